This is an optimization exercise on Yosys and OpenROAD, whose aim is small area, not a production implementation.
Where RTL was checked, it was by simulation tests only, not by an equivalence proof against the original.
Order is by start time. A run may have started before the one above it ended, and the first run may already hold edits.
Some runs may be left out. An edit can pass the tests and still lose a function that they never use.
No functional check of the RTL was part of runs 2 and 3.
The clock cells of runs 17 to 22 come from the design's own scripts or RTL, not from TritonCTS.
The clock port is modelled as an ideal driver, which makes a skipped or thinned clock tree look cheaper than it is; a real chip needs a root buffer or a tree.

## flow/config.mk

```make
export PLATFORM = sky130hd
export DESIGN_NAME = MultMan
export DESIGN_NICKNAME = MultMan
export VERILOG_FILES = /design/flow/design.v
export SDC_FILE = /design/flow/constraint.sdc
export NUM_CORES = 4
export LEC_CHECK = 0
export CAP_MARGIN = 20
export CORE_MARGIN = 2
export CORE_UTILIZATION = 40
export SLEW_MARGIN = 20
```

## flow/run.sh

```bash
#!/bin/bash
# synth_recipe.tcl (not shown) runs the flow's synth.tcl, then flattens the netlist and writes it again
# the make line also repeats each setting of config.mk as NAME=value (left out here)
make -C /OpenROAD-flow-scripts/flow DESIGN_CONFIG=/design/flow/config.mk WORK_HOME=/design/flow/orfs CLKGATE_MAP_FILE= SYNTH_SCRIPT=/design/flow/synth_recipe.tcl finish
```

## flow/design.v

```verilog
module MultCell(
  input         clock,
  input         reset,
  input         io_rstn,
  input         io_en,
  input  [19:0] io_mult1,
  input  [9:0]  io_mult2,
  input  [19:0] io_mult1_acci,
  output [19:0] io_mult1_o,
  output [9:0]  io_mult2_shift,
  output [19:0] io_mult1_acco,
  output        io_rdy
);
  reg [9:0] mult2_shift_reg;  
  reg [19:0] mult1_o_reg;  
  reg [19:0] mult1_acc_reg;  
  reg  rdy_reg;  
  wire [9:0] _mult2_shift_reg_T = {{1'd0}, io_mult2[9:1]};  
  wire [20:0] _mult1_o_reg_T = {io_mult1, 1'h0};  
  wire [19:0] _mult1_acc_reg_T_1 = io_mult1_acci + io_mult1;  
  wire [20:0] _GEN_3 = io_en ? _mult1_o_reg_T : 21'h0;  
  wire [20:0] _GEN_6 = ~io_rstn ? 21'h0 : _GEN_3;  
  wire [20:0] _GEN_10 = reset ? 21'h0 : _GEN_6;  
  assign io_mult1_o = mult1_o_reg;  
  assign io_mult2_shift = mult2_shift_reg;  
  assign io_mult1_acco = mult1_acc_reg;  
  assign io_rdy = rdy_reg;  
  always @(posedge clock) begin
    if (reset) begin  
      mult2_shift_reg <= 10'h0;  
    end else if (~io_rstn) begin  
      mult2_shift_reg <= 10'h0;  
    end else if (io_en) begin  
      mult2_shift_reg <= _mult2_shift_reg_T;  
    end else begin
      mult2_shift_reg <= 10'h0;  
    end
    mult1_o_reg <= _GEN_10[19:0];  
    if (reset) begin  
      mult1_acc_reg <= 20'h0;  
    end else if (~io_rstn) begin  
      mult1_acc_reg <= 20'h0;  
    end else if (io_en) begin  
      if (io_mult2[0]) begin  
        mult1_acc_reg <= _mult1_acc_reg_T_1;  
      end else begin
        mult1_acc_reg <= io_mult1_acci;  
      end
    end else begin
      mult1_acc_reg <= 20'h0;  
    end
    if (reset) begin  
      rdy_reg <= 1'h0;  
    end else if (~io_rstn) begin  
      rdy_reg <= 1'h0;  
    end else begin
      rdy_reg <= io_en;
    end
  end
endmodule
module MultMan(
  input         clock,
  input         reset,
  input         io_rstn,
  input         io_data_rdy,
  input  [9:0]  io_mult1,
  input  [9:0]  io_mult2,
  output        io_res_rdy,
  output [19:0] io_res
);
  wire  u_mult_step0_clock;  
  wire  u_mult_step0_reset;  
  wire  u_mult_step0_io_rstn;  
  wire  u_mult_step0_io_en;  
  wire [19:0] u_mult_step0_io_mult1;  
  wire [9:0] u_mult_step0_io_mult2;  
  wire [19:0] u_mult_step0_io_mult1_acci;  
  wire [19:0] u_mult_step0_io_mult1_o;  
  wire [9:0] u_mult_step0_io_mult2_shift;  
  wire [19:0] u_mult_step0_io_mult1_acco;  
  wire  u_mult_step0_io_rdy;  
  wire  u_mult_step_clock;  
  wire  u_mult_step_reset;  
  wire  u_mult_step_io_rstn;  
  wire  u_mult_step_io_en;  
  wire [19:0] u_mult_step_io_mult1;  
  wire [9:0] u_mult_step_io_mult2;  
  wire [19:0] u_mult_step_io_mult1_acci;  
  wire [19:0] u_mult_step_io_mult1_o;  
  wire [9:0] u_mult_step_io_mult2_shift;  
  wire [19:0] u_mult_step_io_mult1_acco;  
  wire  u_mult_step_io_rdy;  
  wire  u_mult_step_1_clock;  
  wire  u_mult_step_1_reset;  
  wire  u_mult_step_1_io_rstn;  
  wire  u_mult_step_1_io_en;  
  wire [19:0] u_mult_step_1_io_mult1;  
  wire [9:0] u_mult_step_1_io_mult2;  
  wire [19:0] u_mult_step_1_io_mult1_acci;  
  wire [19:0] u_mult_step_1_io_mult1_o;  
  wire [9:0] u_mult_step_1_io_mult2_shift;  
  wire [19:0] u_mult_step_1_io_mult1_acco;  
  wire  u_mult_step_1_io_rdy;  
  wire  u_mult_step_2_clock;  
  wire  u_mult_step_2_reset;  
  wire  u_mult_step_2_io_rstn;  
  wire  u_mult_step_2_io_en;  
  wire [19:0] u_mult_step_2_io_mult1;  
  wire [9:0] u_mult_step_2_io_mult2;  
  wire [19:0] u_mult_step_2_io_mult1_acci;  
  wire [19:0] u_mult_step_2_io_mult1_o;  
  wire [9:0] u_mult_step_2_io_mult2_shift;  
  wire [19:0] u_mult_step_2_io_mult1_acco;  
  wire  u_mult_step_2_io_rdy;  
  wire  u_mult_step_3_clock;  
  wire  u_mult_step_3_reset;  
  wire  u_mult_step_3_io_rstn;  
  wire  u_mult_step_3_io_en;  
  wire [19:0] u_mult_step_3_io_mult1;  
  wire [9:0] u_mult_step_3_io_mult2;  
  wire [19:0] u_mult_step_3_io_mult1_acci;  
  wire [19:0] u_mult_step_3_io_mult1_o;  
  wire [9:0] u_mult_step_3_io_mult2_shift;  
  wire [19:0] u_mult_step_3_io_mult1_acco;  
  wire  u_mult_step_3_io_rdy;  
  wire  u_mult_step_4_clock;  
  wire  u_mult_step_4_reset;  
  wire  u_mult_step_4_io_rstn;  
  wire  u_mult_step_4_io_en;  
  wire [19:0] u_mult_step_4_io_mult1;  
  wire [9:0] u_mult_step_4_io_mult2;  
  wire [19:0] u_mult_step_4_io_mult1_acci;  
  wire [19:0] u_mult_step_4_io_mult1_o;  
  wire [9:0] u_mult_step_4_io_mult2_shift;  
  wire [19:0] u_mult_step_4_io_mult1_acco;  
  wire  u_mult_step_4_io_rdy;  
  wire  u_mult_step_5_clock;  
  wire  u_mult_step_5_reset;  
  wire  u_mult_step_5_io_rstn;  
  wire  u_mult_step_5_io_en;  
  wire [19:0] u_mult_step_5_io_mult1;  
  wire [9:0] u_mult_step_5_io_mult2;  
  wire [19:0] u_mult_step_5_io_mult1_acci;  
  wire [19:0] u_mult_step_5_io_mult1_o;  
  wire [9:0] u_mult_step_5_io_mult2_shift;  
  wire [19:0] u_mult_step_5_io_mult1_acco;  
  wire  u_mult_step_5_io_rdy;  
  wire  u_mult_step_6_clock;  
  wire  u_mult_step_6_reset;  
  wire  u_mult_step_6_io_rstn;  
  wire  u_mult_step_6_io_en;  
  wire [19:0] u_mult_step_6_io_mult1;  
  wire [9:0] u_mult_step_6_io_mult2;  
  wire [19:0] u_mult_step_6_io_mult1_acci;  
  wire [19:0] u_mult_step_6_io_mult1_o;  
  wire [9:0] u_mult_step_6_io_mult2_shift;  
  wire [19:0] u_mult_step_6_io_mult1_acco;  
  wire  u_mult_step_6_io_rdy;  
  wire  u_mult_step_7_clock;  
  wire  u_mult_step_7_reset;  
  wire  u_mult_step_7_io_rstn;  
  wire  u_mult_step_7_io_en;  
  wire [19:0] u_mult_step_7_io_mult1;  
  wire [9:0] u_mult_step_7_io_mult2;  
  wire [19:0] u_mult_step_7_io_mult1_acci;  
  wire [19:0] u_mult_step_7_io_mult1_o;  
  wire [9:0] u_mult_step_7_io_mult2_shift;  
  wire [19:0] u_mult_step_7_io_mult1_acco;  
  wire  u_mult_step_7_io_rdy;  
  wire  u_mult_step_8_clock;  
  wire  u_mult_step_8_reset;  
  wire  u_mult_step_8_io_rstn;  
  wire  u_mult_step_8_io_en;  
  wire [19:0] u_mult_step_8_io_mult1;  
  wire [9:0] u_mult_step_8_io_mult2;  
  wire [19:0] u_mult_step_8_io_mult1_acci;  
  wire [19:0] u_mult_step_8_io_mult1_o;  
  wire [9:0] u_mult_step_8_io_mult2_shift;  
  wire [19:0] u_mult_step_8_io_mult1_acco;  
  wire  u_mult_step_8_io_rdy;  
  MultCell u_mult_step0 (  
    .clock(u_mult_step0_clock),
    .reset(u_mult_step0_reset),
    .io_rstn(u_mult_step0_io_rstn),
    .io_en(u_mult_step0_io_en),
    .io_mult1(u_mult_step0_io_mult1),
    .io_mult2(u_mult_step0_io_mult2),
    .io_mult1_acci(u_mult_step0_io_mult1_acci),
    .io_mult1_o(u_mult_step0_io_mult1_o),
    .io_mult2_shift(u_mult_step0_io_mult2_shift),
    .io_mult1_acco(u_mult_step0_io_mult1_acco),
    .io_rdy(u_mult_step0_io_rdy)
  );
  MultCell u_mult_step (  
    .clock(u_mult_step_clock),
    .reset(u_mult_step_reset),
    .io_rstn(u_mult_step_io_rstn),
    .io_en(u_mult_step_io_en),
    .io_mult1(u_mult_step_io_mult1),
    .io_mult2(u_mult_step_io_mult2),
    .io_mult1_acci(u_mult_step_io_mult1_acci),
    .io_mult1_o(u_mult_step_io_mult1_o),
    .io_mult2_shift(u_mult_step_io_mult2_shift),
    .io_mult1_acco(u_mult_step_io_mult1_acco),
    .io_rdy(u_mult_step_io_rdy)
  );
  MultCell u_mult_step_1 (  
    .clock(u_mult_step_1_clock),
    .reset(u_mult_step_1_reset),
    .io_rstn(u_mult_step_1_io_rstn),
    .io_en(u_mult_step_1_io_en),
    .io_mult1(u_mult_step_1_io_mult1),
    .io_mult2(u_mult_step_1_io_mult2),
    .io_mult1_acci(u_mult_step_1_io_mult1_acci),
    .io_mult1_o(u_mult_step_1_io_mult1_o),
    .io_mult2_shift(u_mult_step_1_io_mult2_shift),
    .io_mult1_acco(u_mult_step_1_io_mult1_acco),
    .io_rdy(u_mult_step_1_io_rdy)
  );
  MultCell u_mult_step_2 (  
    .clock(u_mult_step_2_clock),
    .reset(u_mult_step_2_reset),
    .io_rstn(u_mult_step_2_io_rstn),
    .io_en(u_mult_step_2_io_en),
    .io_mult1(u_mult_step_2_io_mult1),
    .io_mult2(u_mult_step_2_io_mult2),
    .io_mult1_acci(u_mult_step_2_io_mult1_acci),
    .io_mult1_o(u_mult_step_2_io_mult1_o),
    .io_mult2_shift(u_mult_step_2_io_mult2_shift),
    .io_mult1_acco(u_mult_step_2_io_mult1_acco),
    .io_rdy(u_mult_step_2_io_rdy)
  );
  MultCell u_mult_step_3 (  
    .clock(u_mult_step_3_clock),
    .reset(u_mult_step_3_reset),
    .io_rstn(u_mult_step_3_io_rstn),
    .io_en(u_mult_step_3_io_en),
    .io_mult1(u_mult_step_3_io_mult1),
    .io_mult2(u_mult_step_3_io_mult2),
    .io_mult1_acci(u_mult_step_3_io_mult1_acci),
    .io_mult1_o(u_mult_step_3_io_mult1_o),
    .io_mult2_shift(u_mult_step_3_io_mult2_shift),
    .io_mult1_acco(u_mult_step_3_io_mult1_acco),
    .io_rdy(u_mult_step_3_io_rdy)
  );
  MultCell u_mult_step_4 (  
    .clock(u_mult_step_4_clock),
    .reset(u_mult_step_4_reset),
    .io_rstn(u_mult_step_4_io_rstn),
    .io_en(u_mult_step_4_io_en),
    .io_mult1(u_mult_step_4_io_mult1),
    .io_mult2(u_mult_step_4_io_mult2),
    .io_mult1_acci(u_mult_step_4_io_mult1_acci),
    .io_mult1_o(u_mult_step_4_io_mult1_o),
    .io_mult2_shift(u_mult_step_4_io_mult2_shift),
    .io_mult1_acco(u_mult_step_4_io_mult1_acco),
    .io_rdy(u_mult_step_4_io_rdy)
  );
  MultCell u_mult_step_5 (  
    .clock(u_mult_step_5_clock),
    .reset(u_mult_step_5_reset),
    .io_rstn(u_mult_step_5_io_rstn),
    .io_en(u_mult_step_5_io_en),
    .io_mult1(u_mult_step_5_io_mult1),
    .io_mult2(u_mult_step_5_io_mult2),
    .io_mult1_acci(u_mult_step_5_io_mult1_acci),
    .io_mult1_o(u_mult_step_5_io_mult1_o),
    .io_mult2_shift(u_mult_step_5_io_mult2_shift),
    .io_mult1_acco(u_mult_step_5_io_mult1_acco),
    .io_rdy(u_mult_step_5_io_rdy)
  );
  MultCell u_mult_step_6 (  
    .clock(u_mult_step_6_clock),
    .reset(u_mult_step_6_reset),
    .io_rstn(u_mult_step_6_io_rstn),
    .io_en(u_mult_step_6_io_en),
    .io_mult1(u_mult_step_6_io_mult1),
    .io_mult2(u_mult_step_6_io_mult2),
    .io_mult1_acci(u_mult_step_6_io_mult1_acci),
    .io_mult1_o(u_mult_step_6_io_mult1_o),
    .io_mult2_shift(u_mult_step_6_io_mult2_shift),
    .io_mult1_acco(u_mult_step_6_io_mult1_acco),
    .io_rdy(u_mult_step_6_io_rdy)
  );
  MultCell u_mult_step_7 (  
    .clock(u_mult_step_7_clock),
    .reset(u_mult_step_7_reset),
    .io_rstn(u_mult_step_7_io_rstn),
    .io_en(u_mult_step_7_io_en),
    .io_mult1(u_mult_step_7_io_mult1),
    .io_mult2(u_mult_step_7_io_mult2),
    .io_mult1_acci(u_mult_step_7_io_mult1_acci),
    .io_mult1_o(u_mult_step_7_io_mult1_o),
    .io_mult2_shift(u_mult_step_7_io_mult2_shift),
    .io_mult1_acco(u_mult_step_7_io_mult1_acco),
    .io_rdy(u_mult_step_7_io_rdy)
  );
  MultCell u_mult_step_8 (  
    .clock(u_mult_step_8_clock),
    .reset(u_mult_step_8_reset),
    .io_rstn(u_mult_step_8_io_rstn),
    .io_en(u_mult_step_8_io_en),
    .io_mult1(u_mult_step_8_io_mult1),
    .io_mult2(u_mult_step_8_io_mult2),
    .io_mult1_acci(u_mult_step_8_io_mult1_acci),
    .io_mult1_o(u_mult_step_8_io_mult1_o),
    .io_mult2_shift(u_mult_step_8_io_mult2_shift),
    .io_mult1_acco(u_mult_step_8_io_mult1_acco),
    .io_rdy(u_mult_step_8_io_rdy)
  );
  assign io_res_rdy = u_mult_step_8_io_rdy;  
  assign io_res = u_mult_step_8_io_mult1_acco;  
  assign u_mult_step0_clock = clock;
  assign u_mult_step0_reset = reset;
  assign u_mult_step0_io_rstn = io_rstn;  
  assign u_mult_step0_io_en = io_data_rdy;  
  assign u_mult_step0_io_mult1 = {10'h0,io_mult1};  
  assign u_mult_step0_io_mult2 = io_mult2;  
  assign u_mult_step0_io_mult1_acci = 20'h0;  
  assign u_mult_step_clock = clock;
  assign u_mult_step_reset = reset;
  assign u_mult_step_io_rstn = io_rstn;  
  assign u_mult_step_io_en = u_mult_step0_io_rdy;  
  assign u_mult_step_io_mult1 = u_mult_step0_io_mult1_o;  
  assign u_mult_step_io_mult2 = u_mult_step0_io_mult2_shift;  
  assign u_mult_step_io_mult1_acci = u_mult_step0_io_mult1_acco;  
  assign u_mult_step_1_clock = clock;
  assign u_mult_step_1_reset = reset;
  assign u_mult_step_1_io_rstn = io_rstn;  
  assign u_mult_step_1_io_en = u_mult_step_io_rdy;  
  assign u_mult_step_1_io_mult1 = u_mult_step_io_mult1_o;  
  assign u_mult_step_1_io_mult2 = u_mult_step_io_mult2_shift;  
  assign u_mult_step_1_io_mult1_acci = u_mult_step_io_mult1_acco;  
  assign u_mult_step_2_clock = clock;
  assign u_mult_step_2_reset = reset;
  assign u_mult_step_2_io_rstn = io_rstn;  
  assign u_mult_step_2_io_en = u_mult_step_1_io_rdy;  
  assign u_mult_step_2_io_mult1 = u_mult_step_1_io_mult1_o;  
  assign u_mult_step_2_io_mult2 = u_mult_step_1_io_mult2_shift;  
  assign u_mult_step_2_io_mult1_acci = u_mult_step_1_io_mult1_acco;  
  assign u_mult_step_3_clock = clock;
  assign u_mult_step_3_reset = reset;
  assign u_mult_step_3_io_rstn = io_rstn;  
  assign u_mult_step_3_io_en = u_mult_step_2_io_rdy;  
  assign u_mult_step_3_io_mult1 = u_mult_step_2_io_mult1_o;  
  assign u_mult_step_3_io_mult2 = u_mult_step_2_io_mult2_shift;  
  assign u_mult_step_3_io_mult1_acci = u_mult_step_2_io_mult1_acco;  
  assign u_mult_step_4_clock = clock;
  assign u_mult_step_4_reset = reset;
  assign u_mult_step_4_io_rstn = io_rstn;  
  assign u_mult_step_4_io_en = u_mult_step_3_io_rdy;  
  assign u_mult_step_4_io_mult1 = u_mult_step_3_io_mult1_o;  
  assign u_mult_step_4_io_mult2 = u_mult_step_3_io_mult2_shift;  
  assign u_mult_step_4_io_mult1_acci = u_mult_step_3_io_mult1_acco;  
  assign u_mult_step_5_clock = clock;
  assign u_mult_step_5_reset = reset;
  assign u_mult_step_5_io_rstn = io_rstn;  
  assign u_mult_step_5_io_en = u_mult_step_4_io_rdy;  
  assign u_mult_step_5_io_mult1 = u_mult_step_4_io_mult1_o;  
  assign u_mult_step_5_io_mult2 = u_mult_step_4_io_mult2_shift;  
  assign u_mult_step_5_io_mult1_acci = u_mult_step_4_io_mult1_acco;  
  assign u_mult_step_6_clock = clock;
  assign u_mult_step_6_reset = reset;
  assign u_mult_step_6_io_rstn = io_rstn;  
  assign u_mult_step_6_io_en = u_mult_step_5_io_rdy;  
  assign u_mult_step_6_io_mult1 = u_mult_step_5_io_mult1_o;  
  assign u_mult_step_6_io_mult2 = u_mult_step_5_io_mult2_shift;  
  assign u_mult_step_6_io_mult1_acci = u_mult_step_5_io_mult1_acco;  
  assign u_mult_step_7_clock = clock;
  assign u_mult_step_7_reset = reset;
  assign u_mult_step_7_io_rstn = io_rstn;  
  assign u_mult_step_7_io_en = u_mult_step_6_io_rdy;  
  assign u_mult_step_7_io_mult1 = u_mult_step_6_io_mult1_o;  
  assign u_mult_step_7_io_mult2 = u_mult_step_6_io_mult2_shift;  
  assign u_mult_step_7_io_mult1_acci = u_mult_step_6_io_mult1_acco;  
  assign u_mult_step_8_clock = clock;
  assign u_mult_step_8_reset = reset;
  assign u_mult_step_8_io_rstn = io_rstn;  
  assign u_mult_step_8_io_en = u_mult_step_7_io_rdy;  
  assign u_mult_step_8_io_mult1 = u_mult_step_7_io_mult1_o;  
  assign u_mult_step_8_io_mult2 = u_mult_step_7_io_mult2_shift;  
  assign u_mult_step_8_io_mult1_acci = u_mult_step_7_io_mult1_acco;  
endmodule
```

## flow/constraint.sdc

```tcl
create_clock -name core_clock -period 8.0 [get_ports {clock}]
set_input_delay 1.6000 -clock core_clock [delete_from_list [all_inputs] [get_ports {clock}]]
set_output_delay 1.6000 -clock core_clock [all_outputs]
set_load 0.01 [all_outputs]
```

==> metrics.cfg, run 1 <==
[setup_path]
worstSetupPathType=primary input to register
r2r_end=u_mult_step_8.mult1_acc_reg[17]
cpMostUsedCell=nand2_1
path_buf_inv=3
cp_num_cells=7
worst_ep_required_time_ps=8460
slowest_stage=clkdlybuf4s50_1
slowest_delay_ps=460
crit_family=buffers and inverters
startpoint=io_rstn
startpoint_type=primary input
crit_chain=clkdlybuf4s50_1 > nor2b_4 > buf_12 > nand2_1 > inv_1 > nand2_1 > o31ai_1
r2r_cells=9
rr_startpoint=u_mult_step_7.mult1_acc_reg[9]
cp.arrival_ps=3760
critPathCapture=u_mult_step_4.mult1_acc_reg[14]
cp_max_fo=183
reg2reg_slack_ps=5890
critPathCaptureType=register

[yosys]
syn-num-nets=1325
seq_area_frac_synth=0.490
ys.flop_type=dfxtp_1
ys_types=41
ys_ff_latch=299
avgSynthCellArea_um2=10.1
async_flop_share=0
synth-warning-count=1
synth-edff-count=0
synth_cells=1203
synth_area_um2=12200

[placed_design]
placed_cell_area_um2=13000
io_buffer_count=44
place_congestion=0.808
dpl.hpwl_mm=17.0

[clock_network]
worstSkewPairLatency_ps=550
cts_hold_buf=0
cts_root_buffer=clkbuf_16
cts.sinks=299
clk_path_buf_depth=3
cts_setup_buffers=0
cts_tree=built
clk_pin_slew_ps=60
htreeDepth=1
ctsResizeCount=0
cts-buffers-inserted=31

[grt]
grt_overflow_total=0
grt_pass1_vias=8203
grt_use_total=0.147
grt_antenna_before_repair=0
grt_pass1_wl_mm=38.6
grt_max_degree=184

[final_layout]
drive_gt1_frac=0.0486
fin_util=0.469
fin_nets=1355
fin_area_um2=14000
nFillCells=2799
seqCellArea_um2=5990
largest_register_ffs=20
area_growth_syn_to_layout_pct=14.7
antenna_cells=0
multi_input_area_um2=5880

[min_path]
worstHoldPathType=register to register
min-delay-start=u_mult_step_5.mult1_acc_reg[3]

[die]
core_um2=29900
die_w_um=179
start_util=0.409
rows=63
dieArea_um2=31900
ios=45
die_y_um=179

[detailed_routing]
via_per_inst=4.99
ant_nets=0
wirelength_mm=22.9
drtIter0Drc=379
drc=0
via_count=8202
drt_pass1_iterations=4
wl_per_cell_um=13.9

[timing]
post-route-min-period_ps=3300
report.final.slew_viol_count=0
post-route-period-util=0.413
rsz0062_at_grt=false
final_hold_viol_count=0
timing.setup.tns_ps=0
timing.fmax_ghz=0.303
finalSetupViolCount=0
finalClockSkew_ps=8.44
relSlewSlack=0.545
max_slew.worst_pin.slew_ps=682

[outcome]
status=complete, no violations

[run]
max_cap_violations=0

[through the flow]
step | worst slack, ps | std cells | hold WS (ps)
floorplan | 5340 | 1203 | 437
global placement | 4280 | 1590 | 439
detailed placement | 4230 | 1590 | 443
CTS | 4780 | 1645 | 458
global route | 4540 | 1645 | 463
finish | 4700 | 1645 | 454
[how the worst min path moves through the flow]
stage               depth (start not counted)  slack, ps                              to
global placement                            1        440  u_mult_step_6.mult1_acc_reg[3]
detailed placement                          1        440  u_mult_step_5.mult1_acc_reg[1]
finish                                      1        450  u_mult_step_6.mult1_acc_reg[3]
CTS                                         1        460  u_mult_step_4.mult1_acc_reg[0]
floorplan                                   1        440    u_mult_step.mult1_acc_reg[0]
global route                                1        460  u_mult_step_2.mult1_acc_reg[0]
[layout by cell type, fill, tap and decap left out, types with 20 or more instances in the layout]
master / instances
dfxtp_1: 299
and3_1: 173
nor2_1: 119
ha_1: 89
mux2i_1: 53
clkdlybuf4s50_1: 44
inv_1: 43
a21oi_1: 38
xnor2_1: 38
nor2b_1: 31
clkbuf_16: 31
nand2_1: 25
xor2_1: 25
o21a_1: 24
a211oi_1: 20
[layout make-up]
cell class | instances | share of cell area
clock buffer | 40 | 0.0600
inverter | 43 | 0.0115
sequential | 299 | 0.428
multi-input combinational | 813 | 0.420
timing repair buffer | 45 | 0.0329
tap | 390 | 0.0349
clock inverter | 15 | 0.0128
[Yosys cell counts (16+ instances only)]
library cell	number	area share
nor2b_1	32	0.016
xnor2_1	38	0.027
nand2_1	25	0.0077
ha_1	89	0.091
xor2_1	25	0.018
o21a_1	24	0.015
nor2_1	119	0.037
o21ai_0	16	0.0066
and3_1	173	0.089
and2_1	19	0.0097
clkbuf_1	38	0.012
a211oi_1	20	0.012
inv_1	43	0.013
mux2i_1	53	0.043
dfxtp_1	299	0.49
a21oi_1	38	0.016
[kinds of logic after synthesis]
kind of cell | count (synthesis) | share of synthesized area
fa+ha+maj | 98 | 0.106
buf+inv | 91 | 0.0281
xor+xnor | 63 | 0.0452
flops | 299 | 0.490
mux | 61 | 0.0509
simple gates | 423 | 0.187
compound gates | 168 | 0.0920
[layer usage]
metal	vias to the layer above	share of wire	GRT usage
li1	4289	-	-
met1	3785	0.44	0.171
met2	91	0.51	0.276
met3	37	0.027	0.0246
met4	0	0.024	0.0400
met5	-	0	0
Power of run 1 is not shown: the default activity estimate is doubtful for this run.
==> run 2: changes to the inputs <==
==> flow/design.v (replaced) <==
module MultMan(
  input         clock,
  input         reset,
  input         io_rstn,
  input         io_data_rdy,
  input  [9:0]  io_mult1,
  input  [9:0]  io_mult2,
  output        io_res_rdy,
  output [19:0] io_res
);
  reg [99:0] a;
  reg [99:0] b;
  reg [9:0]  v;
  wire clr = reset | ~io_rstn;
  always @(posedge clock) begin
    a <= {a[89:0], io_mult1};
    b <= {b[89:0], io_mult2};
    v <= clr ? 10'd0 : {v[8:0], io_data_rdy};
  end
  assign io_res_rdy = v[9];
  assign io_res = (a[99:90] & {10{v[9]}}) * b[99:90];
endmodule
==> metrics.cfg, run 2 <==
[clock_network]
clk_pin_slew_ps=70
cts-buffers-inserted=17
cts_tree=built
clk_path_buf_depth=3
worstSkewPairLatency_ps=450
cts_root_buffer=clkbuf_16
cts_setup_buffers=0
cts.sinks=210
htreeDepth=1

[yosys]
yosysTopAreaCellShare=0.532
synth_area_leaders=dfxtp_1 (53%), fa_1 (16%), ha_1 (8.7%)
yosys.area.top_type=dfxtp_1
ys_ff_latch=210
seq_area_frac_synth=0.532
ys.flop_type=dfxtp_1
syn-num-nets=800
netlist_top_cells_count=dfxtp_1 (210), inv_1 (74), fa_1 (62)
async_flop_share=0
synth_cells=659
synth_area_um2=7910
synth.most_common_cell=dfxtp_1
avgSynthCellArea_um2=12.0
synth-edff-count=0
synth-warning-count=1
ys_types=46

[min_path]
min-delay-start=a[17]
worstHoldPathType=register to register

[timing]
post-route-period-util=0.959
final_hold_viol_count=0
timing.setup.tns_ps=0
finalClockSkew_ps=3.84
post-route-min-period_ps=7670
max_slew.worst_pin.slew_ps=551
report.final.slew_viol_count=0
timing.fmax_ghz=0.130
rsz0062_at_grt=false
relSlewSlack=0.631
finalSetupViolCount=0

[detailed_routing]
drc=0
wirelength_mm=12.2
wl_per_cell_um=12.6
via_count=4343
via_per_inst=4.48
drt_pass1_iterations=4
drtIter0Drc=122
ant_nets=0

[setup_path]
startpoint=v[9]
startpoint_type=register
cp_max_fo=26
reg2reg_slack_ps=7470
rr_startpoint=v[8]
worstSetupPathType=register to primary output
worst_ep_required_time_ps=6400
cp.arrival_ps=6070
critPathCaptureType=primary output

[placed_design]
io_buffer_count=44
dpl.hpwl_mm=9.33
placed_cell_area_um2=8550
place_congestion=0.831

[die]
dieArea_um2=20900
start_util=0.408
ios=45
rows=51
die_y_um=145
core_um2=19400
die_w_um=145

[run]
max_cap_violations=0

[final_layout]
antenna_cells=0
fin_nets=835
final_cell_mix=dfxtp_1 (209), inv_1 (74), fa_1 (62)
drive_gt1_frac=0.0568
area_growth_syn_to_layout_pct=15.7
layout_commonest_cell=dfxtp_1
fin_area_um2=9150
fin_util=0.472

[outcome]
status=complete, no violations

[grt]
grt_pass1_vias=4476
grt_overflow_total=0
grt_pass1_wl_mm=21.1
grt_antenna_before_repair=0
grt_use_total=0.125
grt_max_degree=47

==> run 2: changes by cell type after synthesis, sizes merged, moves of 21 or more <==
| cell | delta |
|---|---|
| ha | -34 |
| nor2b | -32 |
| fa | +53 |
| xnor2 | -31 |
| clkbuf | -24 |
| and3 | -121 |
| inv | +31 |
| nor2 | -110 |
| dfxtp | -89 |
| a21oi | -21 |
| nand2 | +24 |
| mux2i | -53 |
==> run 2: what timing repair did <==
item                                    4_1_cts  5_1_grt
gates resized for setup                       1        4
endpoints found under the setup margin        1        9
hold buffers                                  0        0
==> run 2: path summary, 6_finish.rpt <==
check / cells past startpoint / endpoint
worst max register to register: 1 / v[9]
worst min-delay path: 0 / a[27]
worst min register to register: 0 / a[27]
worst max-delay path: 18 / io_res[19]
==> run 2: layer usage <==
metal  vias to the layer above  share of wire  global-route usage
li1                       2190              -                   -
met1                      2024           0.47               0.160
met2                       107           0.47               0.216
met3                        22          0.038              0.0129
met4                         0          0.028              0.0496
met5                         -              0                   0
==> run 2: area by class of cell <==
type,instances,area (µm²)
Multi-Input combinational cell,346,3300
Timing Repair Buffer,45,452
Fill cell,1799,10300
Tap cell,265,332
Clock inverter,6,83.8
Sequential cell,210,4210
Clock buffer,23,498
Inverter,74,278
==> run 2: cell families (layout without fill, tap and decap cells) <==
logic type               count (synthesis)  count (layout)  share of synthesized area
adder cells (fa/ha/maj)                117             117                      0.244
flip-flops                             210             210                      0.532
AND/OR/NAND/NOR                        168             168                      0.112
AO/OA/AOI/OAI                           49              49                     0.0469
buffers and inverters                  103             148                     0.0522
XOR/XNOR                                12              12                     0.0133
==> run 2: stage by stage <==
stage               instances  hold WS, ps  setup slack (ps)
floorplan                 659          310              1450
global route              969          328              8.34
CTS                       969          321               229
global placement          940          310               639
detailed placement        940          312               518
finish                    969          324               328
==> run 2: critical path, stage by stage (launching register included) <==
cell and delay (ps):
dfxtp_4 480, and2_1 310, nand2_1 120, fa_1 550, inv_1 50, fa_1 490
inv_1 50, fa_1 520, inv_1 50, fa_1 470, inv_1 50, fa_1 470
inv_1 40, ha_1 370, nand4_1 240, a211oi_4 370, nor4_1 100, nor4_1 290
clkdlybuf4s50_1 600
Power of run 2 is not shown: the default activity estimate is doubtful for this run.
==> run 3: changes to the inputs <==
==> flow/design.v (replaced) <==
module MultMan(
  input         clock,
  input         reset,
  input         io_rstn,
  input         io_data_rdy,
  input  [9:0]  io_mult1,
  input  [9:0]  io_mult2,
  output        io_res_rdy,
  output [19:0] io_res
);
  reg [89:0] a;
  reg [89:0] b;
  reg [9:0]  v;
  reg [19:0] res;
  wire clr = reset | ~io_rstn;
  wire [19:0] prod;
  mul10 u_mul(.x(a[89:80]), .y(b[89:80]), .g(v[8] & ~clr), .p(prod));
  always @(posedge clock) begin
    a <= {a[79:0], io_mult1};
    b <= {b[79:0], io_mult2};
    v <= clr ? 10'd0 : {v[8:0], io_data_rdy};
    res <= prod;
  end
  assign io_res_rdy = v[9];
  assign io_res = res;
endmodule
module mul10(
  input [9:0] x,
  input [9:0] y,
  input g,
  output [19:0] p
);
  wire pp_0_0 = x[0] & y[0] & g;
  wire pp_0_1 = x[0] & y[1] & g;
  wire pp_0_2 = x[0] & y[2] & g;
  wire pp_0_3 = x[0] & y[3] & g;
  wire pp_0_4 = x[0] & y[4] & g;
  wire pp_0_5 = x[0] & y[5] & g;
  wire pp_0_6 = x[0] & y[6] & g;
  wire pp_0_7 = x[0] & y[7] & g;
  wire pp_0_8 = x[0] & y[8] & g;
  wire pp_0_9 = x[0] & y[9] & g;
  wire pp_1_0 = x[1] & y[0] & g;
  wire pp_1_1 = x[1] & y[1] & g;
  wire pp_1_2 = x[1] & y[2] & g;
  wire pp_1_3 = x[1] & y[3] & g;
  wire pp_1_4 = x[1] & y[4] & g;
  wire pp_1_5 = x[1] & y[5] & g;
  wire pp_1_6 = x[1] & y[6] & g;
  wire pp_1_7 = x[1] & y[7] & g;
  wire pp_1_8 = x[1] & y[8] & g;
  wire pp_1_9 = x[1] & y[9] & g;
  wire pp_2_0 = x[2] & y[0] & g;
  wire pp_2_1 = x[2] & y[1] & g;
  wire pp_2_2 = x[2] & y[2] & g;
  wire pp_2_3 = x[2] & y[3] & g;
  wire pp_2_4 = x[2] & y[4] & g;
  wire pp_2_5 = x[2] & y[5] & g;
  wire pp_2_6 = x[2] & y[6] & g;
  wire pp_2_7 = x[2] & y[7] & g;
  wire pp_2_8 = x[2] & y[8] & g;
  wire pp_2_9 = x[2] & y[9] & g;
  wire pp_3_0 = x[3] & y[0] & g;
  wire pp_3_1 = x[3] & y[1] & g;
  wire pp_3_2 = x[3] & y[2] & g;
  wire pp_3_3 = x[3] & y[3] & g;
  wire pp_3_4 = x[3] & y[4] & g;
  wire pp_3_5 = x[3] & y[5] & g;
  wire pp_3_6 = x[3] & y[6] & g;
  wire pp_3_7 = x[3] & y[7] & g;
  wire pp_3_8 = x[3] & y[8] & g;
  wire pp_3_9 = x[3] & y[9] & g;
  wire pp_4_0 = x[4] & y[0] & g;
  wire pp_4_1 = x[4] & y[1] & g;
  wire pp_4_2 = x[4] & y[2] & g;
  wire pp_4_3 = x[4] & y[3] & g;
  wire pp_4_4 = x[4] & y[4] & g;
  wire pp_4_5 = x[4] & y[5] & g;
  wire pp_4_6 = x[4] & y[6] & g;
  wire pp_4_7 = x[4] & y[7] & g;
  wire pp_4_8 = x[4] & y[8] & g;
  wire pp_4_9 = x[4] & y[9] & g;
  wire pp_5_0 = x[5] & y[0] & g;
  wire pp_5_1 = x[5] & y[1] & g;
  wire pp_5_2 = x[5] & y[2] & g;
  wire pp_5_3 = x[5] & y[3] & g;
  wire pp_5_4 = x[5] & y[4] & g;
  wire pp_5_5 = x[5] & y[5] & g;
  wire pp_5_6 = x[5] & y[6] & g;
  wire pp_5_7 = x[5] & y[7] & g;
  wire pp_5_8 = x[5] & y[8] & g;
  wire pp_5_9 = x[5] & y[9] & g;
  wire pp_6_0 = x[6] & y[0] & g;
  wire pp_6_1 = x[6] & y[1] & g;
  wire pp_6_2 = x[6] & y[2] & g;
  wire pp_6_3 = x[6] & y[3] & g;
  wire pp_6_4 = x[6] & y[4] & g;
  wire pp_6_5 = x[6] & y[5] & g;
  wire pp_6_6 = x[6] & y[6] & g;
  wire pp_6_7 = x[6] & y[7] & g;
  wire pp_6_8 = x[6] & y[8] & g;
  wire pp_6_9 = x[6] & y[9] & g;
  wire pp_7_0 = x[7] & y[0] & g;
  wire pp_7_1 = x[7] & y[1] & g;
  wire pp_7_2 = x[7] & y[2] & g;
  wire pp_7_3 = x[7] & y[3] & g;
  wire pp_7_4 = x[7] & y[4] & g;
  wire pp_7_5 = x[7] & y[5] & g;
  wire pp_7_6 = x[7] & y[6] & g;
  wire pp_7_7 = x[7] & y[7] & g;
  wire pp_7_8 = x[7] & y[8] & g;
  wire pp_7_9 = x[7] & y[9] & g;
  wire pp_8_0 = x[8] & y[0] & g;
  wire pp_8_1 = x[8] & y[1] & g;
  wire pp_8_2 = x[8] & y[2] & g;
  wire pp_8_3 = x[8] & y[3] & g;
  wire pp_8_4 = x[8] & y[4] & g;
  wire pp_8_5 = x[8] & y[5] & g;
  wire pp_8_6 = x[8] & y[6] & g;
  wire pp_8_7 = x[8] & y[7] & g;
  wire pp_8_8 = x[8] & y[8] & g;
  wire pp_8_9 = x[8] & y[9] & g;
  wire pp_9_0 = x[9] & y[0] & g;
  wire pp_9_1 = x[9] & y[1] & g;
  wire pp_9_2 = x[9] & y[2] & g;
  wire pp_9_3 = x[9] & y[3] & g;
  wire pp_9_4 = x[9] & y[4] & g;
  wire pp_9_5 = x[9] & y[5] & g;
  wire pp_9_6 = x[9] & y[6] & g;
  wire pp_9_7 = x[9] & y[7] & g;
  wire pp_9_8 = x[9] & y[8] & g;
  wire pp_9_9 = x[9] & y[9] & g;
  wire hs0 = pp_0_1 ^ pp_1_0;
  wire hc0 = pp_0_1 & pp_1_0;
  wire fs0 = pp_0_2 ^ pp_1_1 ^ pp_2_0;
  wire fc0 = (pp_0_2 & pp_1_1) | (pp_2_0 & (pp_0_2 ^ pp_1_1));
  wire hs1 = hc0 ^ fs0;
  wire hc1 = hc0 & fs0;
  wire fs1 = pp_0_3 ^ pp_1_2 ^ pp_2_1;
  wire fc1 = (pp_0_3 & pp_1_2) | (pp_2_1 & (pp_0_3 ^ pp_1_2));
  wire fs2 = pp_3_0 ^ fc0 ^ fs1;
  wire fc2 = (pp_3_0 & fc0) | (fs1 & (pp_3_0 ^ fc0));
  wire hs2 = hc1 ^ fs2;
  wire hc2 = hc1 & fs2;
  wire fs3 = pp_0_4 ^ pp_1_3 ^ pp_2_2;
  wire fc3 = (pp_0_4 & pp_1_3) | (pp_2_2 & (pp_0_4 ^ pp_1_3));
  wire fs4 = pp_3_1 ^ pp_4_0 ^ fc1;
  wire fc4 = (pp_3_1 & pp_4_0) | (fc1 & (pp_3_1 ^ pp_4_0));
  wire fs5 = fs3 ^ fs4 ^ fc2;
  wire fc5 = (fs3 & fs4) | (fc2 & (fs3 ^ fs4));
  wire hs3 = hc2 ^ fs5;
  wire hc3 = hc2 & fs5;
  wire fs6 = pp_0_5 ^ pp_1_4 ^ pp_2_3;
  wire fc6 = (pp_0_5 & pp_1_4) | (pp_2_3 & (pp_0_5 ^ pp_1_4));
  wire fs7 = pp_3_2 ^ pp_4_1 ^ pp_5_0;
  wire fc7 = (pp_3_2 & pp_4_1) | (pp_5_0 & (pp_3_2 ^ pp_4_1));
  wire fs8 = fc3 ^ fs6 ^ fs7;
  wire fc8 = (fc3 & fs6) | (fs7 & (fc3 ^ fs6));
  wire fs9 = fc4 ^ fs8 ^ fc5;
  wire fc9 = (fc4 & fs8) | (fc5 & (fc4 ^ fs8));
  wire hs4 = hc3 ^ fs9;
  wire hc4 = hc3 & fs9;
  wire fs10 = pp_0_6 ^ pp_1_5 ^ pp_2_4;
  wire fc10 = (pp_0_6 & pp_1_5) | (pp_2_4 & (pp_0_6 ^ pp_1_5));
  wire fs11 = pp_3_3 ^ pp_4_2 ^ pp_5_1;
  wire fc11 = (pp_3_3 & pp_4_2) | (pp_5_1 & (pp_3_3 ^ pp_4_2));
  wire fs12 = pp_6_0 ^ fc6 ^ fc7;
  wire fc12 = (pp_6_0 & fc6) | (fc7 & (pp_6_0 ^ fc6));
  wire fs13 = fs10 ^ fs11 ^ fc8;
  wire fc13 = (fs10 & fs11) | (fc8 & (fs10 ^ fs11));
  wire fs14 = fs12 ^ fs13 ^ fc9;
  wire fc14 = (fs12 & fs13) | (fc9 & (fs12 ^ fs13));
  wire hs5 = hc4 ^ fs14;
  wire hc5 = hc4 & fs14;
  wire fs15 = pp_0_7 ^ pp_1_6 ^ pp_2_5;
  wire fc15 = (pp_0_7 & pp_1_6) | (pp_2_5 & (pp_0_7 ^ pp_1_6));
  wire fs16 = pp_3_4 ^ pp_4_3 ^ pp_5_2;
  wire fc16 = (pp_3_4 & pp_4_3) | (pp_5_2 & (pp_3_4 ^ pp_4_3));
  wire fs17 = pp_6_1 ^ pp_7_0 ^ fc10;
  wire fc17 = (pp_6_1 & pp_7_0) | (fc10 & (pp_6_1 ^ pp_7_0));
  wire fs18 = fc11 ^ fs15 ^ fs16;
  wire fc18 = (fc11 & fs15) | (fs16 & (fc11 ^ fs15));
  wire fs19 = fs17 ^ fc12 ^ fs18;
  wire fc19 = (fs17 & fc12) | (fs18 & (fs17 ^ fc12));
  wire fs20 = fc13 ^ fs19 ^ fc14;
  wire fc20 = (fc13 & fs19) | (fc14 & (fc13 ^ fs19));
  wire hs6 = hc5 ^ fs20;
  wire hc6 = hc5 & fs20;
  wire fs21 = pp_0_8 ^ pp_1_7 ^ pp_2_6;
  wire fc21 = (pp_0_8 & pp_1_7) | (pp_2_6 & (pp_0_8 ^ pp_1_7));
  wire fs22 = pp_3_5 ^ pp_4_4 ^ pp_5_3;
  wire fc22 = (pp_3_5 & pp_4_4) | (pp_5_3 & (pp_3_5 ^ pp_4_4));
  wire fs23 = pp_6_2 ^ pp_7_1 ^ pp_8_0;
  wire fc23 = (pp_6_2 & pp_7_1) | (pp_8_0 & (pp_6_2 ^ pp_7_1));
  wire fs24 = fc15 ^ fc16 ^ fs21;
  wire fc24 = (fc15 & fc16) | (fs21 & (fc15 ^ fc16));
  wire fs25 = fs22 ^ fs23 ^ fc17;
  wire fc25 = (fs22 & fs23) | (fc17 & (fs22 ^ fs23));
  wire fs26 = fc18 ^ fs24 ^ fs25;
  wire fc26 = (fc18 & fs24) | (fs25 & (fc18 ^ fs24));
  wire fs27 = fc19 ^ fs26 ^ fc20;
  wire fc27 = (fc19 & fs26) | (fc20 & (fc19 ^ fs26));
  wire hs7 = hc6 ^ fs27;
  wire hc7 = hc6 & fs27;
  wire fs28 = pp_0_9 ^ pp_1_8 ^ pp_2_7;
  wire fc28 = (pp_0_9 & pp_1_8) | (pp_2_7 & (pp_0_9 ^ pp_1_8));
  wire fs29 = pp_3_6 ^ pp_4_5 ^ pp_5_4;
  wire fc29 = (pp_3_6 & pp_4_5) | (pp_5_4 & (pp_3_6 ^ pp_4_5));
  wire fs30 = pp_6_3 ^ pp_7_2 ^ pp_8_1;
  wire fc30 = (pp_6_3 & pp_7_2) | (pp_8_1 & (pp_6_3 ^ pp_7_2));
  wire fs31 = pp_9_0 ^ fc21 ^ fc22;
  wire fc31 = (pp_9_0 & fc21) | (fc22 & (pp_9_0 ^ fc21));
  wire fs32 = fc23 ^ fs28 ^ fs29;
  wire fc32 = (fc23 & fs28) | (fs29 & (fc23 ^ fs28));
  wire fs33 = fs30 ^ fc24 ^ fs31;
  wire fc33 = (fs30 & fc24) | (fs31 & (fs30 ^ fc24));
  wire fs34 = fs32 ^ fc25 ^ fs33;
  wire fc34 = (fs32 & fc25) | (fs33 & (fs32 ^ fc25));
  wire fs35 = fc26 ^ fs34 ^ fc27;
  wire fc35 = (fc26 & fs34) | (fc27 & (fc26 ^ fs34));
  wire hs8 = hc7 ^ fs35;
  wire hc8 = hc7 & fs35;
  wire fs36 = pp_1_9 ^ pp_2_8 ^ pp_3_7;
  wire fc36 = (pp_1_9 & pp_2_8) | (pp_3_7 & (pp_1_9 ^ pp_2_8));
  wire fs37 = pp_4_6 ^ pp_5_5 ^ pp_6_4;
  wire fc37 = (pp_4_6 & pp_5_5) | (pp_6_4 & (pp_4_6 ^ pp_5_5));
  wire fs38 = pp_7_3 ^ pp_8_2 ^ pp_9_1;
  wire fc38 = (pp_7_3 & pp_8_2) | (pp_9_1 & (pp_7_3 ^ pp_8_2));
  wire fs39 = fc28 ^ fc29 ^ fc30;
  wire fc39 = (fc28 & fc29) | (fc30 & (fc28 ^ fc29));
  wire fs40 = fs36 ^ fs37 ^ fs38;
  wire fc40 = (fs36 & fs37) | (fs38 & (fs36 ^ fs37));
  wire fs41 = fc31 ^ fc32 ^ fs39;
  wire fc41 = (fc31 & fc32) | (fs39 & (fc31 ^ fc32));
  wire fs42 = fs40 ^ fc33 ^ fs41;
  wire fc42 = (fs40 & fc33) | (fs41 & (fs40 ^ fc33));
  wire fs43 = fc34 ^ fs42 ^ fc35;
  wire fc43 = (fc34 & fs42) | (fc35 & (fc34 ^ fs42));
  wire hs9 = hc8 ^ fs43;
  wire hc9 = hc8 & fs43;
  wire fs44 = pp_2_9 ^ pp_3_8 ^ pp_4_7;
  wire fc44 = (pp_2_9 & pp_3_8) | (pp_4_7 & (pp_2_9 ^ pp_3_8));
  wire fs45 = pp_5_6 ^ pp_6_5 ^ pp_7_4;
  wire fc45 = (pp_5_6 & pp_6_5) | (pp_7_4 & (pp_5_6 ^ pp_6_5));
  wire fs46 = pp_8_3 ^ pp_9_2 ^ fc36;
  wire fc46 = (pp_8_3 & pp_9_2) | (fc36 & (pp_8_3 ^ pp_9_2));
  wire fs47 = fc37 ^ fc38 ^ fs44;
  wire fc47 = (fc37 & fc38) | (fs44 & (fc37 ^ fc38));
  wire fs48 = fs45 ^ fs46 ^ fc39;
  wire fc48 = (fs45 & fs46) | (fc39 & (fs45 ^ fs46));
  wire fs49 = fc40 ^ fs47 ^ fs48;
  wire fc49 = (fc40 & fs47) | (fs48 & (fc40 ^ fs47));
  wire fs50 = fc41 ^ fs49 ^ fc42;
  wire fc50 = (fc41 & fs49) | (fc42 & (fc41 ^ fs49));
  wire fs51 = fs50 ^ fc43 ^ hc9;
  wire fc51 = (fs50 & fc43) | (hc9 & (fs50 ^ fc43));
  wire fs52 = pp_3_9 ^ pp_4_8 ^ pp_5_7;
  wire fc52 = (pp_3_9 & pp_4_8) | (pp_5_7 & (pp_3_9 ^ pp_4_8));
  wire fs53 = pp_6_6 ^ pp_7_5 ^ pp_8_4;
  wire fc53 = (pp_6_6 & pp_7_5) | (pp_8_4 & (pp_6_6 ^ pp_7_5));
  wire fs54 = pp_9_3 ^ fc44 ^ fc45;
  wire fc54 = (pp_9_3 & fc44) | (fc45 & (pp_9_3 ^ fc44));
  wire fs55 = fs52 ^ fs53 ^ fc46;
  wire fc55 = (fs52 & fs53) | (fc46 & (fs52 ^ fs53));
  wire fs56 = fc47 ^ fs54 ^ fs55;
  wire fc56 = (fc47 & fs54) | (fs55 & (fc47 ^ fs54));
  wire fs57 = fc48 ^ fs56 ^ fc49;
  wire fc57 = (fc48 & fs56) | (fc49 & (fc48 ^ fs56));
  wire fs58 = fs57 ^ fc50 ^ fc51;
  wire fc58 = (fs57 & fc50) | (fc51 & (fs57 ^ fc50));
  wire fs59 = pp_4_9 ^ pp_5_8 ^ pp_6_7;
  wire fc59 = (pp_4_9 & pp_5_8) | (pp_6_7 & (pp_4_9 ^ pp_5_8));
  wire fs60 = pp_7_6 ^ pp_8_5 ^ pp_9_4;
  wire fc60 = (pp_7_6 & pp_8_5) | (pp_9_4 & (pp_7_6 ^ pp_8_5));
  wire fs61 = fc52 ^ fc53 ^ fs59;
  wire fc61 = (fc52 & fc53) | (fs59 & (fc52 ^ fc53));
  wire fs62 = fs60 ^ fc54 ^ fs61;
  wire fc62 = (fs60 & fc54) | (fs61 & (fs60 ^ fc54));
  wire fs63 = fc55 ^ fs62 ^ fc56;
  wire fc63 = (fc55 & fs62) | (fc56 & (fc55 ^ fs62));
  wire fs64 = fs63 ^ fc57 ^ fc58;
  wire fc64 = (fs63 & fc57) | (fc58 & (fs63 ^ fc57));
  wire fs65 = pp_5_9 ^ pp_6_8 ^ pp_7_7;
  wire fc65 = (pp_5_9 & pp_6_8) | (pp_7_7 & (pp_5_9 ^ pp_6_8));
  wire fs66 = pp_8_6 ^ pp_9_5 ^ fc59;
  wire fc66 = (pp_8_6 & pp_9_5) | (fc59 & (pp_8_6 ^ pp_9_5));
  wire fs67 = fc60 ^ fs65 ^ fs66;
  wire fc67 = (fc60 & fs65) | (fs66 & (fc60 ^ fs65));
  wire fs68 = fc61 ^ fs67 ^ fc62;
  wire fc68 = (fc61 & fs67) | (fc62 & (fc61 ^ fs67));
  wire fs69 = fs68 ^ fc63 ^ fc64;
  wire fc69 = (fs68 & fc63) | (fc64 & (fs68 ^ fc63));
  wire fs70 = pp_6_9 ^ pp_7_8 ^ pp_8_7;
  wire fc70 = (pp_6_9 & pp_7_8) | (pp_8_7 & (pp_6_9 ^ pp_7_8));
  wire fs71 = pp_9_6 ^ fc65 ^ fs70;
  wire fc71 = (pp_9_6 & fc65) | (fs70 & (pp_9_6 ^ fc65));
  wire fs72 = fc66 ^ fs71 ^ fc67;
  wire fc72 = (fc66 & fs71) | (fc67 & (fc66 ^ fs71));
  wire fs73 = fs72 ^ fc68 ^ fc69;
  wire fc73 = (fs72 & fc68) | (fc69 & (fs72 ^ fc68));
  wire fs74 = pp_7_9 ^ pp_8_8 ^ pp_9_7;
  wire fc74 = (pp_7_9 & pp_8_8) | (pp_9_7 & (pp_7_9 ^ pp_8_8));
  wire fs75 = fc70 ^ fs74 ^ fc71;
  wire fc75 = (fc70 & fs74) | (fc71 & (fc70 ^ fs74));
  wire fs76 = fs75 ^ fc72 ^ fc73;
  wire fc76 = (fs75 & fc72) | (fc73 & (fs75 ^ fc72));
  wire fs77 = pp_8_9 ^ pp_9_8 ^ fc74;
  wire fc77 = (pp_8_9 & pp_9_8) | (fc74 & (pp_8_9 ^ pp_9_8));
  wire fs78 = fs77 ^ fc75 ^ fc76;
  wire fc78 = (fs77 & fc75) | (fc76 & (fs77 ^ fc75));
  wire fs79 = pp_9_9 ^ fc77 ^ fc78;
  wire fc79 = (pp_9_9 & fc77) | (fc78 & (pp_9_9 ^ fc77));
  assign p = {fc79, fs79, fs78, fs76, fs73, fs69, fs64, fs58, fs51, hs9, hs8, hs7, hs6, hs5, hs4, hs3, hs2, hs1, hs0, pp_0_0};
endmodule
==> metrics.cfg, run 3 <==
[detailed_routing]
drtIter0Drc=140
wirelength_mm=9.82
ant_nets=0
via_per_inst=4.32
drc=0
drt_pass1_iterations=4
via_count=3402
wl_per_cell_um=12.5

[placed_design]
io_buffer_count=44
place_congestion=0.818
placed_cell_area_um2=7620
dpl.hpwl_mm=6.76

[min_path]
worstHoldPathType=register to register

[setup_path]
critPathCaptureType=register
slowest_stage=fa_2
cp_max_fo=5
worstSetupPathType=primary input to register
startpoint_type=primary input
cpMostUsedCell=fa_2
slowest_delay_ps=520
crit_chain=buf_6 > and3b_2 > and3_4 > fa_2 > fa_2 > fa_2 > fa_2 > fa_2 > fa_2 > fa_2 > fa_2 > fa_1 > ha_2 > fa_2 > fa_2 > fa_2 > fa_2 > fa_2 > inv_2 > fa_2 > inv_2 > fa_2 > fa_2
cp.arrival_ps=8590
worst_ep_required_time_ps=8450

[timing]
finalSetupViolCount=2
relSlewSlack=0.689
finalClockSkew_ps=7.20
post-route-min-period_ps=8140
max_slew.worst_pin.slew_ps=466
post-route-period-util=1.02
rsz0062_at_grt=true
finalWorstSetupSlack_ps=-144
final_hold_viol_count=0
report.final.slew_viol_count=0
timing.fmax_ghz=0.123

[grt]
busiest_layer=met2
grt_antenna_before_repair=0
grtUsageMet1=0.140
grt_max_degree=34
grtUsageMet3=0.0303
grt_overflow_total=0
grt_pass1_vias=3631
grt_util_met2=0.207
grt_use_total=0.118
grt_pass1_wl_mm=17.2

[final_layout]
layout_commonest_cell=dfxtp_1
fin_nets=662
antenna_cells=0
final_cell_mix=dfxtp_1 (210), fa_1 (63), inv_1 (57)
area_growth_syn_to_layout_pct=21.6
drive_gt1_frac=0.125
fin_area_um2=8430

[yosys]
avgSynthCellArea_um2=13.9
ys_types=15
synth-edff-count=0
synth.most_common_cell=dfxtp_1
syn-num-nets=614
synth_area_leaders=dfxtp_1 (61%), fa_1 (23%), and3_1 (3.6%)
ys_ff_latch=210
yosysTopAreaCellShare=0.606
seq_area_frac_synth=0.606
async_flop_share=0
netlist_top_cells_count=dfxtp_1 (210), fa_1 (80), inv_1 (59)
synth_cells=500
yosys.area.top_type=dfxtp_1
synth_area_um2=6940
synth-warning-count=1
ys.flop_type=dfxtp_1

[die]
dieArea_um2=18400
core_um2=17100
die_y_um=136
die_w_um=136
ios=45
rows=48
start_util=0.405

[run]
max_cap_violations=0

[clock_network]
cts_setup_buffers=0
clk_path_buf_depth=3
cts_tree=built
cts-buffers-inserted=20
cts_root_buffer=clkbuf_16
cts.sinks=210
worstSkewPairLatency_ps=500
cts_hold_buf=0
clk_pin_slew_ps=60
htreeDepth=1

[outcome]
so_faults=negative setup slack
status=complete, but fails checks

==> run 3: cell types whose count changed in the layout (fill, tap and decap cells not counted), sizes merged, moves of 11 or more <==
cell,change
a21oi,-17
inv,-15
buf,+11
nand2,-32
ha,-45
fa,+18
nand3,+17
and3,-12
==> run 3: logic make-up (layout without fill, tap and decap cells) <==
logic type               Yosys count  in the layout  synth area share
buffers and inverters             87            149            0.0550
AND/OR/NAND/NOR                  113            113            0.0900
adder cells (fa/ha/maj)           90             90             0.249
flip-flops                       210            210             0.606
==> run 3: worst max-delay path: cells and delay by family <==
family | cells | cell delay, ps
adders and majority gates | 18 | 6330
buffers and inverters | 3 | 190
and+or+nand+nor | 2 | 480
==> run 3: repair_timing <==
action                                  in CTS  in global routing
endpoints found under the setup margin       3                  3
pin swaps                                    1                  1
resized for setup                           15                  3
==> run 3: cell type report <==
| class | count | area [µm²] |
|---|---|---|
| clock buffers | 25 | 549 |
| flip-flops and latches | 210 | 4200 |
| multi-input cells | 203 | 2410 |
| repair buffers | 54 | 529 |
| inverters | 59 | 221 |
| well taps | 225 | 282 |
| fillers | 1499 | 8680 |
| clock inverters | 11 | 236 |
==> run 3: metal layers <==
| metal | up-vias | part of all wire |
|---|---|---|
| met5 | - | 0 |
| met4 | 0 | 0.035 |
| met3 | 27 | 0.060 |
| met2 | 88 | 0.50 |
| met1 | 1668 | 0.40 |
| li1 | 1619 | - |
==> run 3: path summary, 6_finish.rpt <==
check	from	endpoint	slack, ps	depth (start not counted)
max reg2reg	b[83]	res[18]	660	21
max	reset	res[18]	-140	23
min reg2reg	b[75]	b[85]	320	0
min	b[75]	b[85]	320	0
==> run 3: metrics by stage <==
| stage | cells | TNS (ps) | utilization | setup slack, ps | hold slack (ps) |
|---|---|---|---|---|---|
| floorplan | 500 | -1080 | - | -488 | 310 |
| global placement | 751 | -3110 | 0.445 | -983 | 310 |
| detailed placement | 751 | -3370 | 0.445 | -1050 | 312 |
| CTS | 787 | -165 | 0.492 | -150 | 312 |
| global route | 787 | -479 | 0.493 | -305 | 320 |
| finish | 787 | -154 | 0.493 | -144 | 321 |
Power of run 3 is not shown: the default activity estimate is doubtful for this run.
==> run 4: changes to the inputs <==
==> flow/design.v (replaced) <==
module MultMan(
  input         clock,
  input         reset,
  input         io_rstn,
  input         io_data_rdy,
  input  [9:0]  io_mult1,
  input  [9:0]  io_mult2,
  output        io_res_rdy,
  output [19:0] io_res
);
  reg [89:0] a;
  reg [89:0] b;
  reg [19:0] res;
  reg v1n, v2, v3n, v4, v5n, v6, v7n, v8, v9n, v10;
  wire clr, clrn;
  ClearDecode u_clr(.reset(reset), .rstn(io_rstn), .clr(clr), .clrn(clrn));
  wire v1n_d, v2_d, v3n_d, v4_d, v5n_d, v6_d, v7n_d, v8_d, v9n_d, v10_d, gn;
  Nand2 u_v1 (.a(io_data_rdy), .b(clrn), .y(v1n_d));
  Nor2  u_v2 (.a(clr), .b(v1n), .y(v2_d));
  Nand2 u_v3 (.a(v2), .b(clrn), .y(v3n_d));
  Nor2  u_v4 (.a(clr), .b(v3n), .y(v4_d));
  Nand2 u_v5 (.a(v4), .b(clrn), .y(v5n_d));
  Nor2  u_v6 (.a(clr), .b(v5n), .y(v6_d));
  Nand2 u_v7 (.a(v6), .b(clrn), .y(v7n_d));
  Nor2  u_v8 (.a(clr), .b(v7n), .y(v8_d));
  Nand2 u_v9 (.a(v8), .b(clrn), .y(v9n_d));
  Nor2  u_v10(.a(clr), .b(v9n), .y(v10_d));
  Inv   u_gn (.a(v10_d), .y(gn));
  wire [19:0] pn, res_d;
  wire pn_0_0;
  Nand2 u_pn_0_0(.a(a[80]), .b(b[80]), .y(pn_0_0));
  wire pn_0_1;
  Nand2 u_pn_0_1(.a(a[80]), .b(b[81]), .y(pn_0_1));
  wire pn_0_2;
  Nand2 u_pn_0_2(.a(a[80]), .b(b[82]), .y(pn_0_2));
  wire pn_0_3;
  Nand2 u_pn_0_3(.a(a[80]), .b(b[83]), .y(pn_0_3));
  wire pn_0_4;
  Nand2 u_pn_0_4(.a(a[80]), .b(b[84]), .y(pn_0_4));
  wire pn_0_5;
  Nand2 u_pn_0_5(.a(a[80]), .b(b[85]), .y(pn_0_5));
  wire pn_0_6;
  Nand2 u_pn_0_6(.a(a[80]), .b(b[86]), .y(pn_0_6));
  wire pn_0_7;
  Nand2 u_pn_0_7(.a(a[80]), .b(b[87]), .y(pn_0_7));
  wire pn_0_8;
  Nand2 u_pn_0_8(.a(a[80]), .b(b[88]), .y(pn_0_8));
  wire pn_0_9;
  Nand2 u_pn_0_9(.a(a[80]), .b(b[89]), .y(pn_0_9));
  wire pn_1_0;
  Nand2 u_pn_1_0(.a(a[81]), .b(b[80]), .y(pn_1_0));
  wire pn_1_1;
  Nand2 u_pn_1_1(.a(a[81]), .b(b[81]), .y(pn_1_1));
  wire pn_1_2;
  Nand2 u_pn_1_2(.a(a[81]), .b(b[82]), .y(pn_1_2));
  wire pn_1_3;
  Nand2 u_pn_1_3(.a(a[81]), .b(b[83]), .y(pn_1_3));
  wire pn_1_4;
  Nand2 u_pn_1_4(.a(a[81]), .b(b[84]), .y(pn_1_4));
  wire pn_1_5;
  Nand2 u_pn_1_5(.a(a[81]), .b(b[85]), .y(pn_1_5));
  wire pn_1_6;
  Nand2 u_pn_1_6(.a(a[81]), .b(b[86]), .y(pn_1_6));
  wire pn_1_7;
  Nand2 u_pn_1_7(.a(a[81]), .b(b[87]), .y(pn_1_7));
  wire pn_1_8;
  Nand2 u_pn_1_8(.a(a[81]), .b(b[88]), .y(pn_1_8));
  wire pn_1_9;
  Nand2 u_pn_1_9(.a(a[81]), .b(b[89]), .y(pn_1_9));
  wire pn_2_0;
  Nand2 u_pn_2_0(.a(a[82]), .b(b[80]), .y(pn_2_0));
  wire pn_2_1;
  Nand2 u_pn_2_1(.a(a[82]), .b(b[81]), .y(pn_2_1));
  wire pn_2_2;
  Nand2 u_pn_2_2(.a(a[82]), .b(b[82]), .y(pn_2_2));
  wire pn_2_3;
  Nand2 u_pn_2_3(.a(a[82]), .b(b[83]), .y(pn_2_3));
  wire pn_2_4;
  Nand2 u_pn_2_4(.a(a[82]), .b(b[84]), .y(pn_2_4));
  wire pn_2_5;
  Nand2 u_pn_2_5(.a(a[82]), .b(b[85]), .y(pn_2_5));
  wire pn_2_6;
  Nand2 u_pn_2_6(.a(a[82]), .b(b[86]), .y(pn_2_6));
  wire pn_2_7;
  Nand2 u_pn_2_7(.a(a[82]), .b(b[87]), .y(pn_2_7));
  wire pn_2_8;
  Nand2 u_pn_2_8(.a(a[82]), .b(b[88]), .y(pn_2_8));
  wire pn_2_9;
  Nand2 u_pn_2_9(.a(a[82]), .b(b[89]), .y(pn_2_9));
  wire pn_3_0;
  Nand2 u_pn_3_0(.a(a[83]), .b(b[80]), .y(pn_3_0));
  wire pn_3_1;
  Nand2 u_pn_3_1(.a(a[83]), .b(b[81]), .y(pn_3_1));
  wire pn_3_2;
  Nand2 u_pn_3_2(.a(a[83]), .b(b[82]), .y(pn_3_2));
  wire pn_3_3;
  Nand2 u_pn_3_3(.a(a[83]), .b(b[83]), .y(pn_3_3));
  wire pn_3_4;
  Nand2 u_pn_3_4(.a(a[83]), .b(b[84]), .y(pn_3_4));
  wire pn_3_5;
  Nand2 u_pn_3_5(.a(a[83]), .b(b[85]), .y(pn_3_5));
  wire pn_3_6;
  Nand2 u_pn_3_6(.a(a[83]), .b(b[86]), .y(pn_3_6));
  wire pn_3_7;
  Nand2 u_pn_3_7(.a(a[83]), .b(b[87]), .y(pn_3_7));
  wire pn_3_8;
  Nand2 u_pn_3_8(.a(a[83]), .b(b[88]), .y(pn_3_8));
  wire pn_3_9;
  Nand2 u_pn_3_9(.a(a[83]), .b(b[89]), .y(pn_3_9));
  wire pn_4_0;
  Nand2 u_pn_4_0(.a(a[84]), .b(b[80]), .y(pn_4_0));
  wire pn_4_1;
  Nand2 u_pn_4_1(.a(a[84]), .b(b[81]), .y(pn_4_1));
  wire pn_4_2;
  Nand2 u_pn_4_2(.a(a[84]), .b(b[82]), .y(pn_4_2));
  wire pn_4_3;
  Nand2 u_pn_4_3(.a(a[84]), .b(b[83]), .y(pn_4_3));
  wire pn_4_4;
  Nand2 u_pn_4_4(.a(a[84]), .b(b[84]), .y(pn_4_4));
  wire pn_4_5;
  Nand2 u_pn_4_5(.a(a[84]), .b(b[85]), .y(pn_4_5));
  wire pn_4_6;
  Nand2 u_pn_4_6(.a(a[84]), .b(b[86]), .y(pn_4_6));
  wire pn_4_7;
  Nand2 u_pn_4_7(.a(a[84]), .b(b[87]), .y(pn_4_7));
  wire pn_4_8;
  Nand2 u_pn_4_8(.a(a[84]), .b(b[88]), .y(pn_4_8));
  wire pn_4_9;
  Nand2 u_pn_4_9(.a(a[84]), .b(b[89]), .y(pn_4_9));
  wire pn_5_0;
  Nand2 u_pn_5_0(.a(a[85]), .b(b[80]), .y(pn_5_0));
  wire pn_5_1;
  Nand2 u_pn_5_1(.a(a[85]), .b(b[81]), .y(pn_5_1));
  wire pn_5_2;
  Nand2 u_pn_5_2(.a(a[85]), .b(b[82]), .y(pn_5_2));
  wire pn_5_3;
  Nand2 u_pn_5_3(.a(a[85]), .b(b[83]), .y(pn_5_3));
  wire pn_5_4;
  Nand2 u_pn_5_4(.a(a[85]), .b(b[84]), .y(pn_5_4));
  wire pn_5_5;
  Nand2 u_pn_5_5(.a(a[85]), .b(b[85]), .y(pn_5_5));
  wire pn_5_6;
  Nand2 u_pn_5_6(.a(a[85]), .b(b[86]), .y(pn_5_6));
  wire pn_5_7;
  Nand2 u_pn_5_7(.a(a[85]), .b(b[87]), .y(pn_5_7));
  wire pn_5_8;
  Nand2 u_pn_5_8(.a(a[85]), .b(b[88]), .y(pn_5_8));
  wire pn_5_9;
  Nand2 u_pn_5_9(.a(a[85]), .b(b[89]), .y(pn_5_9));
  wire pn_6_0;
  Nand2 u_pn_6_0(.a(a[86]), .b(b[80]), .y(pn_6_0));
  wire pn_6_1;
  Nand2 u_pn_6_1(.a(a[86]), .b(b[81]), .y(pn_6_1));
  wire pn_6_2;
  Nand2 u_pn_6_2(.a(a[86]), .b(b[82]), .y(pn_6_2));
  wire pn_6_3;
  Nand2 u_pn_6_3(.a(a[86]), .b(b[83]), .y(pn_6_3));
  wire pn_6_4;
  Nand2 u_pn_6_4(.a(a[86]), .b(b[84]), .y(pn_6_4));
  wire pn_6_5;
  Nand2 u_pn_6_5(.a(a[86]), .b(b[85]), .y(pn_6_5));
  wire pn_6_6;
  Nand2 u_pn_6_6(.a(a[86]), .b(b[86]), .y(pn_6_6));
  wire pn_6_7;
  Nand2 u_pn_6_7(.a(a[86]), .b(b[87]), .y(pn_6_7));
  wire pn_6_8;
  Nand2 u_pn_6_8(.a(a[86]), .b(b[88]), .y(pn_6_8));
  wire pn_6_9;
  Nand2 u_pn_6_9(.a(a[86]), .b(b[89]), .y(pn_6_9));
  wire pn_7_0;
  Nand2 u_pn_7_0(.a(a[87]), .b(b[80]), .y(pn_7_0));
  wire pn_7_1;
  Nand2 u_pn_7_1(.a(a[87]), .b(b[81]), .y(pn_7_1));
  wire pn_7_2;
  Nand2 u_pn_7_2(.a(a[87]), .b(b[82]), .y(pn_7_2));
  wire pn_7_3;
  Nand2 u_pn_7_3(.a(a[87]), .b(b[83]), .y(pn_7_3));
  wire pn_7_4;
  Nand2 u_pn_7_4(.a(a[87]), .b(b[84]), .y(pn_7_4));
  wire pn_7_5;
  Nand2 u_pn_7_5(.a(a[87]), .b(b[85]), .y(pn_7_5));
  wire pn_7_6;
  Nand2 u_pn_7_6(.a(a[87]), .b(b[86]), .y(pn_7_6));
  wire pn_7_7;
  Nand2 u_pn_7_7(.a(a[87]), .b(b[87]), .y(pn_7_7));
  wire pn_7_8;
  Nand2 u_pn_7_8(.a(a[87]), .b(b[88]), .y(pn_7_8));
  wire pn_7_9;
  Nand2 u_pn_7_9(.a(a[87]), .b(b[89]), .y(pn_7_9));
  wire pn_8_0;
  Nand2 u_pn_8_0(.a(a[88]), .b(b[80]), .y(pn_8_0));
  wire pn_8_1;
  Nand2 u_pn_8_1(.a(a[88]), .b(b[81]), .y(pn_8_1));
  wire pn_8_2;
  Nand2 u_pn_8_2(.a(a[88]), .b(b[82]), .y(pn_8_2));
  wire pn_8_3;
  Nand2 u_pn_8_3(.a(a[88]), .b(b[83]), .y(pn_8_3));
  wire pn_8_4;
  Nand2 u_pn_8_4(.a(a[88]), .b(b[84]), .y(pn_8_4));
  wire pn_8_5;
  Nand2 u_pn_8_5(.a(a[88]), .b(b[85]), .y(pn_8_5));
  wire pn_8_6;
  Nand2 u_pn_8_6(.a(a[88]), .b(b[86]), .y(pn_8_6));
  wire pn_8_7;
  Nand2 u_pn_8_7(.a(a[88]), .b(b[87]), .y(pn_8_7));
  wire pn_8_8;
  Nand2 u_pn_8_8(.a(a[88]), .b(b[88]), .y(pn_8_8));
  wire pn_8_9;
  Nand2 u_pn_8_9(.a(a[88]), .b(b[89]), .y(pn_8_9));
  wire pn_9_0;
  Nand2 u_pn_9_0(.a(a[89]), .b(b[80]), .y(pn_9_0));
  wire pn_9_1;
  Nand2 u_pn_9_1(.a(a[89]), .b(b[81]), .y(pn_9_1));
  wire pn_9_2;
  Nand2 u_pn_9_2(.a(a[89]), .b(b[82]), .y(pn_9_2));
  wire pn_9_3;
  Nand2 u_pn_9_3(.a(a[89]), .b(b[83]), .y(pn_9_3));
  wire pn_9_4;
  Nand2 u_pn_9_4(.a(a[89]), .b(b[84]), .y(pn_9_4));
  wire pn_9_5;
  Nand2 u_pn_9_5(.a(a[89]), .b(b[85]), .y(pn_9_5));
  wire pn_9_6;
  Nand2 u_pn_9_6(.a(a[89]), .b(b[86]), .y(pn_9_6));
  wire pn_9_7;
  Nand2 u_pn_9_7(.a(a[89]), .b(b[87]), .y(pn_9_7));
  wire pn_9_8;
  Nand2 u_pn_9_8(.a(a[89]), .b(b[88]), .y(pn_9_8));
  wire pn_9_9;
  Nand2 u_pn_9_9(.a(a[89]), .b(b[89]), .y(pn_9_9));
  wire hsn0;
  Xnor2 u_hsn0(.a(pn_0_1), .b(pn_1_0), .y(hsn0));
  wire hcn0;
  Or2 u_hcn0(.a(pn_0_1), .b(pn_1_0), .y(hcn0));
  wire fsn0, fcn0;
  FullAdd u_fsn0(.a(pn_0_2), .b(pn_1_1), .c(pn_2_0), .s(fsn0), .co(fcn0));
  wire hsn1;
  Xnor2 u_hsn1(.a(hcn0), .b(fsn0), .y(hsn1));
  wire hcn1;
  Or2 u_hcn1(.a(hcn0), .b(fsn0), .y(hcn1));
  wire fsn1, fcn1;
  FullAdd u_fsn1(.a(pn_0_3), .b(pn_1_2), .c(pn_2_1), .s(fsn1), .co(fcn1));
  wire fsn2, fcn2;
  FullAdd u_fsn2(.a(pn_3_0), .b(fcn0), .c(fsn1), .s(fsn2), .co(fcn2));
  wire hsn2;
  Xnor2 u_hsn2(.a(hcn1), .b(fsn2), .y(hsn2));
  wire hcn2;
  Or2 u_hcn2(.a(hcn1), .b(fsn2), .y(hcn2));
  wire fsn3, fcn3;
  FullAdd u_fsn3(.a(pn_0_4), .b(pn_1_3), .c(pn_2_2), .s(fsn3), .co(fcn3));
  wire fsn4, fcn4;
  FullAdd u_fsn4(.a(pn_3_1), .b(pn_4_0), .c(fcn1), .s(fsn4), .co(fcn4));
  wire fsn5, fcn5;
  FullAdd u_fsn5(.a(fsn3), .b(fcn2), .c(fsn4), .s(fsn5), .co(fcn5));
  wire hsn3;
  Xnor2 u_hsn3(.a(hcn2), .b(fsn5), .y(hsn3));
  wire hcn3;
  Or2 u_hcn3(.a(hcn2), .b(fsn5), .y(hcn3));
  wire fsn6, fcn6;
  FullAdd u_fsn6(.a(pn_0_5), .b(pn_1_4), .c(pn_2_3), .s(fsn6), .co(fcn6));
  wire fsn7, fcn7;
  FullAdd u_fsn7(.a(pn_3_2), .b(pn_4_1), .c(pn_5_0), .s(fsn7), .co(fcn7));
  wire fsn8, fcn8;
  FullAdd u_fsn8(.a(fcn3), .b(fsn6), .c(fsn7), .s(fsn8), .co(fcn8));
  wire fsn9, fcn9;
  FullAdd u_fsn9(.a(fcn4), .b(fsn8), .c(fcn5), .s(fsn9), .co(fcn9));
  wire hsn4;
  Xnor2 u_hsn4(.a(hcn3), .b(fsn9), .y(hsn4));
  wire hcn4;
  Or2 u_hcn4(.a(hcn3), .b(fsn9), .y(hcn4));
  wire fsn10, fcn10;
  FullAdd u_fsn10(.a(pn_0_6), .b(pn_1_5), .c(pn_2_4), .s(fsn10), .co(fcn10));
  wire fsn11, fcn11;
  FullAdd u_fsn11(.a(pn_3_3), .b(pn_4_2), .c(pn_5_1), .s(fsn11), .co(fcn11));
  wire fsn12, fcn12;
  FullAdd u_fsn12(.a(pn_6_0), .b(fcn6), .c(fcn7), .s(fsn12), .co(fcn12));
  wire fsn13, fcn13;
  FullAdd u_fsn13(.a(fsn10), .b(fsn11), .c(fcn8), .s(fsn13), .co(fcn13));
  wire fsn14, fcn14;
  FullAdd u_fsn14(.a(fsn12), .b(fsn13), .c(fcn9), .s(fsn14), .co(fcn14));
  wire hsn5;
  Xnor2 u_hsn5(.a(hcn4), .b(fsn14), .y(hsn5));
  wire hcn5;
  Or2 u_hcn5(.a(hcn4), .b(fsn14), .y(hcn5));
  wire fsn15, fcn15;
  FullAdd u_fsn15(.a(pn_0_7), .b(pn_1_6), .c(pn_2_5), .s(fsn15), .co(fcn15));
  wire fsn16, fcn16;
  FullAdd u_fsn16(.a(pn_3_4), .b(pn_4_3), .c(pn_5_2), .s(fsn16), .co(fcn16));
  wire fsn17, fcn17;
  FullAdd u_fsn17(.a(pn_6_1), .b(pn_7_0), .c(fcn10), .s(fsn17), .co(fcn17));
  wire fsn18, fcn18;
  FullAdd u_fsn18(.a(fcn11), .b(fsn15), .c(fsn16), .s(fsn18), .co(fcn18));
  wire fsn19, fcn19;
  FullAdd u_fsn19(.a(fcn12), .b(fsn17), .c(fsn18), .s(fsn19), .co(fcn19));
  wire fsn20, fcn20;
  FullAdd u_fsn20(.a(fcn13), .b(fsn19), .c(fcn14), .s(fsn20), .co(fcn20));
  wire hsn6;
  Xnor2 u_hsn6(.a(hcn5), .b(fsn20), .y(hsn6));
  wire hcn6;
  Or2 u_hcn6(.a(hcn5), .b(fsn20), .y(hcn6));
  wire fsn21, fcn21;
  FullAdd u_fsn21(.a(pn_0_8), .b(pn_1_7), .c(pn_2_6), .s(fsn21), .co(fcn21));
  wire fsn22, fcn22;
  FullAdd u_fsn22(.a(pn_3_5), .b(pn_4_4), .c(pn_5_3), .s(fsn22), .co(fcn22));
  wire fsn23, fcn23;
  FullAdd u_fsn23(.a(pn_6_2), .b(pn_7_1), .c(pn_8_0), .s(fsn23), .co(fcn23));
  wire fsn24, fcn24;
  FullAdd u_fsn24(.a(fcn15), .b(fcn16), .c(fsn21), .s(fsn24), .co(fcn24));
  wire fsn25, fcn25;
  FullAdd u_fsn25(.a(fsn22), .b(fsn23), .c(fcn17), .s(fsn25), .co(fcn25));
  wire fsn26, fcn26;
  FullAdd u_fsn26(.a(fcn18), .b(fsn24), .c(fsn25), .s(fsn26), .co(fcn26));
  wire fsn27, fcn27;
  FullAdd u_fsn27(.a(fcn19), .b(fsn26), .c(fcn20), .s(fsn27), .co(fcn27));
  wire hsn7;
  Xnor2 u_hsn7(.a(hcn6), .b(fsn27), .y(hsn7));
  wire hcn7;
  Or2 u_hcn7(.a(hcn6), .b(fsn27), .y(hcn7));
  wire fsn28, fcn28;
  FullAdd u_fsn28(.a(pn_0_9), .b(pn_1_8), .c(pn_2_7), .s(fsn28), .co(fcn28));
  wire fsn29, fcn29;
  FullAdd u_fsn29(.a(pn_3_6), .b(pn_4_5), .c(pn_5_4), .s(fsn29), .co(fcn29));
  wire fsn30, fcn30;
  FullAdd u_fsn30(.a(pn_6_3), .b(pn_7_2), .c(pn_8_1), .s(fsn30), .co(fcn30));
  wire fsn31, fcn31;
  FullAdd u_fsn31(.a(pn_9_0), .b(fcn21), .c(fcn22), .s(fsn31), .co(fcn31));
  wire fsn32, fcn32;
  FullAdd u_fsn32(.a(fcn23), .b(fsn28), .c(fsn29), .s(fsn32), .co(fcn32));
  wire fsn33, fcn33;
  FullAdd u_fsn33(.a(fsn30), .b(fcn24), .c(fsn31), .s(fsn33), .co(fcn33));
  wire fsn34, fcn34;
  FullAdd u_fsn34(.a(fsn32), .b(fcn25), .c(fsn33), .s(fsn34), .co(fcn34));
  wire fsn35, fcn35;
  FullAdd u_fsn35(.a(fcn26), .b(fsn34), .c(fcn27), .s(fsn35), .co(fcn35));
  wire hsn8;
  Xnor2 u_hsn8(.a(hcn7), .b(fsn35), .y(hsn8));
  wire hcn8;
  Or2 u_hcn8(.a(hcn7), .b(fsn35), .y(hcn8));
  wire fsn36, fcn36;
  FullAdd u_fsn36(.a(pn_1_9), .b(pn_2_8), .c(pn_3_7), .s(fsn36), .co(fcn36));
  wire fsn37, fcn37;
  FullAdd u_fsn37(.a(pn_4_6), .b(pn_5_5), .c(pn_6_4), .s(fsn37), .co(fcn37));
  wire fsn38, fcn38;
  FullAdd u_fsn38(.a(pn_7_3), .b(pn_8_2), .c(pn_9_1), .s(fsn38), .co(fcn38));
  wire fsn39, fcn39;
  FullAdd u_fsn39(.a(fcn28), .b(fcn29), .c(fcn30), .s(fsn39), .co(fcn39));
  wire fsn40, fcn40;
  FullAdd u_fsn40(.a(fsn36), .b(fsn37), .c(fsn38), .s(fsn40), .co(fcn40));
  wire fsn41, fcn41;
  FullAdd u_fsn41(.a(fcn31), .b(fcn32), .c(fsn39), .s(fsn41), .co(fcn41));
  wire fsn42, fcn42;
  FullAdd u_fsn42(.a(fsn40), .b(fcn33), .c(fsn41), .s(fsn42), .co(fcn42));
  wire fsn43, fcn43;
  FullAdd u_fsn43(.a(fcn34), .b(fsn42), .c(fcn35), .s(fsn43), .co(fcn43));
  wire hsn9;
  Xnor2 u_hsn9(.a(hcn8), .b(fsn43), .y(hsn9));
  wire hcn9;
  Or2 u_hcn9(.a(hcn8), .b(fsn43), .y(hcn9));
  wire fsn44, fcn44;
  FullAdd u_fsn44(.a(pn_2_9), .b(pn_3_8), .c(pn_4_7), .s(fsn44), .co(fcn44));
  wire fsn45, fcn45;
  FullAdd u_fsn45(.a(pn_5_6), .b(pn_6_5), .c(pn_7_4), .s(fsn45), .co(fcn45));
  wire fsn46, fcn46;
  FullAdd u_fsn46(.a(pn_8_3), .b(pn_9_2), .c(fcn36), .s(fsn46), .co(fcn46));
  wire fsn47, fcn47;
  FullAdd u_fsn47(.a(fcn37), .b(fcn38), .c(fsn44), .s(fsn47), .co(fcn47));
  wire fsn48, fcn48;
  FullAdd u_fsn48(.a(fsn45), .b(fcn39), .c(fcn40), .s(fsn48), .co(fcn48));
  wire fsn49, fcn49;
  FullAdd u_fsn49(.a(fsn46), .b(fsn47), .c(fcn41), .s(fsn49), .co(fcn49));
  wire fsn50, fcn50;
  FullAdd u_fsn50(.a(fsn48), .b(fsn49), .c(fcn42), .s(fsn50), .co(fcn50));
  wire fsn51, fcn51;
  FullAdd u_fsn51(.a(fsn50), .b(fcn43), .c(hcn9), .s(fsn51), .co(fcn51));
  wire fsn52, fcn52;
  FullAdd u_fsn52(.a(pn_3_9), .b(pn_4_8), .c(pn_5_7), .s(fsn52), .co(fcn52));
  wire fsn53, fcn53;
  FullAdd u_fsn53(.a(pn_6_6), .b(pn_7_5), .c(pn_8_4), .s(fsn53), .co(fcn53));
  wire fsn54, fcn54;
  FullAdd u_fsn54(.a(pn_9_3), .b(fcn44), .c(fcn45), .s(fsn54), .co(fcn54));
  wire fsn55, fcn55;
  FullAdd u_fsn55(.a(fsn52), .b(fsn53), .c(fcn46), .s(fsn55), .co(fcn55));
  wire fsn56, fcn56;
  FullAdd u_fsn56(.a(fcn47), .b(fsn54), .c(fcn48), .s(fsn56), .co(fcn56));
  wire fsn57, fcn57;
  FullAdd u_fsn57(.a(fsn55), .b(fcn49), .c(fsn56), .s(fsn57), .co(fcn57));
  wire fsn58, fcn58;
  FullAdd u_fsn58(.a(fcn50), .b(fsn57), .c(fcn51), .s(fsn58), .co(fcn58));
  wire fsn59, fcn59;
  FullAdd u_fsn59(.a(pn_4_9), .b(pn_5_8), .c(pn_6_7), .s(fsn59), .co(fcn59));
  wire fsn60, fcn60;
  FullAdd u_fsn60(.a(pn_7_6), .b(pn_8_5), .c(pn_9_4), .s(fsn60), .co(fcn60));
  wire fsn61, fcn61;
  FullAdd u_fsn61(.a(fcn52), .b(fcn53), .c(fsn59), .s(fsn61), .co(fcn61));
  wire fsn62, fcn62;
  FullAdd u_fsn62(.a(fsn60), .b(fcn54), .c(fsn61), .s(fsn62), .co(fcn62));
  wire fsn63, fcn63;
  FullAdd u_fsn63(.a(fcn55), .b(fsn62), .c(fcn56), .s(fsn63), .co(fcn63));
  wire fsn64, fcn64;
  FullAdd u_fsn64(.a(fcn57), .b(fsn63), .c(fcn58), .s(fsn64), .co(fcn64));
  wire fsn65, fcn65;
  FullAdd u_fsn65(.a(pn_5_9), .b(pn_6_8), .c(pn_7_7), .s(fsn65), .co(fcn65));
  wire fsn66, fcn66;
  FullAdd u_fsn66(.a(pn_8_6), .b(pn_9_5), .c(fcn59), .s(fsn66), .co(fcn66));
  wire fsn67, fcn67;
  FullAdd u_fsn67(.a(fcn60), .b(fsn65), .c(fcn61), .s(fsn67), .co(fcn67));
  wire fsn68, fcn68;
  FullAdd u_fsn68(.a(fsn66), .b(fcn62), .c(fsn67), .s(fsn68), .co(fcn68));
  wire fsn69, fcn69;
  FullAdd u_fsn69(.a(fsn68), .b(fcn63), .c(fcn64), .s(fsn69), .co(fcn69));
  wire fsn70, fcn70;
  FullAdd u_fsn70(.a(pn_6_9), .b(pn_7_8), .c(pn_8_7), .s(fsn70), .co(fcn70));
  wire fsn71, fcn71;
  FullAdd u_fsn71(.a(pn_9_6), .b(fcn65), .c(fsn70), .s(fsn71), .co(fcn71));
  wire fsn72, fcn72;
  FullAdd u_fsn72(.a(fcn66), .b(fsn71), .c(fcn67), .s(fsn72), .co(fcn72));
  wire fsn73, fcn73;
  FullAdd u_fsn73(.a(fsn72), .b(fcn68), .c(fcn69), .s(fsn73), .co(fcn73));
  wire fsn74, fcn74;
  FullAdd u_fsn74(.a(pn_7_9), .b(pn_8_8), .c(pn_9_7), .s(fsn74), .co(fcn74));
  wire fsn75, fcn75;
  FullAdd u_fsn75(.a(fcn70), .b(fsn74), .c(fcn71), .s(fsn75), .co(fcn75));
  wire fsn76, fcn76;
  FullAdd u_fsn76(.a(fsn75), .b(fcn72), .c(fcn73), .s(fsn76), .co(fcn76));
  wire fsn77, fcn77;
  FullAdd u_fsn77(.a(pn_8_9), .b(pn_9_8), .c(fcn74), .s(fsn77), .co(fcn77));
  wire fsn78, fcn78;
  FullAdd u_fsn78(.a(fsn77), .b(fcn75), .c(fcn76), .s(fsn78), .co(fcn78));
  wire fsn79, fcn79;
  FullAdd u_fsn79(.a(pn_9_9), .b(fcn77), .c(fcn78), .s(fsn79), .co(fcn79));
  assign pn = {fcn79, fsn79, fsn78, fsn76, fsn73, fsn69, fsn64, fsn58, fsn51, hsn9, hsn8, hsn7, hsn6, hsn5, hsn4, hsn3, hsn2, hsn1, hsn0, pn_0_0};
  genvar k;
  generate
    for (k = 0; k < 20; k = k + 1) begin : g_res
      Nor2 u_res(.a(pn[k]), .b(gn), .y(res_d[k]));
    end
  endgenerate
  always @(posedge clock) begin
    a <= {a[79:0], io_mult1};
    b <= {b[79:0], io_mult2};
    v1n <= v1n_d;
    v2  <= v2_d;
    v3n <= v3n_d;
    v4  <= v4_d;
    v5n <= v5n_d;
    v6  <= v6_d;
    v7n <= v7n_d;
    v8  <= v8_d;
    v9n <= v9n_d;
    v10 <= v10_d;
    res <= res_d;
  end
  assign io_res_rdy = v10;
  assign io_res = res;
endmodule
module ClearDecode(
  input  reset,
  input  rstn,
  output clr,
  output clrn
);
  assign clrn = rstn & ~reset;
  assign clr  = ~clrn;
endmodule
module FullAdd(
  input  a,
  input  b,
  input  c,
  output s,
  output co
);
  assign s  = a ^ b ^ c;
  assign co = (a & b) | (c & (a ^ b));
endmodule
module Nand2(input a, input b, output y);
  assign y = ~(a & b);
endmodule
module Nor2(input a, input b, output y);
  assign y = ~(a | b);
endmodule
module Or2(input a, input b, output y);
  assign y = a | b;
endmodule
module Xnor2(input a, input b, output y);
  assign y = ~(a ^ b);
endmodule
module Inv(input a, output y);
  assign y = ~a;
endmodule
==> flow/flow/run.sh (new file) <==
#!/bin/bash
# Own flow: the standard layout, with the smallest buffer on the ports and
# small clock buffers for the clock tree.
set -euo pipefail
CTS="-sink_clustering_enable -repair_clock_nets -dont_use_dummy_load"
CTS="$CTS -buf_list sky130_fd_sc_hd__clkbuf_4 -root_buf sky130_fd_sc_hd__clkbuf_4"
bash standard.sh \
  "BUFFER_PORTS_ARGS=-buffer_cell sky130_fd_sc_hd__buf_1" \
  "CTS_ARGS=$CTS" \
  finish > standard.log 2>&1
==> flow/standard.sh (new file) <==
#!/bin/bash
# synth_recipe.tcl (not shown) runs the flow's synth.tcl, then flattens the netlist and writes it again
# the make line also repeats each setting of config.mk as NAME=value (left out here)
make -C /OpenROAD-flow-scripts/flow DESIGN_CONFIG=/design/flow/config.mk WORK_HOME=/design/flow/orfs CLKGATE_MAP_FILE= SYNTH_SCRIPT=/design/flow/synth_recipe.tcl "${@:-finish}"
--- a/flow/config.mk
+++ b/flow/config.mk
@@ -11 +11,2 @@
 export SLEW_MARGIN = 20
+export SYNTH_HIERARCHICAL = 1
removed: flow/run.sh
==> metrics.cfg, run 4 <==
[outcome]
status=complete, no violations

[yosys]
synth_compound_area_frac=0
synth-warning-count=7
ys_ff_latch=210
netlist_top_cells_count=dfxtp_1 (210), nand2_1 (105), fa_1 (80)
synth_top_family_by_area=adder cells
ys.flop_type=dfxtp_1
synth_area_leaders=dfxtp_1 (65%), fa_1 (25%), nand2_1 (6.1%)
synth_cells=443
seq_area_frac_synth=0.651
yosys.area.top_type=dfxtp_1
avgSynthCellArea_um2=14.6
syn-num-nets=547
synthAdderAreaFrac=0.248
synth-xor-area-share=0.0136
synth-edff-count=0
muxShareOfSynthArea=0
async_flop_share=0
synth.most_common_cell=dfxtp_1
ys_types=9
synth_simple_gate_area_frac=0.0872
yosysTopAreaCellShare=0.651
synth_area_um2=6460

[clock_network]
cts_root_buffer=clkbuf_4
cts_tree=built
cts-buffers-inserted=51
cts_setup_buffers=0
cts_hold_buf=0
clk_pin_slew_ps=60
clk_path_buf_depth=3
cts.sinks=210
htreeDepth=2
worstSkewPairLatency_ps=610

[final_layout]
area_growth_syn_to_layout_pct=14.8
drive_gt1_frac=0.132
final_cell_mix=dfxtp_1 (208), nand2_1 (105), fa_1 (77)
antenna_cells=0
seqCellArea_um2=4210
nFillCells=1435
fin_nets=661
layout_commonest_cell=dfxtp_1
multi_input_area_um2=2260

[setup_path]
worst_ep_required_time_ps=8470
startpoint_type=register
reg2reg_slack_ps=310
worstSetupPathType=register to register
startpoint=a[80]
cp_max_fo=5
r2r_cells=20
cp.arrival_ps=8160
rr_startpoint=a[80]
critPathCaptureType=register
r2r_end=res[18]

[detailed_routing]
drtIter0Drc=49
via_per_inst=4.21
drt_pass1_iterations=4
via_count=3244
ant_nets=0
drc=0
wirelength_mm=9.05
wl_per_cell_um=11.7

[placed_design]
io_buffer_count=44
dp_slack_ps=26.3
place_congestion=0.799
dpl.hpwl_mm=6.47

[grt]
grt_use_total=0.118
grt_pass1_vias=3511
grt_antenna_before_repair=0
grt_max_degree=21
grt_pass1_wl_mm=15.5
grt_overflow_total=0

[die]
start_util=0.408
rows=46
dieArea_um2=17200
die_y_um=131
core_um2=15800
ios=45
die_w_um=131

[timing]
finalSetupViolCount=0
final_hold_viol_count=0
timing.setup.tns_ps=0
finalClockSkew_ps=58.3
report.final.slew_viol_count=0
max_slew.worst_pin.slew_ps=656
post-route-period-util=0.961
hold_ws_ps=268
rsz0062_at_grt=false
timing.fmax_ghz=0.130
finalWorstSetupSlack_ps=311
relSlewSlack=0.562
post-route-min-period_ps=7690

[min_path]
holdPathEnd=a[18]
min-delay-start=a[8]
worstHoldPathType=register to register
hold_depth=0

[run]
max_cap_violations=0

## run 4: cell count changes after synthesis, sizes merged
cell,previous run,this run
nand2,17,105
and4b,2,0
xnor2,0,10
and3,40,0
buf,28,0
nor2,0,25
and3b,1,0
nand3,40,0
ha,10,0
and2,12,0
or2,0,10
nand2b,0,1
inv,59,1
## run 4: what timing repair did
| item | in CTS | in global routing |
|---|---|---|
| endpoints found under the setup margin | 0 | 2 |
| endpoints found under the hold margin | 0 | 0 |
| resized for setup | 0 | 5 |
## run 4: modules after synthesis (local to each module, per instance)
module	times used	cell area (µm²)	cells
Inv	1	3.75	1
Or2	10	6.26	1
MultMan	1	4200	210
Nand2	105	3.75	1
FullAdd	80	20.0	1
ClearDecode	1	12.5	2
Nor2	25	3.75	1
Xnor2	10	8.76	1
## run 4: layout make-up
class | instances | share of cell area
clock buffer | 51 | 0.0516
timing repair buffer | 61 | 0.0395
sequential | 210 | 0.567
inverter | 1 | 0.000506
tap | 216 | 0.0364
multi-input combinational | 232 | 0.305
## run 4: metal layers
layer  GRT usage  vias to the layer above  share of wire  wire (µm)
met5           0                        -              0          0
met4      0.0663                        0          0.030        270
met1       0.130                     1554           0.41       3670
met3      0.0438                       20          0.072        651
li1            -                     1571              -          -
met2       0.197                       99           0.49       4460
## run 4: per-stage QoR
stage,cells,utilization,cell area [µm²]
after floorplan,443,-,6460
after global placement,720,0.444,7020
after detailed placement,720,0.444,7020
after CTS,771,0.468,7410
after global routing,771,0.469,7420
final,771,0.469,7420
## run 4: kinds of logic after synthesis
group,count (synthesis)
fa+ha+maj,80
xor+xnor,10
buf+inv,1
flops,210
simple gates,142
## run 4: worst max-delay path, stage by stage, from the launching register on
cell	delay [ps]
dfxtp_2	360
nand2_1	80
fa_1	440
fa_1	460
fa_1	400
fa_1	400
fa_1	400
fa_1	400
fa_2	360
fa_2	350
fa_1	440
or2_1	260
fa_1	380
fa_1	390
fa_1	390
fa_1	390
fa_1	380
fa_1	380
fa_1	380
fa_1	490
nor2_1	40
## run 4: worst max path at each step
stage,end,slack [ps],cells after the start
finish,res[18],310,20
global route,res[18],20,20
CTS,res[18],50,20
detailed placement,res[18],30,20
global placement,res[18],70,20
floorplan,res[18],270,20
Power of run 4 is not shown: the default activity estimate is doubtful for this run.
==> run 5: changes to the inputs <==
==> flow/run.sh (new file) <==
#!/bin/bash
# synth_recipe.tcl (not shown) runs the flow's synth.tcl, then flattens the netlist and writes it again
# the make line also repeats each setting of config.mk as NAME=value (left out here)
make -C /OpenROAD-flow-scripts/flow DESIGN_CONFIG=/design/flow/config.mk WORK_HOME=/design/flow/orfs CLKGATE_MAP_FILE= SYNTH_SCRIPT=/design/flow/synth_recipe.tcl finish
removed: flow/flow/run.sh
removed: flow/standard.sh
==> metrics.cfg, run 5 <==
[setup_path]
r2r_cells=20
r2r_end=res[18]
critPathCaptureType=register
cp.arrival_ps=8060
critPathCapture=res[18]
rr_startpoint=a[80]
reg2reg_slack_ps=290
worstSetupPathType=register to register
startpoint=a[80]
worst_ep_required_time_ps=8350
cp_max_fo=5
startpoint_type=register

[yosys]
async_flop_share=0
synth.most_common_cell=dfxtp_1
synth-warning-count=7
seq_area_frac_synth=0.651
synth_area_leaders=dfxtp_1 (65%), fa_1 (25%), nand2_1 (6.1%)
ys_types=9
yosys.area.top_type=dfxtp_1
ys.flop_type=dfxtp_1
yosysTopAreaCellShare=0.651
synth_cells=443
ys_ff_latch=210
netlist_top_cells_count=dfxtp_1 (210), nand2_1 (105), fa_1 (80)
synth_area_um2=6460
synth-edff-count=0
avgSynthCellArea_um2=14.6
syn-num-nets=547

[clock_network]
cts.sinks=210
clk_pin_slew_ps=60
cts_tree=built
cts_hold_buf=0
worstSkewPairLatency_ps=480
cts_root_buffer=clkbuf_16
cts-buffers-inserted=21
clk_path_buf_depth=3
htreeDepth=1

[die]
dieArea_um2=17200
die_w_um=131
die_y_um=131
ios=45
core_um2=15800
start_util=0.408
rows=46

[timing]
max_slew.worst_pin.slew_ps=642
final_hold_viol_count=0
finalSetupViolCount=0
post-route-period-util=0.964
relSlewSlack=0.571
rsz0062_at_grt=false
post-route-min-period_ps=7710
timing.fmax_ghz=0.130
finalWorstSetupSlack_ps=291
finalClockSkew_ps=15.3
report.final.slew_viol_count=0

[detailed_routing]
ant_nets=0
wirelength_mm=9.10
via_count=3101
drc=0
drt_pass1_iterations=4
drtIter0Drc=126
via_per_inst=4.10
wl_per_cell_um=12.0

[grt]
grt_pass1_vias=3368
grt_antenna_before_repair=0
grt_overflow_total=0
grt_pass1_wl_mm=15.7
grt_max_degree=21
grt_use_total=0.118

[final_layout]
nFillCells=1374
final_cell_mix=dfxtp_1 (209), nand2_1 (105), fa_1 (76)
area_growth_syn_to_layout_pct=24.0
layout_commonest_cell=dfxtp_1
drive_gt1_frac=0.105
fin_nets=631
antenna_cells=0

[outcome]
status=complete, no violations

[placed_design]
io_buffer_count=44
dp_slack_ps=-2.14
place_congestion=0.800
dpl.hpwl_mm=6.64

[min_path]
min-delay-start=b[34]
worstHoldPathType=register to register

[run]
max_cap_violations=0

==> run 5: per-stage QoR <==
stage          utilization  cell area (µm²)  hold WS [ps]  TNS (ps)  cells
2_1_floorplan            -             6460           310         0    443
3_3_place_gp         0.461             7300           310         0    720
3_5_place_dp         0.461             7300           312     -2.14    720
4_1_cts              0.505             8000           306         0    757
5_1_grt              0.506             8010           329         0    757
6_report             0.506             8010           313         0    757
==> run 5: layout make-up <==
type	count	area [µm²]	share of cell area
sequential	210	4210	0.525
multi-input combinational	232	2260	0.282
clock buffer	29	616	0.0769
timing repair buffer	61	568	0.0709
tap	216	270	0.0337
clock inverter	8	83.8	0.0105
inverter	1	3.75	0.000469
==> run 5: layer usage <==
metal / up-vias / GRT usage / part of all wire
met5: - / 0 / 0
met4: 0 / 0.0388 / 0.019
met3: 18 / 0.0313 / 0.050
met2: 62 / 0.202 / 0.49
met1: 1505 / 0.145 / 0.44
li1: 1516 / - / -
==> run 5: cell families (layout without fill, tap and decap cells) <==
kind of cell	count (synthesis)	in the layout	share of synthesized area
buf+inv	1	99	0.000581
xor+xnor	10	10	0.0136
simple gates	142	142	0.0872
flops	210	210	0.651
fa+ha+maj	80	80	0.248
==> run 5: timing repair <==
| item | 4_1_cts | 5_1_grt |
|---|---|---|
| setup endpoints to repair | 0 | 2 |
| setup buffers | 0 | 0 |
| resized for setup | 0 | 5 |
==> run 5: how the worst min path moves through the flow <==
| stage | to | cells after the start |
|---|---|---|
| finish | b[44] | 0 |
| global route | a[40] | 0 |
| CTS | b[44] | 0 |
| detailed placement | a[14] | 0 |
| global placement | b[16] | 0 |
| floorplan | a[10] | 0 |
==> run 5: worst max-delay path, stage by stage (launching register included) <==
cell and delay, ps:
dfxtp_2 360, nand2_1 90, fa_1 460, fa_1 460
fa_1 400, fa_2 360, fa_2 350, fa_2 350
fa_1 400, fa_1 400, fa_1 450, or2_1 260
fa_1 380, fa_1 390, fa_1 400, fa_1 390
fa_1 380, fa_1 380, fa_1 380, fa_1 490
nor2_1 40
==> run 5: modules after synthesis (local to each module, per instance) <==
module,cells,times used,flip-flops and latches
Nand2,1,105,0
MultMan,210,1,210
ClearDecode,2,1,0
Inv,1,1,0
Nor2,1,25,0
Or2,1,10,0
FullAdd,1,80,0
Xnor2,1,10,0
Power of run 5 is not shown: the default activity estimate is doubtful for this run.
==> run 6: changes to the inputs <==
==> flow/flow/run.sh (new file) <==
#!/bin/bash
# Own flow: the standard layout, with the smallest buffer on the ports and
# small clock buffers for the clock tree.
set -euo pipefail
CTS="-sink_clustering_enable -repair_clock_nets -dont_use_dummy_load"
CTS="$CTS -buf_list sky130_fd_sc_hd__clkbuf_8 -root_buf sky130_fd_sc_hd__clkbuf_8"
CTS="$CTS -sink_clustering_size 22 -sink_clustering_max_diameter 50"
bash standard.sh \
  "BUFFER_PORTS_ARGS=-buffer_cell sky130_fd_sc_hd__buf_1" \
  "CTS_ARGS=$CTS" \
  finish > standard.log 2>&1
==> flow/standard.sh (new file) <==
#!/bin/bash
# synth_recipe.tcl (not shown) runs the flow's synth.tcl, then flattens the netlist and writes it again
# the make line also repeats each setting of config.mk as NAME=value (left out here)
make -C /OpenROAD-flow-scripts/flow DESIGN_CONFIG=/design/flow/config.mk WORK_HOME=/design/flow/orfs CLKGATE_MAP_FILE= SYNTH_SCRIPT=/design/flow/synth_recipe.tcl "${@:-finish}"
--- a/flow/config.mk
+++ b/flow/config.mk
@@ -10,2 +10,3 @@
 export CORE_UTILIZATION = 40
+export GPL_TIMING_DRIVEN = 0
 export SLEW_MARGIN = 20
removed: flow/run.sh
==> metrics.cfg, run 6 <==
[outcome]
status=complete, no violations

[clock_network]
cts_root_buffer=clkbuf_8
clk_path_buf_depth=3
cts-buffers-inserted=17
cts.sinks=210
clk_pin_slew_ps=110
htreeDepth=1
cts_hold_buf=0
cts_tree=built
worstSkewPairLatency_ps=500

[setup_path]
reg2reg_slack_ps=330
cpMostUsedCell=fa_1
worstSetupPathType=register to register
cp_max_fo=2
critPathCaptureType=register
startpoint_type=register
rr_startpoint=b[83]
crit_chain=nand2_1 > fa_2 > fa_1 > fa_2 > fa_1 > fa_1 > fa_1 > fa_2 > fa_1 > fa_1 > or2_1 > fa_1 > fa_2 > fa_2 > fa_2 > fa_1 > fa_1 > fa_1 > fa_1 > nor2_1
cp.arrival_ps=8010
r2r_end=res[18]
slowest_stage=fa_1
r2r_cells=20
worst_ep_required_time_ps=8340
slowest_delay_ps=500

[timing]
post-route-period-util=0.959
report.final.slew_viol_count=0
rsz0062_at_grt=false
final_hold_viol_count=0
post-route-min-period_ps=7670
timing.fmax_ghz=0.130
timing.setup.tns_ps=0
finalClockSkew_ps=62.8
hold_ws_ps=299
relSlewSlack=0.558
finalSetupViolCount=0
max_slew.worst_pin.slew_ps=662

[yosys]
ys.flop_type=dfxtp_1
synth-edff-count=0
synth_top_family_by_area=adder cells
syn-num-nets=547
yosys.area.top_type=dfxtp_1
synth_area_leaders=dfxtp_1 (65%), fa_1 (25%), nand2_1 (6.1%)
synth_compound_area_frac=0
synth-warning-count=7
synth_area_um2=6460
avgSynthCellArea_um2=14.6
netlist_top_cells_count=dfxtp_1 (210), nand2_1 (105), fa_1 (80)
synth-xor-area-share=0.0136
yosysTopAreaCellShare=0.651
muxShareOfSynthArea=0
ys_ff_latch=210
async_flop_share=0
synth_simple_gate_area_frac=0.0872
seq_area_frac_synth=0.651
synth_cells=443
synthAdderAreaFrac=0.248
synth.most_common_cell=dfxtp_1
ys_types=9

[grt]
grt_antenna_before_repair=0
busiest_layer=met2
grt_util_met2=0.183
grtUsageMet3=0.0333
grt_max_degree=23
grt_overflow_total=0
grt_pass1_wl_mm=14.8
grt_pass1_vias=3160
grt_use_total=0.111
grtUsageMet1=0.138

[final_layout]
instances_no_fill=727
layout_commonest_cell=dfxtp_1
final_cell_mix=dfxtp_1 (199), nand2_1 (105), fa_1 (73)
nFillCells=1424
drive_gt1_frac=0.0822
antenna_cells=0
area_growth_syn_to_layout_pct=11.9
fin_area_um2=7230
fin_nets=617

[placed_design]
placed_cell_area_um2=6900
dp.cells=703
io_buffer_count=44
place_congestion=0.817
dpl.hpwl_mm=5.98

[min_path]
holdPathEnd=b[26]
min-delay-start=b[16]
worstHoldPathType=register to register
hold_depth=0

[detailed_routing]
via_count=3011
wl_per_cell_um=11.9
drc=0
wirelength_mm=8.62
via_per_inst=4.14
drtIter0Drc=125
ant_nets=0
drt_pass1_iterations=4

[die]
dieArea_um2=17200
start_util=0.408
die_w_um=131
ios=45
rows=46
core_um2=15800
die_y_um=131

[run]
max_cap_violations=0

==> run 6: cell counts after synthesis <==
Identical to the previous run, type by type.
==> run 6: timing repair <==
action | 4_1_cts | 5_1_grt
buffers inserted | 7 | 0
resized for setup | 18 | 7
endpoints found under the setup margin | 2 | 2
pin swaps | 0 | 1
==> run 6: area by class of cell <==
class	count	area [µm²]	share of cell area
Clock buffer	17	234	0.0324
Sequential cell	210	4240	0.586
Inverter	1	3.75	0.000519
Tap cell	216	270	0.0374
Timing Repair Buffer	51	218	0.0301
Multi-Input combinational cell	232	2270	0.314
==> run 6: kinds of logic after synthesis <==
kind of cell  Yosys count
fa+ha+maj              80
simple gates          142
buf+inv                 1
xor+xnor               10
flops                 210
==> run 6: routing by layer <==
metal	part of all wire	vias up
li1	-	1468
met1	0.44	1439
met2	0.47	74
met3	0.058	30
met4	0.036	0
met5	0	-
==> run 6: how the worst max path moves through the flow <==
stage	cells after the start	endpoint	startpoint	slack (ps)
after floorplan	20	res[18]	a[80]	270
after global placement	20	res[18]	b[83]	-220
after detailed placement	20	res[18]	a[80]	-280
after CTS	20	res[18]	b[83]	6
after global routing	19	res[18]	a[85]	10
final	20	res[18]	b[83]	330
==> run 6: per-stage QoR <==
stage,utilization,setup WS (ps)
6_report,0.457,330
5_1_grt,0.457,9.84
4_1_cts,0.456,6.35
3_5_place_dp,0.436,-283
3_3_place_gp,0.436,-222
2_1_floorplan,-,266
==> run 6: modules after synthesis, one instance, submodules excluded <==
module	copies in the design	cells	area (µm²)	flip-flops and latches
Or2	10	1	6.26	0
Xnor2	10	1	8.76	0
Nand2	105	1	3.75	0
FullAdd	80	1	20.0	0
ClearDecode	1	2	12.5	0
MultMan	1	210	4200	210
Inv	1	1	3.75	0
Nor2	25	1	3.75	0
==> run 6: critical path, delay by kind of cell, from the launching register on <==
kind | cells | cell delay (ps)
fa+ha+maj | 17 | 6770
flops | 1 | 360
simple gates | 3 | 370
Power of run 6 is not shown: the default activity estimate is doubtful for this run.
==> run 7: changes to the inputs <==
--- a/flow/flow/run.sh
+++ b/flow/flow/run.sh
@@ -5,4 +5,4 @@
 CTS="-sink_clustering_enable -repair_clock_nets -dont_use_dummy_load"
-CTS="$CTS -buf_list sky130_fd_sc_hd__clkbuf_8 -root_buf sky130_fd_sc_hd__clkbuf_8"
-CTS="$CTS -sink_clustering_size 22 -sink_clustering_max_diameter 50"
+CTS="$CTS -buf_list sky130_fd_sc_hd__clkbuf_16 -root_buf sky130_fd_sc_hd__clkbuf_16"
+CTS="$CTS -sink_clustering_size 40 -sink_clustering_max_diameter 70"
 bash standard.sh \
==> metrics.cfg, run 7 <==
[yosys]
yosysTopAreaCellShare=0.651
yosys.area.top_type=dfxtp_1
synth-edff-count=0
ys_types=9
syn-num-nets=547
avgSynthCellArea_um2=14.6
netlist_top_cells_count=dfxtp_1 (210), nand2_1 (105), fa_1 (80)
seq_area_frac_synth=0.651
synth_cells=443
ys.flop_type=dfxtp_1
synth_area_um2=6460
async_flop_share=0
synth-warning-count=7
ys_ff_latch=210
synth_area_leaders=dfxtp_1 (65%), fa_1 (25%), nand2_1 (6.1%)
synth.most_common_cell=dfxtp_1

[final_layout]
layout_commonest_cell=dfxtp_1
area_growth_syn_to_layout_pct=12.8
fin_area_um2=7290
final_cell_mix=dfxtp_1 (198), nand2_1 (105), fa_1 (73)
drive_gt1_frac=0.0733
instances_no_fill=721
fin_nets=611
nFillCells=1422
antenna_cells=0

[detailed_routing]
drt_pass1_iterations=4
drtIter0Drc=152
via_per_inst=4.10
via_count=2959
wirelength_mm=8.54
wl_per_cell_um=11.8
ant_nets=0
drc=0

[clock_network]
worstSkewPairLatency_ps=490
cts_root_buffer=clkbuf_16
cts-buffers-inserted=12
clk_pin_slew_ps=120
cts_hold_buf=0
clk_path_buf_depth=3
cts.sinks=210
cts_tree=built
htreeDepth=1

[setup_path]
worst_ep_required_time_ps=8300
critPathCaptureType=register
slowest_delay_ps=510
critPathCapture=res[18]
crit_family=adder cells
path_buf_inv=0
reg2reg_slack_ps=280
r2r_end=res[18]
rr_startpoint=b[83]
slowest_stage=fa_1
cp.arrival_ps=8020
cp_num_cells=20
cpMostUsedCell=fa_1
crit_chain=nand2_1 > fa_2 > fa_1 > fa_2 > fa_1 > fa_1 > fa_1 > fa_2 > fa_1 > fa_1 > or2_1 > fa_1 > fa_2 > fa_1 > fa_2 > fa_1 > fa_1 > fa_2 > fa_1 > nor2_1
r2r_cells=20
startpoint=b[83]
worstSetupPathType=register to register
cp_max_fo=2
startpoint_type=register

[placed_design]
io_buffer_count=44
dpl.hpwl_mm=5.98
place_congestion=0.817
placed_cell_area_um2=6900
dp_slack_ps=-283
dp.cells=703

[die]
dieArea_um2=17200
rows=46
die_y_um=131
core_um2=15800
ios=45
start_util=0.408
die_w_um=131

[grt]
grt_pass1_wl_mm=14.7
grt_use_total=0.111
grt_overflow_total=0
grt_antenna_before_repair=0
grt_pass1_vias=3128
grt_max_degree=41

[run]
max_cap_violations=0

[timing]
finalSetupViolCount=0
relSlewSlack=0.563
finalClockSkew_ps=105
report.final.slew_viol_count=0
rsz0062_at_grt=false
post-route-period-util=0.965
timing.fmax_ghz=0.130
final_hold_viol_count=0
post-route-min-period_ps=7720
timing.setup.tns_ps=0
max_slew.worst_pin.slew_ps=655
finalWorstSetupSlack_ps=279

[outcome]
status=complete, no violations

[min_path]
worstHoldPathType=register to register

## run 7: layout make-up
type / count / area, µm² / share of cell area
multi-input cells: 232 / 2270 / 0.311
well taps: 216 / 270 / 0.0371
flip-flops and latches: 210 / 4230 / 0.581
clock buffers: 12 / 300 / 0.0412
inverters: 1 / 3.75 / 0.000515
repair buffers: 50 / 210 / 0.0288
## run 7: worst reg2reg max path, stage by stage, from the launching register on
cell and delay (ps):
dfxtp_4 370, nand2_1 80, fa_2 390, fa_1 510, fa_2 360, fa_1 390
fa_1 400, fa_1 400, fa_2 360, fa_1 390, fa_1 470, or2_1 260
fa_1 390, fa_2 350, fa_1 400, fa_2 350, fa_1 390, fa_1 400
fa_2 350, fa_1 480, nor2_1 40
## run 7: kinds of logic (layout without fill, tap and decap cells)
group / Yosys count / after routing / share of synthesized area
adder cells (fa/ha/maj): 80 / 80 / 0.248
XOR/XNOR: 10 / 10 / 0.0136
buffers and inverters: 1 / 63 / 0.000581
flip-flops: 210 / 210 / 0.651
AND/OR/NAND/NOR: 142 / 142 / 0.0872
## run 7: routing by layer
metal	track usage	wire (µm)	part of all wire
met3	0.0268	370	0.043
met2	0.186	3990	0.47
met4	0.0444	295	0.035
met5	0	0	0
met1	0.139	3880	0.45
## run 7: worst min path at each step
stage                from  endpoint  cells after the start
finish              b[60]     b[70]                      0
CTS                 b[60]     b[70]                      0
global route        b[60]     b[70]                      0
global placement    a[69]     a[79]                      0
detailed placement   a[1]     a[11]                      0
floorplan            a[0]     a[10]                      0
## run 7: per-module statistics from Yosys, one instance, submodules excluded, excerpt
module	cells inside	times used	flip-flops and latches	cell area (µm²)
Xnor2	1	10	0	8.76
MultMan	210	1	210	4200
Nor2	1	25	0	3.75
Nand2	1	105	0	3.75
ClearDecode	2	1	0	12.5
Inv	1	1	0	3.75
Or2	1	10	0	6.26
## run 7: repair_timing
item | in CTS | in global routing
resized for setup | 18 | 7
setup endpoints to repair | 2 | 2
buffers inserted | 6 | 0
pin swaps | 0 | 1
cloned | 0 | 0
endpoints found under the hold margin | 0 | 0
## run 7: through the flow
stage	hold WS, ps	utilization
finish	229	0.460
global route	225	0.460
CTS	226	0.460
detailed placement	312	0.436
global placement	310	0.436
floorplan	310	-
Power of run 7 is not shown: the default activity estimate is doubtful for this run.
==> run 8: changes to the inputs <==
--- a/flow/flow/run.sh
+++ b/flow/flow/run.sh
@@ -5,4 +5,4 @@
 CTS="-sink_clustering_enable -repair_clock_nets -dont_use_dummy_load"
-CTS="$CTS -buf_list sky130_fd_sc_hd__clkbuf_16 -root_buf sky130_fd_sc_hd__clkbuf_16"
-CTS="$CTS -sink_clustering_size 40 -sink_clustering_max_diameter 70"
+CTS="$CTS -buf_list {sky130_fd_sc_hd__clkbuf_2 sky130_fd_sc_hd__clkbuf_4 sky130_fd_sc_hd__clkbuf_8} -root_buf sky130_fd_sc_hd__clkbuf_8"
+CTS="$CTS -sink_clustering_size 16 -sink_clustering_max_diameter 45"
 bash standard.sh \
==> metrics.cfg, run 8 <==
[yosys]
syn-num-nets=547
synth-edff-count=0
synth-warning-count=7
netlist_top_cells_count=dfxtp_1 (210), nand2_1 (105), fa_1 (80)
synth_area_leaders=dfxtp_1 (65%), fa_1 (25%), nand2_1 (6.1%)
synth_area_um2=6460
yosysTopAreaCellShare=0.651
yosys.area.top_type=dfxtp_1
ys.flop_type=dfxtp_1
seq_area_frac_synth=0.651
ys_ff_latch=210
ys_types=9
synth.most_common_cell=dfxtp_1
async_flop_share=0
avgSynthCellArea_um2=14.6
synth_cells=443

[timing]
max_slew.worst_pin.slew_ps=664
relSlewSlack=0.557
final_hold_viol_count=0
finalClockSkew_ps=71.7
post-route-period-util=0.964
finalSetupViolCount=0
report.final.slew_viol_count=0
timing.fmax_ghz=0.130
post-route-min-period_ps=7710
rsz0062_at_grt=false

[die]
dieArea_um2=17200
die_w_um=131
start_util=0.408
core_um2=15800
die_y_um=131
ios=45
rows=46

[setup_path]
slowest_delay_ps=500
critPathCaptureType=register
crit_family=adder cells
cpMostUsedCell=fa_1
startpoint_type=register
crit_chain=nand2_1 > fa_1 > fa_1 > fa_2 > fa_1 > fa_1 > fa_1 > fa_2 > fa_1 > fa_1 > or2_1 > fa_1 > fa_2 > fa_2 > fa_2 > fa_1 > fa_1 > fa_1 > fa_1 > nor2_1
worstSetupPathType=register to register
slowest_stage=fa_1
worst_ep_required_time_ps=8360
path_buf_inv=0
cp.arrival_ps=8070
reg2reg_slack_ps=290
cp_max_fo=5

[clock_network]
cts_hold_buf=0
worstSkewPairLatency_ps=510
clk_path_buf_depth=3
cts-buffers-inserted=20
htreeDepth=1
cts_root_buffer=clkbuf_8
cts_tree=built
clk_pin_slew_ps=80
cts.sinks=210

[final_layout]
drive_gt1_frac=0.0874
final_cell_mix=dfxtp_1 (199), nand2_1 (105), fa_1 (74)
layout_commonest_cell=dfxtp_1
area_growth_syn_to_layout_pct=12.6
fin_nets=621
instances_no_fill=731
antenna_cells=0

[detailed_routing]
via_count=3042
drtIter0Drc=136
wirelength_mm=8.67
ant_nets=0
wl_per_cell_um=11.9
via_per_inst=4.16
drt_pass1_iterations=4
drc=0

[placed_design]
dp.cells=703
io_buffer_count=44
place_congestion=0.817
dpl.hpwl_mm=5.98

[grt]
grt_pass1_wl_mm=14.9
grt_use_total=0.112
grt_antenna_before_repair=0
grt_max_degree=21
grt_pass1_vias=3197
grt_overflow_total=0

[run]
max_cap_violations=0

[min_path]
worstHoldPathType=register to register

[outcome]
status=complete, no violations

## run 8: cell counts after synthesis
Identical to the previous run, type by type.
## run 8: kinds of logic (layout without fill, tap and decap cells)
| family | after synthesis | in the layout | synth area share |
|---|---|---|---|
| buf+inv | 1 | 73 | 0.000581 |
| simple gates | 142 | 142 | 0.0872 |
| flops | 210 | 210 | 0.651 |
| fa+ha+maj | 80 | 80 | 0.248 |
| xor+xnor | 10 | 10 | 0.0136 |
## run 8: final timing paths
check                           startpoint       to  cells after the start
worst max-delay path                 a[80]  res[18]                     20
worst min register to register       a[64]    a[74]                      0
worst max register to register       a[80]  res[18]                     20
worst min-delay path                 a[64]    a[74]                      0
## run 8: Yosys stat by module (local to each module, per instance)
module | cells | area [µm²] | flops+latches | times used
ClearDecode | 2 | 12.5 | 0 | 1
FullAdd | 1 | 20.0 | 0 | 80
Inv | 1 | 3.75 | 0 | 1
MultMan | 210 | 4200 | 210 | 1
Nand2 | 1 | 3.75 | 0 | 105
Nor2 | 1 | 3.75 | 0 | 25
Or2 | 1 | 6.26 | 0 | 10
Xnor2 | 1 | 8.76 | 0 | 10
## run 8: repair_timing
action                     CTS  global route
setup endpoints to repair    2             2
buffers inserted             8             0
pin swaps                    0             1
resized for setup           15             9
## run 8: layout make-up
class,count,area [µm²]
Tap cell,216,270
Inverter,1,3.75
Timing Repair Buffer,52,225
Clock buffer,20,275
Sequential cell,210,4240
Multi-Input combinational cell,232,2270
Fill cell,1422,8550
## run 8: routing by layer
layer / part of all wire / up-vias / global-route usage
met5: 0 / - / 0
met4: 0.045 / 0 / 0.0532
met3: 0.052 / 32 / 0.0308
met2: 0.47 / 73 / 0.185
met1: 0.44 / 1460 / 0.136
li1: - / 1477 / -
## run 8: per-stage QoR
stage | area, µm² | setup WS [ps] | hold WS [ps] | util | setup TNS (ps)
floorplan | 6460 | 266 | 310 | - | 0
global placement | 6900 | -222 | 310 | 0.436 | -293
detailed placement | 6900 | -283 | 312 | 0.436 | -407
CTS | 7260 | 6.56 | 296 | 0.459 | 0
global route | 7280 | 4.12 | 290 | 0.460 | 0
finish | 7280 | 292 | 291 | 0.460 | 0
Power of run 8 is not shown: the default activity estimate is doubtful for this run.
==> run 9: changes to the inputs <==
==> flow/flow/run.sh (replaced) <==
#!/bin/bash
# Own flow: the standard layout, with the smallest buffer on the ports and
# small clock buffers for the clock tree.
set -euo pipefail
CTS="-sink_clustering_enable -repair_clock_nets -dont_use_dummy_load"
CTS="$CTS -buf_list sky130_fd_sc_hd__clkbuf_4 -root_buf sky130_fd_sc_hd__clkbuf_4"
CTS="$CTS -sink_clustering_size 12 -sink_clustering_max_diameter 40"
bash standard.sh \
  "BUFFER_PORTS_ARGS=-buffer_cell sky130_fd_sc_hd__buf_1" \
  "CTS_ARGS=$CTS" \
  finish > standard.log 2>&1
==> metrics.cfg, run 9 <==
[setup_path]
critPathCaptureType=register
cp_num_cells=20
r2r_cells=20
critPathCapture=res[18]
worst_ep_required_time_ps=8430
cpMostUsedCell=fa_1
reg2reg_slack_ps=250
r2r_end=res[18]
crit_chain=nand2_1 > fa_2 > fa_1 > fa_2 > fa_1 > fa_1 > fa_1 > fa_2 > fa_1 > fa_1 > or2_1 > fa_1 > fa_2 > fa_1 > fa_2 > fa_1 > fa_1 > fa_2 > fa_1 > nor2_1
startpoint_type=register
crit_family=adder cells
worstSetupPathType=register to register
slowest_delay_ps=510
rr_startpoint=a[80]
path_buf_inv=0
startpoint=a[80]
cp.arrival_ps=8180
slowest_stage=fa_1
cp_max_fo=5

[run]
max_cap_violations=0

[detailed_routing]
ant_nets=0
drtIter0Drc=99
wirelength_mm=8.65
via_per_inst=4.18
wl_per_cell_um=11.8
drt_pass1_iterations=7
via_count=3075
drc=0

[yosys]
synth-warning-count=7
yosys.area.top_type=dfxtp_1
async_flop_share=0
ys_ff_latch=210
syn-num-nets=547
avgSynthCellArea_um2=14.6
yosysTopAreaCellShare=0.651
synth_area_leaders=dfxtp_1 (65%), fa_1 (25%), nand2_1 (6.1%)
synth-edff-count=0
ys.flop_type=dfxtp_1
synth.most_common_cell=dfxtp_1
ys_types=9
synth_area_um2=6460
synth_cells=443
netlist_top_cells_count=dfxtp_1 (210), nand2_1 (105), fa_1 (80)
seq_area_frac_synth=0.651

[clock_network]
cts_tree=built
clk_pin_slew_ps=110
cts.sinks=210
cts_root_buffer=clkbuf_4
worstSkewPairLatency_ps=600
htreeDepth=1
cts-buffers-inserted=25
clk_path_buf_depth=3

[final_layout]
fin_nets=626
final_cell_mix=dfxtp_1 (198), nand2_1 (105), fa_1 (73)
area_growth_syn_to_layout_pct=11.4
layout_commonest_cell=dfxtp_1
drive_gt1_frac=0.100
antenna_cells=0

[die]
dieArea_um2=17200
ios=45
die_w_um=131
core_um2=15800
die_y_um=131
rows=46
start_util=0.408

[grt]
grt_overflow_total=0
grt_max_degree=21
grt_antenna_before_repair=0
grt_pass1_wl_mm=15.0
grt_use_total=0.112
grt_pass1_vias=3240

[min_path]
min-delay-start=a[10]
worstHoldPathType=register to register

[timing]
post-route-period-util=0.969
final_hold_viol_count=0
timing.fmax_ghz=0.129
finalClockSkew_ps=59.1
relSlewSlack=0.565
report.final.slew_viol_count=0
post-route-min-period_ps=7750
max_slew.worst_pin.slew_ps=653
finalSetupViolCount=0
hold_ws_ps=291
rsz0062_at_grt=false

[placed_design]
place_congestion=0.817
dpl.hpwl_mm=5.98
io_buffer_count=44

[outcome]
status=complete, no violations

-- run 9: cell counts after synthesis --
No cell type changed its count.
-- run 9: cells by family (layout without fill, tap and decap cells) --
kind of cell	after synthesis	count (layout)	synth area share
flops	210	210	0.651
simple gates	142	142	0.0872
fa+ha+maj	80	80	0.248
xor+xnor	10	10	0.0136
buf+inv	1	78	0.000581
-- run 9: Yosys stat by module (local to each module, per instance), excerpt --
module,flip-flops and latches,cell area (µm²),copies in the design,cells
Or2,0,6.26,10,1
ClearDecode,0,12.5,1,2
Nand2,0,3.75,105,1
Nor2,0,3.75,25,1
FullAdd,0,20.0,80,1
MultMan,210,4200,1,210
-- run 9: repair_timing --
action	4_1_cts	5_1_grt
gates resized for setup	17	9
hold buffers	0	0
setup endpoints to repair	2	2
pin swaps	0	1
buffers inserted	8	0
-- run 9: per-stage QoR --
stage | area (µm²) | setup TNS (ps) | cells | utilization | setup WS [ps]
after detailed placement | 6900 | -407 | 703 | 0.436 | -283
after global placement | 6900 | -293 | 703 | 0.436 | -222
after CTS | 7180 | 0 | 736 | 0.453 | 1.37
final | 7190 | 0 | 736 | 0.454 | 246
after floorplan | 6460 | 0 | 443 | - | 266
after global routing | 7190 | 0 | 736 | 0.454 | 14.4
-- run 9: area by class of cell --
class	instances	area (µm²)
fillers	1444	8630
flip-flops and latches	210	4240
inverters	1	3.75
well taps	216	270
multi-input cells	232	2270
repair buffers	52	225
clock buffers	25	188
-- run 9: metal layers --
layer,vias up,track usage,wire length [µm]
met3,27,0.0313,426
met5,-,0,0
met1,1467,0.135,3750
met2,83,0.186,4080
met4,0,0.0582,396
li1,1498,-,-
-- run 9: worst min-delay path by stage --
stage,to,slack [ps],cells after the start
finish,a[20],290,0
CTS,a[20],290,0
detailed placement,a[11],310,0
global placement,a[79],310,0
global route,a[23],290,0
floorplan,a[10],310,0
Power of run 9 is not shown: the default activity estimate is doubtful for this run.
==> run 10: changes to the inputs <==
--- a/flow/flow/run.sh
+++ b/flow/flow/run.sh
@@ -10,2 +10,3 @@
   "CTS_ARGS=$CTS" \
+  RECOVER_POWER=100 \
   finish > standard.log 2>&1
==> metrics.cfg, run 10 <==
[yosys]
async_flop_share=0
syn-num-nets=547
synth-warning-count=7
netlist_top_cells_count=dfxtp_1 (210), nand2_1 (105), fa_1 (80)
synth_area_um2=6460
ys_types=9
synth-edff-count=0
yosysTopAreaCellShare=0.651
synth_area_leaders=dfxtp_1 (65%), fa_1 (25%), nand2_1 (6.1%)
avgSynthCellArea_um2=14.6
ys_ff_latch=210
synth.most_common_cell=dfxtp_1
yosys.area.top_type=dfxtp_1
seq_area_frac_synth=0.651
ys.flop_type=dfxtp_1
synth_cells=443

[clock_network]
worstSkewPairLatency_ps=600
cts_tree=built
cts.sinks=210
cts-buffers-inserted=25
clk_pin_slew_ps=110
clk_path_buf_depth=3
htreeDepth=1
cts_root_buffer=clkbuf_4
cts_hold_buf=0

[final_layout]
layout_commonest_cell=dfxtp_1
antenna_cells=0
fin_util=0.454
fin_nets=626
drive_gt1_frac=0.100
final_cell_mix=dfxtp_1 (198), nand2_1 (105), fa_1 (73)
area_growth_syn_to_layout_pct=11.4
fin_area_um2=7190

[min_path]
hold_depth=0
worstHoldPathType=register to register

[setup_path]
rr_startpoint=a[80]
r2r_end=res[18]
reg2reg_slack_ps=250
startpoint=a[80]
critPathCaptureType=register
startpoint_type=register
cp.arrival_ps=8180
worstSetupPathType=register to register
cp_max_fo=5
r2r_cells=20
critPathCapture=res[18]
worst_ep_required_time_ps=8430

[timing]
report.final.slew_viol_count=0
rsz0062_at_grt=false
hold_ws_ps=291
relSlewSlack=0.565
post-route-period-util=0.969
finalSetupViolCount=0
post-route-min-period_ps=7750
max_slew.worst_pin.slew_ps=653
finalClockSkew_ps=59.1
final_hold_viol_count=0
timing.fmax_ghz=0.129

[placed_design]
placed_cell_area_um2=6900
place_congestion=0.817
io_buffer_count=44
dpl.hpwl_mm=5.98

[die]
ios=45
rows=46
core_um2=15800
start_util=0.408
die_w_um=131
die_y_um=131
dieArea_um2=17200

[grt]
grt_overflow_total=0
grt_max_degree=21
grt_pass1_vias=3240
grt_antenna_before_repair=0
grt_pass1_wl_mm=15.0
grt_use_total=0.112

[run]
max_cap_violations=0

[detailed_routing]
via_per_inst=4.18
drtIter0Drc=99
wirelength_mm=8.65
wl_per_cell_um=11.8
ant_nets=0
drt_pass1_iterations=7
via_count=3075
drc=0

[outcome]
status=complete, no violations

==> run 10: cell counts in the layout (fill, tap and decap cells not counted) <==
Identical to the previous run, type by type.
==> run 10: layer usage <==
| metal | track usage | up-vias | part of all wire |
|---|---|---|---|
| met5 | 0 | - | 0 |
| met2 | 0.186 | 83 | 0.47 |
| met1 | 0.135 | 1467 | 0.43 |
| met4 | 0.0582 | 0 | 0.046 |
| li1 | - | 1498 | - |
| met3 | 0.0313 | 27 | 0.049 |
==> run 10: worst min-delay path by stage <==
stage,start,endpoint,slack (ps)
finish,a[10],a[20],290
global route,a[13],a[23],290
CTS,a[10],a[20],290
detailed placement,a[1],a[11],310
global placement,a[69],a[79],310
floorplan,a[0],a[10],310
==> run 10: cell families after synthesis <==
family	count (synthesis)	synth area share
adder cells (fa/ha/maj)	80	0.248
AND/OR/NAND/NOR	142	0.0872
buffers and inverters	1	0.000581
XOR/XNOR	10	0.0136
flip-flops	210	0.651
==> run 10: area by class of cell <==
type	count	area [µm²]
Sequential cell	210	4240
Timing Repair Buffer	52	225
Tap cell	216	270
Multi-Input combinational cell	232	2270
Fill cell	1444	8630
Inverter	1	3.75
Clock buffer	25	188
==> run 10: through the flow <==
step / setup WS, ps / instances / TNS, ps
2_1_floorplan: 266 / 443 / 0
3_3_place_gp: -222 / 703 / -293
3_5_place_dp: -283 / 703 / -407
4_1_cts: 1.37 / 736 / 0
5_1_grt: 14.4 / 736 / 0
6_report: 246 / 736 / 0
==> run 10: critical path, stage by stage, from the launching register on <==
cell and delay [ps]:
dfxtp_4 390, nand2_1 90, fa_2 390, fa_1 510
fa_2 360, fa_1 390, fa_1 400, fa_1 400
fa_2 360, fa_1 390, fa_1 470, or2_1 260
fa_1 390, fa_2 350, fa_1 390, fa_2 350
fa_1 390, fa_1 400, fa_2 350, fa_1 480
nor2_1 40
==> run 10: repair_timing <==
item,4_1_cts,5_1_grt
pin swaps,0,1
setup buffers,8,0
gates resized for setup,17,9
endpoints found under the setup margin,2,2
gates cloned,0,0
hold endpoints to repair,0,0
==> run 10: Yosys stat by module (local to each module, per instance), excerpt <==
module / flip-flops and latches / times used / cells inside / cell area [µm²]
ClearDecode: 0 / 1 / 2 / 12.5
FullAdd: 0 / 80 / 1 / 20.0
Inv: 0 / 1 / 1 / 3.75
MultMan: 210 / 1 / 210 / 4200
Nand2: 0 / 105 / 1 / 3.75
Or2: 0 / 10 / 1 / 6.26
Xnor2: 0 / 10 / 1 / 8.76
Power of run 10 is not shown: the default activity estimate is doubtful for this run.
==> run 11: changes to the inputs <==
--- a/flow/design.v
+++ b/flow/design.v
@@ -233,30 +233,34 @@
   Or2 u_hcn0(.a(pn_0_1), .b(pn_1_0), .y(hcn0));
-  wire fsn0, fcn0;
-  FullAdd u_fsn0(.a(pn_0_2), .b(pn_1_1), .c(pn_2_0), .s(fsn0), .co(fcn0));
   wire hsn1;
-  Xnor2 u_hsn1(.a(hcn0), .b(fsn0), .y(hsn1));
+  Xnor2 u_hsn1(.a(pn_0_2), .b(pn_1_1), .y(hsn1));
   wire hcn1;
-  Or2 u_hcn1(.a(hcn0), .b(fsn0), .y(hcn1));
-  wire fsn1, fcn1;
-  FullAdd u_fsn1(.a(pn_0_3), .b(pn_1_2), .c(pn_2_1), .s(fsn1), .co(fcn1));
-  wire fsn2, fcn2;
-  FullAdd u_fsn2(.a(pn_3_0), .b(fcn0), .c(fsn1), .s(fsn2), .co(fcn2));
+  Or2 u_hcn1(.a(pn_0_2), .b(pn_1_1), .y(hcn1));
+  wire fsn0, fcn0;
+  FullAdd u_fsn0(.a(pn_2_0), .b(hsn1), .c(hcn0), .s(fsn0), .co(fcn0));
   wire hsn2;
-  Xnor2 u_hsn2(.a(hcn1), .b(fsn2), .y(hsn2));
+  Xnor2 u_hsn2(.a(pn_0_3), .b(pn_1_2), .y(hsn2));
   wire hcn2;
-  Or2 u_hcn2(.a(hcn1), .b(fsn2), .y(hcn2));
+  Or2 u_hcn2(.a(pn_0_3), .b(pn_1_2), .y(hcn2));
+  wire fsn1, fcn1;
+  FullAdd u_fsn1(.a(pn_2_1), .b(pn_3_0), .c(hsn2), .s(fsn1), .co(fcn1));
+  wire fsn2, fcn2;
+  FullAdd u_fsn2(.a(hcn1), .b(fcn0), .c(fsn1), .s(fsn2), .co(fcn2));
+  wire hsn3;
+  Xnor2 u_hsn3(.a(pn_0_4), .b(pn_1_3), .y(hsn3));
+  wire hcn3;
+  Or2 u_hcn3(.a(pn_0_4), .b(pn_1_3), .y(hcn3));
   wire fsn3, fcn3;
-  FullAdd u_fsn3(.a(pn_0_4), .b(pn_1_3), .c(pn_2_2), .s(fsn3), .co(fcn3));
+  FullAdd u_fsn3(.a(pn_2_2), .b(pn_3_1), .c(pn_4_0), .s(fsn3), .co(fcn3));
   wire fsn4, fcn4;
-  FullAdd u_fsn4(.a(pn_3_1), .b(pn_4_0), .c(fcn1), .s(fsn4), .co(fcn4));
+  FullAdd u_fsn4(.a(hsn3), .b(hcn2), .c(fsn3), .s(fsn4), .co(fcn4));
   wire fsn5, fcn5;
-  FullAdd u_fsn5(.a(fsn3), .b(fcn2), .c(fsn4), .s(fsn5), .co(fcn5));
-  wire hsn3;
-  Xnor2 u_hsn3(.a(hcn2), .b(fsn5), .y(hsn3));
-  wire hcn3;
-  Or2 u_hcn3(.a(hcn2), .b(fsn5), .y(hcn3));
+  FullAdd u_fsn5(.a(fcn1), .b(fsn4), .c(fcn2), .s(fsn5), .co(fcn5));
+  wire hsn4;
+  Xnor2 u_hsn4(.a(pn_0_5), .b(pn_1_4), .y(hsn4));
+  wire hcn4;
+  Or2 u_hcn4(.a(pn_0_5), .b(pn_1_4), .y(hcn4));
   wire fsn6, fcn6;
-  FullAdd u_fsn6(.a(pn_0_5), .b(pn_1_4), .c(pn_2_3), .s(fsn6), .co(fcn6));
+  FullAdd u_fsn6(.a(pn_2_3), .b(pn_3_2), .c(pn_4_1), .s(fsn6), .co(fcn6));
   wire fsn7, fcn7;
-  FullAdd u_fsn7(.a(pn_3_2), .b(pn_4_1), .c(pn_5_0), .s(fsn7), .co(fcn7));
+  FullAdd u_fsn7(.a(pn_5_0), .b(hsn4), .c(hcn3), .s(fsn7), .co(fcn7));
   wire fsn8, fcn8;
@@ -265,28 +269,28 @@
   FullAdd u_fsn9(.a(fcn4), .b(fsn8), .c(fcn5), .s(fsn9), .co(fcn9));
-  wire hsn4;
-  Xnor2 u_hsn4(.a(hcn3), .b(fsn9), .y(hsn4));
-  wire hcn4;
-  Or2 u_hcn4(.a(hcn3), .b(fsn9), .y(hcn4));
+  wire hsn5;
+  Xnor2 u_hsn5(.a(pn_0_6), .b(pn_1_5), .y(hsn5));
+  wire hcn5;
+  Or2 u_hcn5(.a(pn_0_6), .b(pn_1_5), .y(hcn5));
   wire fsn10, fcn10;
-  FullAdd u_fsn10(.a(pn_0_6), .b(pn_1_5), .c(pn_2_4), .s(fsn10), .co(fcn10));
+  FullAdd u_fsn10(.a(pn_2_4), .b(pn_3_3), .c(pn_4_2), .s(fsn10), .co(fcn10));
   wire fsn11, fcn11;
-  FullAdd u_fsn11(.a(pn_3_3), .b(pn_4_2), .c(pn_5_1), .s(fsn11), .co(fcn11));
+  FullAdd u_fsn11(.a(pn_5_1), .b(pn_6_0), .c(hsn5), .s(fsn11), .co(fcn11));
   wire fsn12, fcn12;
-  FullAdd u_fsn12(.a(pn_6_0), .b(fcn6), .c(fcn7), .s(fsn12), .co(fcn12));
+  FullAdd u_fsn12(.a(hcn4), .b(fcn6), .c(fsn10), .s(fsn12), .co(fcn12));
   wire fsn13, fcn13;
-  FullAdd u_fsn13(.a(fsn10), .b(fsn11), .c(fcn8), .s(fsn13), .co(fcn13));
+  FullAdd u_fsn13(.a(fcn7), .b(fsn11), .c(fsn12), .s(fsn13), .co(fcn13));
   wire fsn14, fcn14;
-  FullAdd u_fsn14(.a(fsn12), .b(fsn13), .c(fcn9), .s(fsn14), .co(fcn14));
-  wire hsn5;
-  Xnor2 u_hsn5(.a(hcn4), .b(fsn14), .y(hsn5));
-  wire hcn5;
-  Or2 u_hcn5(.a(hcn4), .b(fsn14), .y(hcn5));
+  FullAdd u_fsn14(.a(fcn8), .b(fsn13), .c(fcn9), .s(fsn14), .co(fcn14));
+  wire hsn6;
+  Xnor2 u_hsn6(.a(pn_0_7), .b(pn_1_6), .y(hsn6));
+  wire hcn6;
+  Or2 u_hcn6(.a(pn_0_7), .b(pn_1_6), .y(hcn6));
   wire fsn15, fcn15;
-  FullAdd u_fsn15(.a(pn_0_7), .b(pn_1_6), .c(pn_2_5), .s(fsn15), .co(fcn15));
+  FullAdd u_fsn15(.a(pn_2_5), .b(pn_3_4), .c(pn_4_3), .s(fsn15), .co(fcn15));
   wire fsn16, fcn16;
-  FullAdd u_fsn16(.a(pn_3_4), .b(pn_4_3), .c(pn_5_2), .s(fsn16), .co(fcn16));
+  FullAdd u_fsn16(.a(pn_5_2), .b(pn_6_1), .c(pn_7_0), .s(fsn16), .co(fcn16));
   wire fsn17, fcn17;
-  FullAdd u_fsn17(.a(pn_6_1), .b(pn_7_0), .c(fcn10), .s(fsn17), .co(fcn17));
+  FullAdd u_fsn17(.a(hsn6), .b(hcn5), .c(fcn10), .s(fsn17), .co(fcn17));
   wire fsn18, fcn18;
-  FullAdd u_fsn18(.a(fcn11), .b(fsn15), .c(fsn16), .s(fsn18), .co(fcn18));
+  FullAdd u_fsn18(.a(fsn15), .b(fsn16), .c(fcn11), .s(fsn18), .co(fcn18));
   wire fsn19, fcn19;
@@ -295,12 +299,12 @@
   FullAdd u_fsn20(.a(fcn13), .b(fsn19), .c(fcn14), .s(fsn20), .co(fcn20));
-  wire hsn6;
-  Xnor2 u_hsn6(.a(hcn5), .b(fsn20), .y(hsn6));
-  wire hcn6;
-  Or2 u_hcn6(.a(hcn5), .b(fsn20), .y(hcn6));
+  wire hsn7;
+  Xnor2 u_hsn7(.a(pn_0_8), .b(pn_1_7), .y(hsn7));
+  wire hcn7;
+  Or2 u_hcn7(.a(pn_0_8), .b(pn_1_7), .y(hcn7));
   wire fsn21, fcn21;
-  FullAdd u_fsn21(.a(pn_0_8), .b(pn_1_7), .c(pn_2_6), .s(fsn21), .co(fcn21));
+  FullAdd u_fsn21(.a(pn_2_6), .b(pn_3_5), .c(pn_4_4), .s(fsn21), .co(fcn21));
   wire fsn22, fcn22;
-  FullAdd u_fsn22(.a(pn_3_5), .b(pn_4_4), .c(pn_5_3), .s(fsn22), .co(fcn22));
+  FullAdd u_fsn22(.a(pn_5_3), .b(pn_6_2), .c(pn_7_1), .s(fsn22), .co(fcn22));
   wire fsn23, fcn23;
-  FullAdd u_fsn23(.a(pn_6_2), .b(pn_7_1), .c(pn_8_0), .s(fsn23), .co(fcn23));
+  FullAdd u_fsn23(.a(pn_8_0), .b(hsn7), .c(hcn6), .s(fsn23), .co(fcn23));
   wire fsn24, fcn24;
@@ -310,19 +314,19 @@
   wire fsn26, fcn26;
-  FullAdd u_fsn26(.a(fcn18), .b(fsn24), .c(fsn25), .s(fsn26), .co(fcn26));
+  FullAdd u_fsn26(.a(fsn24), .b(fcn18), .c(fsn25), .s(fsn26), .co(fcn26));
   wire fsn27, fcn27;
   FullAdd u_fsn27(.a(fcn19), .b(fsn26), .c(fcn20), .s(fsn27), .co(fcn27));
-  wire hsn7;
-  Xnor2 u_hsn7(.a(hcn6), .b(fsn27), .y(hsn7));
-  wire hcn7;
-  Or2 u_hcn7(.a(hcn6), .b(fsn27), .y(hcn7));
+  wire hsn8;
+  Xnor2 u_hsn8(.a(pn_0_9), .b(pn_1_8), .y(hsn8));
+  wire hcn8;
+  Or2 u_hcn8(.a(pn_0_9), .b(pn_1_8), .y(hcn8));
   wire fsn28, fcn28;
-  FullAdd u_fsn28(.a(pn_0_9), .b(pn_1_8), .c(pn_2_7), .s(fsn28), .co(fcn28));
+  FullAdd u_fsn28(.a(pn_2_7), .b(pn_3_6), .c(pn_4_5), .s(fsn28), .co(fcn28));
   wire fsn29, fcn29;
-  FullAdd u_fsn29(.a(pn_3_6), .b(pn_4_5), .c(pn_5_4), .s(fsn29), .co(fcn29));
+  FullAdd u_fsn29(.a(pn_5_4), .b(pn_6_3), .c(pn_7_2), .s(fsn29), .co(fcn29));
   wire fsn30, fcn30;
-  FullAdd u_fsn30(.a(pn_6_3), .b(pn_7_2), .c(pn_8_1), .s(fsn30), .co(fcn30));
+  FullAdd u_fsn30(.a(pn_8_1), .b(pn_9_0), .c(hsn8), .s(fsn30), .co(fcn30));
   wire fsn31, fcn31;
-  FullAdd u_fsn31(.a(pn_9_0), .b(fcn21), .c(fcn22), .s(fsn31), .co(fcn31));
+  FullAdd u_fsn31(.a(hcn7), .b(fcn21), .c(fcn22), .s(fsn31), .co(fcn31));
   wire fsn32, fcn32;
-  FullAdd u_fsn32(.a(fcn23), .b(fsn28), .c(fsn29), .s(fsn32), .co(fcn32));
+  FullAdd u_fsn32(.a(fsn28), .b(fsn29), .c(fcn23), .s(fsn32), .co(fcn32));
   wire fsn33, fcn33;
@@ -333,18 +337,18 @@
   FullAdd u_fsn35(.a(fcn26), .b(fsn34), .c(fcn27), .s(fsn35), .co(fcn35));
-  wire hsn8;
-  Xnor2 u_hsn8(.a(hcn7), .b(fsn35), .y(hsn8));
-  wire hcn8;
-  Or2 u_hcn8(.a(hcn7), .b(fsn35), .y(hcn8));
+  wire hsn9;
+  Xnor2 u_hsn9(.a(pn_1_9), .b(pn_2_8), .y(hsn9));
+  wire hcn9;
+  Or2 u_hcn9(.a(pn_1_9), .b(pn_2_8), .y(hcn9));
   wire fsn36, fcn36;
-  FullAdd u_fsn36(.a(pn_1_9), .b(pn_2_8), .c(pn_3_7), .s(fsn36), .co(fcn36));
+  FullAdd u_fsn36(.a(pn_3_7), .b(pn_4_6), .c(pn_5_5), .s(fsn36), .co(fcn36));
   wire fsn37, fcn37;
-  FullAdd u_fsn37(.a(pn_4_6), .b(pn_5_5), .c(pn_6_4), .s(fsn37), .co(fcn37));
+  FullAdd u_fsn37(.a(pn_6_4), .b(pn_7_3), .c(pn_8_2), .s(fsn37), .co(fcn37));
   wire fsn38, fcn38;
-  FullAdd u_fsn38(.a(pn_7_3), .b(pn_8_2), .c(pn_9_1), .s(fsn38), .co(fcn38));
+  FullAdd u_fsn38(.a(pn_9_1), .b(hsn9), .c(hcn8), .s(fsn38), .co(fcn38));
   wire fsn39, fcn39;
-  FullAdd u_fsn39(.a(fcn28), .b(fcn29), .c(fcn30), .s(fsn39), .co(fcn39));
+  FullAdd u_fsn39(.a(fcn28), .b(fcn29), .c(fsn36), .s(fsn39), .co(fcn39));
   wire fsn40, fcn40;
-  FullAdd u_fsn40(.a(fsn36), .b(fsn37), .c(fsn38), .s(fsn40), .co(fcn40));
+  FullAdd u_fsn40(.a(fsn37), .b(fcn30), .c(fsn38), .s(fsn40), .co(fcn40));
   wire fsn41, fcn41;
-  FullAdd u_fsn41(.a(fcn31), .b(fcn32), .c(fsn39), .s(fsn41), .co(fcn41));
+  FullAdd u_fsn41(.a(fcn31), .b(fsn39), .c(fcn32), .s(fsn41), .co(fcn41));
   wire fsn42, fcn42;
@@ -353,6 +357,2 @@
   FullAdd u_fsn43(.a(fcn34), .b(fsn42), .c(fcn35), .s(fsn43), .co(fcn43));
-  wire hsn9;
-  Xnor2 u_hsn9(.a(hcn8), .b(fsn43), .y(hsn9));
-  wire hcn9;
-  Or2 u_hcn9(.a(hcn8), .b(fsn43), .y(hcn9));
   wire fsn44, fcn44;
@@ -362,13 +362,13 @@
   wire fsn46, fcn46;
-  FullAdd u_fsn46(.a(pn_8_3), .b(pn_9_2), .c(fcn36), .s(fsn46), .co(fcn46));
+  FullAdd u_fsn46(.a(pn_8_3), .b(pn_9_2), .c(hcn9), .s(fsn46), .co(fcn46));
   wire fsn47, fcn47;
-  FullAdd u_fsn47(.a(fcn37), .b(fcn38), .c(fsn44), .s(fsn47), .co(fcn47));
+  FullAdd u_fsn47(.a(fcn36), .b(fcn37), .c(fsn44), .s(fsn47), .co(fcn47));
   wire fsn48, fcn48;
-  FullAdd u_fsn48(.a(fsn45), .b(fcn39), .c(fcn40), .s(fsn48), .co(fcn48));
+  FullAdd u_fsn48(.a(fsn45), .b(fcn38), .c(fsn46), .s(fsn48), .co(fcn48));
   wire fsn49, fcn49;
-  FullAdd u_fsn49(.a(fsn46), .b(fsn47), .c(fcn41), .s(fsn49), .co(fcn49));
+  FullAdd u_fsn49(.a(fcn39), .b(fsn47), .c(fcn40), .s(fsn49), .co(fcn49));
   wire fsn50, fcn50;
-  FullAdd u_fsn50(.a(fsn48), .b(fsn49), .c(fcn42), .s(fsn50), .co(fcn50));
+  FullAdd u_fsn50(.a(fsn48), .b(fcn41), .c(fsn49), .s(fsn50), .co(fcn50));
   wire fsn51, fcn51;
-  FullAdd u_fsn51(.a(fsn50), .b(fcn43), .c(hcn9), .s(fsn51), .co(fcn51));
+  FullAdd u_fsn51(.a(fcn42), .b(fsn50), .c(fcn43), .s(fsn51), .co(fcn51));
   wire fsn52, fcn52;
@@ -429,3 +429,3 @@
   FullAdd u_fsn79(.a(pn_9_9), .b(fcn77), .c(fcn78), .s(fsn79), .co(fcn79));
-  assign pn = {fcn79, fsn79, fsn78, fsn76, fsn73, fsn69, fsn64, fsn58, fsn51, hsn9, hsn8, hsn7, hsn6, hsn5, hsn4, hsn3, hsn2, hsn1, hsn0, pn_0_0};
+  assign pn = {fcn79, fsn79, fsn78, fsn76, fsn73, fsn69, fsn64, fsn58, fsn51, fsn43, fsn35, fsn27, fsn20, fsn14, fsn9, fsn5, fsn2, fsn0, hsn0, pn_0_0};
   genvar k;
--- a/flow/flow/run.sh
+++ b/flow/flow/run.sh
@@ -10,3 +10,2 @@
   "CTS_ARGS=$CTS" \
-  RECOVER_POWER=100 \
   finish > standard.log 2>&1
==> metrics.cfg, run 11 <==
[outcome]
status=complete, no violations

[detailed_routing]
drc=0
wl_per_cell_um=11.9
ant_nets=0
via_count=3137
via_per_inst=4.23
wirelength_mm=8.83
drtIter0Drc=153
drt_pass1_iterations=4

[die]
ios=45
dieArea_um2=17200
die_y_um=131
die_w_um=131
core_um2=15800
start_util=0.408
rows=46

[placed_design]
dp_slack_ps=-121
place_congestion=0.807
io_buffer_count=44
dpl.hpwl_mm=6.11

[timing]
relSlewSlack=0.541
timing.fmax_ghz=0.130
finalSetupViolCount=0
rsz0062_at_grt=false
finalClockSkew_ps=79.1
post-route-min-period_ps=7710
max_slew.worst_pin.slew_ps=688
post-route-period-util=0.964
report.final.slew_viol_count=0
final_hold_viol_count=0
finalWorstSetupSlack_ps=289

[setup_path]
cp.arrival_ps=8140
crit_chain=nand2_1 > xnor2_2 > fa_1 > fa_1 > fa_1 > fa_1 > fa_1 > fa_1 > fa_1 > fa_1 > fa_2 > fa_1 > fa_1 > fa_1 > fa_1 > fa_1 > fa_1 > fa_1 > fa_1 > nor2_1
worstSetupPathType=register to register
worst_ep_required_time_ps=8430
startpoint_type=register
cp_max_fo=5
slowest_stage=fa_1
cpMostUsedCell=fa_1
slowest_delay_ps=510
critPathCaptureType=register

[grt]
grt_pass1_wl_mm=15.1
grt_antenna_before_repair=0
grt_use_total=0.112
grt_pass1_vias=3240
grt_overflow_total=0
grt_max_degree=21

[yosys]
netlist_top_cells_count=dfxtp_1 (210), nand2_1 (105), fa_1 (80)
ys_ff_latch=210
ys_types=9
ys.flop_type=dfxtp_1
syn-num-nets=547
synth_area_um2=6460
synth_cells=443
synth.most_common_cell=dfxtp_1
yosys.area.top_type=dfxtp_1
synth-warning-count=7
async_flop_share=0
seq_area_frac_synth=0.651
yosysTopAreaCellShare=0.651
synth-edff-count=0
avgSynthCellArea_um2=14.6
synth_area_leaders=dfxtp_1 (65%), fa_1 (25%), nand2_1 (6.1%)

[final_layout]
drive_gt1_frac=0.0971
final_cell_mix=dfxtp_1 (199), nand2_1 (105), fa_1 (79)
nFillCells=1439
area_growth_syn_to_layout_pct=11.9
fin_util=0.457
fin_nets=631
layout_commonest_cell=dfxtp_1
antenna_cells=0

[clock_network]
htreeDepth=1
worstSkewPairLatency_ps=590
cts-buffers-inserted=26
cts_root_buffer=clkbuf_4
cts.sinks=210
clk_pin_slew_ps=110
cts_tree=built
cts_hold_buf=0
clk_path_buf_depth=3

[min_path]
worstHoldPathType=register to register

[run]
max_cap_violations=0

-- run 11: logic make-up (layout without fill, tap and decap cells) --
| kind of cell | count (synthesis) | count (layout) | synth area share |
|---|---|---|---|
| adders and majority gates | 80 | 80 | 0.248 |
| and+or+nand+nor | 142 | 142 | 0.0872 |
| xor gates and xnor gates | 10 | 10 | 0.0136 |
| buffers and inverters | 1 | 83 | 0.000581 |
| DFF | 210 | 210 | 0.651 |
-- run 11: layout make-up --
type,instances,area (µm²),share of cell area
Sequential cell,210,4240,0.587
Clock buffer,26,195,0.0270
Multi-Input combinational cell,232,2260,0.313
Timing Repair Buffer,56,255,0.0353
Inverter,1,3.75,0.000519
Tap cell,216,270,0.0374
-- run 11: repair_timing --
action                                  CTS  global route
hold endpoints to repair                  0             0
resized for setup                        10            12
endpoints found under the setup margin    2             2
setup buffers                             0            12
-- run 11: routing by layer --
layer | share of wire | wire length (µm) | up-vias | track usage
li1 | - | - | 1510 | -
met1 | 0.42 | 3750 | 1528 | 0.133
met2 | 0.50 | 4390 | 78 | 0.192
met3 | 0.056 | 496 | 21 | 0.0325
met4 | 0.022 | 195 | 0 | 0.0432
met5 | 0 | 0 | - | 0
-- run 11: worst paths after layout --
path | start | endpoint | slack (ps) | cells past startpoint
setup reg to reg | a[81] | res[18] | 290 | 20
hold reg to reg | a[31] | a[41] | 300 | 0
setup / recovery | a[81] | res[18] | 290 | 20
hold / removal | a[31] | a[41] | 300 | 0
-- run 11: critical path, delay by kind of cell, from the launching register on --
kind,cells,cell delay [ps]
xor+xnor,1,190
fa+ha+maj,17,6830
simple gates,2,160
flops,1,390
-- run 11: Yosys stat by module, one instance, submodules excluded, a selection --
module / flops+latches / cell area [µm²] / copies in the design
ClearDecode: 0 / 12.5 / 1
Inv: 0 / 3.75 / 1
FullAdd: 0 / 20.0 / 80
Or2: 0 / 6.26 / 10
Nand2: 0 / 3.75 / 105
Xnor2: 0 / 8.76 / 10
MultMan: 210 / 4200 / 1
-- run 11: stage by stage --
stage | area [µm²] | setup TNS, ps | instances | hold slack [ps]
2_1_floorplan | 6460 | 0 | 443 | 310
3_3_place_gp | 6900 | -47.9 | 703 | 310
3_5_place_dp | 6900 | -121 | 703 | 312
4_1_cts | 7100 | 0 | 729 | 304
5_1_grt | 7230 | 0 | 741 | 301
6_report | 7230 | 0 | 741 | 300
Power of run 11 is not shown: the default activity estimate is doubtful for this run.
==> run 12: changes to the inputs <==
--- a/flow/flow/run.sh
+++ b/flow/flow/run.sh
@@ -6,3 +6,3 @@
 CTS="$CTS -buf_list sky130_fd_sc_hd__clkbuf_4 -root_buf sky130_fd_sc_hd__clkbuf_4"
-CTS="$CTS -sink_clustering_size 12 -sink_clustering_max_diameter 40"
+CTS="$CTS -sink_clustering_size 10 -sink_clustering_max_diameter 30"
 bash standard.sh \
--- a/flow/config.mk
+++ b/flow/config.mk
@@ -9,4 +9,5 @@
 export CORE_MARGIN = 2
-export CORE_UTILIZATION = 40
+export CORE_UTILIZATION = 70
 export GPL_TIMING_DRIVEN = 0
+export PLACE_DENSITY = 0.8
 export SLEW_MARGIN = 20
==> metrics.cfg, run 12 <==
[timing]
max_slew.worst_pin.slew_ps=745
report.final.slew_viol_count=0
timing.fmax_ghz=0.127
finalSetupViolCount=0
post-route-min-period_ps=7840
hold_ws_ps=275
finalClockSkew_ps=65.4
final_hold_viol_count=0
relSlewSlack=0.503
timing.setup.tns_ps=0
post-route-period-util=0.980

[clock_network]
cts-buffers-inserted=29
worstSkewPairLatency_ps=600
cts_hold_buf=0
clk_path_buf_depth=3
cts_root_buffer=clkbuf_4
cts.sinks=210
cts_tree=built
clk_pin_slew_ps=90
htreeDepth=1

[placed_design]
place_congestion=0.877
dpl.hpwl_mm=6.75
io_buffer_count=44
dp.cells=598

[die]
rows=35
die_w_um=100
core_um2=9110
die_y_um=100
ios=45
dieArea_um2=10000
start_util=0.709

[final_layout]
drive_gt1_frac=0.0827
area_growth_syn_to_layout_pct=9.14
layout_commonest_cell=dfxtp_1
fin_nets=626
antenna_cells=0
fin_util=0.774
instances_no_fill=631
final_cell_mix=dfxtp_1 (201), nand2_1 (105), fa_1 (80)

[yosys]
seq_area_frac_synth=0.651
synth.most_common_cell=dfxtp_1
synth-edff-count=0
synth-warning-count=7
async_flop_share=0
ys_types=9
synth_area_um2=6460
avgSynthCellArea_um2=14.6
yosysTopAreaCellShare=0.651
syn-num-nets=547
synth_cells=443
yosys.area.top_type=dfxtp_1
ys_ff_latch=210
netlist_top_cells_count=dfxtp_1 (210), nand2_1 (105), fa_1 (80)
ys.flop_type=dfxtp_1
synth_area_leaders=dfxtp_1 (65%), fa_1 (25%), nand2_1 (6.1%)

[setup_path]
worst_ep_required_time_ps=8460
cp.arrival_ps=8300
crit_chain=nand2_1 > or2_1 > fa_1 > fa_1 > fa_1 > fa_1 > fa_1 > fa_1 > fa_1 > fa_1 > fa_1 > fa_1 > fa_1 > fa_1 > fa_1 > fa_1 > fa_1 > fa_1 > nor2_1
startpoint=b[84]
crit_family=adder cells
r2r_end=res[18]
reg2reg_slack_ps=160
worstSetupPathType=register to register
cpMostUsedCell=fa_1
r2r_cells=19
critPathCaptureType=register
slowest_delay_ps=620
slowest_stage=dfxtp_1
path_buf_inv=0
cp_max_fo=10
startpoint_type=register
rr_startpoint=b[84]

[grt]
grt_use_total=0.208
grt_pass1_vias=3543
grt_antenna_before_repair=0
grt_overflow_total=0
grt_max_degree=21
grt_pass1_wl_mm=15.9

[min_path]
worstHoldPathType=register to register
min-delay-start=b[74]
holdPathEnd=b[84]
hold_depth=0

[detailed_routing]
wirelength_mm=9.56
via_count=3223
wl_per_cell_um=15.2
via_per_inst=5.11
drtIter0Drc=80
drt_pass1_iterations=4
ant_nets=0
drc=0

[run]
max_cap_violations=0

[outcome]
status=complete, no violations

## run 12: cell counts after synthesis
Identical to the previous run, type by type.
## run 12: timing repair
item / CTS / global route
pin swaps: 0 / 0
resized for setup: 8 / 10
gates cloned: 0 / 0
setup endpoints to repair: 2 / 2
setup buffers: 0 / 4
## run 12: layout make-up
type | count | area [µm²]
multi-input combinational | 232 | 2260
fill | 506 | 2060
tap | 111 | 139
timing repair buffer | 48 | 195
inverter | 1 | 3.75
clock buffer | 29 | 218
sequential | 210 | 4240
## run 12: worst max-delay path by stage
stage | slack [ps] | cells past startpoint | endpoint
2_1_floorplan | 470 | 20 | res[18]
3_3_place_gp | -40 | 20 | res[18]
3_5_place_dp | -150 | 20 | res[18]
4_1_cts | 30 | 19 | res[18]
5_1_grt | -10 | 19 | res[18]
6_report | 160 | 19 | res[18]
## run 12: modules after synthesis (local to each module, per instance), excerpt
| module | cells inside | flip-flops and latches | area [µm²] | times used |
|---|---|---|---|---|
| MultMan | 210 | 210 | 4200 | 1 |
| Xnor2 | 1 | 0 | 8.76 | 10 |
| Inv | 1 | 0 | 3.75 | 1 |
| FullAdd | 1 | 0 | 20.0 | 80 |
| Nand2 | 1 | 0 | 3.75 | 105 |
| ClearDecode | 2 | 0 | 12.5 | 1 |
## run 12: kinds of logic (layout without fill, tap and decap cells)
| family | after synthesis | count (layout) | synth area share |
|---|---|---|---|
| buffers and inverters | 1 | 78 | 0.000581 |
| xor gates and xnor gates | 10 | 10 | 0.0136 |
| and+or+nand+nor | 142 | 142 | 0.0872 |
| DFF | 210 | 210 | 0.651 |
| adders and majority gates | 80 | 80 | 0.248 |
## run 12: stage by stage
| stage | cell area, µm² | setup WS (ps) |
|---|---|---|
| after floorplan | 6460 | 469 |
| after global placement | 6760 | -37.4 |
| after detailed placement | 6760 | -152 |
| after CTS | 6990 | 25.5 |
| after global routing | 7050 | -13.6 |
| final | 7050 | 156 |
## run 12: layer usage
layer	vias to the layer above	global-route usage	share of wire
met3	36	0.0515	0.065
met2	121	0.380	0.52
li1	1501	-	-
met1	1565	0.235	0.38
met5	-	0	0
met4	0	0.0801	0.036
Power of run 12 is not shown: the default activity estimate is doubtful for this run.
==> run 13: changes to the inputs <==
--- a/flow/flow/run.sh
+++ b/flow/flow/run.sh
@@ -6,3 +6,3 @@
 CTS="$CTS -buf_list sky130_fd_sc_hd__clkbuf_4 -root_buf sky130_fd_sc_hd__clkbuf_4"
-CTS="$CTS -sink_clustering_size 10 -sink_clustering_max_diameter 30"
+CTS="$CTS -sink_clustering_size 12 -sink_clustering_max_diameter 40"
 bash standard.sh \
--- a/flow/config.mk
+++ b/flow/config.mk
@@ -9,5 +9,5 @@
 export CORE_MARGIN = 2
-export CORE_UTILIZATION = 70
+export CORE_UTILIZATION = 60
 export GPL_TIMING_DRIVEN = 0
-export PLACE_DENSITY = 0.8
+export PLACE_DENSITY = 0.7
 export SLEW_MARGIN = 20
==> metrics.cfg, run 13 <==
[timing]
hold_ws_ps=273
finalSetupViolCount=0
rsz0062_at_grt=false
max_slew.worst_pin.slew_ps=681
timing.fmax_ghz=0.128
post-route-min-period_ps=7790
report.final.slew_viol_count=0
finalClockSkew_ps=59.4
final_hold_viol_count=0
finalWorstSetupSlack_ps=206
relSlewSlack=0.545
post-route-period-util=0.974

[detailed_routing]
drt-met1-wl_mm=3.80
drc=0
drt_pass1_iterations=4
dr_wl_met3_um=548
drtIter0Drc=85
wirelength_mm=8.98
via_per_inst=4.84
wl_per_cell_um=13.9
via_count=3135
route.met2.wl_mm=4.47
ant_nets=0
top_layer_used=met4

[yosys]
synthAdderAreaFrac=0.248
syn-num-nets=547
synth_top_family_by_area=adder cells
synth_compound_area_frac=0
yosysTopAreaCellShare=0.651
muxShareOfSynthArea=0
async_flop_share=0
synth_area_leaders=dfxtp_1 (65%), fa_1 (25%), nand2_1 (6.1%)
synth-warning-count=7
ys_ff_latch=210
ys_types=9
synth_simple_gate_area_frac=0.0872
avgSynthCellArea_um2=14.6
yosys.area.top_type=dfxtp_1
synth_area_um2=6460
synth-edff-count=0
seq_area_frac_synth=0.651
synth-xor-area-share=0.0136
synth_cells=443
ys.flop_type=dfxtp_1
netlist_top_cells_count=dfxtp_1 (210), nand2_1 (105), fa_1 (80)
synth.most_common_cell=dfxtp_1

[grt]
grt_use_total=0.176
grt_pass1_wl_mm=15.8
grt_antenna_before_repair=0
grt_max_degree=21
grt_pass1_vias=3409
grt_overflow_total=0

[final_layout]
fin_nets=618
layout_commonest_cell=dfxtp_1
nFillCells=758
multi_input_area_um2=2260
seqCellArea_um2=4230
final_cell_mix=dfxtp_1 (201), nand2_1 (105), fa_1 (80)
antenna_cells=0
area_growth_syn_to_layout_pct=8.66
drive_gt1_frac=0.0684

[setup_path]
cp_max_fo=10
startpoint_type=register
worst_ep_required_time_ps=8460
critPathCaptureType=register
cp.arrival_ps=8260
worstSetupPathType=register to register

[placed_design]
dp_slack_ps=-51.5
dpl.hpwl_mm=6.38
io_buffer_count=44
place_congestion=0.847

[die]
start_util=0.623
dieArea_um2=11600
die_w_um=108
die_y_um=108
ios=45
core_um2=10400
rows=37

[min_path]
worstHoldPathType=register to register

[clock_network]
cts_tree=built
cts_setup_buffers=0
cts.sinks=210
cts_root_buffer=clkbuf_4
clk_path_buf_depth=3
cts-buffers-inserted=25
cts_hold_buf=0
clk_pin_slew_ps=110
htreeDepth=1
worstSkewPairLatency_ps=590

[run]
max_cap_violations=0

[outcome]
status=complete, no violations

==> run 13: cell counts after synthesis <==
Identical to the previous run, type by type.
==> run 13: cell type report <==
| class | count | area share |
|---|---|---|
| multi-input combinational | 232 | 0.322 |
| inverter | 1 | 0.000535 |
| sequential | 210 | 0.603 |
| timing repair buffer | 44 | 0.0235 |
| tap | 136 | 0.0242 |
| clock buffer | 25 | 0.0267 |
==> run 13: what timing repair did <==
action,CTS,global route
setup endpoints to repair,1,2
resized for setup,3,14
hold endpoints to repair,0,0
cloned,0,0
==> run 13: layer usage <==
| metal | vias to the layer above | global-route usage |
|---|---|---|
| li1 | 1481 | - |
| met1 | 1563 | 0.220 |
| met2 | 78 | 0.304 |
| met3 | 13 | 0.0448 |
| met4 | 0 | 0.0495 |
| met5 | - | 0 |
==> run 13: logic make-up (layout without fill, tap and decap cells) <==
group,count (synthesis),count (layout)
buf+inv,1,70
flops,210,210
xor+xnor,10,10
simple gates,142,142
fa+ha+maj,80,80
==> run 13: worst max-delay path, cell delays in order, from the launching register on <==
cell and delay [ps]:
dfxtp_2 480, nand2_1 120, fa_1 540, fa_1 440, fa_1 420, fa_1 400, fa_1 410, fa_1 400
fa_1 410, fa_1 400, fa_1 430, fa_1 400, fa_1 380, fa_1 390, fa_1 390, fa_1 390
fa_1 390, fa_1 390, fa_1 490, nor2_1 40
==> run 13: worst paths after layout <==
kind	start	end	slack, ps	cells past startpoint
min	a[2]	a[12]	270	0
max	a[83]	res[18]	210	19
max reg2reg	a[83]	res[18]	210	19
min reg2reg	a[2]	a[12]	270	0
==> run 13: Yosys stat by module, one instance, submodules excluded <==
module | cells | times used | flip-flops and latches | area, µm²
MultMan | 210 | 1 | 210 | 4200
FullAdd | 1 | 80 | 0 | 20.0
ClearDecode | 2 | 1 | 0 | 12.5
Xnor2 | 1 | 10 | 0 | 8.76
Or2 | 1 | 10 | 0 | 6.26
Inv | 1 | 1 | 0 | 3.75
Nand2 | 1 | 105 | 0 | 3.75
Nor2 | 1 | 25 | 0 | 3.75
==> run 13: through the flow <==
stage | utilization | std cells | setup TNS [ps] | cell area [µm²]
global route | 0.677 | 648 | 0 | 7020
global placement | 0.655 | 623 | -25.7 | 6800
CTS | 0.674 | 648 | 0 | 6990
floorplan | - | 443 | 0 | 6460
finish | 0.677 | 648 | 0 | 7020
detailed placement | 0.655 | 623 | -51.5 | 6800
Power of run 13 is not shown: the default activity estimate is doubtful for this run.
==> run 14: changes to the inputs <==
--- a/flow/flow/run.sh
+++ b/flow/flow/run.sh
@@ -6,3 +6,3 @@
 CTS="$CTS -buf_list sky130_fd_sc_hd__clkbuf_4 -root_buf sky130_fd_sc_hd__clkbuf_4"
-CTS="$CTS -sink_clustering_size 12 -sink_clustering_max_diameter 40"
+CTS="$CTS -sink_clustering_size 14 -sink_clustering_max_diameter 35"
 bash standard.sh \
==> metrics.cfg, run 14 <==
[setup_path]
startpoint_type=register
cp_max_fo=10
worst_ep_required_time_ps=8450
crit_chain=nand2_1 > fa_1 > fa_1 > fa_1 > fa_1 > fa_1 > fa_1 > fa_1 > fa_1 > fa_1 > fa_1 > fa_1 > fa_1 > fa_1 > fa_1 > fa_1 > fa_1 > fa_1 > nor2_1
critPathCaptureType=register
cp.arrival_ps=8210
worstSetupPathType=register to register
cpMostUsedCell=fa_1
slowest_stage=fa_1
r2r_cells=19
slowest_delay_ps=560

[yosys]
synth_top_family_by_area=adder cells
muxShareOfSynthArea=0
ys.flop_type=dfxtp_1
netlist_top_cells_count=dfxtp_1 (210), nand2_1 (105), fa_1 (80)
seq_area_frac_synth=0.651
synth_simple_gate_area_frac=0.0872
yosys.area.top_type=dfxtp_1
synth-edff-count=0
synth.most_common_cell=dfxtp_1
synth_compound_area_frac=0
ys_ff_latch=210
ys_types=9
synth-xor-area-share=0.0136
synth_area_um2=6460
synth-warning-count=7
synth_cells=443
async_flop_share=0
syn-num-nets=547
synthAdderAreaFrac=0.248
synth_area_leaders=dfxtp_1 (65%), fa_1 (25%), nand2_1 (6.1%)
avgSynthCellArea_um2=14.6
yosysTopAreaCellShare=0.651

[timing]
finalSetupViolCount=0
report.final.slew_viol_count=0
max_slew.worst_pin.slew_ps=680
final_hold_viol_count=0
timing.fmax_ghz=0.129
timing.setup.tns_ps=0
rsz0062_at_grt=false
relSlewSlack=0.546
post-route-period-util=0.970
finalClockSkew_ps=56.0
post-route-min-period_ps=7760

[detailed_routing]
drt_pass1_iterations=4
wirelength_mm=9.08
via_per_inst=4.82
drtIter0Drc=120
drc=0
ant_nets=0
wl_per_cell_um=13.9
via_count=3144

[grt]
grt_max_degree=21
grt_overflow_total=0
grt_use_total=0.177
grt_antenna_before_repair=0
grt_pass1_vias=3434
grt_pass1_wl_mm=15.8

[placed_design]
io_buffer_count=44
place_congestion=0.847
dp.cells=623
dpl.hpwl_mm=6.38

[final_layout]
layout_commonest_cell=dfxtp_1
final_cell_mix=dfxtp_1 (199), nand2_1 (105), fa_1 (80)
fin_nets=622
multi_input_area_um2=2260
area_growth_syn_to_layout_pct=9.20
nFillCells=750
seqCellArea_um2=4240
drive_gt1_frac=0.0795
instances_no_fill=652
antenna_cells=0

[die]
die_y_um=108
rows=37
dieArea_um2=11600
ios=45
die_w_um=108
start_util=0.623
core_um2=10400

[outcome]
status=complete, no violations

[clock_network]
cts.sinks=210
htreeDepth=1
cts-buffers-inserted=25
clk_pin_slew_ps=110
cts_root_buffer=clkbuf_4
cts_tree=built
worstSkewPairLatency_ps=580
clk_path_buf_depth=3
cts_hold_buf=0

[min_path]
worstHoldPathType=register to register
hold_depth=0

[run]
max_cap_violations=0

[run 14: cell count changes in the layout (fill, tap and decap cells not counted)]
cell | before | now
buf_4 | 0 | 4
dfxtp_1 | 201 | 199
dfxtp_2 | 2 | 3
dfxtp_4 | 7 | 8
[run 14: final timing paths]
check,from,end,slack [ps]
hold reg to reg,a[67],a[77],310
setup / recovery,a[82],res[18],240
hold / removal,a[67],a[77],310
setup reg to reg,a[82],res[18],240
[run 14: layout make-up]
cell class              count  share of cell area
multi-input cells         232               0.320
clock buffers              25              0.0266
inverters                   1            0.000532
repair buffers             48              0.0277
well taps                 136              0.0241
flip-flops and latches    210               0.601
[run 14: through the flow]
| stage | worst slack (ps) | area [µm²] | hold slack (ps) | util |
|---|---|---|---|---|
| detailed placement | -51.5 | 6800 | 312 | 0.655 |
| CTS | 6.05 | 6990 | 315 | 0.674 |
| floorplan | 469 | 6460 | 310 | - |
| finish | 242 | 7050 | 315 | 0.680 |
| global route | 1.13 | 7050 | 319 | 0.680 |
| global placement | -25.7 | 6800 | 310 | 0.655 |
[run 14: metal layers]
layer / wire length [µm] / GRT usage / vias up / part of all wire
met5: 0 / 0 / - / 0
met4: 308 / 0.0577 / 0 / 0.034
met3: 433 / 0.0436 / 28 / 0.048
met2: 4450 / 0.305 / 76 / 0.49
met1: 3890 / 0.219 / 1549 / 0.43
li1: - / - / 1491 / -
[run 14: critical path: cells and delay by family, from the launching register on]
family	cells	cell delay (ps)
DFF	1	440
adders and majority gates	17	7090
and+or+nand+nor	2	140
[run 14: what timing repair did]
item,CTS,global route
setup buffers,0,4
setup endpoints to repair,1,2
resized for setup,6,14
[run 14: per-module statistics from Yosys (local to each module, per instance)]
| module | cells | flops+latches |
|---|---|---|
| Inv | 1 | 0 |
| FullAdd | 1 | 0 |
| Nor2 | 1 | 0 |
| Xnor2 | 1 | 0 |
| Nand2 | 1 | 0 |
| ClearDecode | 2 | 0 |
| MultMan | 210 | 210 |
| Or2 | 1 | 0 |
[run 14: logic make-up (layout without fill, tap and decap cells)]
logic type / after synthesis / count (layout)
buffers and inverters: 1 / 74
and+or+nand+nor: 142 / 142
DFF: 210 / 210
xor gates and xnor gates: 10 / 10
adders and majority gates: 80 / 80
Power of run 14 is not shown: the default activity estimate is doubtful for this run.
==> run 15: changes to the inputs <==
--- a/flow/flow/run.sh
+++ b/flow/flow/run.sh
@@ -5,4 +5,4 @@
 CTS="-sink_clustering_enable -repair_clock_nets -dont_use_dummy_load"
-CTS="$CTS -buf_list sky130_fd_sc_hd__clkbuf_4 -root_buf sky130_fd_sc_hd__clkbuf_4"
-CTS="$CTS -sink_clustering_size 14 -sink_clustering_max_diameter 35"
+CTS="$CTS -buf_list sky130_fd_sc_hd__clkbuf_8 -root_buf sky130_fd_sc_hd__clkbuf_8"
+CTS="$CTS -sink_clustering_size 24 -sink_clustering_max_diameter 40"
 bash standard.sh \
==> metrics.cfg, run 15 <==
[grt]
grt_overflow_total=0
grt_use_total=0.176
grt_antenna_before_repair=0
grt_max_degree=21
grt_pass1_wl_mm=15.8
grt_pass1_vias=3425

[die]
rows=37
die_y_um=108
dieArea_um2=11600
start_util=0.623
ios=45
core_um2=10400
die_w_um=108

[detailed_routing]
ant_nets=0
drc=0
wirelength_mm=9.08
drt_pass1_iterations=4
via_per_inst=4.81
drtIter0Drc=98
via_count=3119
wl_per_cell_um=14.0

[yosys]
synth_area_um2=6460
ys.flop_type=dfxtp_1
netlist_top_cells_count=dfxtp_1 (210), nand2_1 (105), fa_1 (80)
yosys.area.top_type=dfxtp_1
synth-edff-count=0
ys_ff_latch=210
synth.most_common_cell=dfxtp_1
synth_cells=443
avgSynthCellArea_um2=14.6
yosysTopAreaCellShare=0.651
syn-num-nets=547
async_flop_share=0
seq_area_frac_synth=0.651
synth-warning-count=7
ys_types=9
synth_area_leaders=dfxtp_1 (65%), fa_1 (25%), nand2_1 (6.1%)

[timing]
post-route-min-period_ps=7790
max_slew.worst_pin.slew_ps=681
hold_ws_ps=278
finalSetupViolCount=0
timing.setup.tns_ps=0
post-route-period-util=0.973
timing.fmax_ghz=0.128
report.final.slew_viol_count=0
rsz0062_at_grt=false
finalWorstSetupSlack_ps=213
relSlewSlack=0.545
final_hold_viol_count=0
finalClockSkew_ps=66.4

[placed_design]
dp_slack_ps=-51.5
dpl.hpwl_mm=6.38
place_congestion=0.847
io_buffer_count=44

[clock_network]
clk_pin_slew_ps=90
cts.sinks=210
clk_path_buf_depth=3
cts-buffers-inserted=23
worstSkewPairLatency_ps=520
cts_root_buffer=clkbuf_8
cts_tree=built
htreeDepth=1
cts_hold_buf=0

[setup_path]
critPathCaptureType=register
startpoint_type=register
worst_ep_required_time_ps=8370
r2r_cells=19
worstSetupPathType=register to register
cp_max_fo=10
cp.arrival_ps=8160

[final_layout]
area_growth_syn_to_layout_pct=11.0
layout_commonest_cell=dfxtp_1
final_cell_mix=dfxtp_1 (201), nand2_1 (105), fa_1 (80)
antenna_cells=0
nFillCells=732
fin_nets=619
drive_gt1_frac=0.0702
fin_util=0.691

[min_path]
hold_depth=0
worstHoldPathType=register to register

[run]
max_cap_violations=0

[outcome]
status=complete, no violations

## run 15: changes by cell type in the layout (fill, tap and decap cells not counted)
cell,before,now
dfxtp_4,8,7
dfxtp_2,3,2
buf_4,4,3
clkbuf_8,0,23
clkbuf_4,25,0
dfxtp_1,199,201
## run 15: layer usage
metal,GRT usage,routed length (µm),part of all wire,up-vias
met5,0,0,0,-
met4,0.0559,238,0.026,0
met3,0.0387,444,0.049,17
met2,0.306,4500,0.50,71
met1,0.220,3900,0.43,1556
li1,-,-,-,1475
## run 15: repair_timing
item / 4_1_cts / 5_1_grt
endpoints found under the setup margin: 1 / 2
gates resized for setup: 5 / 12
buffers inserted: 0 / 3
## run 15: critical path, cell delays in order, from the launching register on
cell and delay, ps:
dfxtp_2 480, nand2_1 120, fa_1 540, fa_1 440, fa_1 420, fa_1 400
fa_1 410, fa_1 400, fa_1 410, fa_1 400, fa_1 430, fa_1 400
fa_1 380, fa_1 390, fa_1 390, fa_1 390, fa_1 390, fa_1 390
fa_1 490, nor2_1 40
## run 15: stage by stage
step	cells	area, µm²
after floorplan	443	6460
after global placement	623	6800
after detailed placement	623	6800
after CTS	646	7120
after global routing	649	7170
final	649	7170
## run 15: cell type report
| cell class | count | area, µm² | area share |
|---|---|---|---|
| sequential | 210 | 4230 | 0.590 |
| timing repair buffer | 47 | 188 | 0.0262 |
| tap | 136 | 170 | 0.0237 |
| clock buffer | 23 | 317 | 0.0441 |
| multi-input combinational | 232 | 2260 | 0.315 |
| inverter | 1 | 3.75 | 0.000523 |
## run 15: worst paths after layout
| check | to | slack [ps] | startpoint |
|---|---|---|---|
| worst max-delay path | res[18] | 210 | a[83] |
| worst min register to register | b[45] | 280 | b[35] |
| worst max register to register | res[18] | 210 | a[83] |
| worst min-delay path | b[45] | 280 | b[35] |
## run 15: kinds of logic after synthesis
family,share of synthesized area
flip-flops,0.651
buffers and inverters,0.000581
AND/OR/NAND/NOR,0.0872
XOR/XNOR,0.0136
adder cells (fa/ha/maj),0.248
## run 15: per-module statistics from Yosys (local to each module, per instance)
module       flip-flops and latches  cells  copies in the design
ClearDecode                       0      2                     1
Nand2                             0      1                   105
FullAdd                           0      1                    80
Inv                               0      1                     1
Nor2                              0      1                    25
Xnor2                             0      1                    10
Or2                               0      1                    10
MultMan                         210    210                     1
Power of run 15 is not shown: the default activity estimate is doubtful for this run.
==> run 16: changes to the inputs <==
--- a/flow/flow/run.sh
+++ b/flow/flow/run.sh
@@ -5,4 +5,4 @@
 CTS="-sink_clustering_enable -repair_clock_nets -dont_use_dummy_load"
-CTS="$CTS -buf_list sky130_fd_sc_hd__clkbuf_8 -root_buf sky130_fd_sc_hd__clkbuf_8"
-CTS="$CTS -sink_clustering_size 24 -sink_clustering_max_diameter 40"
+CTS="$CTS -buf_list sky130_fd_sc_hd__clkbuf_4 -root_buf sky130_fd_sc_hd__clkbuf_4"
+CTS="$CTS -sink_clustering_size 14 -sink_clustering_max_diameter 35 -tree_buf sky130_fd_sc_hd__clkbuf_2"
 bash standard.sh \
==> metrics.cfg, run 16 <==
[outcome]
status=complete, no violations

[yosys]
ys_types=9
async_flop_share=0
avgSynthCellArea_um2=14.6
yosysTopAreaCellShare=0.651
synth_area_um2=6460
ys_ff_latch=210
ys.flop_type=dfxtp_1
netlist_top_cells_count=dfxtp_1 (210), nand2_1 (105), fa_1 (80)
synth_area_leaders=dfxtp_1 (65%), fa_1 (25%), nand2_1 (6.1%)
synth-edff-count=0
seq_area_frac_synth=0.651
yosys.area.top_type=dfxtp_1
synth-warning-count=7
syn-num-nets=547
synth_cells=443
synth.most_common_cell=dfxtp_1

[final_layout]
antenna_cells=0
drive_gt1_frac=0.0795
final_cell_mix=dfxtp_1 (199), nand2_1 (105), fa_1 (80)
layout_commonest_cell=dfxtp_1
fin_area_um2=7050
area_growth_syn_to_layout_pct=9.20
fin_nets=622

[clock_network]
cts_root_buffer=clkbuf_4
worstSkewPairLatency_ps=580
cts.sinks=210
clk_path_buf_depth=3
htreeDepth=1
cts-buffers-inserted=25
clk_pin_slew_ps=110
cts_tree=built

[setup_path]
cpMostUsedCell=fa_1
startpoint=a[82]
critPathCaptureType=register
reg2reg_slack_ps=240
slowest_delay_ps=560
rr_startpoint=a[82]
cp.arrival_ps=8210
crit_chain=nand2_1 > fa_1 > fa_1 > fa_1 > fa_1 > fa_1 > fa_1 > fa_1 > fa_1 > fa_1 > fa_1 > fa_1 > fa_1 > fa_1 > fa_1 > fa_1 > fa_1 > fa_1 > nor2_1
r2r_cells=19
r2r_end=res[18]
worstSetupPathType=register to register
slowest_stage=fa_1
worst_ep_required_time_ps=8450
startpoint_type=register
cp_max_fo=10

[timing]
finalClockSkew_ps=56.0
post-route-period-util=0.970
timing.fmax_ghz=0.129
final_hold_viol_count=0
max_slew.worst_pin.slew_ps=680
rsz0062_at_grt=false
report.final.slew_viol_count=0
finalSetupViolCount=0
post-route-min-period_ps=7760
relSlewSlack=0.546

[grt]
grt_overflow_total=0
grt_pass1_wl_mm=15.8
grt_pass1_vias=3434
grt_max_degree=21
grt_antenna_before_repair=0
grt_use_total=0.177

[min_path]
worstHoldPathType=register to register
holdPathEnd=a[77]
hold_depth=0
min-delay-start=a[67]

[placed_design]
dpl.hpwl_mm=6.38
placed_cell_area_um2=6800
io_buffer_count=44
place_congestion=0.847

[detailed_routing]
drtIter0Drc=120
wirelength_mm=9.08
ant_nets=0
wl_per_cell_um=13.9
drc=0
via_count=3144
drt_pass1_iterations=4
via_per_inst=4.82

[die]
ios=45
die_w_um=108
rows=37
dieArea_um2=11600
core_um2=10400
die_y_um=108
start_util=0.623

[run]
max_cap_violations=0

[run 16: timing repair]
action / 4_1_cts / 5_1_grt
resized for setup: 6 / 14
hold buffers: 0 / 0
setup buffers: 0 / 4
endpoints found under the hold margin: 0 / 0
cloned: 0 / 0
setup endpoints to repair: 1 / 2
[run 16: cell type report]
type                    count  area [µm²]
flip-flops and latches    210        4240
well taps                 136         170
repair buffers             48         195
multi-input cells         232        2260
inverters                   1        3.75
clock buffers              25         188
fillers                   750        3320
[run 16: Yosys stat by module, one instance, submodules excluded]
module	flops+latches	times used	cells inside	cell area, µm²
MultMan	210	1	210	4200
FullAdd	0	80	1	20.0
ClearDecode	0	1	2	12.5
Xnor2	0	10	1	8.76
Or2	0	10	1	6.26
Inv	0	1	1	3.75
Nand2	0	105	1	3.75
Nor2	0	25	1	3.75
[run 16: worst max path at each step]
stage                     endpoint  depth (start not counted)
after floorplan            res[18]                         20
after global placement     res[18]                         20
after detailed placement   res[18]                         20
after CTS                  res[18]                         20
after global routing       res[18]                         20
final                      res[18]                         19
[run 16: critical path: cells and delay by family, from the launching register on]
family / cells / cell delay [ps]
adder cells (fa/ha/maj): 17 / 7090
flip-flops: 1 / 440
AND/OR/NAND/NOR: 2 / 140
[run 16: kinds of logic (layout without fill, tap and decap cells)]
kind of cell / Yosys count / after routing / share of synthesized area
DFF: 210 / 210 / 0.651
buffers and inverters: 1 / 74 / 0.000581
and+or+nand+nor: 142 / 142 / 0.0872
xor gates and xnor gates: 10 / 10 / 0.0136
adders and majority gates: 80 / 80 / 0.248
[run 16: per-layer routing]
metal | up-vias | track usage | part of all wire | routed length (µm)
met4 | 0 | 0.0577 | 0.034 | 308
li1 | 1491 | - | - | -
met2 | 76 | 0.305 | 0.49 | 4450
met5 | - | 0 | 0 | 0
met3 | 28 | 0.0436 | 0.048 | 433
met1 | 1549 | 0.219 | 0.43 | 3890
[run 16: stage by stage]
step           setup WS, ps  TNS (ps)  cells  hold slack [ps]   util
2_1_floorplan           469         0    443              310      -
3_3_place_gp          -25.7     -25.7    623              310  0.655
3_5_place_dp          -51.5     -51.5    623              312  0.655
4_1_cts                6.05         0    648              315  0.674
5_1_grt                1.13         0    652              319  0.680
6_report                242         0    652              315  0.680
Power of run 16 is not shown: the default activity estimate is doubtful for this run.
==> run 17: changes to the inputs <==
==> flow/flow/run.sh (replaced) <==
#!/bin/bash
# Own flow: the standard layout, with the smallest buffer on the ports and
# a two-level clock tree (flow/mycts.tcl) in place of TritonCTS: compact groups
# of at most MYCTS_CAP flip-flops, one leaf buffer each, one root buffer.
set -euo pipefail
export PRE_CTS_TCL="$PWD/flow/mycts.tcl"
export MYCTS_CAP=12
export MYCTS_LEAF=sky130_fd_sc_hd__clkbuf_4
export MYCTS_ROOT=sky130_fd_sc_hd__clkbuf_8
export MYCTS_BIG=sky130_fd_sc_hd__clkbuf_8
export MYCTS_SLEW=0.120
bash standard.sh \
  "BUFFER_PORTS_ARGS=-buffer_cell sky130_fd_sc_hd__buf_1" \
  finish > standard.log 2>&1
==> flow/flow/mycts.tcl (new file) <==
# Clock tree for a design with one clock and a few hundred flip-flops: the
# flip-flops are split into compact groups of at most MYCTS_CAP (balanced,
# capacity-limited k-means on their placed positions), each group gets one
# leaf clock buffer at its centre, and one root buffer at the centre of the
# leaves drives all of them from the clock port.  Sourced as PRE_CTS_TCL; it
# replaces clock_tree_synthesis for the rest of the CTS step.

proc mycts_build { } {
  set block [ord::get_db_block]
  set db [ord::get_db]
  set cap $::env(MYCTS_CAP)
  set leaf_master [$db findMaster $::env(MYCTS_LEAF)]
  set root_master [$db findMaster $::env(MYCTS_ROOT)]
  set clk_net [[$block findBTerm clock] getNet]

  set sinks {}
  foreach it [$clk_net getITerms] {
    set bb [[$it getInst] getBBox]
    lappend sinks [list $it [expr {([$bb xMin] + [$bb xMax]) / 2}] \
      [expr {([$bb yMin] + [$bb yMax]) / 2}]]
  }
  set n [llength $sinks]
  set k [expr {int(ceil(double($n) / $cap))}]
  puts "mycts: $n sinks, $k leaf buffers of at most $cap"

  # start: horizontal bands of equal count, each cut into runs along x
  set rows [expr {max(1, int(round(sqrt($k))))}]
  set by_y [lsort -integer -index 2 $sinks]
  set cent {}
  set per_row [expr {int(ceil(double($k) / $rows))}]
  set left $k
  set start 0
  for {set r 0} {$r < $rows} {incr r} {
    set kr [expr {min($per_row, $left)}]
    set left [expr {$left - $kr}]
    set cnt [expr {$r == $rows - 1 ? $n - $start : $kr * $cap * $n / ($k * $cap)}]
    set band [lsort -integer -index 1 [lrange $by_y $start [expr {$start + $cnt - 1}]]]
    set start [expr {$start + $cnt}]
    set bn [llength $band]
    for {set c 0} {$c < $kr} {incr c} {
      set lo [expr {$c * $bn / $kr}]
      set hi [expr {($c + 1) * $bn / $kr - 1}]
      set sx 0; set sy 0; set m 0
      foreach s [lrange $band $lo $hi] {
        incr sx [lindex $s 1]; incr sy [lindex $s 2]; incr m
      }
      lappend cent [list [expr {$sx / max($m,1)}] [expr {$sy / max($m,1)}]]
    }
  }
  set k [llength $cent]

  # capacity-limited k-means
  for {set iter 0} {$iter < 30} {incr iter} {
    set pairs {}
    for {set i 0} {$i < $n} {incr i} {
      set s [lindex $sinks $i]
      for {set j 0} {$j < $k} {incr j} {
        set c [lindex $cent $j]
        lappend pairs [list [expr {abs([lindex $s 1] - [lindex $c 0]) + abs([lindex $s 2] - [lindex $c 1])}] $i $j]
      }
    }
    set pairs [lsort -integer -index 0 $pairs]
    set assign [lrepeat $n -1]
    set count [lrepeat $k 0]
    set done 0
    foreach p $pairs {
      lassign $p d i j
      if {[lindex $assign $i] >= 0 || [lindex $count $j] >= $cap} { continue }
      lset assign $i $j
      lset count $j [expr {[lindex $count $j] + 1}]
      incr done
      if {$done == $n} { break }
    }
    set sx [lrepeat $k 0]; set sy [lrepeat $k 0]
    for {set i 0} {$i < $n} {incr i} {
      set j [lindex $assign $i]
      lset sx $j [expr {[lindex $sx $j] + [lindex $sinks $i 1]}]
      lset sy $j [expr {[lindex $sy $j] + [lindex $sinks $i 2]}]
    }
    set new {}
    for {set j 0} {$j < $k} {incr j} {
      set m [lindex $count $j]
      if {$m > 0} {
        lappend new [list [expr {[lindex $sx $j] / $m}] [expr {[lindex $sy $j] / $m}]]
      } else {
        lappend new [lindex $cent $j]
      }
    }
    if {$new eq $cent} { break }
    set cent $new
  }
  puts "mycts: k-means stopped after $iter rounds, group sizes $count"

  # root buffer at the centre of the leaves
  set rx 0; set ry 0
  foreach c $cent { incr rx [lindex $c 0]; incr ry [lindex $c 1] }
  set rx [expr {$rx / $k}]; set ry [expr {$ry / $k}]
  set root [odb::dbInst_create $block $root_master clkbuf_root]
  $root setLocation [expr {$rx - [$root_master getWidth] / 2}] [expr {$ry - [$root_master getHeight] / 2}]
  $root setPlacementStatus PLACED
  set rnet [odb::dbNet_create $block clknet_root]
  $rnet setSigType CLOCK
  set leaf_nets {}
  for {set j 0} {$j < $k} {incr j} {
    set b [odb::dbInst_create $block $leaf_master clkbuf_leaf_$j]
    lassign [lindex $cent $j] cx cy
    $b setLocation [expr {$cx - [$leaf_master getWidth] / 2}] [expr {$cy - [$leaf_master getHeight] / 2}]
    $b setPlacementStatus PLACED
    set lnet [odb::dbNet_create $block clknet_leaf_$j]
    $lnet setSigType CLOCK
    [$b findITerm A] connect $rnet
    [$b findITerm X] connect $lnet
    lappend leaf_nets $lnet
  }
  for {set i 0} {$i < $n} {incr i} {
    set it [lindex $sinks $i 0]
    $it disconnect
    $it connect [lindex $leaf_nets [lindex $assign $i]]
  }
  [$root findITerm A] connect $clk_net
  [$root findITerm X] connect $rnet
  $clk_net setSigType CLOCK
  global_connect
  set_propagated_clock [all_clocks]

  # a leaf whose flip-flops would see too slow a clock edge gets a stronger
  # buffer
  if { [info exists ::env(MYCTS_BIG)] } {
    set big [$db findMaster $::env(MYCTS_BIG)]
    estimate_parasitics -placement
    for {set j 0} {$j < $k} {incr j} {
      set worst 0
      foreach p [get_pins -of_objects [get_nets clknet_leaf_$j] -filter "direction==input"] {
        set worst [expr {max($worst, [get_property $p slew_max])}]
      }
      if { $worst > $::env(MYCTS_SLEW) } {
        puts "mycts: leaf $j slew $worst, using $::env(MYCTS_BIG)"
        [$block findInst clkbuf_leaf_$j] swapMaster $big
      }
    }
  }
}

rename clock_tree_synthesis orfs_clock_tree_synthesis
proc clock_tree_synthesis { args } {
  mycts_build
}
==> metrics.cfg, run 17 <==
[detailed_routing]
wirelength_mm=9.10
wl_per_cell_um=14.0
ant_nets=0
drc=0
drtIter0Drc=122
via_count=3095
drt_pass1_iterations=4
via_per_inst=4.78

[yosys]
yosysTopAreaCellShare=0.651
syn-num-nets=547
synth_area_leaders=dfxtp_1 (65%), fa_1 (25%), nand2_1 (6.1%)
netlist_top_cells_count=dfxtp_1 (210), nand2_1 (105), fa_1 (80)
synth_cells=443
avgSynthCellArea_um2=14.6
async_flop_share=0
ys.flop_type=dfxtp_1
yosys.area.top_type=dfxtp_1
synth-warning-count=7
synth_area_um2=6460
synth.most_common_cell=dfxtp_1
synth-edff-count=0
ys_ff_latch=210
ys_types=9
seq_area_frac_synth=0.651

[final_layout]
layout_commonest_cell=dfxtp_1
antenna_cells=0
drive_gt1_frac=0.0723
area_growth_syn_to_layout_pct=9.08
fin_nets=618
nFillCells=750
final_cell_mix=dfxtp_1 (199), nand2_1 (105), fa_1 (80)

[timing]
post-route-period-util=0.973
post-route-min-period_ps=7780
relSlewSlack=0.539
timing.fmax_ghz=0.129
report.final.slew_viol_count=0
max_slew.worst_pin.slew_ps=691
finalClockSkew_ps=32.5
hold_ws_ps=292
finalSetupViolCount=0
final_hold_viol_count=0
rsz0062_at_grt=false

[placed_design]
io_buffer_count=44
dpl.hpwl_mm=6.38
place_congestion=0.847

[setup_path]
slowest_stage=fa_1
slowest_delay_ps=510
worst_ep_required_time_ps=8330
cpMostUsedCell=fa_1
critPathCaptureType=register
worstSetupPathType=register to register
crit_chain=nand2_1 > fa_1 > fa_1 > fa_1 > fa_1 > fa_1 > fa_1 > fa_1 > fa_1 > fa_1 > fa_1 > fa_1 > fa_1 > fa_1 > fa_1 > fa_1 > fa_1 > fa_1 > nor2_1
crit_family=adder cells
path_buf_inv=0
cp.arrival_ps=8110
startpoint_type=register
cp_max_fo=10

[min_path]
worstHoldPathType=register to register

[grt]
grt_max_degree=21
grt_pass1_vias=3361
grt_antenna_before_repair=0
grt_use_total=0.171
grt_overflow_total=0
grt_pass1_wl_mm=15.7

[run]
max_cap_violations=0

[outcome]
status=complete, no violations

[clock_network]
clk_pin_slew_ps=110
worstSkewPairLatency_ps=450
cts_hold_buf=0

[die]
rows=37
ios=45
dieArea_um2=11600
die_y_um=108
core_um2=10400
start_util=0.623
die_w_um=108

run 17: modules after synthesis (local to each module, per instance):
module       cells inside  flip-flops and latches
MultMan               210                     210
Or2                     1                       0
Nand2                   1                       0
Nor2                    1                       0
Xnor2                   1                       0
Inv                     1                       0
ClearDecode             2                       0
FullAdd                 1                       0
run 17: kinds of logic (layout without fill, tap and decap cells):
group / Yosys count / after routing / synth area share
DFF: 210 / 210 / 0.651
and+or+nand+nor: 142 / 142 / 0.0872
adders and majority gates: 80 / 80 / 0.248
xor gates and xnor gates: 10 / 10 / 0.0136
buffers and inverters: 1 / 70 / 0.000581
run 17: final timing paths:
kind,slack (ps),start,cells past startpoint,endpoint
setup / recovery,220,a[84],19,res[18]
hold / removal,290,a[74],0,a[84]
hold reg to reg,290,a[74],0,a[84]
setup reg to reg,220,a[84],19,res[18]
run 17: metrics by stage:
| step | setup WS [ps] | instance area, µm² | cells | TNS, ps | util |
|---|---|---|---|---|---|
| 2_1_floorplan | 469 | 6460 | 443 | 0 | - |
| 3_3_place_gp | -25.7 | 6800 | 623 | -25.7 | 0.655 |
| 3_5_place_dp | -51.5 | 6800 | 623 | -51.5 | 0.655 |
| 4_1_cts | 6.98 | 6970 | 642 | 0 | 0.672 |
| 5_1_grt | 6.51 | 7050 | 648 | 0 | 0.680 |
| 6_report | 218 | 7050 | 648 | 0 | 0.680 |
run 17: layer usage:
layer / up-vias / GRT usage / wire length, µm
met4: 0 / 0.0321 / 104
met5: - / 0 / 0
met2: 73 / 0.303 / 4520
li1: 1480 / - / -
met1: 1533 / 0.224 / 3980
met3: 9 / 0.0297 / 491
run 17: what timing repair did:
action                                  in CTS  in global routing
buffers inserted                             0                  6
resized for setup                            7                 13
endpoints found under the hold margin        0                  0
endpoints found under the setup margin       1                  2
run 17: area by class of cell:
type,instances,area (µm²),area share
Inverter,1,3.75,0.000533
Timing Repair Buffer,50,208,0.0295
Buffer,19,168,0.0238
Tap cell,136,170,0.0241
Multi-Input combinational cell,232,2260,0.321
Sequential cell,210,4240,0.601
Power of run 17 is not shown: the default activity estimate is doubtful for this run.
==> run 18: changes to the inputs <==
--- a/flow/flow/run.sh
+++ b/flow/flow/run.sh
@@ -6,3 +6,3 @@
 export PRE_CTS_TCL="$PWD/flow/mycts.tcl"
-export MYCTS_CAP=12
+export MYCTS_CAP=11
 export MYCTS_LEAF=sky130_fd_sc_hd__clkbuf_4
@@ -11,2 +11,4 @@
 export MYCTS_SLEW=0.120
+export MYCTS_LATE='res*'
+export MYCTS_LATE_BUF=sky130_fd_sc_hd__clkbuf_2
 bash standard.sh \
--- a/flow/flow/mycts.tcl
+++ b/flow/flow/mycts.tcl
@@ -4,19 +4,12 @@
 # leaf clock buffer at its centre, and one root buffer at the centre of the
-# leaves drives all of them from the clock port.  Sourced as PRE_CTS_TCL; it
-# replaces clock_tree_synthesis for the rest of the CTS step.
+# leaves drives all of them from the clock port.  Flip-flops named by
+# MYCTS_LATE get their own leaves behind one extra buffer, a later clock edge
+# for the registers at the end of the design's longest register-to-register
+# path.  Sourced as PRE_CTS_TCL; it replaces clock_tree_synthesis for the
+# rest of the CTS step.
 
-proc mycts_build { } {
-  set block [ord::get_db_block]
-  set db [ord::get_db]
-  set cap $::env(MYCTS_CAP)
-  set leaf_master [$db findMaster $::env(MYCTS_LEAF)]
-  set root_master [$db findMaster $::env(MYCTS_ROOT)]
-  set clk_net [[$block findBTerm clock] getNet]
 
-  set sinks {}
-  foreach it [$clk_net getITerms] {
-    set bb [[$it getInst] getBBox]
-    lappend sinks [list $it [expr {([$bb xMin] + [$bb xMax]) / 2}] \
-      [expr {([$bb yMin] + [$bb yMax]) / 2}]]
-  }
+# Capacity-limited k-means of sinks {iterm x y} into groups of at most cap.
+# Returns {centroids assignment}.
+proc mycts_cluster { sinks cap } {
   set n [llength $sinks]
@@ -93,28 +86,85 @@
 
-  # root buffer at the centre of the leaves
-  set rx 0; set ry 0
-  foreach c $cent { incr rx [lindex $c 0]; incr ry [lindex $c 1] }
-  set rx [expr {$rx / $k}]; set ry [expr {$ry / $k}]
-  set root [odb::dbInst_create $block $root_master clkbuf_root]
-  $root setLocation [expr {$rx - [$root_master getWidth] / 2}] [expr {$ry - [$root_master getHeight] / 2}]
-  $root setPlacementStatus PLACED
-  set rnet [odb::dbNet_create $block clknet_root]
-  $rnet setSigType CLOCK
-  set leaf_nets {}
-  for {set j 0} {$j < $k} {incr j} {
-    set b [odb::dbInst_create $block $leaf_master clkbuf_leaf_$j]
-    lassign [lindex $cent $j] cx cy
-    $b setLocation [expr {$cx - [$leaf_master getWidth] / 2}] [expr {$cy - [$leaf_master getHeight] / 2}]
-    $b setPlacementStatus PLACED
-    set lnet [odb::dbNet_create $block clknet_leaf_$j]
-    $lnet setSigType CLOCK
-    [$b findITerm A] connect $rnet
+  return [list $cent $assign]
+}
+
+proc mycts_place { inst master x y } {
+  $inst setLocation [expr {$x - [$master getWidth] / 2}] [expr {$y - [$master getHeight] / 2}]
+  $inst setPlacementStatus PLACED
+}
+
+proc mycts_clock_net { block name } {
+  set net [odb::dbNet_create $block $name]
+  $net setSigType CLOCK
+  return $net
+}
+
+# Build the leaves of one group of sinks under driver net drv; returns the
+# leaf centres.  Leaf nets are named clknet_leaf_<n>, counted on from next.
+proc mycts_leaves { block sinks cap master drv next_var } {
+  upvar $next_var next
+  lassign [mycts_cluster $sinks $cap] cent assign
+  set nets {}
+  foreach c $cent {
+    set b [odb::dbInst_create $block $master clkbuf_leaf_$next]
+    mycts_place $b $master {*}$c
+    set lnet [mycts_clock_net $block clknet_leaf_$next]
+    [$b findITerm A] connect $drv
     [$b findITerm X] connect $lnet
-    lappend leaf_nets $lnet
+    lappend nets $lnet
+    incr next
   }
-  for {set i 0} {$i < $n} {incr i} {
+  for {set i 0} {$i < [llength $sinks]} {incr i} {
     set it [lindex $sinks $i 0]
     $it disconnect
-    $it connect [lindex $leaf_nets [lindex $assign $i]]
+    $it connect [lindex $nets [lindex $assign $i]]
   }
+  return $cent
+}
+
+proc mycts_centre { pts } {
+  set x 0; set y 0
+  foreach p $pts { incr x [lindex $p 0]; incr y [lindex $p 1] }
+  return [list [expr {$x / [llength $pts]}] [expr {$y / [llength $pts]}]]
+}
+
+proc mycts_build { } {
+  set block [ord::get_db_block]
+  set db [ord::get_db]
+  set cap $::env(MYCTS_CAP)
+  set leaf_master [$db findMaster $::env(MYCTS_LEAF)]
+  set root_master [$db findMaster $::env(MYCTS_ROOT)]
+  set clk_net [[$block findBTerm clock] getNet]
+
+  # sinks whose instance name matches MYCTS_LATE get their clock through one
+  # more buffer (MYCTS_LATE_BUF)
+  set sinks {}
+  set late {}
+  foreach it [$clk_net getITerms] {
+    set inst [$it getInst]
+    set bb [$inst getBBox]
+    set s [list $it [expr {([$bb xMin] + [$bb xMax]) / 2}]       [expr {([$bb yMin] + [$bb yMax]) / 2}]]
+    if { [info exists ::env(MYCTS_LATE)] && [string match $::env(MYCTS_LATE) [$inst getName]] } {
+      lappend late $s
+    } else {
+      lappend sinks $s
+    }
+  }
+
+  set root [odb::dbInst_create $block $root_master clkbuf_root]
+  set rnet [mycts_clock_net $block clknet_root]
+  set next 0
+  set cent [mycts_leaves $block $sinks $cap $leaf_master $rnet next]
+  if { [llength $late] > 0 } {
+    set lmaster [$db findMaster $::env(MYCTS_LATE_BUF)]
+    set lbuf [odb::dbInst_create $block $lmaster clkbuf_late]
+    set lnet [mycts_clock_net $block clknet_late]
+    set lcent [mycts_leaves $block $late $cap $leaf_master $lnet next]
+    set lc [mycts_centre $lcent]
+    mycts_place $lbuf $lmaster {*}$lc
+    [$lbuf findITerm A] connect $rnet
+    [$lbuf findITerm X] connect $lnet
+    lappend cent $lc
+    puts "mycts: [llength $late] late sinks under [llength $lcent] leaves"
+  }
+  mycts_place $root $root_master {*}[mycts_centre $cent]
   [$root findITerm A] connect $clk_net
@@ -130,3 +180,3 @@
     estimate_parasitics -placement
-    for {set j 0} {$j < $k} {incr j} {
+    for {set j 0} {$j < $next} {incr j} {
       set worst 0
==> metrics.cfg, run 18 <==
[outcome]
status=complete, no violations

[yosys]
syn-num-nets=547
synth-edff-count=0
synth_cells=443
synth-warning-count=7
netlist_top_cells_count=dfxtp_1 (210), nand2_1 (105), fa_1 (80)
yosys.area.top_type=dfxtp_1
ys.flop_type=dfxtp_1
async_flop_share=0
ys_ff_latch=210
yosysTopAreaCellShare=0.651
seq_area_frac_synth=0.651
synth_area_leaders=dfxtp_1 (65%), fa_1 (25%), nand2_1 (6.1%)
synth_area_um2=6460
synth.most_common_cell=dfxtp_1
ys_types=9
avgSynthCellArea_um2=14.6

[min_path]
min-delay-start=b[72]
worstHoldPathType=register to register

[grt]
grt_use_total=0.174
grt_pass1_vias=3406
grt_pass1_wl_mm=16.0
grtUsageMet1=0.226
grt_antenna_before_repair=0
grtUsageMet3=0.0297
busiest_layer=met2
grt_overflow_total=0
grt_util_met2=0.306
grt_max_degree=21

[timing]
max_slew.worst_pin.slew_ps=695
finalClockSkew_ps=215
rsz0062_at_grt=false
post-route-period-util=0.968
hold_ws_ps=307
finalSetupViolCount=0
timing.fmax_ghz=0.129
relSlewSlack=0.536
report.final.slew_viol_count=0
final_hold_viol_count=0
post-route-min-period_ps=7740

[detailed_routing]
via_count=3125
drtIter0Drc=106
ant_nets=0
wl_per_cell_um=14.1
wirelength_mm=9.12
via_per_inst=4.84
drc=0
drt_pass1_iterations=4

[placed_design]
place_congestion=0.847
io_buffer_count=44
dpl.hpwl_mm=6.38
dp.cells=623

[setup_path]
startpoint_type=register
rr_startpoint=a[84]
worst_ep_required_time_ps=8500
cp_max_fo=10
critPathCaptureType=register
slowest_delay_ps=610
cp.arrival_ps=8240
startpoint=a[84]
slowest_stage=dfxtp_1
worstSetupPathType=register to register
cpMostUsedCell=fa_1
crit_family=adder cells
path_buf_inv=0
crit_chain=nand2_1 > fa_1 > fa_1 > fa_1 > fa_1 > fa_1 > fa_1 > fa_1 > fa_1 > fa_1 > fa_1 > fa_1 > fa_1 > fa_1 > fa_1 > fa_1 > fa_1 > fa_1 > nor2_1

[final_layout]
layout_commonest_cell=dfxtp_1
fin_util=0.674
fin_nets=615
area_growth_syn_to_layout_pct=8.15
final_cell_mix=dfxtp_1 (202), nand2_1 (105), fa_1 (80)
antenna_cells=0
drive_gt1_frac=0.0589
nFillCells=754
instances_no_fill=645

[die]
die_y_um=108
core_um2=10400
ios=45
die_w_um=108
dieArea_um2=11600
start_util=0.623
rows=37

[clock_network]
clk_pin_slew_ps=110
worstSkewPairLatency_ps=620
cts_hold_buf=0

[run]
max_cap_violations=0

run 18: changes by cell type in the layout (fill, tap and decap cells not counted), sizes merged:
cell / change
buf: -6
clkbuf: +3
run 18: path summary, 6_finish.rpt:
kind	end	slack (ps)	cells past startpoint
setup reg to reg	res[18]	260	19
hold reg to reg	b[82]	310	0
setup / recovery	res[18]	260	19
hold / removal	b[82]	310	0
run 18: logic make-up after synthesis:
family | Yosys count | synth area share
AND/OR/NAND/NOR | 142 | 0.0872
flip-flops | 210 | 0.651
XOR/XNOR | 10 | 0.0136
buffers and inverters | 1 | 0.000581
adder cells (fa/ha/maj) | 80 | 0.248
run 18: final cells by class:
cell class	count	area, µm²	share of cell area
Buffer	22	181	0.0260
Sequential cell	210	4210	0.603
Tap cell	136	170	0.0244
Multi-Input combinational cell	232	2250	0.322
Timing Repair Buffer	44	165	0.0236
Inverter	1	3.75	0.000537
run 18: metal layers:
layer  wire length [µm]  vias up
li1                   -     1477
met1               3900     1554
met2               4470       75
met3                504       19
met4                244        0
met5                  0        -
run 18: timing repair:
item / in CTS / in global routing
buffers inserted: 0 / 0
setup endpoints to repair: 0 / 2
resized for setup: 0 / 8
run 18: modules after synthesis (local to each module, per instance):
module       times used  flops+latches
MultMan               1            210
FullAdd              80              0
ClearDecode           1              0
Xnor2                10              0
Or2                  10              0
Inv                   1              0
Nand2               105              0
Nor2                 25              0
run 18: stage by stage:
step / TNS [ps] / instance area (µm²) / setup slack [ps]
after detailed placement: -51.5 / 6800 / -51.5
after CTS: 0 / 6980 / 145
after floorplan: 0 / 6460 / 469
final: 0 / 6990 / 259
after global routing: 0 / 6990 / 28.6
after global placement: -25.7 / 6800 / -25.7
run 18: worst reg2reg max path, delay by kind of cell (launching register included):
kind | cells | cell delay, ps
AND/OR/NAND/NOR | 2 | 170
adder cells (fa/ha/maj) | 17 | 7050
flip-flops | 1 | 610
Power of run 18 is not shown: the default activity estimate is doubtful for this run.
==> run 19: changes to the inputs <==
--- a/flow/flow/run.sh
+++ b/flow/flow/run.sh
@@ -6,3 +6,3 @@
 export PRE_CTS_TCL="$PWD/flow/mycts.tcl"
-export MYCTS_CAP=11
+export MYCTS_CAP=12
 export MYCTS_LEAF=sky130_fd_sc_hd__clkbuf_4
@@ -12,3 +12,3 @@
 export MYCTS_LATE='res*'
-export MYCTS_LATE_BUF=sky130_fd_sc_hd__clkbuf_2
+export MYCTS_LATE_BUF=sky130_fd_sc_hd__clkbuf_1
 bash standard.sh \
==> metrics.cfg, run 19 <==
[timing]
finalSetupViolCount=0
relSlewSlack=0.528
post-route-min-period_ps=7770
report.final.slew_viol_count=0
finalClockSkew_ps=314
final_hold_viol_count=0
post-route-period-util=0.971
max_slew.worst_pin.slew_ps=707
timing.fmax_ghz=0.129
rsz0062_at_grt=false

[yosys]
ys_ff_latch=210
synth.most_common_cell=dfxtp_1
synth_area_um2=6460
synth_cells=443
syn-num-nets=547
yosys.area.top_type=dfxtp_1
ys_types=9
seq_area_frac_synth=0.651
async_flop_share=0
netlist_top_cells_count=dfxtp_1 (210), nand2_1 (105), fa_1 (80)
synth_area_leaders=dfxtp_1 (65%), fa_1 (25%), nand2_1 (6.1%)
avgSynthCellArea_um2=14.6
yosysTopAreaCellShare=0.651
ys.flop_type=dfxtp_1
synth-edff-count=0
synth-warning-count=7

[setup_path]
cp.arrival_ps=8360
critPathCapture=res[18]
cp_max_fo=10
worst_ep_required_time_ps=8590
startpoint=b[81]
critPathCaptureType=register
startpoint_type=register
reg2reg_slack_ps=230
r2r_end=res[18]
r2r_cells=20
rr_startpoint=b[81]
worstSetupPathType=register to register

[die]
die_w_um=108
ios=45
dieArea_um2=11600
core_um2=10400
start_util=0.623
rows=37
die_y_um=108

[detailed_routing]
wirelength_mm=9.07
drc=0
wl_per_cell_um=14.1
ant_nets=0
drtIter0Drc=88
via_per_inst=4.82
drt_pass1_iterations=4
via_count=3097

[final_layout]
fin_area_um2=6970
layout_commonest_cell=dfxtp_1
area_growth_syn_to_layout_pct=7.94
seqCellArea_um2=4200
nFillCells=753
multi_input_area_um2=2250
drive_gt1_frac=0.0375
fin_nets=613
antenna_cells=0
final_cell_mix=dfxtp_1 (210), nand2_1 (105), fa_1 (80)

[grt]
grt_max_degree=21
grt_overflow_total=0
grt_pass1_wl_mm=15.9
grt_antenna_before_repair=0
grt_pass1_vias=3411
grt_use_total=0.174

[placed_design]
placed_cell_area_um2=6800
dpl.hpwl_mm=6.38
io_buffer_count=44
place_congestion=0.847

[clock_network]
ctsResizeCount=0
cts_setup_buffers=0
cts_hold_buf=0
clk_pin_slew_ps=120
worstSkewPairLatency_ps=710

[run]
max_cap_violations=0

[min_path]
worstHoldPathType=register to register

[outcome]
status=complete, no violations

run 19: changes by cell type in the layout (fill, tap and decap cells not counted), sizes merged:
| cell | before | now |
|---|---|---|
| clkbuf | 22 | 20 |
run 19: per-layer routing:
layer  global-route usage  part of all wire
met3               0.0278             0.047
met4               0.0394             0.022
met2                0.311              0.50
met1                0.223              0.43
met5                    0                 0
run 19: worst min path at each step:
stage	start	end	slack (ps)	cells past startpoint
after detailed placement	a[20]	a[30]	310	0
after CTS	a[33]	a[43]	300	0
after global placement	a[15]	a[25]	310	0
after floorplan	a[0]	a[10]	310	0
final	b[3]	b[13]	290	0
after global routing	a[14]	a[24]	300	0
run 19: cell families (layout without fill, tap and decap cells):
family                     count (synthesis)  in the layout  share of synthesized area
xor gates and xnor gates                  10             10                     0.0136
adders and majority gates                 80             80                      0.248
buffers and inverters                      1             65                   0.000581
DFF                                      210            210                      0.651
and+or+nand+nor                          142            142                     0.0872
run 19: final cells by class:
class | instances | area share
Buffer | 20 | 0.0255
Inverter | 1 | 0.000538
Tap cell | 136 | 0.0244
Multi-Input combinational cell | 232 | 0.323
Sequential cell | 210 | 0.603
Timing Repair Buffer | 44 | 0.0237
run 19: through the flow:
step,hold slack [ps],utilization,instances,setup slack [ps],setup TNS (ps)
global placement,310,0.655,623,-25.7,-25.7
finish,293,0.672,643,232,0
global route,300,0.672,643,11.7,0
CTS,297,0.672,643,284,0
detailed placement,312,0.655,623,-51.5,-51.5
floorplan,310,-,443,469,0
run 19: modules after synthesis (local to each module, per instance):
module / times used / area (µm²) / flip-flops and latches
Xnor2: 10 / 8.76 / 0
Nand2: 105 / 3.75 / 0
MultMan: 1 / 4200 / 210
Nor2: 25 / 3.75 / 0
FullAdd: 80 / 20.0 / 0
ClearDecode: 1 / 12.5 / 0
Or2: 10 / 6.26 / 0
Inv: 1 / 3.75 / 0
run 19: critical path: stages, from the launching register on:
cell and delay [ps]:
dfxtp_1 610, nand2_1 160, or2_1 250, fa_1 390, fa_1 420, fa_1 400
fa_1 400, fa_1 410, fa_1 400, fa_1 410, fa_1 400, fa_1 430
fa_1 400, fa_1 380, fa_1 390, fa_1 390, fa_1 390, fa_1 390
fa_1 390, fa_1 490, nor2_1 40
Power of run 19 is not shown: the default activity estimate is doubtful for this run.
==> run 20: changes to the inputs <==
--- a/flow/flow/run.sh
+++ b/flow/flow/run.sh
@@ -12,3 +12,3 @@
 export MYCTS_LATE='res*'
-export MYCTS_LATE_BUF=sky130_fd_sc_hd__clkbuf_1
+export MYCTS_LATE_BUF=sky130_fd_sc_hd__clkbuf_2
 bash standard.sh \
==> metrics.cfg, run 20 <==
[yosys]
synth.most_common_cell=dfxtp_1
synth_area_leaders=dfxtp_1 (65%), fa_1 (25%), nand2_1 (6.1%)
ys_types=9
synth-edff-count=0
ys_ff_latch=210
synth_cells=443
seq_area_frac_synth=0.651
yosysTopAreaCellShare=0.651
yosys.area.top_type=dfxtp_1
synth-warning-count=7
synth_area_um2=6460
syn-num-nets=547
async_flop_share=0
avgSynthCellArea_um2=14.6
netlist_top_cells_count=dfxtp_1 (210), nand2_1 (105), fa_1 (80)
ys.flop_type=dfxtp_1

[setup_path]
r2r_cells=19
cp.arrival_ps=8270
r2r_end=res[18]
rr_startpoint=a[83]
critPathCaptureType=register
cp_max_fo=10
startpoint_type=register
worst_ep_required_time_ps=8490
reg2reg_slack_ps=220
worstSetupPathType=register to register

[detailed_routing]
ant_nets=0
via_count=3103
wl_per_cell_um=14.2
drc=0
drtIter0Drc=90
drt_pass1_iterations=4
wirelength_mm=9.13
via_per_inst=4.83

[timing]
max_slew.worst_pin.slew_ps=704
relSlewSlack=0.530
final_hold_viol_count=0
timing.setup.tns_ps=0
report.final.slew_viol_count=0
post-route-min-period_ps=7780
finalClockSkew_ps=215
finalSetupViolCount=0
timing.fmax_ghz=0.129
rsz0062_at_grt=false
post-route-period-util=0.972
finalWorstSetupSlack_ps=225

[die]
dieArea_um2=11600
core_um2=10400
die_y_um=108
start_util=0.623
ios=45
rows=37
die_w_um=108

[placed_design]
dpl.hpwl_mm=6.38
io_buffer_count=44
place_congestion=0.847
dp_slack_ps=-51.5

[min_path]
worstHoldPathType=register to register
min-delay-start=b[3]
holdPathEnd=b[13]
hold_depth=0

[grt]
grt_antenna_before_repair=0
grt_overflow_total=0
grt_pass1_wl_mm=15.9
grt_use_total=0.174
grt_max_degree=21
grt_pass1_vias=3411

[final_layout]
area_growth_syn_to_layout_pct=8.10
fin_util=0.673
fin_nets=613
drive_gt1_frac=0.0533
final_cell_mix=dfxtp_1 (203), nand2_1 (105), fa_1 (80)
antenna_cells=0
layout_commonest_cell=dfxtp_1

[clock_network]
cts_hold_buf=0
clk_pin_slew_ps=120
worstSkewPairLatency_ps=620
cts_setup_buffers=0

[run]
max_cap_violations=0

[outcome]
status=complete, no violations

run 20: logic make-up after synthesis:
logic type	count (synthesis)	share of synthesized area
flip-flops	210	0.651
AND/OR/NAND/NOR	142	0.0872
adder cells (fa/ha/maj)	80	0.248
XOR/XNOR	10	0.0136
buffers and inverters	1	0.000581
run 20: final cells by class:
cell class	instances	area, µm²
Multi-Input combinational cell	232	2250
Inverter	1	3.75
Tap cell	136	170
Sequential cell	210	4210
Fill cell	756	3390
Timing Repair Buffer	44	165
Buffer	20	179
run 20: per-module statistics from Yosys, one instance, submodules excluded:
module | times used | area, µm² | cells | flops+latches
MultMan | 1 | 4200 | 210 | 210
FullAdd | 80 | 20.0 | 1 | 0
ClearDecode | 1 | 12.5 | 2 | 0
Xnor2 | 10 | 8.76 | 1 | 0
Or2 | 10 | 6.26 | 1 | 0
Inv | 1 | 3.75 | 1 | 0
Nand2 | 105 | 3.75 | 1 | 0
Nor2 | 25 | 3.75 | 1 | 0
run 20: worst max path at each step:
stage | from | end | slack, ps | depth (start not counted)
after global placement | b[82] | res[18] | -30 | 20
after global routing | a[83] | res[18] | 20 | 19
after CTS | b[80] | res[18] | 160 | 20
final | a[83] | res[18] | 220 | 19
after floorplan | a[81] | res[18] | 470 | 20
after detailed placement | b[82] | res[18] | -50 | 20
run 20: what timing repair did:
item / 4_1_cts / 5_1_grt
endpoints found under the setup margin: 0 / 1
endpoints found under the hold margin: 0 / 0
resized for setup: 0 / 7
run 20: per-stage QoR:
step / area, µm² / hold WS, ps / std cells
floorplan: 6460 / 310 / 443
CTS: 6970 / 297 / 643
global placement: 6800 / 310 / 623
global route: 6980 / 300 / 643
detailed placement: 6800 / 312 / 623
finish: 6980 / 293 / 643
run 20: layer usage:
| layer | part of all wire | wire [µm] | GRT usage |
|---|---|---|---|
| met1 | 0.43 | 3890 | 0.223 |
| met4 | 0.022 | 200 | 0.0394 |
| met3 | 0.053 | 481 | 0.0278 |
| met5 | 0 | 0 | 0 |
| met2 | 0.50 | 4550 | 0.311 |
run 20: worst max-delay path, stage by stage, from the launching register on:
cell     delay [ps]
dfxtp_1         620
nand2_1         150
fa_1            550
fa_1            440
fa_1            420
fa_1            400
fa_1            410
fa_1            400
fa_1            410
fa_1            400
fa_1            430
fa_1            400
fa_1            380
fa_1            390
fa_1            390
fa_1            390
fa_1            390
fa_1            390
fa_1            490
nor2_1           40
Power of run 20 is not shown: the default activity estimate is doubtful for this run.
==> run 21: changes to the inputs <==
--- a/flow/flow/run.sh
+++ b/flow/flow/run.sh
@@ -6,5 +6,5 @@
 export PRE_CTS_TCL="$PWD/flow/mycts.tcl"
-export MYCTS_CAP=12
+export MYCTS_CAP=13
 export MYCTS_LEAF=sky130_fd_sc_hd__clkbuf_4
-export MYCTS_ROOT=sky130_fd_sc_hd__clkbuf_8
+export MYCTS_ROOT=sky130_fd_sc_hd__clkbuf_4
 export MYCTS_BIG=sky130_fd_sc_hd__clkbuf_8
@@ -12,3 +12,3 @@
 export MYCTS_LATE='res*'
-export MYCTS_LATE_BUF=sky130_fd_sc_hd__clkbuf_2
+export MYCTS_LATE_BUF=sky130_fd_sc_hd__clkbuf_1
 bash standard.sh \
--- a/flow/config.mk
+++ b/flow/config.mk
@@ -9,5 +9,5 @@
 export CORE_MARGIN = 2
-export CORE_UTILIZATION = 60
+export CORE_UTILIZATION = 75
 export GPL_TIMING_DRIVEN = 0
-export PLACE_DENSITY = 0.7
+export PLACE_DENSITY = 0.85
 export SLEW_MARGIN = 20
==> metrics.cfg, run 21 <==
[outcome]
status=complete, no violations

[yosys]
ys.flop_type=dfxtp_1
yosysTopAreaCellShare=0.651
synth_area_um2=6460
ys_ff_latch=210
avgSynthCellArea_um2=14.6
seq_area_frac_synth=0.651
ys_types=9
synth_area_leaders=dfxtp_1 (65%), fa_1 (25%), nand2_1 (6.1%)
async_flop_share=0
synth-warning-count=7
netlist_top_cells_count=dfxtp_1 (210), nand2_1 (105), fa_1 (80)
synth.most_common_cell=dfxtp_1
syn-num-nets=547
synth_cells=443
synth-edff-count=0
yosys.area.top_type=dfxtp_1

[timing]
final_hold_viol_count=0
rsz0062_at_grt=false
max_slew.worst_pin.slew_ps=690
timing.fmax_ghz=0.129
report.final.slew_viol_count=0
timing.setup.tns_ps=0
post-route-period-util=0.969
finalWorstSetupSlack_ps=249
post-route-min-period_ps=7750
finalClockSkew_ps=300
relSlewSlack=0.540
finalSetupViolCount=0

[final_layout]
drive_gt1_frac=0.0474
instances_no_fill=611
final_cell_mix=dfxtp_1 (204), nand2_1 (105), fa_1 (80)
layout_commonest_cell=dfxtp_1
antenna_cells=0
seqCellArea_um2=4210
area_growth_syn_to_layout_pct=7.15
fin_nets=612
nFillCells=387
multi_input_area_um2=2250
fin_area_um2=6920

[clock_network]
cts_hold_buf=0
cts_setup_buffers=0
clk_pin_slew_ps=110
worstSkewPairLatency_ps=800

[detailed_routing]
via_count=3232
ant_nets=0
drc=0
drt_pass1_iterations=5
via_per_inst=5.29
wirelength_mm=9.70
drtIter0Drc=129
wl_per_cell_um=15.9

[grt]
grt_overflow_total=0
grt_use_total=0.209
grt_max_degree=21
grt_pass1_vias=3581
grt_pass1_wl_mm=15.9
grt_antenna_before_repair=0

[setup_path]
worstSetupPathType=register to register
startpoint_type=register
critPathCaptureType=register
worst_ep_required_time_ps=8640
cp_max_fo=10
cp.arrival_ps=8390

[die]
core_um2=8300
start_util=0.778
die_y_um=96.8
die_w_um=96.8
dieArea_um2=9370
rows=33
ios=45

[placed_design]
dp_slack_ps=-108
placed_cell_area_um2=6760
dpl.hpwl_mm=7.04
dp.cells=592
io_buffer_count=44
place_congestion=0.871

[run]
max_cap_violations=0

[min_path]
worstHoldPathType=register to register

run 21: cell counts after synthesis:
No cell type changed its count.
run 21: path summary, 6_finish.rpt:
check | from | to | slack, ps | cells past startpoint
max | a[82] | res[18] | 250 | 19
min | b[20] | b[30] | 290 | 0
max reg2reg | a[82] | res[18] | 250 | 19
min reg2reg | b[20] | b[30] | 290 | 0
run 21: timing repair:
item	in CTS	in global routing
hold endpoints to repair	0	0
resized for setup	0	6
endpoints found under the setup margin	0	2
run 21: layout make-up:
type | instances | share of cell area
buffer | 19 | 0.0228
multi-input combinational | 232 | 0.325
tap | 105 | 0.0190
timing repair buffer | 44 | 0.0239
inverter | 1 | 0.000542
sequential | 210 | 0.608
run 21: Yosys stat by module, one instance, submodules excluded, a selection:
module       cells  flip-flops and latches  cell area (µm²)  times used
Xnor2            1                       0             8.76          10
Or2              1                       0             6.26          10
Nor2             1                       0             3.75          25
ClearDecode      2                       0             12.5           1
FullAdd          1                       0             20.0          80
Inv              1                       0             3.75           1
run 21: kinds of logic (layout without fill, tap and decap cells):
kind of cell	Yosys count	in the layout	share of synthesized area
flip-flops	210	210	0.651
AND/OR/NAND/NOR	142	142	0.0872
adder cells (fa/ha/maj)	80	80	0.248
XOR/XNOR	10	10	0.0136
buffers and inverters	1	64	0.000581
run 21: routing by layer:
metal	part of all wire	wire length [µm]	GRT usage	up-vias
met4	0.037	356	0.0997	0
met1	0.38	3650	0.242	1565
li1	-	-	-	1466
met5	0	0	0	-
met2	0.52	5080	0.382	161
met3	0.064	619	0.0311	40
run 21: critical path, stage by stage, from the launching register on:
cell	delay, ps
dfxtp_1	610
nand2_1	150
fa_1	570
fa_1	430
fa_1	420
fa_1	400
fa_1	410
fa_1	400
fa_1	390
fa_1	420
fa_1	410
fa_1	390
fa_1	380
fa_1	390
fa_1	390
fa_1	390
fa_1	390
fa_1	390
fa_1	500
nor2_1	40
run 21: stage by stage:
step	utilization	hold slack (ps)
floorplan	-	310
global placement	0.814	310
detailed placement	0.814	312
CTS	0.833	292
global route	0.834	289
finish	0.834	291
Power of run 21 is not shown: the default activity estimate is doubtful for this run.
==> run 22: changes to the inputs <==
--- a/flow/config.mk
+++ b/flow/config.mk
@@ -9,5 +9,5 @@
 export CORE_MARGIN = 2
-export CORE_UTILIZATION = 75
+export CORE_UTILIZATION = 60
 export GPL_TIMING_DRIVEN = 0
-export PLACE_DENSITY = 0.85
+export PLACE_DENSITY = 0.7
 export SLEW_MARGIN = 20
==> metrics.cfg, run 22 <==
[outcome]
status=complete, no violations

[detailed_routing]
via_count=3103
drtIter0Drc=107
drc=0
drt_pass1_iterations=4
wl_per_cell_um=14.1
ant_nets=0
wirelength_mm=9.04
via_per_inst=4.83

[setup_path]
r2r_end=res[18]
slowest_stage=dfxtp_1
reg2reg_slack_ps=240
crit_chain=nand2_1 > fa_1 > fa_1 > fa_1 > fa_1 > fa_1 > fa_1 > fa_1 > fa_1 > fa_1 > fa_1 > fa_1 > fa_1 > fa_1 > fa_1 > fa_1 > fa_1 > fa_1 > nor2_1
cp_max_fo=10
rr_startpoint=a[82]
worst_ep_required_time_ps=8690
worstSetupPathType=register to register
critPathCaptureType=register
cp.arrival_ps=8450
cpMostUsedCell=fa_1
startpoint_type=register
slowest_delay_ps=620
r2r_cells=19

[yosys]
ys_ff_latch=210
synthAdderAreaFrac=0.248
async_flop_share=0
ys_types=9
yosys.area.top_type=dfxtp_1
synth_simple_gate_area_frac=0.0872
synth_compound_area_frac=0
synth_cells=443
synth-xor-area-share=0.0136
synth_area_leaders=dfxtp_1 (65%), fa_1 (25%), nand2_1 (6.1%)
netlist_top_cells_count=dfxtp_1 (210), nand2_1 (105), fa_1 (80)
syn-num-nets=547
ys.flop_type=dfxtp_1
synth.most_common_cell=dfxtp_1
synth-edff-count=0
avgSynthCellArea_um2=14.6
synth_area_um2=6460
muxShareOfSynthArea=0
seq_area_frac_synth=0.651
yosysTopAreaCellShare=0.651
synth_top_family_by_area=adder cells
synth-warning-count=7

[placed_design]
io_buffer_count=44
placed_cell_area_um2=6800
place_congestion=0.847
dp.cells=623
dpl.hpwl_mm=6.38

[run]
max_cap_violations=0

[timing]
post-route-min-period_ps=7760
report.final.slew_viol_count=0
timing.fmax_ghz=0.129
finalClockSkew_ps=293
post-route-period-util=0.970
max_slew.worst_pin.slew_ps=687
rsz0062_at_grt=false
finalSetupViolCount=0
final_hold_viol_count=0
relSlewSlack=0.541

[grt]
grt_pass1_wl_mm=15.8
grt_antenna_before_repair=1
grtUsageMet3=0.0285
busiest_layer=met2
grt_util_met2=0.304
grt_max_degree=21
grt_use_total=0.173
grt_overflow_total=0
grtUsageMet1=0.224
grt_pass1_vias=3390

[clock_network]
cts_setup_buffers=0
worstSkewPairLatency_ps=810
clk_pin_slew_ps=110

[final_layout]
final_cell_mix=dfxtp_1 (209), nand2_1 (105), fa_1 (80)
area_growth_syn_to_layout_pct=7.69
drive_gt1_frac=0.0375
fin_area_um2=6960
fin_nets=612
instances_no_fill=643
layout_commonest_cell=dfxtp_1

[die]
die_y_um=108
rows=37
start_util=0.623
core_um2=10400
ios=45
die_w_um=108
dieArea_um2=11600

[min_path]
hold_depth=0
min-delay-start=a[76]
worstHoldPathType=register to register
holdPathEnd=a[86]

==> run 22: worst max-delay path, delay by kind of cell, from the launching register on <==
| family | cells | cell delay, ps |
|---|---|---|
| flops | 1 | 620 |
| fa+ha+maj | 17 | 7110 |
| simple gates | 2 | 190 |
==> run 22: final cells by class <==
cell class	count	area (µm²)
sequential	210	4210
fill	751	3410
multi-input combinational	232	2250
tap	136	170
timing repair buffer	44	165
buffer	19	158
inverter	1	3.75
antenna	1	2.50
==> run 22: through the flow <==
| stage | utilization | setup TNS [ps] | hold slack (ps) | worst slack (ps) |
|---|---|---|---|---|
| after floorplan | - | 0 | 310 | 469 |
| after global placement | 0.655 | -25.7 | 310 | -25.7 |
| after detailed placement | 0.655 | -51.5 | 312 | -51.5 |
| after CTS | 0.670 | 0 | 296 | 260 |
| after global routing | 0.671 | 0 | 309 | 1.95 |
| final | 0.671 | 0 | 301 | 241 |
==> run 22: how the worst max path moves through the flow <==
stage                     slack, ps   from       to
after floorplan                 470  a[81]  res[18]
after global placement          -30  b[82]  res[18]
after detailed placement        -50  b[82]  res[18]
after CTS                       260  a[80]  res[18]
after global routing              2  a[81]  res[18]
final                           240  a[82]  res[18]
==> run 22: kinds of logic after synthesis <==
family        Yosys count
fa+ha+maj              80
xor+xnor               10
buf+inv                 1
simple gates          142
flops                 210
==> run 22: timing repair <==
action,in CTS,in global routing
endpoints found under the hold margin,0,0
gates resized for setup,0,1
endpoints found under the setup margin,0,1
hold buffers,0,0
==> run 22: per-module statistics from Yosys (local to each module, per instance) <==
module / area [µm²] / cells / flip-flops and latches
Or2: 6.26 / 1 / 0
Inv: 3.75 / 1 / 0
MultMan: 4200 / 210 / 210
FullAdd: 20.0 / 1 / 0
Nor2: 3.75 / 1 / 0
ClearDecode: 12.5 / 2 / 0
Nand2: 3.75 / 1 / 0
Xnor2: 8.76 / 1 / 0
==> run 22: metal layers <==
layer / up-vias / part of all wire
met3: 19 / 0.056
met5: - / 0
li1: 1469 / -
met2: 78 / 0.49
met1: 1537 / 0.42
met4: 0 / 0.030
Power of run 22 is not shown: the default activity estimate is doubtful for this run.

what the ideal ports hide:
Ports are ideal in the flow. The routed layouts listed here were re-timed in OpenROAD. Step 1 (the two cells are an assumption about what drives the block):
set clk [get_ports {clock}]
set_driving_cell -lib_cell sky130_fd_sc_hd__clkbuf_16 $clk
set_driving_cell -lib_cell sky130_fd_sc_hd__buf_2 [delete_from_list [all_inputs] $clk]
Step 2, shift: input delay + t, output delay - t, t = (earliest + latest rising clock arrival at the registers) / 2. This alone moves slack from input paths to output paths. a / b / c = no drivers / after step 1 / after step 2; a / b = the first two.
| run | t, ns | setup slack, ns | hold slack, ns | worst setup path after step 2 | latest minus earliest clock arrival (ns) |
|---|---|---|---|---|---|
| run 1 | 0.595 | 4.700 / 4.730 / 4.134 | 0.454 / 0.454 / 0.454 | input to register | 0.010 / 0.009 |
| run 2 | 0.481 | 0.328 / 0.294 / 0.776 | 0.324 / 0.324 / 0.324 | register to output | 0.007 / 0.007 |
| run 3 | 0.538 | -0.144 / -0.136 / -0.674 | 0.321 / 0.321 / 0.321 | input to register | 0.008 / 0.008 |
| run 4 | 0.607 | 0.311 / 0.311 / 0.311 | 0.268 / 0.268 / 0.268 | register to register | 0.077 / 0.077 |
| run 5 | 0.516 | 0.291 / 0.291 / 0.291 | 0.313 / 0.313 / 0.313 | register to register | 0.016 / 0.015 |
| run 6 | 0.506 | 0.330 / 0.330 / 0.330 | 0.299 / 0.299 / 0.299 | register to register | 0.064 / 0.064 |
| run 7 | 0.478 | 0.279 / 0.279 / 0.279 | 0.229 / 0.229 / 0.229 | register to register | 0.105 / 0.105 |
| run 8 | 0.513 | 0.292 / 0.292 / 0.292 | 0.291 / 0.291 / 0.291 | register to register | 0.075 / 0.076 |
| run 9 | 0.612 | 0.246 / 0.246 / 0.246 | 0.291 / 0.291 / 0.291 | register to register | 0.070 / 0.070 |
| run 10 | 0.612 | 0.246 / 0.246 / 0.246 | 0.291 / 0.291 / 0.291 | register to register | 0.070 / 0.070 |
| run 11 | 0.590 | 0.289 / 0.289 / 0.289 | 0.300 / 0.300 / 0.300 | register to register | 0.086 / 0.086 |
| run 12 | 0.601 | 0.156 / 0.156 / 0.156 | 0.275 / 0.275 / 0.275 | register to register | 0.070 / 0.071 |
| run 13 | 0.591 | 0.206 / 0.206 / 0.206 | 0.273 / 0.273 / 0.273 | register to register | 0.065 / 0.065 |
| run 14 | 0.593 | 0.242 / 0.242 / 0.242 | 0.315 / 0.315 / 0.315 | register to register | 0.077 / 0.077 |
| run 15 | 0.518 | 0.213 / 0.213 / 0.213 | 0.278 / 0.278 / 0.278 | register to register | 0.068 / 0.067 |
| run 16 | 0.593 | 0.242 / 0.242 / 0.242 | 0.315 / 0.315 / 0.315 | register to register | 0.077 / 0.077 |
| run 17 | 0.460 | 0.218 / 0.218 / 0.218 | 0.292 / 0.292 / 0.292 | register to register | 0.036 / 0.037 |
| run 18 | 0.542 | 0.259 / 0.259 / 0.259 | 0.307 / 0.307 / 0.307 | register to register | 0.216 / 0.215 |
| run 19 | 0.583 | 0.232 / 0.232 / 0.232 | 0.293 / 0.293 / 0.293 | register to register | 0.317 / 0.317 |
| run 20 | 0.534 | 0.225 / 0.225 / 0.225 | 0.293 / 0.293 / 0.293 | register to register | 0.220 / 0.219 |
| run 21 | 0.676 | 0.249 / 0.249 / 0.249 | 0.291 / 0.291 / 0.291 | register to register | 0.306 / 0.306 |
| run 22 | 0.695 | 0.241 / 0.241 / 0.241 | 0.301 / 0.301 / 0.301 | register to register | 0.293 / 0.293 |
Clock arrivals are far apart in run 19 and run 21, so t is only a midpoint there and step 2 fits no single register. For run 1, which loses most, drivers alone change the setup slack by +0.030 ns; drivers and shift together by -0.566 ns.
